From an optimization exercise on the open Yosys and OpenROAD flow, aimed at small area and a short achievable clock period; shortcuts taken in it are not production practice.
At most, simulation tests tie the RTL to the original design; equivalence was not proved.
Runs are listed by start time; runs that overlapped did not see each other's results, and the first one shown may already differ from the original design.
Some runs may be left out. An edit can pass the tests and still lose a function that they never use.
The RTL of runs 2, 5, 6, 8 and 13 was laid out without a check of its function.
Power is estimated from default activity; no workload was simulated.

`flow/config.mk`:
```
export PLATFORM = sky130hd
export DESIGN_NAME = pcore_exe
export DESIGN_NICKNAME = pcore_exe
export VERILOG_FILES = /design/flow/design.v
export SDC_FILE = /design/flow/constraint.sdc
export NUM_CORES = 4
export LEC_CHECK = 0
export CAP_MARGIN = 20
export CORE_MARGIN = 2
export CORE_UTILIZATION = 40
export SETUP_SLACK_MARGIN = 0.3
export SLEW_MARGIN = 20
```
`flow/constraint.sdc`:
```
create_clock -name core_clock -period 12.0 [get_ports {clk}]
set_input_delay 2.4000 -clock core_clock [delete_from_list [all_inputs] [get_ports {clk}]]
set_output_delay 2.4000 -clock core_clock [all_outputs]
set_load 0.01 [all_outputs]
```
`flow/design.v`:
```
typedef enum logic [16-1:0] {
    MTIME_LOW_R     = 16'hbff8,
    MTIME_HIGH_R    = 16'hbffc,
    MTIMECMP_LOW_R  = 16'h4000,
    MTIMECMP_HIGH_R = 16'h4004
} type_mtime_regs_e;
localparam int unsigned CSR_MTVEC_BASE_ALIGN_VECTOR = 6;
localparam int unsigned CSR_MTVEC_BASE_ALIGN_DIRECT = 2;
localparam int unsigned MODE_BIT = 0;
localparam int unsigned CSR_STVEC_BASE_ALIGN_VECTOR = 6;
localparam int unsigned CSR_STVEC_BASE_ALIGN_DIRECT = 2;
typedef enum logic [11:0] {
    CSR_ADDR_MVENDORID  = 12'hF11,
    CSR_ADDR_MARCHID    = 12'hF12,
    CSR_ADDR_MIMPID     = 12'hF13,
    CSR_ADDR_MHARTID    = 12'hF14,
    CSR_ADDR_MSTATUS    = 12'h300,   
    CSR_ADDR_MISA       = 12'h301,   
    CSR_ADDR_MEDELEG    = 12'h302,   
    CSR_ADDR_MIDELEG    = 12'h303,   
    CSR_ADDR_MIE        = 12'h304,   
    CSR_ADDR_MTVEC      = 12'h305,   
    CSR_ADDR_MCOUNTEREN = 12'h306,   
    CSR_ADDR_MSTATUSH   = 12'h310,   
    CSR_ADDR_MSCRATCH   = 12'h340,   
    CSR_ADDR_MEPC       = 12'h341,   
    CSR_ADDR_MCAUSE     = 12'h342,   
    CSR_ADDR_MTVAL      = 12'h343,   
    CSR_ADDR_MIP        = 12'h344,   
    CSR_ADDR_SSTATUS    = 12'h100,
    CSR_ADDR_SIE        = 12'h104,
    CSR_ADDR_STVEC      = 12'h105,
    CSR_ADDR_SCOUNTEREN = 12'h106,
    CSR_ADDR_SSCRATCH   = 12'h140,
    CSR_ADDR_SEPC       = 12'h141,
    CSR_ADDR_SCAUSE     = 12'h142,
    CSR_ADDR_STVAL      = 12'h143,
    CSR_ADDR_SIP        = 12'h144,
    CSR_ADDR_SATP       = 12'h180,
    CSR_ADDR_PMPCFG0   = 12'h3A0,
    CSR_ADDR_PMPADDR0  = 12'h3B0,
    CSR_ADDR_PMPADDR1  = 12'h3B1,
    CSR_ADDR_PMPADDR2  = 12'h3B2,
    CSR_ADDR_PMPADDR3  = 12'h3B3,
    CSR_ADDR_MCYCLE        = 12'hB00,
    CSR_ADDR_MINSTRET      = 12'hB02,
    CSR_ADDR_MHPMCOUNTER3  = 12'hB03,
    CSR_ADDR_MINSTRETH     = 12'hB82,
    CSR_ADDR_MCYCLEH       = 12'hB80,
    CSR_ADDR_MHPMCOUNTER3H = 12'hB83,
    CSR_ADDR_MCOUNTINHIBIT = 12'h320,
    CSR_ADDR_CYCLE         = 12'hC00,
    CSR_ADDR_TIME          = 12'hC01,
    CSR_ADDR_INSTRET       = 12'hC02,
    CSR_ADDR_CYCLEH        = 12'hC80,
    CSR_ADDR_TIMEH         = 12'hC81,
    CSR_ADDR_INSTRETH      = 12'hC82
} type_csr_addr_e;
localparam int unsigned EXC_CODE_WIDTH = 4;
typedef enum logic [EXC_CODE_WIDTH-1:0] {
    EXC_CODE_INSTR_MISALIGN        = 4'd0,      
    EXC_CODE_INSTR_ACCESS_FAULT    = 4'd1,      
    EXC_CODE_ILLEGAL_INSTR         = 4'd2,      
    EXC_CODE_BREAKPOINT            = 4'd3,      
    EXC_CODE_LD_ADDR_MISALIGN      = 4'd4,      
    EXC_CODE_LD_ACCESS_FAULT       = 4'd5,      
    EXC_CODE_ST_ADDR_MISALIGN      = 4'd6,      
    EXC_CODE_ST_ACCESS_FAULT       = 4'd7,      
    EXC_CODE_ECALL_UMODE           = 4'd8,      
    EXC_CODE_ECALL_SMODE           = 4'd9,      
    EXC_CODE_ECALL_MMODE           = 4'd11,     
    EXC_CODE_INST_PAGE_FAULT       = 4'd12,     
    EXC_CODE_LD_PAGE_FAULT         = 4'd13,     
    EXC_CODE_ST_PAGE_FAULT         = 4'd15,     
    EXC_CODE_NO_EXCEPTION          = 4'd14      
} type_exc_code_e;
localparam int unsigned S_SOFT_INT_IDX  = 1;
localparam int unsigned M_SOFT_INT_IDX  = 3;
localparam int unsigned S_TIMER_INT_IDX = 5;
localparam int unsigned M_TIMER_INT_IDX = 7;
localparam int unsigned S_EXT_INT_IDX   = 9;
localparam int unsigned M_EXT_INT_IDX   = 11;
localparam logic [32-1:0] MIE_SSIP = 1 << S_SOFT_INT_IDX;
localparam logic [32-1:0] MIE_MSIP = 1 << M_SOFT_INT_IDX;
localparam logic [32-1:0] MIE_STIP = 1 << S_TIMER_INT_IDX;
localparam logic [32-1:0] MIE_MTIP = 1 << M_TIMER_INT_IDX;
localparam logic [32-1:0] MIE_SEIP = 1 << S_EXT_INT_IDX;
localparam logic [32-1:0] MIE_MEIP = 1 << M_EXT_INT_IDX;
localparam logic [32-1:0] MIE_MASK = MIE_SSIP | MIE_STIP | MIE_SEIP | MIE_MSIP | MIE_MTIP | MIE_MEIP;
localparam logic [32-1:0] MIP_MASK = MIE_MASK;
localparam logic [32-1:0] SIE_MASK = MIE_SSIP | MIE_STIP | MIE_SEIP;
localparam logic [32-1:0] SIP_MASK = SIE_MASK;
localparam logic [32-1:0] SIE_SSIP = MIE_SSIP;
localparam logic [32-1:0] SIP_SSIP = SIE_SSIP;
localparam int unsigned IRQ_CODE_WIDTH = 4;
typedef enum logic [IRQ_CODE_WIDTH-1:0] {
    IRQ_CODE_NONE       = 4'd0,
    IRQ_CODE_S_SOFTWARE = 4'd1,      
    IRQ_CODE_M_SOFTWARE = 4'd3,      
    IRQ_CODE_S_TIMER    = 4'd5,      
    IRQ_CODE_M_TIMER    = 4'd7,      
    IRQ_CODE_S_EXTERNAL = 4'd9,      
    IRQ_CODE_M_EXTERNAL = 4'd11      
} type_irq_code_e;
typedef enum logic[1:0] {
    PRIV_MODE_M = 2'b11,
    PRIV_MODE_S = 2'b01,
    PRIV_MODE_U = 2'b00
} type_priv_mode_e;
 typedef struct packed {
    logic              sd;      
    logic [7:0]        wpri3;   
    logic              tsr;     
    logic              tw;      
    logic              tvm;     
    logic              mxr;     
    logic              sum;     
    logic              mprv;    
    logic [1:0]        xs;      
    logic [1:0]        fs;      
    type_priv_mode_e   mpp;     
    logic [1:0]        vs;      
    logic              spp;     
    logic              mpie;    
    logic              ube;     
    logic              spie;    
    logic              wpri2;   
    logic              mie;     
    logic              wpri1;   
    logic              sie;     
    logic              wpri0;   
} type_status_reg_s;
localparam logic [32-1:0] STATUS_SIE  = 'h00000002;
localparam logic [32-1:0] STATUS_SPIE = 'h00000020;
localparam logic [32-1:0] STATUS_UBE  = 'h00000040;
localparam logic [32-1:0] STATUS_SPP  = 'h00000100;
localparam logic [32-1:0] STATUS_VS   = 'h00000600;
localparam logic [32-1:0] STATUS_FS   = 'h00006000;
localparam logic [32-1:0] STATUS_XS   = 'h00018000;
localparam logic [32-1:0] STATUS_SUM  = 'h00040000;
localparam logic [32-1:0] STATUS_MXR  = 'h00080000;
localparam logic [32-1:0] STATUS_SD   = 'h80000000;
localparam logic [32-1:0] SSTATUS_READ_MASK  = STATUS_SIE | STATUS_SPIE
                                                | STATUS_UBE | STATUS_SPP
                                                | STATUS_VS  | STATUS_FS
                                                | STATUS_XS  | STATUS_SUM
                                                | STATUS_MXR | STATUS_SD;
localparam logic [32-1:0] SSTATUS_WRITE_MASK = STATUS_SIE | STATUS_SPIE
                                                | STATUS_SPP | STATUS_FS
                                                | STATUS_SUM | STATUS_MXR;
localparam logic [32-1:0] SATP_ASID_MASK  = 'h803FFFFF;
localparam SATP_MODE_WIDTH = 1;
localparam SATP_ASID_WIDTH = 9;
localparam SATP_PPN_WIDTH  = 22;
localparam MODE_SV32       = 1;
typedef struct packed {
    logic [SATP_MODE_WIDTH-1:0] mode;
    logic [SATP_ASID_WIDTH-1:0] asid;
    logic [SATP_PPN_WIDTH-1:0]  ppn;
} type_satp_reg_s;
localparam TVEC_MODE_WIDTH = 2;
localparam TVEC_BASE_WIDTH = 30;
typedef struct packed {
    logic [TVEC_BASE_WIDTH-1:0] base;
    logic [TVEC_MODE_WIDTH-1:0] mode;
} type_tvec_reg_s;
typedef struct packed {
    logic [14:0]                warl7;    
    logic                       uart;
    logic [3:0]                 warl6;
    logic                       meie;     
    logic                       warl5;
    logic                       seie;     
    logic                       warl4;
    logic                       mtie;     
    logic                       warl3;
    logic                       stie;     
    logic                       warl2;
    logic                       msie;     
    logic                       warl1;
    logic                       ssie;     
    logic                       warl0;
} type_mie_reg_s;
typedef struct packed {
    logic [14:0]                warl7;    
    logic                       uart;
    logic [3:0]                 warl6;
    logic                       meip;     
    logic                       warl5;
    logic                       seip;     
    logic                       warl4;
    logic                       mtip;     
    logic                       warl3;
    logic                       stip;     
    logic                       warl2;
    logic                       msip;     
    logic                       warl1;
    logic                       ssip;     
    logic                       warl0;
} type_mip_reg_s;
typedef struct packed {
    logic [14:0]                warl10;    
    logic                       uart;
    logic [3:0]                 warl9;
    logic                       warl8;   
    logic                       warl7;
    logic                       seie;     
    logic                       warl6;
    logic                       warl5;    
    logic                       warl4;
    logic                       stie;     
    logic                       warl3;
    logic                       warl2;    
    logic                       warl1;
    logic                       ssie;     
    logic                       warl0;
} type_sie_reg_s;
typedef struct packed {
    logic [14:0]                warl10;    
    logic                       uart;
    logic [3:0]                 warl9;
    logic                       warl8;   
    logic                       warl7;
    logic                       seip;     
    logic                       warl6;
    logic                       warl5;    
    logic                       warl4;
    logic                       stip;     
    logic                       warl3;
    logic                       warl2;    
    logic                       warl1;
    logic                       ssip;     
    logic                       warl0;
} type_sip_reg_s;
typedef struct packed {
    logic [27:0]               warl1;
    logic                       hpm3;
    logic                       ir;
    logic                       warl0;
    logic                       cy;
} type_mcountinhibit_reg_s;
 typedef enum logic [3:0] {
    AMO_OPS_NONE = '0,
    AMO_OPS_LR,
    AMO_OPS_SC,
    AMO_OPS_SWAP,
    AMO_OPS_ADD,
    AMO_OPS_XOR,
    AMO_OPS_AND,
    AMO_OPS_OR,
    AMO_OPS_MIN,
    AMO_OPS_MAX,
    AMO_OPS_MINU,
    AMO_OPS_MAXU
} type_amo_ops_e;
typedef enum logic [2:0] {
    AMO_IDLE  = 3'h0,
    AMO_LOAD  = 3'h1,
    AMO_OP    = 3'h2,
    AMO_ST    = 3'h3,
    AMO_DONE  = 3'h4
} type_amo_states_e;
typedef struct packed {                            
    type_amo_ops_e                   amo_ops;              
    logic                            is_amo; 
    logic                            amo_flush; 
    logic                            ack;  
} type_lsu2amo_ctrl_s;
typedef struct packed {                            
    logic [32-1:0]                lsu_addr;
    logic [32-1:0]                rs2_operand;
    logic [32-1:0]                r_data; 
} type_lsu2amo_data_s;
typedef struct packed {                      
    logic                            amo_done;      
    logic                            ld_req;     
    logic                            st_req; 
    logic                            rd_wr_req;
} type_amo2lsu_ctrl_s;
typedef struct packed {                            
    logic [32-1:0]                w_data; 
    logic [32-1:0]                amo_wrb_data; 
} type_amo2lsu_data_s;
typedef enum logic [4:0] {
    OPCODE_LOAD_INST      = 5'b00000,
    OPCODE_STORE_INST     = 5'b01000,
    OPCODE_MEM_FENCE_INST = 5'b00011,
    OPCODE_IMM_INST       = 5'b00100,
    OPCODE_AUIPC_INST     = 5'b00101,
    OPCODE_ARITH_INST     = 5'b01100,
    OPCODE_LUI_INST       = 5'b01101,
    OPCODE_BRANCH_INST    = 5'b11000,
    OPCODE_JALR_INST      = 5'b11001,
    OPCODE_JAL_INST       = 5'b11011,
    OPCODE_AMO_INST       = 5'b01011,
    OPCODE_SYSTEM_INST    = 5'b11100
} type_rv_opcode_e;
typedef enum logic {
    ALU_OPR1_PC = '0,        
    ALU_OPR1_REG             
} type_alu_opr1_sel_e;
typedef enum logic {
    ALU_OPR2_IMM = '0,      
    ALU_OPR2_REG            
} type_alu_opr2_sel_e;
typedef enum logic {
    ALU_CMP_OPR2_IMM = '0,  
    ALU_CMP_OPR2_REG        
} type_alu_cmp_opr2_sel_e;
typedef enum logic [3:0] {
    ALU_I_OPS_NONE = '0,    
    ALU_I_OPS_ADD,           
    ALU_I_OPS_SUB,           
    ALU_I_OPS_AND,           
    ALU_I_OPS_OR,            
    ALU_I_OPS_XOR,           
    ALU_I_OPS_SLT,           
    ALU_I_OPS_SLTU,          
    ALU_I_OPS_SLL,           
    ALU_I_OPS_SRL,           
    ALU_I_OPS_SRA,           
    ALU_I_OPS_COPY_OPR1,     
    ALU_I_OPS_COPY_OPR2      
} type_alu_i_ops_e;
typedef enum logic [2:0] {
    ALU_M_OPS_NONE   = '0,    
    ALU_M_OPS_MUL    =  3'b100,         
    ALU_M_OPS_MULHU  =  3'b101,         
    ALU_M_OPS_MULHSU =  3'b110,         
    ALU_M_OPS_MULH   =  3'b111          
} type_alu_m_ops_e;
typedef enum logic [2:0] {
    ALU_D_OPS_NONE   = '0,    
    ALU_D_OPS_DIV    =  3'b100,          
    ALU_D_OPS_DIVU   =  3'b101,          
    ALU_D_OPS_REM    =  3'b110,          
    ALU_D_OPS_REMU   =  3'b111           
} type_alu_d_ops_e;
typedef enum logic [2:0] {
    BR_OPS_NONE = '0,   
    BR_OPS_EQ,           
    BR_OPS_NE,           
    BR_OPS_GE,           
    BR_OPS_GEU,          
    BR_OPS_LT,           
    BR_OPS_LTU           
} type_br_ops_e;
typedef enum logic [2:0] {
    LD_OPS_NONE = '0,
    LD_OPS_LB,
    LD_OPS_LBU,
    LD_OPS_LH,
    LD_OPS_LHU,
    LD_OPS_LW
} type_ld_ops_e;
typedef enum logic [1:0] {
    ST_OPS_NONE = '0,
    ST_OPS_SB,
    ST_OPS_SH,
    ST_OPS_SW
} type_st_ops_e;
typedef enum logic [2:0] {
    RD_WRB_NONE = '0,
    RD_WRB_ALU,                            
    RD_WRB_INC_PC,                         
    RD_WRB_DMEM,                           
    RD_WRB_CSR,                            
    RD_WRB_D_ALU                           
} type_rd_wrb_sel_e;
 typedef enum logic [2:0] {
    SYS_OPS_NONE = '0,
    SYS_OPS_SFENCE_VMA,
    SYS_OPS_SRET,
    SYS_OPS_MRET,
    SYS_OPS_WFI 
} type_sys_ops_e;
 typedef enum logic [1:0] {
    CSR_OPS_NONE = '0,
    CSR_OPS_WRITE,
    CSR_OPS_SET,
    CSR_OPS_CLEAR
} type_csr_ops_e;
typedef enum logic {
    CSR_OPR_REG = '0,        
    CSR_OPR_IMM              
} type_csr_opr_sel_e;
typedef struct packed {                            
    logic [32-1:0]                addr;
    logic                            req; 
} type_if2imem_s;
typedef struct packed {                            
    logic [32-1:0]                r_data;
    logic                            ack;  
} type_imem2if_s;
typedef struct packed {                            
    logic [32-1:0]                instr;
    logic [32-1:0]                pc;
    logic [32-1:0]                pc_next;
    type_exc_code_e                  exc_code;
    logic                            instr_flushed;
} type_if2id_data_s;
typedef struct packed {                            
    logic                            exc_req;
    logic                            irq_req;
} type_if2id_ctrl_s;
typedef struct packed {                            
    logic [32-1:0]                rs1_data;     
    logic [32-1:0]                rs2_data;
    logic [32-1:0]                instr;
    logic [32-1:0]                pc;
    logic [32-1:0]                pc_next;
    logic [32-1:0]                imm;  
    type_exc_code_e                  exc_code;
    logic                            instr_flushed;   
} type_id2exe_data_s;
typedef struct packed {                           
    type_alu_i_ops_e                 alu_i_ops;
    type_alu_m_ops_e                 alu_m_ops;
    type_alu_d_ops_e                 alu_d_ops;
    type_ld_ops_e                    ld_ops;
    type_st_ops_e                    st_ops;
    type_br_ops_e                    branch_ops;
    type_csr_ops_e                   csr_ops;
    type_amo_ops_e                   amo_ops;
    type_sys_ops_e                   sys_ops;
    type_alu_opr1_sel_e              alu_opr1_sel;
    type_alu_opr2_sel_e              alu_opr2_sel;
    type_alu_cmp_opr2_sel_e          alu_cmp_opr2_sel;
    type_csr_opr_sel_e               csr_opr_sel;
    type_rd_wrb_sel_e                rd_wrb_sel;
    logic                            exc_req;
    logic                            rd_wr_req;
    logic                            jump_req;
    logic                            branch_req;
    logic                            fence_i_req;
    logic                            fence_req;
    logic                            irq_req;
} type_id2exe_ctrl_s;
typedef struct packed {                            
    logic [32-1:0]                alu_result;
    logic [32-1:0]                pc_next;
    logic [32-1:0]                rs2_data;
} type_exe2lsu_data_s;
typedef struct packed {  
    logic [4:0]                      rd_addr;                         
    type_rd_wrb_sel_e                rd_wrb_sel;
    type_ld_ops_e                    ld_ops;
    type_st_ops_e                    st_ops;
    type_amo_ops_e                   amo_ops;
    logic                            rd_wr_req;
    logic                            jump_req;
    logic                            branch_req;
    logic                            fence_req;
} type_exe2lsu_ctrl_s;
typedef struct packed {                            
    logic [11:0]                     csr_addr;
    logic [32-1:0]                pc;
    logic [32-1:0]                instr;
    logic [32-1:0]                csr_wdata;  
    type_exc_code_e                  exc_code; 
    logic                            instr_flushed;     
} type_exe2csr_data_s;
typedef struct packed {                           
    type_csr_ops_e                   csr_ops;
    type_sys_ops_e                   sys_ops;
    logic                            exc_req;
    logic                            irq_req;
    logic                            csr_rd_req;
    logic                            csr_wr_req;
    logic                            fence_i_req;
} type_exe2csr_ctrl_s;
typedef struct packed {                           
    type_ld_ops_e                    ld_ops;
    type_st_ops_e                    st_ops;
    logic                            ld_page_fault;
    logic                            st_page_fault;
    logic                            dcache_flush_ack;  
} type_lsu2csr_ctrl_s;
typedef struct packed {                            
    logic [32-1:0]                dbus_addr;
    logic [32-1:0]                pc_next; 
} type_lsu2csr_data_s;
typedef struct packed {                            
    logic [32-1:0]                csr_rdata;     
} type_csr2wrb_data_s;
typedef struct packed { 
    logic [32-1:0]                csr_mhartid;                           
    logic [1:0]                      ext_irq;   
    logic                            timer_irq;   
    logic                            soft_irq; 
    logic                            uart_irq;    
} type_pipe2csr_s;
typedef struct packed {                            
    logic [32-1:0]                alu_result;
    logic [32-1:0]                pc_next;
    logic [32-1:0]                r_data;  
    logic [5-1:0]           rd_addr; 
} type_lsu2wrb_data_s;
typedef struct packed {                           
    type_rd_wrb_sel_e                rd_wrb_sel;
    logic                            rd_wr_req;
} type_lsu2wrb_ctrl_s;
typedef struct packed {                            
    logic [32-1:0]                addr;
    logic [32-1:0]                w_data;
    type_st_ops_e                    st_ops;
    logic                            ld_req;  
    logic                            st_req;  
} type_lsu2dbus_s;
typedef struct packed {                            
    logic [32-1:0]                r_data;
    logic                            ack;  
} type_dbus2lsu_s;
typedef struct packed {                            
    logic [32-1:0]                addr;
    logic [32-1:0]                w_data;
    logic [3:0]                      sel_byte;  
    logic                            w_en;  
    logic                            req;
} type_dbus2peri_s;
typedef struct packed {                            
    logic [32-1:0]                r_data;
    logic                            ack;  
} type_peri2dbus_s;
typedef struct packed {                            
    logic [32-1:0]                pc_new;
} type_exe2if_fb_s;
typedef struct packed {                            
    logic [32-1:0]                pc_new;
    logic                            icache_flush; 
    logic                            irq_req;
} type_csr2if_fb_s;
typedef struct packed {                            
    type_priv_mode_e                 priv_mode;
} type_csr2id_fb_s;
typedef struct packed {                            
    logic [32-1:0]                rd_data;
    logic [5-1:0]           rd_addr;
    logic                            rd_wr_req;  
} type_wrb2id_fb_s;
typedef struct packed {                        
    logic [5-1:0]           rd_addr;
    logic                            rd_wr_req;  
    logic                            lsu_req;
    logic                            lsu_ack;   
} type_lsu2fwd_s;
typedef struct packed {                            
    logic [5-1:0]           rd_addr;
    logic                            rd_wr_req;    
} type_wrb2fwd_s;
typedef struct packed {                            
    logic [5-1:0]           rs1_addr;
    logic [5-1:0]           rs2_addr;
    logic                            new_pc_req;  
    logic                            use_rs1;
    logic                            use_rs2; 
} type_exe2fwd_s;
typedef struct packed {                            
    logic                            new_pc_req; 
    logic                            irq_flush_lsu;
    logic                            wfi_req; 
    logic                            csr_read_req;
} type_csr2fwd_s;
typedef struct packed {  
    logic                            exe_new_pc_req;                            
    logic                            csr_new_pc_req;
    logic                            wfi_req; 
    logic                            if_stall;
} type_fwd2if_s;
typedef struct packed {                            
    logic                            fwd_wrb_rs1;
    logic                            fwd_wrb_rs2; 
    logic                            fwd_lsu_rs1;
    logic                            fwd_lsu_rs2; 
} type_fwd2exe_s;
typedef struct packed {  
    logic                            if2id_pipe_flush; 
    logic                            if2id_pipe_stall;
    logic                            id2exe_pipe_flush;  
    logic                            id2exe_pipe_stall; 
    logic                            exe2lsu_pipe_stall;
    logic                            exe2lsu_pipe_flush;
    logic                            lsu2wrb_pipe_flush; 
    logic                            pipe_fwd_wrb_rs1; 
    logic                            pipe_fwd_wrb_rs2;                          
} type_fwd2ptop_s;
typedef struct packed {  
    logic                            pipe_stall; 
} type_fwd2csr_s;
typedef struct packed {  
    logic                            lsu_flush;                           
} type_fwd2lsu_s;
typedef struct packed {                            
    logic [22-1:0]           satp_ppn;  
    logic                            en_vaddr;
    logic                            en_ld_st_vaddr;
    logic                            mxr; 
    logic                            lsu_flush;  
    logic                            tlb_flush;
    logic                            dcache_flush;
} type_csr2lsu_data_s;
typedef struct packed {                            
    logic [32-1:0]                timer_val_low;  
    logic [32-1:0]                timer_val_high;  
} type_clint2csr_s;
typedef struct packed {                            
    logic [32-1:0]                reg_data;
    logic [5-1:0]           reg_addr;
    logic                            reg_wr_req;  
} type_debug_port_s;
typedef struct packed {                            
    logic [32-1:0]                alu_operand_1;     
    logic [32-1:0]                alu_operand_2; 
    type_alu_d_ops_e                 alu_d_ops;
} type_exe2div_s;
typedef struct packed {                            
    logic                            div_req;
    logic                            div_ack;
} type_div2fwd_s;
typedef struct packed {                            
    logic  [32-1:0]                alu_d_result;   
} type_div2wrb_s;
typedef enum logic [1:0] {
    DIV_IDLE  = 2'h0,
    DIV_START = 2'h1,
    DIV_DONE  = 2'h2
} type_div_states_e;
module execute (
    input   logic                        rst_n,                     
    input   logic                        clk,                       
    input  wire type_id2exe_data_s       id2exe_data_i,
    input  wire type_id2exe_ctrl_s       id2exe_ctrl_i,             
    output type_exe2div_s                exe2div_o,
    output type_exe2lsu_data_s           exe2lsu_data_o,
    output type_exe2lsu_ctrl_s           exe2lsu_ctrl_o,
    output type_exe2csr_data_s           exe2csr_data_o,
    output type_exe2csr_ctrl_s           exe2csr_ctrl_o,
    input wire type_fwd2exe_s            fwd2exe_i,
    output type_exe2fwd_s                exe2fwd_o,    
    output type_exe2if_fb_s              exe2if_fb_o,
    input logic [32-1:0]              lsu2exe_fb_alu_result_i,
    input logic [32-1:0]              wrb2exe_fb_rd_data_i
);
type_id2exe_ctrl_s                   id2exe_ctrl;
type_id2exe_data_s                   id2exe_data;
type_exe2lsu_ctrl_s                  exe2lsu_ctrl;
type_exe2lsu_data_s                  exe2lsu_data;
type_exe2csr_ctrl_s                  exe2csr_ctrl;
type_exe2csr_data_s                  exe2csr_data;
type_exe2div_s                       exe2div;
type_exe2if_fb_s                     exe2if_fb;
type_alu_i_ops_e                     alu_i_operator;
type_br_ops_e                        branch_ops;
type_exe2fwd_s                       exe2fwd;
type_fwd2exe_s                       fwd2exe;
logic [32-1:0]                    lsu2exe_fb_alu_result;
logic [32-1:0]                    wrb2exe_fb_rd_data;
logic [32-1:0]                    operand_rs1_data;
logic [32-1:0]                    operand_rs2_data;
logic  [32-1:0]                   alu_adder_output;
logic  [32-1:0]                   alu_operand_1;
logic  [32-1:0]                   alu_operand_2;
logic  [32-1:0]                   alu_result;
logic  [32-1:0]                   cmp_operand_1;
logic  [32-1:0]                   cmp_operand_2;
logic  [32:0]                     cmp_output;
logic                                cmp_not_zero;
logic                                cmp_neg;
logic                                cmp_overflow;
logic                                branch_res;
logic                                fence_i_req;
logic  [4:0]                         shift_amt;
logic [5-1:0]               rs1_addr;            
logic [5-1:0]               rs2_addr;           
logic [5-1:0]               rd_addr;            
assign alu_i_operator = type_alu_i_ops_e'(id2exe_ctrl_i.alu_i_ops);
assign branch_ops     = type_br_ops_e'(id2exe_ctrl_i.branch_ops);
assign id2exe_ctrl    = id2exe_ctrl_i;
assign id2exe_data    = id2exe_data_i;
assign fence_i_req    = id2exe_ctrl.fence_i_req;
assign rd_addr  = id2exe_data.instr[11:7];
assign rs1_addr = id2exe_data.instr[19:15];
assign rs2_addr = id2exe_data.instr[24:20];
assign lsu2exe_fb_alu_result = lsu2exe_fb_alu_result_i;
assign wrb2exe_fb_rd_data    = wrb2exe_fb_rd_data_i;
assign fwd2exe = fwd2exe_i;
always_comb begin
    case (1'b1)
        fwd2exe.fwd_lsu_rs1 : begin
            operand_rs1_data = lsu2exe_fb_alu_result;
        end
        fwd2exe.fwd_wrb_rs1 : begin
            operand_rs1_data = wrb2exe_fb_rd_data;
        end
        default             : begin
            operand_rs1_data = id2exe_data.rs1_data;
        end
    endcase
end
always_comb begin
    case (1'b1)
        fwd2exe.fwd_lsu_rs2 : begin
            operand_rs2_data = lsu2exe_fb_alu_result;
        end
        fwd2exe.fwd_wrb_rs2 : begin
            operand_rs2_data = wrb2exe_fb_rd_data;
        end
        default             : begin
            operand_rs2_data = id2exe_data.rs2_data;
        end
    endcase
end
assign shift_amt = alu_operand_2[4:0];
always_comb begin
   alu_operand_1 = (id2exe_ctrl.alu_opr1_sel == ALU_OPR1_PC)
                 ? (id2exe_data.pc)                                
                 : (operand_rs1_data);                             
   alu_operand_2 = (id2exe_ctrl.alu_opr2_sel == ALU_OPR2_IMM)
                 ? (id2exe_data.imm)                               
                 : (operand_rs2_data);                             
end
always_comb begin
    alu_adder_output = (alu_i_operator == ALU_I_OPS_ADD)
                     ? (alu_operand_1 + alu_operand_2)    
                     : (alu_operand_1 - alu_operand_2);   
end
assign cmp_operand_1 = operand_rs1_data;
assign cmp_operand_2 = (id2exe_ctrl.alu_cmp_opr2_sel == ALU_CMP_OPR2_IMM)
                     ? id2exe_data.imm 
                     : operand_rs2_data;
assign cmp_output    = {1'b0, cmp_operand_1} - {1'b0, cmp_operand_2};
assign cmp_not_zero  = |cmp_output[32-1:0];
assign cmp_neg       = cmp_output[32-1];
assign cmp_overflow  = (cmp_neg & ~cmp_operand_1[32-1] & cmp_operand_2[32-1]) |
                       (~cmp_neg & cmp_operand_1[32-1] & ~cmp_operand_2[32-1]); 
always_comb begin 
   branch_res = 1'b0;
   case (id2exe_ctrl.branch_ops)
      BR_OPS_EQ:  branch_res = ~cmp_not_zero;
      BR_OPS_NE:  branch_res = cmp_not_zero;
      BR_OPS_LT:  branch_res = (cmp_neg ^ cmp_overflow);
      BR_OPS_LTU: branch_res = cmp_output[32];              
      BR_OPS_GE:  branch_res = ~(cmp_neg ^ cmp_overflow);
      BR_OPS_GEU: branch_res = ~cmp_output[32];             
      default: branch_res = 1'b0;
   endcase
end
always_comb begin
   alu_result = '0;
   case (alu_i_operator)
      ALU_I_OPS_AND : begin
         alu_result = alu_operand_1 & alu_operand_2;
      end
      ALU_I_OPS_OR : begin
         alu_result = alu_operand_1 | alu_operand_2;
      end
      ALU_I_OPS_XOR : begin
         alu_result = alu_operand_1 ^ alu_operand_2;
      end
      ALU_I_OPS_ADD : begin
         alu_result = alu_adder_output;
      end
      ALU_I_OPS_SUB : begin
         alu_result = alu_adder_output;
      end
      ALU_I_OPS_SLL : begin
         alu_result = alu_operand_1 << shift_amt;
      end
      ALU_I_OPS_SRL : begin
         alu_result = alu_operand_1 >> shift_amt;
      end
      ALU_I_OPS_SRA : begin
         alu_result = $signed(alu_operand_1) >>> shift_amt;
      end
      ALU_I_OPS_COPY_OPR1 : begin
         alu_result = alu_operand_1;
      end
      ALU_I_OPS_COPY_OPR2 : begin
         alu_result = alu_operand_2;
      end
      ALU_I_OPS_SLT : begin
         alu_result = 32'({cmp_neg ^ cmp_overflow});
      end
      ALU_I_OPS_SLTU : begin
         alu_result = 32'(cmp_output[32]);
      end
      default : begin 
         alu_result = '0; 
      end
   endcase
end
type_alu_m_ops_e                    alu_m_ops;
logic                               is_opr1_signed;
logic                               is_opr2_signed;
logic                               opr1_sgn;
logic                               opr2_sgn;
logic                               mul_cmd, mul_cmd_hi;
logic signed [32:0]              mul_opr1;
logic signed [32:0]              mul_opr2;
logic signed [2*32-1:0]          mul_output;
logic [32-1:0]                   alu_m_result;
assign alu_m_ops      = type_alu_m_ops_e'(id2exe_ctrl_i.alu_m_ops);
assign mul_cmd        = |alu_m_ops;
assign mul_cmd_hi     = alu_m_ops[1] | alu_m_ops[0];
assign is_opr1_signed = alu_m_ops[1];                
assign is_opr2_signed = alu_m_ops[1] & alu_m_ops[0];
assign opr1_sgn       = is_opr1_signed & alu_operand_1[32-1];
assign opr2_sgn       = is_opr2_signed & alu_operand_2[32-1];
assign mul_opr1 = $signed({opr1_sgn, alu_operand_1});
assign mul_opr2 = $signed({opr2_sgn, alu_operand_2});
assign mul_output = mul_opr1 * mul_opr2; 
assign alu_m_result = mul_cmd_hi ? mul_output[2*32-1:32]
                    : mul_output[32-1:0];
logic                               csr_rd_req;
logic                               csr_wr_req;
always_comb begin
    case (id2exe_ctrl.csr_ops)
        CSR_OPS_WRITE  : begin
            csr_rd_req = |rd_addr;
            csr_wr_req = 1'b1;
        end
        CSR_OPS_SET,
        CSR_OPS_CLEAR  : begin
            csr_rd_req = 1'b1;
            csr_wr_req = |rs1_addr;
        end
        default : begin
            csr_rd_req = 1'b0;
            csr_wr_req = 1'b0;
        end
    endcase
end
assign exe2csr_ctrl.csr_rd_req = csr_rd_req;
assign exe2csr_ctrl.csr_wr_req = csr_wr_req;
assign exe2div.alu_operand_1 = alu_operand_1;
assign exe2div.alu_operand_2 = alu_operand_2;
assign exe2div.alu_d_ops  = id2exe_ctrl.alu_d_ops;
assign exe2lsu_data.alu_result = mul_cmd ? alu_m_result : alu_result;
assign exe2lsu_data.pc_next    = id2exe_data.pc_next;
assign exe2lsu_data.rs2_data   = operand_rs2_data;  
assign exe2lsu_ctrl.rd_addr    = id2exe_data.instr[11:7];
assign exe2lsu_ctrl.rd_wrb_sel = id2exe_ctrl.rd_wrb_sel;
assign exe2lsu_ctrl.ld_ops     = id2exe_ctrl.ld_ops;
assign exe2lsu_ctrl.st_ops     = id2exe_ctrl.st_ops;
assign exe2lsu_ctrl.jump_req   = id2exe_ctrl.jump_req;                          
assign exe2lsu_ctrl.branch_req = id2exe_ctrl.branch_req; 
assign exe2lsu_ctrl.amo_ops    = id2exe_ctrl.amo_ops;
assign exe2lsu_ctrl.fence_req = id2exe_ctrl.fence_req;
assign exe2lsu_ctrl.rd_wr_req  = (|id2exe_ctrl.csr_ops) 
                               ? csr_rd_req 
                               : id2exe_ctrl.rd_wr_req;
assign exe2csr_ctrl.csr_ops    = id2exe_ctrl.csr_ops;
assign exe2csr_ctrl.exc_req    = id2exe_ctrl.exc_req;
assign exe2csr_ctrl.irq_req    = id2exe_ctrl.irq_req;                      
assign exe2csr_ctrl.sys_ops    = id2exe_ctrl.sys_ops;  
assign exe2csr_ctrl.fence_i_req = fence_i_req;                     
assign exe2csr_data.csr_addr   = id2exe_data.instr[31:20];
assign exe2csr_data.pc         = id2exe_data.pc;
assign exe2csr_data.instr      = id2exe_data.instr;
assign exe2csr_data.exc_code   = id2exe_data.exc_code;
assign exe2csr_data.instr_flushed = id2exe_data.instr_flushed;
assign exe2csr_data.csr_wdata = (id2exe_ctrl.csr_opr_sel == CSR_OPR_REG)
                              ? operand_rs1_data                                  
                              : {{32-5{1'b0}}, rs1_addr};             
assign exe2fwd.rs1_addr   = rs1_addr;
assign exe2fwd.rs2_addr   = rs2_addr;
assign exe2fwd.new_pc_req = id2exe_ctrl.jump_req || (id2exe_ctrl.branch_req & branch_res);  
assign exe2fwd.use_rs1 = (id2exe_ctrl.alu_opr1_sel == ALU_OPR1_REG) 
                       | id2exe_ctrl.branch_req;
assign exe2fwd.use_rs2 = (id2exe_ctrl.alu_opr2_sel == ALU_OPR2_REG) 
                       | (|id2exe_ctrl.st_ops)
                       | id2exe_ctrl.branch_req;
assign exe2lsu_ctrl_o  = exe2lsu_ctrl;
assign exe2lsu_data_o  = exe2lsu_data;
assign exe2csr_ctrl_o  = exe2csr_ctrl;
assign exe2csr_data_o  = exe2csr_data;
assign exe2fwd_o       = exe2fwd;
assign exe2div_o       = exe2div;
assign exe2if_fb.pc_new       = {alu_result[31:2], 2'b0};   
assign exe2if_fb_o            = exe2if_fb;                  
endmodule
module pcore_exe (
    input  logic          clk,
    input  logic          rst_n,                  
    input  logic [196:0]  id2exe_data_i,          
    input  logic [40:0]   id2exe_ctrl_i,          
    input  logic [3:0]    fwd2exe_i,              
    input  logic [31:0]   lsu2exe_fb_alu_result_i,
    input  logic [31:0]   wrb2exe_fb_rd_data_i,
    output logic [66:0]   exe2div_o,              
    output logic [95:0]   exe2lsu_data_o,         
    output logic [20:0]   exe2lsu_ctrl_o,         
    output logic [112:0]  exe2csr_data_o,         
    output logic [9:0]    exe2csr_ctrl_o,         
    output logic [12:0]   exe2fwd_o,              
    output logic [31:0]   exe2if_fb_o             
);
type_exe2div_s        exe2div;
type_exe2lsu_data_s   exe2lsu_data;
type_exe2lsu_ctrl_s   exe2lsu_ctrl;
type_exe2csr_data_s   exe2csr_data;
type_exe2csr_ctrl_s   exe2csr_ctrl;
type_exe2fwd_s        exe2fwd;
type_exe2if_fb_s      exe2if_fb;
execute execute_module (
    .rst_n                   (rst_n),
    .clk                     (clk),
    .id2exe_data_i           (type_id2exe_data_s'(id2exe_data_i)),
    .id2exe_ctrl_i           (type_id2exe_ctrl_s'(id2exe_ctrl_i)),
    .exe2div_o               (exe2div),
    .exe2lsu_data_o          (exe2lsu_data),
    .exe2lsu_ctrl_o          (exe2lsu_ctrl),
    .exe2csr_data_o          (exe2csr_data),
    .exe2csr_ctrl_o          (exe2csr_ctrl),
    .fwd2exe_i               (type_fwd2exe_s'(fwd2exe_i)),
    .exe2fwd_o               (exe2fwd),
    .exe2if_fb_o             (exe2if_fb),
    .lsu2exe_fb_alu_result_i (lsu2exe_fb_alu_result_i),
    .wrb2exe_fb_rd_data_i    (wrb2exe_fb_rd_data_i)
);
always_ff @(posedge clk) begin
    if (~rst_n) begin
        exe2div_o      <= '0;
        exe2lsu_data_o <= '0;
        exe2lsu_ctrl_o <= '0;
        exe2csr_data_o <= '0;
        exe2csr_ctrl_o <= '0;
        exe2fwd_o      <= '0;
        exe2if_fb_o    <= '0;
    end else begin
        exe2div_o      <= exe2div;
        exe2lsu_data_o <= exe2lsu_data;
        exe2lsu_ctrl_o <= exe2lsu_ctrl;
        exe2csr_data_o <= exe2csr_data;
        exe2csr_ctrl_o <= exe2csr_ctrl;
        exe2fwd_o      <= exe2fwd;
        exe2if_fb_o    <= exe2if_fb;
    end
end
endmodule
```
`flow/run.sh`:
```
#!/bin/bash
# synth_recipe.tcl (not shown) runs the flow's synth.tcl, then flattens the netlist and writes it again
# the make line also repeats each setting of config.mk as NAME=value (left out here)
make -C /OpenROAD-flow-scripts/flow DESIGN_CONFIG=/design/flow/config.mk WORK_HOME=/design/flow/orfs CLKGATE_MAP_FILE= SYNTH_SCRIPT=/design/flow/synth_recipe.tcl finish
```
==> results.py, run 1 <==
metrics = {
    "status": {
        "status": "finished clean",
    },
    "clock_tree": {
        "cts-resized-gates": 2,
        "hold_buffers": 0,
        "root_buffer": "clkbuf_16",
        "clock_path_buffers": 3,
        "clock_sinks": 323,
        "cts_setup_buffers": 0,
        "cts_tree": "done",
        "numCtsBuffers": 38,
        "clk_pin_slew_ns": 0.06,
        "h-tree-depth": 2,
    },
    "route": {
        "ant_nets": 0,
        "dr.pass1.iters": 6,
        "routedWlPerCell_um": 32.7,
        "routed_wirelength_um": 311000,
        "vias_per_cell": 5.67,
        "drc": 0,
        "drt-initial-drc-count": 5078,
        "vias": 53900,
    },
    "finish": {
        "nFillCells": 14200,
        "area_delta_synth_final_pct": 21.9,
        "final_cells": 9504,
        "layout-drive-gt1-share_pct": 9.62,
        "layout.nets": 9296,
    },
    "timing": {
        "rsz0062_at_grt": "false",
        "setup_ws_ns": 0.543,
        "setup_viol": 0,
        "max_slew_margin_pct": 14.5,
        "period_needed_ns": 11.46,
        "final-hold-violation-count": 0,
        "finalCritPeriodShare_pct": 95.5,
        "timing.fmax_mhz": 87.3,
        "maxSlewViolCount": 0,
        "tightest_slew_ns": 1.27,
    },
    "global_routing": {
        "grt-ovfl-total": 0,
        "grt_use_total_pct": 41.3,
        "grt_first_pass_wirelength_um": 436000,
        "grt_max_degree": 79,
        "grt_pass1_vias": 56300,
        "antenna_found_initial": 26,
    },
    "die": {
        "core-area_sq_um": 146000,
        "die_h_um": 387,
        "die_area_sq_um": 150000,
        "io_pins": 660,
        "dieWidth_um": 387,
        "rows": 140,
        "start_util_pct": 40.4,
    },
    "synth": {
        "netlist_top_cells_area": "fa_1, dfxtp_1, inv_1",
        "synth_edf_count": 0,
        "yosys.cell_count.top_type": "inv_1",
        "synth_xor_area_share_pct": 2.00,
        "ys_seq_area_share_pct": 11.0,
        "synth-warning-count": 2,
        "yosys-top-cells-count": "inv_1, fa_1, nand2_1",
        "syn_area_sq_um": 58800,
        "synth_mux_area_share_pct": 5.51,
        "synth_largest_area_cell": "fa_1",
        "synth_ff_type": "dfxtp_1",
        "synthArstFlopShare_pct": 0,
        "synth_adder_area_share_pct": 45.6,
        "synth.avg_cell_area_sq_um": 8.68,
        "netlist_instances": 6776,
        "synth_top_cell_area_share_pct": 38.4,
        "synth-simple-area-share_pct": 15.0,
        "synth_compound_area_share_pct": 10.0,
        "synth_top_family_by_area": "adder cells",
        "synth-seq-cells": 323,
        "ys_types": 93,
    },
    "placement": {
        "dp_hpwl_um": 262000,
        "place.gp.congestion": 1.07,
        "dp.cells": 9397,
        "place_ws_ns": -0.408,
        "io_buffers": 657,
    },
    "critical_path": {
        "cp-start-kind": "input pin",
        "end_kind": "flop",
        "crit_type": "input pin to flop",
        "arrival_ns": 11.96,
        "crit_path_max_incr_delay_ns": 0.63,
        "cp_slowest_cell": "clkdlybuf4s50_1",
        "worstPathRequired_ns": 12.50,
        "cpMostUsedCell": "fa_1",
        "worstPathMaxFanout": 4,
    },
    "flow_run": {
        "maxCapViolCount": 0,
    },
    "min_path": {
        "hold_class": "input pin to flop",
    },
}
flip-flops by register name, indices dropped and copies added (netlist names):
signal,count
exe2lsu_ctrl_o,20
exe2fwd_o,3
exe2csr_data_o,97
exe2lsu_data_o,96
exe2div_o,67
exe2csr_ctrl_o,10
exe2if_fb_o,30
per-stage QoR:
step	setup TNS [ns]	hold WS (ns)	cell area, sq um	utilization (%)
after floorplan	0	2.51	58800	-
after global placement	-2.56	2.86	70200	48.2
after detailed placement	-3.04	2.85	70200	48.2
after CTS	0	2.17	71600	49.1
after global routing	0	2.21	71700	49.2
final	0	2.21	71700	49.2
placed cells by master (no fill, tap or decap), types with 27 or more instances in the layout:
cell,count
clkdlybuf4s50_1,649
dfxtp_1,323
xnor2_1,94
nor2b_1,74
a221oi_1,41
inv_1,1177
a22oi_1,47
buf_4,455
clkbuf_16,38
a21o_1,63
diode_2,37
mux2i_1,232
nand3_1,63
fa_1,1128
o211ai_1,27
a21oi_1,158
nor3_1,35
buf_12,31
nor2_1,592
mux2_2,61
a31oi_1,33
ha_1,340
nand4_1,32
and2_1,153
a211oi_1,35
xor2_1,39
o21ai_0,168
nand2_1,978
layer usage:
metal / track usage (%) / vias up / part of all wire [%] / wire, um
li1: - / 22700 / - / -
met1: 48.8 / 27300 / 36 / 113000
met2: 64.8 / 3075 / 45 / 138000
met3: 8.31 / 851 / 8.4 / 26100
met4: 35.1 / 16 / 11 / 32800
met5: 0 / - / 0.036 / 113
kinds of logic (layout without fill, tap and decap cells):
| kind of cell | count (synthesis) | after routing |
|---|---|---|
| and+or+nand+nor | 2053 | 2053 |
| buffers and inverters | 1640 | 2413 |
| adders and majority gates | 1468 | 1468 |
| xor gates and xnor gates | 134 | 134 |
| DFF | 323 | 323 |
| AOI/OAI and AO/OA | 844 | 844 |
| other | 1 | 39 |
| muxes | 313 | 313 |
path summary, 6_finish.rpt:
path	startpoint	cells past startpoint	end
hold / removal	rst_n	2	exe2lsu_data_o[79]
setup / recovery	wrb2exe_fb_rd_data_i[31]	33	exe2lsu_data_o[81]
worst max-delay path: cells and delay by family:
family	cells	cell delay, ns
compound gates	7	2.07
mux	3	0.30
buf+inv	9	1.82
simple gates	5	1.19
fa+ha+maj	9	4.17
final cells by class:
cell class / count / area (sq um) / area share, %
tap: 1917 / 2400 / 3.35
inverter: 1201 / 4520 / 6.30
clock inverter: 16 / 278 / 0.387
antenna: 37 / 92.6 / 0.129
timing repair buffer: 1142 / 10600 / 14.7
sequential: 323 / 6470 / 9.02
multi-input combinational: 4814 / 46300 / 64.5
clock buffer: 54 / 1100 / 1.54
Power of run 1 is left out: the tool's default activity adds up to more than one toggle a clock period on the data nets, which glitch-free logic cannot reach.
## Run 2: large edit since run 1, in outline
flow/design.v: 940 -> 3702 lines; modules unchanged: 0
  pcore_mul_csa: new, 2863 lines, shown in part
  pcore_exe: edited, 59 -> 212 lines
  removed: execute
==> module pcore_mul_csa as of run 2, first 46 of 2863 lines <==
module pcore_mul_csa (
    input  wire [32:0] x,
    input  wire [32:0] y,
    output wire [63:0] s,
    output wire [63:0] c
);
wire one0 = y[0];
wire two0 = y[1] & ~y[0];
wire neg0 = y[1];
wire one1 = y[2] ^ y[1];
wire two1 = (y[3] & ~y[2] & ~y[1]) | (~y[3] & y[2] & y[1]);
wire neg1 = y[3] & ~(y[2] & y[1]);
wire one2 = y[4] ^ y[3];
wire two2 = (y[5] & ~y[4] & ~y[3]) | (~y[5] & y[4] & y[3]);
wire neg2 = y[5] & ~(y[4] & y[3]);
wire one3 = y[6] ^ y[5];
wire two3 = (y[7] & ~y[6] & ~y[5]) | (~y[7] & y[6] & y[5]);
wire neg3 = y[7] & ~(y[6] & y[5]);
wire one4 = y[8] ^ y[7];
wire two4 = (y[9] & ~y[8] & ~y[7]) | (~y[9] & y[8] & y[7]);
wire neg4 = y[9] & ~(y[8] & y[7]);
wire one5 = y[10] ^ y[9];
wire two5 = (y[11] & ~y[10] & ~y[9]) | (~y[11] & y[10] & y[9]);
wire neg5 = y[11] & ~(y[10] & y[9]);
wire one6 = y[12] ^ y[11];
wire two6 = (y[13] & ~y[12] & ~y[11]) | (~y[13] & y[12] & y[11]);
wire neg6 = y[13] & ~(y[12] & y[11]);
wire one7 = y[14] ^ y[13];
wire two7 = (y[15] & ~y[14] & ~y[13]) | (~y[15] & y[14] & y[13]);
wire neg7 = y[15] & ~(y[14] & y[13]);
wire one8 = y[16] ^ y[15];
wire two8 = (y[17] & ~y[16] & ~y[15]) | (~y[17] & y[16] & y[15]);
wire neg8 = y[17] & ~(y[16] & y[15]);
wire one9 = y[18] ^ y[17];
wire two9 = (y[19] & ~y[18] & ~y[17]) | (~y[19] & y[18] & y[17]);
wire neg9 = y[19] & ~(y[18] & y[17]);
wire one10 = y[20] ^ y[19];
wire two10 = (y[21] & ~y[20] & ~y[19]) | (~y[21] & y[20] & y[19]);
wire neg10 = y[21] & ~(y[20] & y[19]);
wire one11 = y[22] ^ y[21];
wire two11 = (y[23] & ~y[22] & ~y[21]) | (~y[23] & y[22] & y[21]);
wire neg11 = y[23] & ~(y[22] & y[21]);
wire one12 = y[24] ^ y[23];
wire two12 = (y[25] & ~y[24] & ~y[23]) | (~y[25] & y[24] & y[23]);
wire neg12 = y[25] & ~(y[24] & y[23]);
wire one13 = y[26] ^ y[25];
==> module pcore_exe as of run 2 <==
module pcore_exe (
    input  logic          clk,
    input  logic          rst_n,                  
    input  logic [196:0]  id2exe_data_i,          
    input  logic [40:0]   id2exe_ctrl_i,          
    input  logic [3:0]    fwd2exe_i,              
    input  logic [31:0]   lsu2exe_fb_alu_result_i,
    input  logic [31:0]   wrb2exe_fb_rd_data_i,
    output logic [66:0]   exe2div_o,              
    output logic [95:0]   exe2lsu_data_o,         
    output logic [20:0]   exe2lsu_ctrl_o,         
    output logic [112:0]  exe2csr_data_o,         
    output logic [9:0]    exe2csr_ctrl_o,         
    output logic [12:0]   exe2fwd_o,              
    output logic [31:0]   exe2if_fb_o             
);
wire [31:0] rs1_data      = id2exe_data_i[196:165];
wire [31:0] rs2_data      = id2exe_data_i[164:133];
wire [31:0] instr         = id2exe_data_i[132:101];
wire [31:0] pc            = id2exe_data_i[100:69];
wire [31:0] pc_next       = id2exe_data_i[68:37];
wire [31:0] imm           = id2exe_data_i[36:5];
wire [3:0]  exc_code      = id2exe_data_i[4:1];
wire        instr_flushed = id2exe_data_i[0];
wire [3:0]  alu_i_ops     = id2exe_ctrl_i[40:37];
wire [2:0]  alu_m_ops     = id2exe_ctrl_i[36:34];
wire [2:0]  alu_d_ops     = id2exe_ctrl_i[33:31];
wire [2:0]  ld_ops        = id2exe_ctrl_i[30:28];
wire [1:0]  st_ops        = id2exe_ctrl_i[27:26];
wire [2:0]  branch_ops    = id2exe_ctrl_i[25:23];
wire [1:0]  csr_ops       = id2exe_ctrl_i[22:21];
wire [3:0]  amo_ops       = id2exe_ctrl_i[20:17];
wire [2:0]  sys_ops       = id2exe_ctrl_i[16:14];
wire        opr1_sel      = id2exe_ctrl_i[13];    
wire        opr2_sel      = id2exe_ctrl_i[12];    
wire        cmp_opr2_sel  = id2exe_ctrl_i[11];    
wire        csr_opr_sel   = id2exe_ctrl_i[10];    
wire [2:0]  rd_wrb_sel    = id2exe_ctrl_i[9:7];
wire        exc_req       = id2exe_ctrl_i[6];
wire        rd_wr_req     = id2exe_ctrl_i[5];
wire        jump_req      = id2exe_ctrl_i[4];
wire        branch_req    = id2exe_ctrl_i[3];
wire        fence_i_req   = id2exe_ctrl_i[2];
wire        fence_req     = id2exe_ctrl_i[1];
wire        irq_req       = id2exe_ctrl_i[0];
wire        fwd_wrb_rs1   = fwd2exe_i[3];
wire        fwd_wrb_rs2   = fwd2exe_i[2];
wire        fwd_lsu_rs1   = fwd2exe_i[1];
wire        fwd_lsu_rs2   = fwd2exe_i[0];
wire [31:0] opr_a = fwd_lsu_rs1 ? lsu2exe_fb_alu_result_i
                  : fwd_wrb_rs1 ? wrb2exe_fb_rd_data_i : rs1_data;
wire [31:0] opr_b = fwd_lsu_rs2 ? lsu2exe_fb_alu_result_i
                  : fwd_wrb_rs2 ? wrb2exe_fb_rd_data_i : rs2_data;
wire [31:0] alu_opr1 = opr1_sel ? opr_a : pc;
wire [31:0] alu_opr2 = opr2_sel ? opr_b : imm;
wire [31:0] cmp_opr2 = cmp_opr2_sel ? opr_b : imm;
wire [32:0] cmp_diff = {1'b0, opr_a} - {1'b0, cmp_opr2};
wire        cmp_eq   = (opr_a == cmp_opr2);
wire        cmp_ltu  = cmp_diff[32];
wire        cmp_lt   = cmp_diff[32] ^ opr_a[31] ^ cmp_opr2[31];
logic branch_res;
always_comb begin
    case (branch_ops)
        3'd1:    branch_res = cmp_eq;
        3'd2:    branch_res = ~cmp_eq;
        3'd3:    branch_res = ~cmp_lt;
        3'd4:    branch_res = ~cmp_ltu;
        3'd5:    branch_res = cmp_lt;
        3'd6:    branch_res = cmp_ltu;
        default: branch_res = 1'b0;
    endcase
end
wire new_pc_req = jump_req | (branch_req & branch_res);
wire set_bit    = alu_i_ops[0] ? cmp_ltu : cmp_lt;    
logic csr_rd_req, csr_wr_req;
always_comb begin
    case (csr_ops)
        2'd1:    begin csr_rd_req = |instr[11:7]; csr_wr_req = 1'b1;          end
        2'd2,
        2'd3:    begin csr_rd_req = 1'b1;         csr_wr_req = |instr[19:15]; end
        default: begin csr_rd_req = 1'b0;         csr_wr_req = 1'b0;          end
    endcase
end
wire        lsu_rd_wr_req = (|csr_ops) ? csr_rd_req : rd_wr_req;
wire [31:0] csr_wdata     = csr_opr_sel ? {27'b0, instr[19:15]} : opr_a;
wire        use_rs1       = opr1_sel | branch_req;
wire        use_rs2       = opr2_sel | (|st_ops) | branch_req;
wire        mul_cmd    = |alu_m_ops;
wire        mul_cmd_hi = alu_m_ops[1] | alu_m_ops[0];
wire        opr1_sgn   = alu_m_ops[1] & alu_opr1[31];
wire        opr2_sgn   = alu_m_ops[1] & alu_m_ops[0] & alu_opr2[31];
wire [63:0] mul_s, mul_c;
pcore_mul_csa mul_csa (
    .x ({opr1_sgn, alu_opr1}),
    .y ({opr2_sgn, alu_opr2}),
    .s (mul_s),
    .c (mul_c)
);
logic [31:0] opr1_q, opr2_q, opr_b_q, csr_wdata_q, instr_q, pc_q, pc_next_q;
logic [2:0]  alu_d_ops_q, rd_wrb_sel_q, ld_ops_q, sys_ops_q;
logic [1:0]  st_ops_q, csr_ops_q;
logic [3:0]  amo_ops_q, exc_code_q, alu_op_q;
logic        rd_wr_req_q, jump_req_q, branch_req_q, fence_req_q, instr_flushed_q;
logic        exc_req_q, irq_req_q, csr_rd_req_q, csr_wr_req_q, fence_i_req_q;
logic        new_pc_req_q, use_rs1_q, use_rs2_q, mul_cmd_q, mul_hi_q;
always_ff @(posedge clk) begin
    if (~rst_n) begin
        opr1_q          <= '0;
        opr2_q          <= '0;
        opr_b_q         <= '0;
        csr_wdata_q     <= '0;
        instr_q         <= '0;
        pc_q            <= '0;
        pc_next_q       <= '0;
        alu_d_ops_q     <= '0;
        rd_wrb_sel_q    <= '0;
        ld_ops_q        <= '0;
        sys_ops_q       <= '0;
        st_ops_q        <= '0;
        csr_ops_q       <= '0;
        amo_ops_q       <= '0;
        exc_code_q      <= '0;
        alu_op_q        <= '0;
        rd_wr_req_q     <= '0;
        jump_req_q      <= '0;
        branch_req_q    <= '0;
        fence_req_q     <= '0;
        instr_flushed_q <= '0;
        exc_req_q       <= '0;
        irq_req_q       <= '0;
        csr_rd_req_q    <= '0;
        csr_wr_req_q    <= '0;
        fence_i_req_q   <= '0;
        new_pc_req_q    <= '0;
        use_rs1_q       <= '0;
        use_rs2_q       <= '0;
        mul_cmd_q       <= '0;
        mul_hi_q        <= '0;
    end else begin
        opr1_q          <= alu_opr1;
        opr2_q          <= alu_opr2;
        opr_b_q         <= opr_b;
        csr_wdata_q     <= csr_wdata;
        instr_q         <= instr;
        pc_q            <= pc;
        pc_next_q       <= pc_next;
        alu_d_ops_q     <= alu_d_ops;
        rd_wrb_sel_q    <= rd_wrb_sel;
        ld_ops_q        <= ld_ops;
        sys_ops_q       <= sys_ops;
        st_ops_q        <= st_ops;
        csr_ops_q       <= csr_ops;
        amo_ops_q       <= amo_ops;
        exc_code_q      <= exc_code;
        alu_op_q        <= alu_i_ops;
        rd_wr_req_q     <= lsu_rd_wr_req;
        jump_req_q      <= jump_req;
        branch_req_q    <= branch_req;
        fence_req_q     <= fence_req;
        instr_flushed_q <= instr_flushed;
        exc_req_q       <= exc_req;
        irq_req_q       <= irq_req;
        csr_rd_req_q    <= csr_rd_req;
        csr_wr_req_q    <= csr_wr_req;
        fence_i_req_q   <= fence_i_req;
        new_pc_req_q    <= new_pc_req;
        use_rs1_q       <= use_rs1;
        use_rs2_q       <= use_rs2;
        mul_cmd_q       <= mul_cmd;
        mul_hi_q        <= mul_cmd_hi;
    end
end
logic [63:0] mul_s_q, mul_c_q;
logic        set_bit_q;
always_ff @(posedge clk) begin
    mul_s_q   <= mul_s;
    mul_c_q   <= mul_c;
    set_bit_q <= set_bit;
end
wire        alu_sub   = (alu_op_q != 4'd1);
wire [31:0] alu_sum   = opr1_q + (alu_sub ? ~opr2_q : opr2_q) + {31'b0, alu_sub};
wire [4:0]  shamt     = opr2_q[4:0];
wire [31:0] shl       = opr1_q << shamt;
wire [31:0] shr       = $signed({alu_op_q == 4'd10 & opr1_q[31], opr1_q}) >>> shamt;
logic [31:0] alu_result;
always_comb begin
    case (alu_op_q)
        4'd1, 4'd2: alu_result = alu_sum;
        4'd3:       alu_result = opr1_q & opr2_q;
        4'd4:       alu_result = opr1_q | opr2_q;
        4'd5:       alu_result = opr1_q ^ opr2_q;
        4'd6, 4'd7: alu_result = {31'b0, set_bit_q};
        4'd8:       alu_result = shl;
        4'd9, 4'd10: alu_result = shr;
        4'd11:      alu_result = opr1_q;
        4'd12:      alu_result = opr2_q;
        default:    alu_result = '0;
    endcase
end
wire [63:0] mul_sum    = mul_s_q + mul_c_q;
wire [31:0] mul_result = mul_hi_q ? mul_sum[63:32] : mul_sum[31:0];
assign exe2div_o      = {opr1_q, opr2_q, alu_d_ops_q};
assign exe2lsu_data_o = {(mul_cmd_q ? mul_result : alu_result), pc_next_q, opr_b_q};
assign exe2lsu_ctrl_o = {instr_q[11:7], rd_wrb_sel_q, ld_ops_q, st_ops_q, amo_ops_q,
                         rd_wr_req_q, jump_req_q, branch_req_q, fence_req_q};
assign exe2csr_data_o = {instr_q[31:20], pc_q, instr_q, csr_wdata_q, exc_code_q,
                         instr_flushed_q};
assign exe2csr_ctrl_o = {csr_ops_q, sys_ops_q, exc_req_q, irq_req_q, csr_rd_req_q,
                         csr_wr_req_q, fence_i_req_q};
assign exe2fwd_o      = {instr_q[19:15], instr_q[24:20], new_pc_req_q, use_rs1_q, use_rs2_q};
assign exe2if_fb_o    = {alu_result[31:2], 2'b00};
endmodule
--- a/flow/config.mk
+++ b/flow/config.mk
@@ -10,3 +10,3 @@
 export CORE_UTILIZATION = 40
-export SETUP_SLACK_MARGIN = 0.3
+export SETUP_SLACK_MARGIN = 4.0
 export SLEW_MARGIN = 20
==> run 2 against run 1 <==
- still clean
- sequential share of layout area increased by 4.6 points
- synthesized cell count decreased by 21%
- via count decreased by 16%
- non-clock buffer count decreased by 329
- wire length decreased by 23%
- critical path type is now flop to output pin
- critical endpoint is now exe2lsu_data_o[81]
==> results.py, run 2 <==
metrics = {
    "status": {
        "status": "finished clean",
    },
    "synth": {
        "synth_ff_type": "dfxtp_1",
        "netlist_top_cells_area": "fa_1, dfxtp_1, xnor2_1",
        "synth-seq-cells": 395,
        "synth_largest_area_cell": "fa_1",
        "yosys.cell_count.top_type": "xnor2_1",
        "synthArstFlopShare_pct": 0,
        "synth_top_cell_area_share_pct": 19.7,
        "yosys-top-cells-count": "xnor2_1, inv_1, fa_1",
        "synth-warning-count": 1,
        "ys_types": 97,
        "netlist_instances": 5346,
        "synth.avg_cell_area_sq_um": 8.93,
        "ys_seq_area_share_pct": 16.6,
        "synth_edf_count": 0,
        "syn_area_sq_um": 47700,
    },
    "clock_tree": {
        "clock_sinks": 395,
        "clk_pin_slew_ns": 0.06,
        "h-tree-depth": 2,
        "root_buffer": "clkbuf_16",
        "hold_buffers": 0,
        "numCtsBuffers": 50,
        "clock_path_buffers": 3,
        "cts_tree": "done",
    },
    "die": {
        "start_util_pct": 40.4,
        "rows": 126,
        "die_h_um": 349,
        "die_area_sq_um": 122000,
        "io_pins": 660,
        "core-area_sq_um": 118000,
        "dieWidth_um": 349,
    },
    "placement": {
        "place.gp.congestion": 1.01,
        "place_ws_ns": 2.69,
        "dp.cells": 7221,
        "io_buffers": 657,
        "dp_hpwl_um": 181000,
    },
    "timing": {
        "timing.fmax_mhz": 127,
        "finalCritPeriodShare_pct": 65.8,
        "final-hold-violation-count": 0,
        "rsz0062_at_grt": "false",
        "max_slew_margin_pct": 14.1,
        "period_needed_ns": 7.90,
        "setup_ws_ns": 4.10,
        "tightest_slew_ns": 1.28,
        "timing.hold.ws_ns": 2.19,
        "maxSlewViolCount": 0,
        "setup_tns_ns": 0,
        "setup_viol": 0,
    },
    "finish": {
        "final_cells": 7352,
        "largest_reg_flops": 64,
        "layout.nets": 6792,
        "regMostFlops": "mul_s_q",
        "final_common_cell": "clkdlybuf4s50_1",
        "mostFrequentLayoutCells": "clkdlybuf4s50_1, xnor2_1, inv_1",
        "reg_top3": "mul_s_q (64), mul_c_q (63)",
        "layout-drive-gt1-share_pct": 8.14,
        "nFillCells": 11300,
        "multiInputGateArea_sq_um": 36600,
        "regArea_sq_um": 7920,
        "area_delta_synth_final_pct": 21.5,
    },
    "min_path": {
        "min-delay-start": "rst_n",
        "whs_endpoint": "instr_q[3]",
        "hold_class": "input pin to flop",
        "hold_path_depth": 2,
    },
    "route": {
        "routedWlPerCell_um": 32.4,
        "vias": 45500,
        "drc": 0,
        "routed_wirelength_um": 238000,
        "vias_per_cell": 6.19,
        "ant_nets": 0,
        "dr.pass1.iters": 6,
        "drt-initial-drc-count": 6299,
    },
    "power": {
        "p_comb_share_pct": 77.4,
        "switching_share_pct": 51.9,
        "p_int_uw": 8070,
        "p_clk_share_pct": 9.9,
        "p_leak_uw": 0.0234,
        "ir_drop_uv": 300,
        "p_per_area_nw_per_um2": 289,
        "seq_power_share_pct": 12.7,
        "power.switching_uw": 8690,
        "power_uw": 16800,
    },
    "global_routing": {
        "antenna_found_initial": 37,
        "grt_pass1_vias": 44600,
        "grt_use_total_pct": 37.9,
        "grt_first_pass_wirelength_um": 334000,
        "grt_max_degree": 105,
        "grt-ovfl-total": 0,
    },
    "critical_path": {
        "end_kind": "output pin",
        "crit_start": "alu_op_q[2]",
        "worstPathRequired_ns": 9.60,
        "cp-start-kind": "flop",
        "worstPathMaxFanout": 17,
        "crit_type": "flop to output pin",
        "arrival_ns": 5.50,
    },
    "flow_run": {
        "maxCapViolCount": 0,
    },
}
==> run 2: worst max-delay path by stage <==
stage                               to  slack, ns  depth (start not counted)
floorplan                  mul_c_q[29]       4.21                         20
global placement           mul_c_q[35]       2.78                         19
detailed placement         mul_c_q[35]       2.69                         19
CTS                        mul_c_q[31]       3.94                         19
global route               mul_c_q[34]       4.02                         18
finish              exe2lsu_data_o[81]       4.10                         14
==> run 2: layout make-up <==
class                   instances  area share (%)
clock buffers                  69            2.42
inverters                     521            3.39
repair buffers                813            13.4
diodes                         19          0.0820
flip-flops and latches        395            13.7
clock inverters                22           0.597
multi-input cells            3977            63.1
well taps                    1536            3.31
==> run 2: layer usage <==
layer | up-vias | track usage (%) | part of all wire, %
li1 | 19200 | - | -
met1 | 22400 | 51.2 | 41
met2 | 3200 | 55.5 | 41
met3 | 657 | 10.8 | 12
met4 | 18 | 18.5 | 6.1
met5 | - | 0 | 0.049
==> run 2: power by group through the flow <==
stage	clock [uW]	combinational, uW	sequential (uW)
2_1_floorplan	0	8360	2000
3_3_place_gp	0	12300	2140
3_5_place_dp	0	12600	2130
4_1_cts	1680	12800	2110
5_1_grt	1730	14600	2140
6_report	1660	13000	2130
==> run 2: critical path, cell delays in order, from the launching register on <==
cell,delay [ns]
dfxtp_1,0.46
nor4b_4,0.40
clkbuf_16,0.27
xnor2_1,0.14
ha_1,0.30
o21ai_0,0.32
a211oi_1,0.13
a22o_2,0.32
a22o_1,0.28
a31o_1,0.27
a21oi_1,0.20
a31oi_1,0.18
o211ai_1,0.67
o22a_1,0.34
clkdlybuf4s50_1,0.58
==> run 2: cell families (layout without fill, tap and decap cells) <==
family	count (synthesis)	after routing	share of synthesized area, %
AOI/OAI and AO/OA	1301	1301	19.1
muxes	296	296	7.85
other	1	22	0.00786
buffers and inverters	980	1425	8.40
DFF	395	395	16.6
adders and majority gates	726	726	26.4
and+or+nand+nor	1063	1067	10.9
xor gates and xnor gates	584	584	10.7
==> run 2: repair_timing <==
action,in CTS,in global routing
setup endpoints to repair,73,61
buffers inserted,5,10
gates cloned,2,3
pin swaps,6,6
resized for setup,24,26
==> run 2: per-stage QoR <==
step	utilization, %	cell area, sq um
after floorplan	-	47700
after global placement	47.2	55800
after detailed placement	47.2	55800
after CTS	48.8	57700
after global routing	49.0	58000
final	49.1	58000
==> inputs of run 3 (changes only) <==
--- a/flow/design.v
+++ b/flow/design.v
@@ -3490,2 +3490,651 @@
 endmodule
+module pcore_add64 (input wire [63:0] a, input wire [63:0] b, output wire [63:0] s);
+wire [63:0] p = a ^ b;
+wire [63:0] g = a & b;
+wire G0_1 = g[1] | (p[1] & g[0]);
+wire P0_1 = p[1] & p[0];
+wire G0_3 = g[3] | (p[3] & g[2]);
+wire P0_3 = p[3] & p[2];
+wire G0_5 = g[5] | (p[5] & g[4]);
+wire P0_5 = p[5] & p[4];
+wire G0_7 = g[7] | (p[7] & g[6]);
+wire P0_7 = p[7] & p[6];
+wire G0_9 = g[9] | (p[9] & g[8]);
+wire P0_9 = p[9] & p[8];
+wire G0_11 = g[11] | (p[11] & g[10]);
+wire P0_11 = p[11] & p[10];
+wire G0_13 = g[13] | (p[13] & g[12]);
+wire P0_13 = p[13] & p[12];
+wire G0_15 = g[15] | (p[15] & g[14]);
+wire P0_15 = p[15] & p[14];
+wire G0_17 = g[17] | (p[17] & g[16]);
+wire P0_17 = p[17] & p[16];
+wire G0_19 = g[19] | (p[19] & g[18]);
+wire P0_19 = p[19] & p[18];
+wire G0_21 = g[21] | (p[21] & g[20]);
+wire P0_21 = p[21] & p[20];
+wire G0_23 = g[23] | (p[23] & g[22]);
+wire P0_23 = p[23] & p[22];
+wire G0_25 = g[25] | (p[25] & g[24]);
+wire P0_25 = p[25] & p[24];
+wire G0_27 = g[27] | (p[27] & g[26]);
+wire P0_27 = p[27] & p[26];
+wire G0_29 = g[29] | (p[29] & g[28]);
+wire P0_29 = p[29] & p[28];
+wire G0_31 = g[31] | (p[31] & g[30]);
+wire P0_31 = p[31] & p[30];
+wire G0_33 = g[33] | (p[33] & g[32]);
+wire P0_33 = p[33] & p[32];
+wire G0_35 = g[35] | (p[35] & g[34]);
+wire P0_35 = p[35] & p[34];
+wire G0_37 = g[37] | (p[37] & g[36]);
+wire P0_37 = p[37] & p[36];
+wire G0_39 = g[39] | (p[39] & g[38]);
+wire P0_39 = p[39] & p[38];
+wire G0_41 = g[41] | (p[41] & g[40]);
+wire P0_41 = p[41] & p[40];
+wire G0_43 = g[43] | (p[43] & g[42]);
+wire P0_43 = p[43] & p[42];
+wire G0_45 = g[45] | (p[45] & g[44]);
+wire P0_45 = p[45] & p[44];
+wire G0_47 = g[47] | (p[47] & g[46]);
+wire P0_47 = p[47] & p[46];
+wire G0_49 = g[49] | (p[49] & g[48]);
+wire P0_49 = p[49] & p[48];
+wire G0_51 = g[51] | (p[51] & g[50]);
+wire P0_51 = p[51] & p[50];
+wire G0_53 = g[53] | (p[53] & g[52]);
+wire P0_53 = p[53] & p[52];
+wire G0_55 = g[55] | (p[55] & g[54]);
+wire P0_55 = p[55] & p[54];
+wire G0_57 = g[57] | (p[57] & g[56]);
+wire P0_57 = p[57] & p[56];
+wire G0_59 = g[59] | (p[59] & g[58]);
+wire P0_59 = p[59] & p[58];
+wire G0_61 = g[61] | (p[61] & g[60]);
+wire P0_61 = p[61] & p[60];
+wire G0_63 = g[63] | (p[63] & g[62]);
+wire P0_63 = p[63] & p[62];
+wire G1_2 = g[2] | (p[2] & G0_1);
+wire P1_2 = p[2] & P0_1;
+wire G1_3 = G0_3 | (P0_3 & G0_1);
+wire P1_3 = P0_3 & P0_1;
+wire G1_6 = g[6] | (p[6] & G0_5);
+wire P1_6 = p[6] & P0_5;
+wire G1_7 = G0_7 | (P0_7 & G0_5);
+wire P1_7 = P0_7 & P0_5;
+wire G1_10 = g[10] | (p[10] & G0_9);
+wire P1_10 = p[10] & P0_9;
+wire G1_11 = G0_11 | (P0_11 & G0_9);
+wire P1_11 = P0_11 & P0_9;
+wire G1_14 = g[14] | (p[14] & G0_13);
+wire P1_14 = p[14] & P0_13;
+wire G1_15 = G0_15 | (P0_15 & G0_13);
+wire P1_15 = P0_15 & P0_13;
+wire G1_18 = g[18] | (p[18] & G0_17);
+wire P1_18 = p[18] & P0_17;
+wire G1_19 = G0_19 | (P0_19 & G0_17);
+wire P1_19 = P0_19 & P0_17;
+wire G1_22 = g[22] | (p[22] & G0_21);
+wire P1_22 = p[22] & P0_21;
+wire G1_23 = G0_23 | (P0_23 & G0_21);
+wire P1_23 = P0_23 & P0_21;
+wire G1_26 = g[26] | (p[26] & G0_25);
+wire P1_26 = p[26] & P0_25;
+wire G1_27 = G0_27 | (P0_27 & G0_25);
+wire P1_27 = P0_27 & P0_25;
+wire G1_30 = g[30] | (p[30] & G0_29);
+wire P1_30 = p[30] & P0_29;
+wire G1_31 = G0_31 | (P0_31 & G0_29);
+wire P1_31 = P0_31 & P0_29;
+wire G1_34 = g[34] | (p[34] & G0_33);
+wire P1_34 = p[34] & P0_33;
+wire G1_35 = G0_35 | (P0_35 & G0_33);
+wire P1_35 = P0_35 & P0_33;
+wire G1_38 = g[38] | (p[38] & G0_37);
+wire P1_38 = p[38] & P0_37;
+wire G1_39 = G0_39 | (P0_39 & G0_37);
+wire P1_39 = P0_39 & P0_37;
+wire G1_42 = g[42] | (p[42] & G0_41);
+wire P1_42 = p[42] & P0_41;
+wire G1_43 = G0_43 | (P0_43 & G0_41);
+wire P1_43 = P0_43 & P0_41;
+wire G1_46 = g[46] | (p[46] & G0_45);
+wire P1_46 = p[46] & P0_45;
+wire G1_47 = G0_47 | (P0_47 & G0_45);
+wire P1_47 = P0_47 & P0_45;
+wire G1_50 = g[50] | (p[50] & G0_49);
+wire P1_50 = p[50] & P0_49;
+wire G1_51 = G0_51 | (P0_51 & G0_49);
+wire P1_51 = P0_51 & P0_49;
+wire G1_54 = g[54] | (p[54] & G0_53);
+wire P1_54 = p[54] & P0_53;
+wire G1_55 = G0_55 | (P0_55 & G0_53);
+wire P1_55 = P0_55 & P0_53;
+wire G1_58 = g[58] | (p[58] & G0_57);
+wire P1_58 = p[58] & P0_57;
+wire G1_59 = G0_59 | (P0_59 & G0_57);
+wire P1_59 = P0_59 & P0_57;
+wire G1_62 = g[62] | (p[62] & G0_61);
+wire P1_62 = p[62] & P0_61;
+wire G1_63 = G0_63 | (P0_63 & G0_61);
+wire P1_63 = P0_63 & P0_61;
+wire G2_4 = g[4] | (p[4] & G1_3);
+wire P2_4 = p[4] & P1_3;
+wire G2_5 = G0_5 | (P0_5 & G1_3);
+wire P2_5 = P0_5 & P1_3;
+wire G2_6 = G1_6 | (P1_6 & G1_3);
+wire P2_6 = P1_6 & P1_3;
+wire G2_7 = G1_7 | (P1_7 & G1_3);
+wire P2_7 = P1_7 & P1_3;
+wire G2_12 = g[12] | (p[12] & G1_11);
+wire P2_12 = p[12] & P1_11;
+wire G2_13 = G0_13 | (P0_13 & G1_11);
+wire P2_13 = P0_13 & P1_11;
+wire G2_14 = G1_14 | (P1_14 & G1_11);
+wire P2_14 = P1_14 & P1_11;
+wire G2_15 = G1_15 | (P1_15 & G1_11);
+wire P2_15 = P1_15 & P1_11;
+wire G2_20 = g[20] | (p[20] & G1_19);
+wire P2_20 = p[20] & P1_19;
+wire G2_21 = G0_21 | (P0_21 & G1_19);
+wire P2_21 = P0_21 & P1_19;
+wire G2_22 = G1_22 | (P1_22 & G1_19);
+wire P2_22 = P1_22 & P1_19;
+wire G2_23 = G1_23 | (P1_23 & G1_19);
+wire P2_23 = P1_23 & P1_19;
+wire G2_28 = g[28] | (p[28] & G1_27);
+wire P2_28 = p[28] & P1_27;
+wire G2_29 = G0_29 | (P0_29 & G1_27);
+wire P2_29 = P0_29 & P1_27;
+wire G2_30 = G1_30 | (P1_30 & G1_27);
+wire P2_30 = P1_30 & P1_27;
+wire G2_31 = G1_31 | (P1_31 & G1_27);
+wire P2_31 = P1_31 & P1_27;
+wire G2_36 = g[36] | (p[36] & G1_35);
+wire P2_36 = p[36] & P1_35;
+wire G2_37 = G0_37 | (P0_37 & G1_35);
+wire P2_37 = P0_37 & P1_35;
+wire G2_38 = G1_38 | (P1_38 & G1_35);
+wire P2_38 = P1_38 & P1_35;
+wire G2_39 = G1_39 | (P1_39 & G1_35);
+wire P2_39 = P1_39 & P1_35;
+wire G2_44 = g[44] | (p[44] & G1_43);
+wire P2_44 = p[44] & P1_43;
+wire G2_45 = G0_45 | (P0_45 & G1_43);
+wire P2_45 = P0_45 & P1_43;
+wire G2_46 = G1_46 | (P1_46 & G1_43);
+wire P2_46 = P1_46 & P1_43;
+wire G2_47 = G1_47 | (P1_47 & G1_43);
+wire P2_47 = P1_47 & P1_43;
+wire G2_52 = g[52] | (p[52] & G1_51);
+wire P2_52 = p[52] & P1_51;
+wire G2_53 = G0_53 | (P0_53 & G1_51);
+wire P2_53 = P0_53 & P1_51;
+wire G2_54 = G1_54 | (P1_54 & G1_51);
+wire P2_54 = P1_54 & P1_51;
+wire G2_55 = G1_55 | (P1_55 & G1_51);
+wire P2_55 = P1_55 & P1_51;
+wire G2_60 = g[60] | (p[60] & G1_59);
+wire P2_60 = p[60] & P1_59;
+wire G2_61 = G0_61 | (P0_61 & G1_59);
+wire P2_61 = P0_61 & P1_59;
+wire G2_62 = G1_62 | (P1_62 & G1_59);
+wire P2_62 = P1_62 & P1_59;
+wire G2_63 = G1_63 | (P1_63 & G1_59);
+wire P2_63 = P1_63 & P1_59;
+wire G3_8 = g[8] | (p[8] & G2_7);
+wire P3_8 = p[8] & P2_7;
+wire G3_9 = G0_9 | (P0_9 & G2_7);
+wire P3_9 = P0_9 & P2_7;
+wire G3_10 = G1_10 | (P1_10 & G2_7);
+wire P3_10 = P1_10 & P2_7;
+wire G3_11 = G1_11 | (P1_11 & G2_7);
+wire P3_11 = P1_11 & P2_7;
+wire G3_12 = G2_12 | (P2_12 & G2_7);
+wire P3_12 = P2_12 & P2_7;
+wire G3_13 = G2_13 | (P2_13 & G2_7);
+wire P3_13 = P2_13 & P2_7;
+wire G3_14 = G2_14 | (P2_14 & G2_7);
+wire P3_14 = P2_14 & P2_7;
+wire G3_15 = G2_15 | (P2_15 & G2_7);
+wire P3_15 = P2_15 & P2_7;
+wire G3_24 = g[24] | (p[24] & G2_23);
+wire P3_24 = p[24] & P2_23;
+wire G3_25 = G0_25 | (P0_25 & G2_23);
+wire P3_25 = P0_25 & P2_23;
+wire G3_26 = G1_26 | (P1_26 & G2_23);
+wire P3_26 = P1_26 & P2_23;
+wire G3_27 = G1_27 | (P1_27 & G2_23);
+wire P3_27 = P1_27 & P2_23;
+wire G3_28 = G2_28 | (P2_28 & G2_23);
+wire P3_28 = P2_28 & P2_23;
+wire G3_29 = G2_29 | (P2_29 & G2_23);
+wire P3_29 = P2_29 & P2_23;
+wire G3_30 = G2_30 | (P2_30 & G2_23);
+wire P3_30 = P2_30 & P2_23;
+wire G3_31 = G2_31 | (P2_31 & G2_23);
+wire P3_31 = P2_31 & P2_23;
+wire G3_40 = g[40] | (p[40] & G2_39);
+wire P3_40 = p[40] & P2_39;
+wire G3_41 = G0_41 | (P0_41 & G2_39);
+wire P3_41 = P0_41 & P2_39;
+wire G3_42 = G1_42 | (P1_42 & G2_39);
+wire P3_42 = P1_42 & P2_39;
+wire G3_43 = G1_43 | (P1_43 & G2_39);
+wire P3_43 = P1_43 & P2_39;
+wire G3_44 = G2_44 | (P2_44 & G2_39);
+wire P3_44 = P2_44 & P2_39;
+wire G3_45 = G2_45 | (P2_45 & G2_39);
+wire P3_45 = P2_45 & P2_39;
+wire G3_46 = G2_46 | (P2_46 & G2_39);
+wire P3_46 = P2_46 & P2_39;
+wire G3_47 = G2_47 | (P2_47 & G2_39);
+wire P3_47 = P2_47 & P2_39;
+wire G3_56 = g[56] | (p[56] & G2_55);
+wire P3_56 = p[56] & P2_55;
+wire G3_57 = G0_57 | (P0_57 & G2_55);
+wire P3_57 = P0_57 & P2_55;
+wire G3_58 = G1_58 | (P1_58 & G2_55);
+wire P3_58 = P1_58 & P2_55;
+wire G3_59 = G1_59 | (P1_59 & G2_55);
+wire P3_59 = P1_59 & P2_55;
+wire G3_60 = G2_60 | (P2_60 & G2_55);
+wire P3_60 = P2_60 & P2_55;
+wire G3_61 = G2_61 | (P2_61 & G2_55);
+wire P3_61 = P2_61 & P2_55;
+wire G3_62 = G2_62 | (P2_62 & G2_55);
+wire P3_62 = P2_62 & P2_55;
+wire G3_63 = G2_63 | (P2_63 & G2_55);
+wire P3_63 = P2_63 & P2_55;
+wire G4_16 = g[16] | (p[16] & G3_15);
+wire P4_16 = p[16] & P3_15;
+wire G4_17 = G0_17 | (P0_17 & G3_15);
+wire P4_17 = P0_17 & P3_15;
+wire G4_18 = G1_18 | (P1_18 & G3_15);
+wire P4_18 = P1_18 & P3_15;
+wire G4_19 = G1_19 | (P1_19 & G3_15);
+wire P4_19 = P1_19 & P3_15;
+wire G4_20 = G2_20 | (P2_20 & G3_15);
+wire P4_20 = P2_20 & P3_15;
+wire G4_21 = G2_21 | (P2_21 & G3_15);
+wire P4_21 = P2_21 & P3_15;
+wire G4_22 = G2_22 | (P2_22 & G3_15);
+wire P4_22 = P2_22 & P3_15;
+wire G4_23 = G2_23 | (P2_23 & G3_15);
+wire P4_23 = P2_23 & P3_15;
+wire G4_24 = G3_24 | (P3_24 & G3_15);
+wire P4_24 = P3_24 & P3_15;
+wire G4_25 = G3_25 | (P3_25 & G3_15);
+wire P4_25 = P3_25 & P3_15;
+wire G4_26 = G3_26 | (P3_26 & G3_15);
+wire P4_26 = P3_26 & P3_15;
+wire G4_27 = G3_27 | (P3_27 & G3_15);
+wire P4_27 = P3_27 & P3_15;
+wire G4_28 = G3_28 | (P3_28 & G3_15);
+wire P4_28 = P3_28 & P3_15;
+wire G4_29 = G3_29 | (P3_29 & G3_15);
+wire P4_29 = P3_29 & P3_15;
+wire G4_30 = G3_30 | (P3_30 & G3_15);
+wire P4_30 = P3_30 & P3_15;
+wire G4_31 = G3_31 | (P3_31 & G3_15);
+wire P4_31 = P3_31 & P3_15;
+wire G4_48 = g[48] | (p[48] & G3_47);
+wire P4_48 = p[48] & P3_47;
+wire G4_49 = G0_49 | (P0_49 & G3_47);
+wire P4_49 = P0_49 & P3_47;
+wire G4_50 = G1_50 | (P1_50 & G3_47);
+wire P4_50 = P1_50 & P3_47;
+wire G4_51 = G1_51 | (P1_51 & G3_47);
+wire P4_51 = P1_51 & P3_47;
+wire G4_52 = G2_52 | (P2_52 & G3_47);
+wire P4_52 = P2_52 & P3_47;
+wire G4_53 = G2_53 | (P2_53 & G3_47);
+wire P4_53 = P2_53 & P3_47;
+wire G4_54 = G2_54 | (P2_54 & G3_47);
+wire P4_54 = P2_54 & P3_47;
+wire G4_55 = G2_55 | (P2_55 & G3_47);
+wire P4_55 = P2_55 & P3_47;
+wire G4_56 = G3_56 | (P3_56 & G3_47);
+wire P4_56 = P3_56 & P3_47;
+wire G4_57 = G3_57 | (P3_57 & G3_47);
+wire P4_57 = P3_57 & P3_47;
+wire G4_58 = G3_58 | (P3_58 & G3_47);
+wire P4_58 = P3_58 & P3_47;
+wire G4_59 = G3_59 | (P3_59 & G3_47);
+wire P4_59 = P3_59 & P3_47;
+wire G4_60 = G3_60 | (P3_60 & G3_47);
+wire P4_60 = P3_60 & P3_47;
+wire G4_61 = G3_61 | (P3_61 & G3_47);
+wire P4_61 = P3_61 & P3_47;
+wire G4_62 = G3_62 | (P3_62 & G3_47);
+wire P4_62 = P3_62 & P3_47;
+wire G4_63 = G3_63 | (P3_63 & G3_47);
+wire P4_63 = P3_63 & P3_47;
+wire G5_32 = g[32] | (p[32] & G4_31);
+wire P5_32 = p[32] & P4_31;
+wire G5_33 = G0_33 | (P0_33 & G4_31);
+wire P5_33 = P0_33 & P4_31;
+wire G5_34 = G1_34 | (P1_34 & G4_31);
+wire P5_34 = P1_34 & P4_31;
+wire G5_35 = G1_35 | (P1_35 & G4_31);
+wire P5_35 = P1_35 & P4_31;
+wire G5_36 = G2_36 | (P2_36 & G4_31);
+wire P5_36 = P2_36 & P4_31;
+wire G5_37 = G2_37 | (P2_37 & G4_31);
+wire P5_37 = P2_37 & P4_31;
+wire G5_38 = G2_38 | (P2_38 & G4_31);
+wire P5_38 = P2_38 & P4_31;
+wire G5_39 = G2_39 | (P2_39 & G4_31);
+wire P5_39 = P2_39 & P4_31;
+wire G5_40 = G3_40 | (P3_40 & G4_31);
+wire P5_40 = P3_40 & P4_31;
+wire G5_41 = G3_41 | (P3_41 & G4_31);
+wire P5_41 = P3_41 & P4_31;
+wire G5_42 = G3_42 | (P3_42 & G4_31);
+wire P5_42 = P3_42 & P4_31;
+wire G5_43 = G3_43 | (P3_43 & G4_31);
+wire P5_43 = P3_43 & P4_31;
+wire G5_44 = G3_44 | (P3_44 & G4_31);
+wire P5_44 = P3_44 & P4_31;
+wire G5_45 = G3_45 | (P3_45 & G4_31);
+wire P5_45 = P3_45 & P4_31;
+wire G5_46 = G3_46 | (P3_46 & G4_31);
+wire P5_46 = P3_46 & P4_31;
+wire G5_47 = G3_47 | (P3_47 & G4_31);
+wire P5_47 = P3_47 & P4_31;
+wire G5_48 = G4_48 | (P4_48 & G4_31);
+wire P5_48 = P4_48 & P4_31;
+wire G5_49 = G4_49 | (P4_49 & G4_31);
+wire P5_49 = P4_49 & P4_31;
+wire G5_50 = G4_50 | (P4_50 & G4_31);
+wire P5_50 = P4_50 & P4_31;
+wire G5_51 = G4_51 | (P4_51 & G4_31);
+wire P5_51 = P4_51 & P4_31;
+wire G5_52 = G4_52 | (P4_52 & G4_31);
+wire P5_52 = P4_52 & P4_31;
+wire G5_53 = G4_53 | (P4_53 & G4_31);
+wire P5_53 = P4_53 & P4_31;
+wire G5_54 = G4_54 | (P4_54 & G4_31);
+wire P5_54 = P4_54 & P4_31;
+wire G5_55 = G4_55 | (P4_55 & G4_31);
+wire P5_55 = P4_55 & P4_31;
+wire G5_56 = G4_56 | (P4_56 & G4_31);
+wire P5_56 = P4_56 & P4_31;
+wire G5_57 = G4_57 | (P4_57 & G4_31);
+wire P5_57 = P4_57 & P4_31;
+wire G5_58 = G4_58 | (P4_58 & G4_31);
+wire P5_58 = P4_58 & P4_31;
+wire G5_59 = G4_59 | (P4_59 & G4_31);
+wire P5_59 = P4_59 & P4_31;
+wire G5_60 = G4_60 | (P4_60 & G4_31);
+wire P5_60 = P4_60 & P4_31;
+wire G5_61 = G4_61 | (P4_61 & G4_31);
+wire P5_61 = P4_61 & P4_31;
+wire G5_62 = G4_62 | (P4_62 & G4_31);
+wire P5_62 = P4_62 & P4_31;
+wire G5_63 = G4_63 | (P4_63 & G4_31);
+wire P5_63 = P4_63 & P4_31;
+assign s[0] = p[0] ^ 1'b0;
+assign s[1] = p[1] ^ g[0];
+assign s[2] = p[2] ^ G0_1;
+assign s[3] = p[3] ^ G1_2;
+assign s[4] = p[4] ^ G1_3;
+assign s[5] = p[5] ^ G2_4;
+assign s[6] = p[6] ^ G2_5;
+assign s[7] = p[7] ^ G2_6;
+assign s[8] = p[8] ^ G2_7;
+assign s[9] = p[9] ^ G3_8;
+assign s[10] = p[10] ^ G3_9;
+assign s[11] = p[11] ^ G3_10;
+assign s[12] = p[12] ^ G3_11;
+assign s[13] = p[13] ^ G3_12;
+assign s[14] = p[14] ^ G3_13;
+assign s[15] = p[15] ^ G3_14;
+assign s[16] = p[16] ^ G3_15;
+assign s[17] = p[17] ^ G4_16;
+assign s[18] = p[18] ^ G4_17;
+assign s[19] = p[19] ^ G4_18;
+assign s[20] = p[20] ^ G4_19;
+assign s[21] = p[21] ^ G4_20;
+assign s[22] = p[22] ^ G4_21;
+assign s[23] = p[23] ^ G4_22;
+assign s[24] = p[24] ^ G4_23;
+assign s[25] = p[25] ^ G4_24;
+assign s[26] = p[26] ^ G4_25;
+assign s[27] = p[27] ^ G4_26;
+assign s[28] = p[28] ^ G4_27;
+assign s[29] = p[29] ^ G4_28;
+assign s[30] = p[30] ^ G4_29;
+assign s[31] = p[31] ^ G4_30;
+assign s[32] = p[32] ^ G4_31;
+assign s[33] = p[33] ^ G5_32;
+assign s[34] = p[34] ^ G5_33;
+assign s[35] = p[35] ^ G5_34;
+assign s[36] = p[36] ^ G5_35;
+assign s[37] = p[37] ^ G5_36;
+assign s[38] = p[38] ^ G5_37;
+assign s[39] = p[39] ^ G5_38;
+assign s[40] = p[40] ^ G5_39;
+assign s[41] = p[41] ^ G5_40;
+assign s[42] = p[42] ^ G5_41;
+assign s[43] = p[43] ^ G5_42;
+assign s[44] = p[44] ^ G5_43;
+assign s[45] = p[45] ^ G5_44;
+assign s[46] = p[46] ^ G5_45;
+assign s[47] = p[47] ^ G5_46;
+assign s[48] = p[48] ^ G5_47;
+assign s[49] = p[49] ^ G5_48;
+assign s[50] = p[50] ^ G5_49;
+assign s[51] = p[51] ^ G5_50;
+assign s[52] = p[52] ^ G5_51;
+assign s[53] = p[53] ^ G5_52;
+assign s[54] = p[54] ^ G5_53;
+assign s[55] = p[55] ^ G5_54;
+assign s[56] = p[56] ^ G5_55;
+assign s[57] = p[57] ^ G5_56;
+assign s[58] = p[58] ^ G5_57;
+assign s[59] = p[59] ^ G5_58;
+assign s[60] = p[60] ^ G5_59;
+assign s[61] = p[61] ^ G5_60;
+assign s[62] = p[62] ^ G5_61;
+assign s[63] = p[63] ^ G5_62;
+endmodule
+module pcore_add32c (input wire [31:0] a, input wire [31:0] b, input wire ci, output wire [31:0] s);
+wire [31:0] p = a ^ b;
+wire [31:0] g = a & b;
+wire g0c = g[0] | (p[0] & ci);
+wire G0_1 = g[1] | (p[1] & g0c);
+wire P0_1 = p[1] & p[0];
+wire G0_3 = g[3] | (p[3] & g[2]);
+wire P0_3 = p[3] & p[2];
+wire G0_5 = g[5] | (p[5] & g[4]);
+wire P0_5 = p[5] & p[4];
+wire G0_7 = g[7] | (p[7] & g[6]);
+wire P0_7 = p[7] & p[6];
+wire G0_9 = g[9] | (p[9] & g[8]);
+wire P0_9 = p[9] & p[8];
+wire G0_11 = g[11] | (p[11] & g[10]);
+wire P0_11 = p[11] & p[10];
+wire G0_13 = g[13] | (p[13] & g[12]);
+wire P0_13 = p[13] & p[12];
+wire G0_15 = g[15] | (p[15] & g[14]);
+wire P0_15 = p[15] & p[14];
+wire G0_17 = g[17] | (p[17] & g[16]);
+wire P0_17 = p[17] & p[16];
+wire G0_19 = g[19] | (p[19] & g[18]);
+wire P0_19 = p[19] & p[18];
+wire G0_21 = g[21] | (p[21] & g[20]);
+wire P0_21 = p[21] & p[20];
+wire G0_23 = g[23] | (p[23] & g[22]);
+wire P0_23 = p[23] & p[22];
+wire G0_25 = g[25] | (p[25] & g[24]);
+wire P0_25 = p[25] & p[24];
+wire G0_27 = g[27] | (p[27] & g[26]);
+wire P0_27 = p[27] & p[26];
+wire G0_29 = g[29] | (p[29] & g[28]);
+wire P0_29 = p[29] & p[28];
+wire G0_31 = g[31] | (p[31] & g[30]);
+wire P0_31 = p[31] & p[30];
+wire G1_2 = g[2] | (p[2] & G0_1);
+wire P1_2 = p[2] & P0_1;
+wire G1_3 = G0_3 | (P0_3 & G0_1);
+wire P1_3 = P0_3 & P0_1;
+wire G1_6 = g[6] | (p[6] & G0_5);
+wire P1_6 = p[6] & P0_5;
+wire G1_7 = G0_7 | (P0_7 & G0_5);
+wire P1_7 = P0_7 & P0_5;
+wire G1_10 = g[10] | (p[10] & G0_9);
+wire P1_10 = p[10] & P0_9;
+wire G1_11 = G0_11 | (P0_11 & G0_9);
+wire P1_11 = P0_11 & P0_9;
+wire G1_14 = g[14] | (p[14] & G0_13);
+wire P1_14 = p[14] & P0_13;
+wire G1_15 = G0_15 | (P0_15 & G0_13);
+wire P1_15 = P0_15 & P0_13;
+wire G1_18 = g[18] | (p[18] & G0_17);
+wire P1_18 = p[18] & P0_17;
+wire G1_19 = G0_19 | (P0_19 & G0_17);
+wire P1_19 = P0_19 & P0_17;
+wire G1_22 = g[22] | (p[22] & G0_21);
+wire P1_22 = p[22] & P0_21;
+wire G1_23 = G0_23 | (P0_23 & G0_21);
+wire P1_23 = P0_23 & P0_21;
+wire G1_26 = g[26] | (p[26] & G0_25);
+wire P1_26 = p[26] & P0_25;
+wire G1_27 = G0_27 | (P0_27 & G0_25);
+wire P1_27 = P0_27 & P0_25;
+wire G1_30 = g[30] | (p[30] & G0_29);
+wire P1_30 = p[30] & P0_29;
+wire G1_31 = G0_31 | (P0_31 & G0_29);
+wire P1_31 = P0_31 & P0_29;
+wire G2_4 = g[4] | (p[4] & G1_3);
+wire P2_4 = p[4] & P1_3;
+wire G2_5 = G0_5 | (P0_5 & G1_3);
+wire P2_5 = P0_5 & P1_3;
+wire G2_6 = G1_6 | (P1_6 & G1_3);
+wire P2_6 = P1_6 & P1_3;
+wire G2_7 = G1_7 | (P1_7 & G1_3);
+wire P2_7 = P1_7 & P1_3;
+wire G2_12 = g[12] | (p[12] & G1_11);
+wire P2_12 = p[12] & P1_11;
+wire G2_13 = G0_13 | (P0_13 & G1_11);
+wire P2_13 = P0_13 & P1_11;
+wire G2_14 = G1_14 | (P1_14 & G1_11);
+wire P2_14 = P1_14 & P1_11;
+wire G2_15 = G1_15 | (P1_15 & G1_11);
+wire P2_15 = P1_15 & P1_11;
+wire G2_20 = g[20] | (p[20] & G1_19);
+wire P2_20 = p[20] & P1_19;
+wire G2_21 = G0_21 | (P0_21 & G1_19);
+wire P2_21 = P0_21 & P1_19;
+wire G2_22 = G1_22 | (P1_22 & G1_19);
+wire P2_22 = P1_22 & P1_19;
+wire G2_23 = G1_23 | (P1_23 & G1_19);
+wire P2_23 = P1_23 & P1_19;
+wire G2_28 = g[28] | (p[28] & G1_27);
+wire P2_28 = p[28] & P1_27;
+wire G2_29 = G0_29 | (P0_29 & G1_27);
+wire P2_29 = P0_29 & P1_27;
+wire G2_30 = G1_30 | (P1_30 & G1_27);
+wire P2_30 = P1_30 & P1_27;
+wire G2_31 = G1_31 | (P1_31 & G1_27);
+wire P2_31 = P1_31 & P1_27;
+wire G3_8 = g[8] | (p[8] & G2_7);
+wire P3_8 = p[8] & P2_7;
+wire G3_9 = G0_9 | (P0_9 & G2_7);
+wire P3_9 = P0_9 & P2_7;
+wire G3_10 = G1_10 | (P1_10 & G2_7);
+wire P3_10 = P1_10 & P2_7;
+wire G3_11 = G1_11 | (P1_11 & G2_7);
+wire P3_11 = P1_11 & P2_7;
+wire G3_12 = G2_12 | (P2_12 & G2_7);
+wire P3_12 = P2_12 & P2_7;
+wire G3_13 = G2_13 | (P2_13 & G2_7);
+wire P3_13 = P2_13 & P2_7;
+wire G3_14 = G2_14 | (P2_14 & G2_7);
+wire P3_14 = P2_14 & P2_7;
+wire G3_15 = G2_15 | (P2_15 & G2_7);
+wire P3_15 = P2_15 & P2_7;
+wire G3_24 = g[24] | (p[24] & G2_23);
+wire P3_24 = p[24] & P2_23;
+wire G3_25 = G0_25 | (P0_25 & G2_23);
+wire P3_25 = P0_25 & P2_23;
+wire G3_26 = G1_26 | (P1_26 & G2_23);
+wire P3_26 = P1_26 & P2_23;
+wire G3_27 = G1_27 | (P1_27 & G2_23);
+wire P3_27 = P1_27 & P2_23;
+wire G3_28 = G2_28 | (P2_28 & G2_23);
+wire P3_28 = P2_28 & P2_23;
+wire G3_29 = G2_29 | (P2_29 & G2_23);
+wire P3_29 = P2_29 & P2_23;
+wire G3_30 = G2_30 | (P2_30 & G2_23);
+wire P3_30 = P2_30 & P2_23;
+wire G3_31 = G2_31 | (P2_31 & G2_23);
+wire P3_31 = P2_31 & P2_23;
+wire G4_16 = g[16] | (p[16] & G3_15);
+wire P4_16 = p[16] & P3_15;
+wire G4_17 = G0_17 | (P0_17 & G3_15);
+wire P4_17 = P0_17 & P3_15;
+wire G4_18 = G1_18 | (P1_18 & G3_15);
+wire P4_18 = P1_18 & P3_15;
+wire G4_19 = G1_19 | (P1_19 & G3_15);
+wire P4_19 = P1_19 & P3_15;
+wire G4_20 = G2_20 | (P2_20 & G3_15);
+wire P4_20 = P2_20 & P3_15;
+wire G4_21 = G2_21 | (P2_21 & G3_15);
+wire P4_21 = P2_21 & P3_15;
+wire G4_22 = G2_22 | (P2_22 & G3_15);
+wire P4_22 = P2_22 & P3_15;
+wire G4_23 = G2_23 | (P2_23 & G3_15);
+wire P4_23 = P2_23 & P3_15;
+wire G4_24 = G3_24 | (P3_24 & G3_15);
+wire P4_24 = P3_24 & P3_15;
+wire G4_25 = G3_25 | (P3_25 & G3_15);
+wire P4_25 = P3_25 & P3_15;
+wire G4_26 = G3_26 | (P3_26 & G3_15);
+wire P4_26 = P3_26 & P3_15;
+wire G4_27 = G3_27 | (P3_27 & G3_15);
+wire P4_27 = P3_27 & P3_15;
+wire G4_28 = G3_28 | (P3_28 & G3_15);
+wire P4_28 = P3_28 & P3_15;
+wire G4_29 = G3_29 | (P3_29 & G3_15);
+wire P4_29 = P3_29 & P3_15;
+wire G4_30 = G3_30 | (P3_30 & G3_15);
+wire P4_30 = P3_30 & P3_15;
+wire G4_31 = G3_31 | (P3_31 & G3_15);
+wire P4_31 = P3_31 & P3_15;
+assign s[0] = p[0] ^ ci;
+assign s[1] = p[1] ^ g0c;
+assign s[2] = p[2] ^ G0_1;
+assign s[3] = p[3] ^ G1_2;
+assign s[4] = p[4] ^ G1_3;
+assign s[5] = p[5] ^ G2_4;
+assign s[6] = p[6] ^ G2_5;
+assign s[7] = p[7] ^ G2_6;
+assign s[8] = p[8] ^ G2_7;
+assign s[9] = p[9] ^ G3_8;
+assign s[10] = p[10] ^ G3_9;
+assign s[11] = p[11] ^ G3_10;
+assign s[12] = p[12] ^ G3_11;
+assign s[13] = p[13] ^ G3_12;
+assign s[14] = p[14] ^ G3_13;
+assign s[15] = p[15] ^ G3_14;
+assign s[16] = p[16] ^ G3_15;
+assign s[17] = p[17] ^ G4_16;
+assign s[18] = p[18] ^ G4_17;
+assign s[19] = p[19] ^ G4_18;
+assign s[20] = p[20] ^ G4_19;
+assign s[21] = p[21] ^ G4_20;
+assign s[22] = p[22] ^ G4_21;
+assign s[23] = p[23] ^ G4_22;
+assign s[24] = p[24] ^ G4_23;
+assign s[25] = p[25] ^ G4_24;
+assign s[26] = p[26] ^ G4_25;
+assign s[27] = p[27] ^ G4_26;
+assign s[28] = p[28] ^ G4_27;
+assign s[29] = p[29] ^ G4_28;
+assign s[30] = p[30] ^ G4_29;
+assign s[31] = p[31] ^ G4_30;
+endmodule
 module pcore_exe (
@@ -3563,3 +4212,13 @@
 wire new_pc_req = jump_req | (branch_req & branch_res);
-wire set_bit    = alu_i_ops[0] ? cmp_ltu : cmp_lt;    
+wire sel_sum = (alu_i_ops == 4'd1) | (alu_i_ops == 4'd2);
+wire sel_and = (alu_i_ops == 4'd3);
+wire sel_or  = (alu_i_ops == 4'd4);
+wire sel_xor = (alu_i_ops == 4'd5);
+wire sel_sll = (alu_i_ops == 4'd8);
+wire sel_shr = (alu_i_ops == 4'd9) | (alu_i_ops == 4'd10);
+wire sel_op1 = (alu_i_ops == 4'd11);
+wire sel_op2 = (alu_i_ops == 4'd12);
+wire alu_sub = (alu_i_ops == 4'd2);
+wire alu_sra = (alu_i_ops == 4'd10);
+wire set_val = ((alu_i_ops == 4'd6) & cmp_lt) | ((alu_i_ops == 4'd7) & cmp_ltu);
 logic csr_rd_req, csr_wr_req;
@@ -3579,2 +4238,4 @@
 wire        mul_cmd_hi = alu_m_ops[1] | alu_m_ops[0];
+wire        mul_lo     = alu_m_ops[2] & ~mul_cmd_hi;    
+wire        mul_hi     = mul_cmd_hi;                    
 wire        opr1_sgn   = alu_m_ops[1] & alu_opr1[31];
@@ -3591,6 +4252,8 @@
 logic [1:0]  st_ops_q, csr_ops_q;
-logic [3:0]  amo_ops_q, exc_code_q, alu_op_q;
+logic [3:0]  amo_ops_q, exc_code_q;
 logic        rd_wr_req_q, jump_req_q, branch_req_q, fence_req_q, instr_flushed_q;
 logic        exc_req_q, irq_req_q, csr_rd_req_q, csr_wr_req_q, fence_i_req_q;
-logic        new_pc_req_q, use_rs1_q, use_rs2_q, mul_cmd_q, mul_hi_q;
+logic        new_pc_req_q, use_rs1_q, use_rs2_q;
+logic        sel_sum_q, sel_and_q, sel_or_q, sel_xor_q, sel_sll_q, sel_shr_q;
+logic        sel_op1_q, sel_op2_q, set_val_q, mul_lo_q, mul_hi_q, alu_out_q;
 always_ff @(posedge clk) begin
@@ -3612,3 +4275,2 @@
         exc_code_q      <= '0;
-        alu_op_q        <= '0;
         rd_wr_req_q     <= '0;
@@ -3626,4 +4288,14 @@
         use_rs2_q       <= '0;
-        mul_cmd_q       <= '0;
+        sel_sum_q       <= '0;
+        sel_and_q       <= '0;
+        sel_or_q        <= '0;
+        sel_xor_q       <= '0;
+        sel_sll_q       <= '0;
+        sel_shr_q       <= '0;
+        sel_op1_q       <= '0;
+        sel_op2_q       <= '0;
+        set_val_q       <= '0;
+        mul_lo_q        <= '0;
         mul_hi_q        <= '0;
+        alu_out_q       <= '0;
     end else begin
@@ -3644,3 +4316,2 @@
         exc_code_q      <= exc_code;
-        alu_op_q        <= alu_i_ops;
         rd_wr_req_q     <= lsu_rd_wr_req;
@@ -3658,4 +4329,14 @@
         use_rs2_q       <= use_rs2;
-        mul_cmd_q       <= mul_cmd;
-        mul_hi_q        <= mul_cmd_hi;
+        sel_sum_q       <= sel_sum;
+        sel_and_q       <= sel_and;
+        sel_or_q        <= sel_or;
+        sel_xor_q       <= sel_xor;
+        sel_sll_q       <= sel_sll;
+        sel_shr_q       <= sel_shr;
+        sel_op1_q       <= sel_op1;
+        sel_op2_q       <= sel_op2;
+        set_val_q       <= set_val;
+        mul_lo_q        <= mul_lo;
+        mul_hi_q        <= mul_hi;
+        alu_out_q       <= ~mul_cmd;
     end
@@ -3663,3 +4344,3 @@
 logic [63:0] mul_s_q, mul_c_q;
-logic        set_bit_q;
+logic        alu_sub_q, alu_sra_q;
 always_ff @(posedge clk) begin
@@ -3667,28 +4348,39 @@
     mul_c_q   <= mul_c;
-    set_bit_q <= set_bit;
+    alu_sub_q <= alu_sub;
+    alu_sra_q <= alu_sra;
 end
-wire        alu_sub   = (alu_op_q != 4'd1);
-wire [31:0] alu_sum   = opr1_q + (alu_sub ? ~opr2_q : opr2_q) + {31'b0, alu_sub};
-wire [4:0]  shamt     = opr2_q[4:0];
-wire [31:0] shl       = opr1_q << shamt;
-wire [31:0] shr       = $signed({alu_op_q == 4'd10 & opr1_q[31], opr1_q}) >>> shamt;
-logic [31:0] alu_result;
-always_comb begin
-    case (alu_op_q)
-        4'd1, 4'd2: alu_result = alu_sum;
-        4'd3:       alu_result = opr1_q & opr2_q;
-        4'd4:       alu_result = opr1_q | opr2_q;
-        4'd5:       alu_result = opr1_q ^ opr2_q;
-        4'd6, 4'd7: alu_result = {31'b0, set_bit_q};
-        4'd8:       alu_result = shl;
-        4'd9, 4'd10: alu_result = shr;
-        4'd11:      alu_result = opr1_q;
-        4'd12:      alu_result = opr2_q;
-        default:    alu_result = '0;
-    endcase
-end
-wire [63:0] mul_sum    = mul_s_q + mul_c_q;
-wire [31:0] mul_result = mul_hi_q ? mul_sum[63:32] : mul_sum[31:0];
+wire [31:0] alu_sum;
+pcore_add32c alu_adder (
+    .a  (opr1_q),
+    .b  (alu_sub_q ? ~opr2_q : opr2_q),
+    .ci (alu_sub_q),
+    .s  (alu_sum)
+);
+function automatic [31:0] rev32(input [31:0] v);
+    for (int i = 0; i < 32; i++) rev32[i] = v[31 - i];
+endfunction
+wire [31:0] shift_in   = sel_sll_q ? rev32(opr1_q) : opr1_q;
+wire        shift_fill = alu_sra_q & opr1_q[31];
+wire [32:0] shift_ext  = {shift_fill, shift_in};
+wire [31:0] shift_out  = 32'($signed(shift_ext) >>> opr2_q[4:0]);
+wire [31:0] alu_result = ({32{sel_sum_q}} & alu_sum)
+                       | ({32{sel_and_q}} & (opr1_q & opr2_q))
+                       | ({32{sel_or_q}}  & (opr1_q | opr2_q))
+                       | ({32{sel_xor_q}} & (opr1_q ^ opr2_q))
+                       | ({32{sel_sll_q}} & rev32(shift_out))
+                       | ({32{sel_shr_q}} & shift_out)
+                       | ({32{sel_op1_q}} & opr1_q)
+                       | ({32{sel_op2_q}} & opr2_q)
+                       | {31'b0, set_val_q};
+wire [63:0] mul_sum;
+pcore_add64 mul_adder (
+    .a (mul_s_q),
+    .b (mul_c_q),
+    .s (mul_sum)
+);
+wire [31:0] lsu_result = ({32{mul_lo_q}}  & mul_sum[31:0])
+                       | ({32{mul_hi_q}}  & mul_sum[63:32])
+                       | ({32{alu_out_q}} & alu_result);
 assign exe2div_o      = {opr1_q, opr2_q, alu_d_ops_q};
-assign exe2lsu_data_o = {(mul_cmd_q ? mul_result : alu_result), pc_next_q, opr_b_q};
+assign exe2lsu_data_o = {lsu_result, pc_next_q, opr_b_q};
 assign exe2lsu_ctrl_o = {instr_q[11:7], rd_wrb_sel_q, ld_ops_q, st_ops_q, amo_ops_q,
==> flow/flow/run.sh (new file) <==
#!/bin/bash
# Layout flow: the standard synthesis and layout, with two changes that
# leave the design's function and registers as the standard synthesis makes
# them:
#  - after synthesis, flow/fa_polarity.py removes inverters around the full
#    adders by complementing the inputs and outputs of some of them (a full
#    adder is self-dual), and
#  - the port buffers are sky130_fd_sc_hd__buf_1 rather than the default
#    delay buffer, and
#  - repair_timing aims at a setup slack of 6.5 ns (SETUP_SLACK_MARGIN).
set -euo pipefail
RES=orfs/results/sky130hd/pcore_exe/base
bash standard.sh synth > synth.log 2>&1
cp $RES/1_2_yosys.v $RES/1_2_yosys_standard.v
python3 flow/fa_polarity.py $RES/1_2_yosys_standard.v $RES/1_2_yosys.v > polarity.log 2>&1
rm -f $RES/1_synth.odb $RES/1_synth.sdc
export BUFFER_PORTS_ARGS="-buffer_cell sky130_fd_sc_hd__buf_1"
bash standard.sh SETUP_SLACK_MARGIN=6.5 finish > layout.log 2>&1
==> flow/flow/fa_polarity.py (new file) <==
#!/usr/bin/env python3
"""Remove inverters around full adders in a mapped sky130hd netlist.

A full adder is self-dual: FA(~a, ~b, ~c) = (~sum, ~carry). Each fa cell may
therefore be "flipped" (fed complemented inputs, producing complemented
outputs) without changing the function. This script chooses flips greedily to
minimise the number of inverters needed, then rewires the netlist with one
inverter per net that needs both polarities.

usage: fa_polarity.py IN.v OUT.v
"""
import re
import sys
from collections import defaultdict

OUT_PINS = {"X", "Y", "SUM", "COUT", "Q", "Q_N", "HI", "LO"}
INV = "sky130_fd_sc_hd__inv_1"


def parse(path):
    lines = open(path).read().split("\n")
    head, insts, tail = [], [], []
    i = 0
    hdr = re.compile(r"^  (sky130_fd_sc_hd__\S+) (.+?) \($")
    pin = re.compile(r"^    \.(\w+)\((.*)\),?$")
    while i < len(lines) and not hdr.match(lines[i]):
        head.append(lines[i])
        i += 1
    while i < len(lines):
        m = hdr.match(lines[i])
        if not m:
            break
        typ, name = m.group(1), m.group(2)
        pins = []
        i += 1
        while lines[i] != "  );":
            pm = pin.match(lines[i])
            assert pm, lines[i]
            pins.append([pm.group(1), pm.group(2)])
            i += 1
        i += 1
        insts.append([typ, name, pins])
    tail = lines[i:]
    return head, insts, tail


def main(inp, outp):
    head, insts, tail = parse(inp)
    # port nets: anything declared input/output in the header
    ports = set()
    for l in head:
        m = re.match(r"^\s*(input|output)\s+(\[(\d+):(\d+)\]\s+)?(\S+);", l)
        if m:
            if m.group(2):
                hi, lo = int(m.group(3)), int(m.group(4))
                for b in range(min(hi, lo), max(hi, lo) + 1):
                    ports.add(f"{m.group(5)}[{b}]")
            else:
                ports.add(m.group(5))
    driver = {}
    for k, (typ, name, pins) in enumerate(insts):
        for p, n in pins:
            if p in OUT_PINS:
                driver[n] = (k, p)
    is_inv = lambda k: insts[k][0].startswith("sky130_fd_sc_hd__inv_") or insts[k][0].startswith("sky130_fd_sc_hd__clkinv_")
    is_fa = lambda k: insts[k][0].startswith("sky130_fd_sc_hd__fa_")

    # canonical (root, parity) of each net through inverter chains
    canon_cache = {}

    def canon(n):
        if n in canon_cache:
            return canon_cache[n]
        d = driver.get(n)
        if d is not None and is_inv(d[0]):
            a = dict(insts[d[0]][2])["A"]
            r, par = canon(a)
            res = (r, par ^ 1)
        else:
            res = (n, 0)
        canon_cache[n] = res
        return res

    # consumers of each root: (inst, pin index, parity) for non-inverter cells
    cons = defaultdict(list)
    inv_out_nets = defaultdict(set)   # root -> nets produced by inverters in its chain
    for k, (typ, name, pins) in enumerate(insts):
        if is_inv(k):
            y = dict(pins)["Y"]
            r, par = canon(y)
            inv_out_nets[r].add(y)
            continue
        for idx, (p, n) in enumerate(pins):
            if p in OUT_PINS:
                continue
            r, par = canon(n)
            cons[r].append((k, idx, par))
    # roots touching ports (other than as plain driver) are frozen
    frozen = set()
    for r, nets in inv_out_nets.items():
        if any(n in ports for n in nets):
            frozen.add(r)
    roots = set(cons) | set(inv_out_nets)
    x = defaultdict(int)   # flip state of fa instances

    def ph(r):
        d = driver.get(r)
        if d is not None and is_fa(d[0]):
            return x[d[0]]
        return 0

    def cost(r):
        if r in frozen:
            return len(inv_out_nets[r])
        p = ph(r)
        need = any((par ^ (x[k] if is_fa(k) else 0)) != p for k, idx, par in cons[r])
        return 1 if need else 0

    fa_roots = defaultdict(set)
    for r in roots:
        d = driver.get(r)
        if d is not None and is_fa(d[0]):
            fa_roots[d[0]].add(r)
        for k, idx, par in cons[r]:
            if is_fa(k):
                fa_roots[k].add(r)
    # frozen roots: their fa driver and fa consumers must not change polarity
    fixed = set()
    for r in frozen:
        d = driver.get(r)
        if d is not None and is_fa(d[0]):
            fixed.add(d[0])
        for k, idx, par in cons[r]:
            if is_fa(k):
                fixed.add(k)
    before = sum(cost(r) for r in roots)
    fas = [k for k in range(len(insts)) if is_fa(k) and k not in fixed]
    # greedy descent, then randomised plateau/uphill moves (annealing),
    # keeping the best assignment seen
    import math
    import random
    rng = random.Random(1)
    cur = before
    best, best_x = cur, dict(x)
    it = 0
    temps = [0.6] * 20 + [0.4] * 20 + [0.25] * 20 + [0.1] * 20 + [0.0] * 10
    for temp in temps:
        it += 1
        rng.shuffle(fas)
        for k in fas:
            rs = fa_roots[k]
            c0 = sum(cost(r) for r in rs)
            x[k] ^= 1
            c1 = sum(cost(r) for r in rs)
            d = c1 - c0
            if d < 0 or (d == 0 and rng.random() < 0.5) or (temp > 0 and rng.random() < math.exp(-d / temp)):
                cur += d
                if cur < best:
                    best, best_x = cur, dict(x)
            else:
                x[k] ^= 1
    x.clear()
    x.update(best_x)
    after = sum(cost(r) for r in roots)

    # rebuild
    new_insts = []
    ninv = [0]
    inv_net = {}

    def inv_of(r):
        if r not in inv_net:
            ninv[0] += 1
            y = f"_polinv_{ninv[0]}_"
            inv_net[r] = y
            new_insts.append([INV, f"_polinv_cell_{ninv[0]}_", [["A", r], ["Y", y]]])
        return inv_net[r]

    newwires = []
    for k, (typ, name, pins) in enumerate(insts):
        if is_inv(k):
            y = dict(pins)["Y"]
            r, par = canon(y)
            if r in frozen:
                new_insts.append([typ, name, pins])
            continue
        newpins = []
        for p, n in pins:
            if p in OUT_PINS:
                newpins.append([p, n])
                continue
            r, par = canon(n)
            if r in frozen:
                newpins.append([p, n])
                continue
            want = par ^ (x[k] if is_fa(k) else 0)
            newpins.append([p, r if want == ph(r) else inv_of(r)])
        new_insts.append([typ, name, newpins])

    # declare new wires after the existing declarations
    decl = [f"  wire {inv_net[r]};" for r in inv_net]
    out = []
    for l in head:
        out.append(l)
    # insert declarations before the first instance: head ends just before instances
    out.extend(decl)
    for typ, name, pins in new_insts:
        out.append(f"  {typ} {name} (")
        for j, (p, n) in enumerate(pins):
            out.append(f"    .{p}({n})" + ("," if j + 1 < len(pins) else ""))
        out.append("  );")
    out.extend(tail)
    open(outp, "w").write("\n".join(out))
    nflip = sum(1 for k in fas if x[k])
    old_inv = sum(1 for k in range(len(insts)) if is_inv(k))
    print(f"fa_polarity: fa={len(fas)} flipped={nflip} inverters {old_inv} -> "
          f"{old_inv - before + after} (root cost {before} -> {after}, {it} passes)")


if __name__ == "__main__":
    main(sys.argv[1], sys.argv[2])
==> flow/standard.sh (new file) <==
#!/bin/bash
# synth_recipe.tcl (not shown) runs the flow's synth.tcl, then flattens the netlist and writes it again
# the make line also repeats each setting of config.mk as NAME=value (left out here)
make -C /OpenROAD-flow-scripts/flow DESIGN_CONFIG=/design/flow/config.mk WORK_HOME=/design/flow/orfs CLKGATE_MAP_FILE= SYNTH_SCRIPT=/design/flow/synth_recipe.tcl "${@:-finish}"
--- a/flow/config.mk
+++ b/flow/config.mk
@@ -10,3 +10,3 @@
 export CORE_UTILIZATION = 40
-export SETUP_SLACK_MARGIN = 4.0
+export SETUP_SLACK_MARGIN = 5.0
 export SLEW_MARGIN = 20
removed: flow/run.sh
==> run 3 against run 2 <==
- still clean
- worst hold slack lost 0.25 ns
- total power grew 5.8%
- global-route usage grew 2.2 points
- via count shrank 3.9%
- core utilization grew 6.2 points
- design area grew 5.0%
- count of clock-buffer cells in the layout shrank 2
- critical path type unchanged
==> results.py, run 3 <==
metrics = {
    "timing": {
        "max_slew_margin_pct": 8.78,
        "rsz0062_at_grt": "true",
        "finalCritPeriodShare_pct": 59.4,
        "period_needed_ns": 7.13,
        "tightest_slew_ns": 1.35,
        "setup_tns_ns": 0,
        "final-hold-violation-count": 0,
        "timing.fmax_mhz": 140,
        "setup_viol": 0,
        "maxSlewViolCount": 0,
    },
    "min_path": {
        "hold_class": "input pin to flop",
        "min-delay-start": "id2exe_ctrl_i[32]",
        "hold_path_depth": 2,
    },
    "critical_path": {
        "cpMostUsedCell": "xor2_1",
        "cp-endpoint": "exe2lsu_data_o[73]",
        "worstPathMaxFanout": 6,
        "crit_type": "flop to output pin",
        "crit_start": "alu_sub_q",
        "crit_path_max_incr_delay_ns": 0.73,
        "cp_slowest_cell": "a222oi_1",
        "path_buf_inv": 4,
        "arrival_ns": 4.73,
        "end_kind": "output pin",
        "worstSetupPathDepth": 17,
        "cp-start-kind": "flop",
        "critPathTopFamily": "compound AO/OA/AOI/OAI gates",
        "crit_chain": "buf_12 > buf_4 > xor2_1 > ha_1 > a21oi_1 > o31ai_2 > and2_4 > o21a_1 > or2_4 > fa_2 > xor2_1 > nand2_1 > o2111ai_2 > a21o_2 > a222oi_1 > inv_1 > buf_2",
        "worstPathRequired_ns": 9.60,
    },
    "power": {
        "p_leak_uw": 0.0241,
        "ir_drop_uv": 264,
        "p_per_area_nw_per_um2": 291,
    },
    "synth": {
        "syn_area_sq_um": 44200,
        "synth.avg_cell_area_sq_um": 9.50,
        "netlist_instances": 4656,
        "synth-warning-count": 1,
    },
    "route": {
        "routed_wirelength_um": 235000,
        "met1_length_um": 89800,
        "wl_met2_um": 95200,
        "routedWlPerCell_um": 33.2,
        "dr.pass1.iters": 6,
        "dr_wl_met3_um": 33100,
        "vias": 43800,
        "drt-initial-drc-count": 5475,
        "drc": 0,
        "ant_nets": 0,
        "top_layer": "met5",
        "vias_per_cell": 6.20,
    },
    "die": {
        "start_util_pct": 40.1,
        "io_pins": 660,
        "die_h_um": 337,
        "core-area_sq_um": 110000,
        "die_area_sq_um": 113000,
        "dieWidth_um": 337,
        "rows": 122,
    },
    "finish": {
        "mostFrequentLayoutCells": "buf_1, dfxtp_1, xnor2_1",
        "stdcell_area_sq_um": 60900,
        "area_delta_synth_final_pct": 37.7,
        "largest_reg_flops": 64,
        "layout-drive-gt1-share_pct": 30.4,
        "reg_top3": "mul_s_q (64), mul_c_q (63)",
        "regMostFlops": "mul_s_q",
        "layout.nets": 6543,
        "final_common_cell": "buf_1",
    },
    "global_routing": {
        "grt_use_total_pct": 40.1,
        "antenna_found_initial": 58,
        "grt_first_pass_wirelength_um": 322000,
        "grt_max_degree": 89,
        "grt-ovfl-total": 0,
        "grt_pass1_vias": 43000,
    },
    "clock_tree": {
        "clk_pin_slew_ns": 0.07,
        "clock_path_buffers": 3,
        "root_buffer": "clkbuf_16",
        "cts_tree": "done",
        "h-tree-depth": 2,
        "hold_buffers": 0,
        "clock_sinks": 402,
        "numCtsBuffers": 48,
    },
    "placement": {
        "place.gp.congestion": 1.01,
        "place_area_sq_um": 49300,
        "io_buffers": 657,
        "dp_hpwl_um": 167000,
    },
    "status": {
        "status": "finished clean",
    },
    "flow_run": {
        "maxCapViolCount": 0,
    },
}
==> run 3: how the worst min path moves through the flow <==
| stage | endpoint | slack [ns] |
|---|---|---|
| after floorplan | alu_out_q | 2.47 |
| after global placement | instr_q[24] | 2.59 |
| after detailed placement | instr_q[24] | 2.60 |
| after CTS | instr_q[24] | 1.92 |
| after global routing | instr_q[20] | 1.94 |
| final | alu_d_ops_q[1] | 1.94 |
==> run 3: per-stage QoR <==
step / util, % / hold slack [ns] / std cells / total power [uW] / setup slack, ns
6_report: 55.3 / 1.94 / 7063 / 17700 / 4.87
5_1_grt: 55.2 / 1.94 / 7032 / 19200 / 4.83
4_1_cts: 53.0 / 1.92 / 6916 / 17100 / 5.02
3_5_place_dp: 44.8 / 2.60 / 6500 / 14200 / 3.11
3_3_place_gp: 44.8 / 2.59 / 6499 / 14100 / 3.15
2_1_floorplan: - / 2.47 / 4658 / 10300 / 4.84
==> run 3: per-layer routing <==
layer	track usage (%)	vias to the layer above
li1	-	17900
met1	51.8	21700
met2	57.1	3252
met3	15.1	834
met4	22.9	36
met5	0	-
==> run 3: final cells by class <==
type	count	area [sq um]
Antenna cell	34	85.1
Clock buffer	67	1370
Clock inverter	22	272
Fill cell	9731	49300
Inverter	329	1270
Multi-Input combinational cell	3523	38600
Sequential cell	402	8070
Tap cell	1488	1860
Timing Repair Buffer	1195	9320
Timing Repair inverter	3	33.8
==> run 3: where the power goes <==
| part | total (uW) | switching [uW] | internal [uW] |
|---|---|---|---|
| clock | 1580 | 682 | 897 |
| combinational | 14100 | 7820 | 6230 |
| sequential | 2090 | 201 | 1890 |
| total | 17700 | 8700 | 9020 |
==> run 3: what timing repair did <==
| item | CTS | global route |
|---|---|---|
| gates resized for setup | 927 | 326 |
| cloned | 37 | 6 |
| pin swaps | 280 | 205 |
| endpoints found under the setup margin | 185 | 173 |
| setup buffers | 290 | 107 |
==> inputs of run 4 (changes only) <==
--- a/flow/flow/run.sh
+++ b/flow/flow/run.sh
@@ -8,4 +8,3 @@
 #  - the port buffers are sky130_fd_sc_hd__buf_1 rather than the default
-#    delay buffer, and
-#  - repair_timing aims at a setup slack of 6.5 ns (SETUP_SLACK_MARGIN).
+#    delay buffer.
 set -euo pipefail
@@ -17,2 +16,2 @@
 export BUFFER_PORTS_ARGS="-buffer_cell sky130_fd_sc_hd__buf_1"
-bash standard.sh SETUP_SLACK_MARGIN=6.5 finish > layout.log 2>&1
+bash standard.sh > layout.log 2>&1
==> run 4 against run 3 <==
- count of clock-buffer cells in the layout fell by 4
- critical endpoint is now mul_c_q[33]
- sequential share of layout area increased by 2.2 points
- total power shrank 10%
- die area did not move
- largest cell class unchanged
- still clean on timing, DRC and antenna
==> results.py, run 4 <==
metrics = {
    "critical_path": {
        "cp-start-kind": "input pin",
        "cp_slowest_cell": "fa_1",
        "end_kind": "flop",
        "crit_path_max_incr_delay_ns": 0.55,
        "cpMostUsedCell": "fa_1",
        "worstPathRequired_ns": 12.52,
        "crit_chain": "clkbuf_2 > buf_12 > mux2i_1 > o21ai_1 > mux2i_4 > buf_4 > xnor2_1 > a22oi_1 > fa_1 > fa_1 > fa_2 > fa_2 > fa_1 > fa_1 > inv_1",
        "crit_type": "input pin to flop",
        "worstPathMaxFanout": 20,
        "arrival_ns": 7.53,
    },
    "clock_tree": {
        "hold_buffers": 0,
        "root_buffer": "clkbuf_16",
        "h-tree-depth": 2,
        "clk_pin_slew_ns": 0.06,
        "cts_tree": "done",
        "numCtsBuffers": 49,
        "clock_path_buffers": 3,
        "clock_sinks": 402,
    },
    "finish": {
        "reg_top3": "mul_s_q (64), mul_c_q (63)",
        "final_common_cell": "buf_1",
        "area_delta_synth_final_pct": 18.3,
        "largest_reg_flops": 64,
        "layout.nets": 6193,
        "mostFrequentLayoutCells": "buf_1, xnor2_1, fa_1",
        "regMostFlops": "mul_s_q",
        "layout-drive-gt1-share_pct": 11.7,
        "stdcell_area_sq_um": 52300,
    },
    "timing": {
        "setup_tns_ns": 0,
        "max_slew_margin_pct": 28.7,
        "maxSlewViolCount": 0,
        "rsz0062_at_grt": "true",
        "timing.fmax_mhz": 143,
        "setup_viol": 0,
        "tightest_slew_ns": 1.04,
        "finalCritPeriodShare_pct": 58.4,
        "period_needed_ns": 7.01,
        "final-hold-violation-count": 0,
    },
    "status": {
        "status": "finished clean",
    },
    "route": {
        "dr.pass1.iters": 7,
        "drc": 0,
        "vias_per_cell": 6.13,
        "vias": 41200,
        "routed_wirelength_um": 215000,
        "ant_nets": 0,
        "routedWlPerCell_um": 32.0,
        "drt-initial-drc-count": 5309,
    },
    "power": {
        "ir_drop_uv": 285,
        "switching_share_pct": 50.3,
        "p_int_uw": 7900,
        "p_leak_uw": 0.0207,
        "seq_power_share_pct": 13.0,
        "p_per_area_nw_per_um2": 303,
        "p_clk_share_pct": 10.4,
        "power.switching_uw": 7980,
        "p_comb_share_pct": 76.6,
    },
    "global_routing": {
        "grt_max_degree": 208,
        "grt-ovfl-total": 0,
        "antenna_found_initial": 64,
        "grt_use_total_pct": 37.0,
        "grt_first_pass_wirelength_um": 299000,
        "grt_pass1_vias": 40100,
    },
    "synth": {
        "synth-warning-count": 1,
        "netlist_instances": 4656,
        "synth.avg_cell_area_sq_um": 9.50,
        "syn_area_sq_um": 44200,
    },
    "die": {
        "io_pins": 660,
        "core-area_sq_um": 110000,
        "start_util_pct": 40.1,
        "die_area_sq_um": 113000,
        "die_h_um": 337,
        "rows": 122,
        "dieWidth_um": 337,
    },
    "placement": {
        "place.gp.congestion": 1.00,
        "dp_hpwl_um": 163000,
        "io_buffers": 657,
        "place_area_sq_um": 48600,
    },
    "flow_run": {
        "maxCapViolCount": 0,
    },
    "min_path": {
        "hold_path_depth": 2,
        "hold_class": "input pin to flop",
    },
}
## run 4: cell types whose count changed in the layout (fill, tap and decap cells not counted), moves of 58 or more
cell	previous run	this run
fa_1	241	442
fa_2	238	37
buf_4	269	136
xnor2_1	371	491
buf_6	131	19
a22oi_1	267	360
a22oi_2	107	14
xnor2_2	95	18
buf_12	84	19
o21ai_2	66	8
## run 4: area by class of cell
type / instances / area, sq um
Inverter: 329 / 1250
Sequential cell: 402 / 8070
Clock inverter: 24 / 379
Timing Repair inverter: 1 / 8.76
Multi-Input combinational cell: 3523 / 34800
Tap cell: 1488 / 1860
Clock buffer: 63 / 1360
Fill cell: 10800 / 57900
Antenna cell: 45 / 113
Timing Repair Buffer: 846 / 4520
## run 4: power groups by stage
stage / combinational (uW) / sequential (uW) / clock (uW)
global placement: 11600 / 2080 / 0
global route: 13600 / 2080 / 1710
CTS: 12000 / 2050 / 1660
detailed placement: 11800 / 2080 / 0
finish: 12200 / 2060 / 1650
floorplan: 7980 / 2030 / 0
## run 4: worst max-delay path: cells and delay by family
family | cells | cell delay (ns)
compound gates | 2 | 0.56
mux | 2 | 0.51
buf+inv | 4 | 0.96
fa+ha+maj | 6 | 2.81
xor+xnor | 1 | 0.19
## run 4: metal layers
| metal | wire [um] | vias to the layer above | global-route usage, % |
|---|---|---|---|
| met5 | 151 | - | 0.0851 |
| met4 | 13100 | 24 | 18.2 |
| met3 | 29200 | 634 | 12.7 |
| met2 | 88000 | 2895 | 53.3 |
| met1 | 84800 | 20400 | 49.3 |
| li1 | - | 17200 | - |
## run 4: path summary, 6_finish.rpt
| kind | from | to |
|---|---|---|
| max | fwd2exe_i[3] | mul_c_q[33] |
| min | id2exe_data_i[104] | instr_q[3] |
## run 4: through the flow
step	setup slack, ns	power (uW)	util (%)	hold WS, ns	std cells
5_1_grt	4.82	17400	47.4	1.93	6680
4_1_cts	4.83	15700	46.7	1.92	6636
2_1_floorplan	4.82	10000	-	2.47	4658
3_3_place_gp	3.29	13700	44.1	2.59	6505
6_report	4.99	15900	47.5	1.93	6721
3_5_place_dp	3.15	13900	44.1	2.60	6505
## run 4: repair_timing
item / in CTS / in global routing
endpoints found under the setup margin: 127 / 57
pin swaps: 24 / 30
setup buffers: 34 / 37
resized for setup: 141 / 111
gates cloned: 10 / 3
==> inputs of run 5 (changes only) <==
--- a/flow/design.v
+++ b/flow/design.v
@@ -3948,158 +3948,256 @@
 wire P0_1 = p[1] & p[0];
+wire G0_2 = g[2] | (p[2] & g[1]);
+wire P0_2 = p[2] & p[1];
 wire G0_3 = g[3] | (p[3] & g[2]);
 wire P0_3 = p[3] & p[2];
+wire G0_4 = g[4] | (p[4] & g[3]);
+wire P0_4 = p[4] & p[3];
 wire G0_5 = g[5] | (p[5] & g[4]);
 wire P0_5 = p[5] & p[4];
+wire G0_6 = g[6] | (p[6] & g[5]);
+wire P0_6 = p[6] & p[5];
 wire G0_7 = g[7] | (p[7] & g[6]);
 wire P0_7 = p[7] & p[6];
+wire G0_8 = g[8] | (p[8] & g[7]);
+wire P0_8 = p[8] & p[7];
 wire G0_9 = g[9] | (p[9] & g[8]);
 wire P0_9 = p[9] & p[8];
+wire G0_10 = g[10] | (p[10] & g[9]);
+wire P0_10 = p[10] & p[9];
 wire G0_11 = g[11] | (p[11] & g[10]);
 wire P0_11 = p[11] & p[10];
+wire G0_12 = g[12] | (p[12] & g[11]);
+wire P0_12 = p[12] & p[11];
 wire G0_13 = g[13] | (p[13] & g[12]);
 wire P0_13 = p[13] & p[12];
+wire G0_14 = g[14] | (p[14] & g[13]);
+wire P0_14 = p[14] & p[13];
 wire G0_15 = g[15] | (p[15] & g[14]);
 wire P0_15 = p[15] & p[14];
+wire G0_16 = g[16] | (p[16] & g[15]);
+wire P0_16 = p[16] & p[15];
 wire G0_17 = g[17] | (p[17] & g[16]);
 wire P0_17 = p[17] & p[16];
+wire G0_18 = g[18] | (p[18] & g[17]);
+wire P0_18 = p[18] & p[17];
 wire G0_19 = g[19] | (p[19] & g[18]);
 wire P0_19 = p[19] & p[18];
+wire G0_20 = g[20] | (p[20] & g[19]);
+wire P0_20 = p[20] & p[19];
 wire G0_21 = g[21] | (p[21] & g[20]);
 wire P0_21 = p[21] & p[20];
+wire G0_22 = g[22] | (p[22] & g[21]);
+wire P0_22 = p[22] & p[21];
 wire G0_23 = g[23] | (p[23] & g[22]);
 wire P0_23 = p[23] & p[22];
+wire G0_24 = g[24] | (p[24] & g[23]);
+wire P0_24 = p[24] & p[23];
 wire G0_25 = g[25] | (p[25] & g[24]);
 wire P0_25 = p[25] & p[24];
+wire G0_26 = g[26] | (p[26] & g[25]);
+wire P0_26 = p[26] & p[25];
 wire G0_27 = g[27] | (p[27] & g[26]);
 wire P0_27 = p[27] & p[26];
+wire G0_28 = g[28] | (p[28] & g[27]);
+wire P0_28 = p[28] & p[27];
 wire G0_29 = g[29] | (p[29] & g[28]);
 wire P0_29 = p[29] & p[28];
+wire G0_30 = g[30] | (p[30] & g[29]);
+wire P0_30 = p[30] & p[29];
 wire G0_31 = g[31] | (p[31] & g[30]);
 wire P0_31 = p[31] & p[30];
-wire G1_2 = g[2] | (p[2] & G0_1);
-wire P1_2 = p[2] & P0_1;
+wire G1_2 = G0_2 | (P0_2 & g0c);
+wire P1_2 = P0_2 & p[0];
 wire G1_3 = G0_3 | (P0_3 & G0_1);
 wire P1_3 = P0_3 & P0_1;
-wire G1_6 = g[6] | (p[6] & G0_5);
-wire P1_6 = p[6] & P0_5;
+wire G1_4 = G0_4 | (P0_4 & G0_2);
+wire P1_4 = P0_4 & P0_2;
+wire G1_5 = G0_5 | (P0_5 & G0_3);
+wire P1_5 = P0_5 & P0_3;
+wire G1_6 = G0_6 | (P0_6 & G0_4);
+wire P1_6 = P0_6 & P0_4;
 wire G1_7 = G0_7 | (P0_7 & G0_5);
 wire P1_7 = P0_7 & P0_5;
-wire G1_10 = g[10] | (p[10] & G0_9);
-wire P1_10 = p[10] & P0_9;
+wire G1_8 = G0_8 | (P0_8 & G0_6);
+wire P1_8 = P0_8 & P0_6;
+wire G1_9 = G0_9 | (P0_9 & G0_7);
+wire P1_9 = P0_9 & P0_7;
+wire G1_10 = G0_10 | (P0_10 & G0_8);
+wire P1_10 = P0_10 & P0_8;
 wire G1_11 = G0_11 | (P0_11 & G0_9);
 wire P1_11 = P0_11 & P0_9;
-wire G1_14 = g[14] | (p[14] & G0_13);
-wire P1_14 = p[14] & P0_13;
+wire G1_12 = G0_12 | (P0_12 & G0_10);
+wire P1_12 = P0_12 & P0_10;
+wire G1_13 = G0_13 | (P0_13 & G0_11);
+wire P1_13 = P0_13 & P0_11;
+wire G1_14 = G0_14 | (P0_14 & G0_12);
+wire P1_14 = P0_14 & P0_12;
 wire G1_15 = G0_15 | (P0_15 & G0_13);
 wire P1_15 = P0_15 & P0_13;
-wire G1_18 = g[18] | (p[18] & G0_17);
-wire P1_18 = p[18] & P0_17;
+wire G1_16 = G0_16 | (P0_16 & G0_14);
+wire P1_16 = P0_16 & P0_14;
+wire G1_17 = G0_17 | (P0_17 & G0_15);
+wire P1_17 = P0_17 & P0_15;
+wire G1_18 = G0_18 | (P0_18 & G0_16);
+wire P1_18 = P0_18 & P0_16;
 wire G1_19 = G0_19 | (P0_19 & G0_17);
 wire P1_19 = P0_19 & P0_17;
-wire G1_22 = g[22] | (p[22] & G0_21);
-wire P1_22 = p[22] & P0_21;
+wire G1_20 = G0_20 | (P0_20 & G0_18);
+wire P1_20 = P0_20 & P0_18;
+wire G1_21 = G0_21 | (P0_21 & G0_19);
+wire P1_21 = P0_21 & P0_19;
+wire G1_22 = G0_22 | (P0_22 & G0_20);
+wire P1_22 = P0_22 & P0_20;
 wire G1_23 = G0_23 | (P0_23 & G0_21);
 wire P1_23 = P0_23 & P0_21;
-wire G1_26 = g[26] | (p[26] & G0_25);
-wire P1_26 = p[26] & P0_25;
+wire G1_24 = G0_24 | (P0_24 & G0_22);
+wire P1_24 = P0_24 & P0_22;
+wire G1_25 = G0_25 | (P0_25 & G0_23);
+wire P1_25 = P0_25 & P0_23;
+wire G1_26 = G0_26 | (P0_26 & G0_24);
+wire P1_26 = P0_26 & P0_24;
 wire G1_27 = G0_27 | (P0_27 & G0_25);
 wire P1_27 = P0_27 & P0_25;
-wire G1_30 = g[30] | (p[30] & G0_29);
-wire P1_30 = p[30] & P0_29;
+wire G1_28 = G0_28 | (P0_28 & G0_26);
+wire P1_28 = P0_28 & P0_26;
+wire G1_29 = G0_29 | (P0_29 & G0_27);
+wire P1_29 = P0_29 & P0_27;
+wire G1_30 = G0_30 | (P0_30 & G0_28);
+wire P1_30 = P0_30 & P0_28;
 wire G1_31 = G0_31 | (P0_31 & G0_29);
 wire P1_31 = P0_31 & P0_29;
-wire G2_4 = g[4] | (p[4] & G1_3);
-wire P2_4 = p[4] & P1_3;
-wire G2_5 = G0_5 | (P0_5 & G1_3);
-wire P2_5 = P0_5 & P1_3;
-wire G2_6 = G1_6 | (P1_6 & G1_3);
-wire P2_6 = P1_6 & P1_3;
+wire G2_4 = G1_4 | (P1_4 & g0c);
+wire P2_4 = P1_4 & p[0];
+wire G2_5 = G1_5 | (P1_5 & G0_1);
+wire P2_5 = P1_5 & P0_1;
+wire G2_6 = G1_6 | (P1_6 & G1_2);
+wire P2_6 = P1_6 & P1_2;
 wire G2_7 = G1_7 | (P1_7 & G1_3);
 wire P2_7 = P1_7 & P1_3;
-wire G2_12 = g[12] | (p[12] & G1_11);
-wire P2_12 = p[12] & P1_11;
-wire G2_13 = G0_13 | (P0_13 & G1_11);
-wire P2_13 = P0_13 & P1_11;
-wire G2_14 = G1_14 | (P1_14 & G1_11);
-wire P2_14 = P1_14 & P1_11;
+wire G2_8 = G1_8 | (P1_8 & G1_4);
+wire P2_8 = P1_8 & P1_4;
+wire G2_9 = G1_9 | (P1_9 & G1_5);
+wire P2_9 = P1_9 & P1_5;
+wire G2_10 = G1_10 | (P1_10 & G1_6);
+wire P2_10 = P1_10 & P1_6;
+wire G2_11 = G1_11 | (P1_11 & G1_7);
+wire P2_11 = P1_11 & P1_7;
+wire G2_12 = G1_12 | (P1_12 & G1_8);
+wire P2_12 = P1_12 & P1_8;
+wire G2_13 = G1_13 | (P1_13 & G1_9);
+wire P2_13 = P1_13 & P1_9;
+wire G2_14 = G1_14 | (P1_14 & G1_10);
+wire P2_14 = P1_14 & P1_10;
 wire G2_15 = G1_15 | (P1_15 & G1_11);
 wire P2_15 = P1_15 & P1_11;
-wire G2_20 = g[20] | (p[20] & G1_19);
-wire P2_20 = p[20] & P1_19;
-wire G2_21 = G0_21 | (P0_21 & G1_19);
-wire P2_21 = P0_21 & P1_19;
-wire G2_22 = G1_22 | (P1_22 & G1_19);
-wire P2_22 = P1_22 & P1_19;
+wire G2_16 = G1_16 | (P1_16 & G1_12);
+wire P2_16 = P1_16 & P1_12;
+wire G2_17 = G1_17 | (P1_17 & G1_13);
+wire P2_17 = P1_17 & P1_13;
+wire G2_18 = G1_18 | (P1_18 & G1_14);
+wire P2_18 = P1_18 & P1_14;
+wire G2_19 = G1_19 | (P1_19 & G1_15);
+wire P2_19 = P1_19 & P1_15;
+wire G2_20 = G1_20 | (P1_20 & G1_16);
+wire P2_20 = P1_20 & P1_16;
+wire G2_21 = G1_21 | (P1_21 & G1_17);
+wire P2_21 = P1_21 & P1_17;
+wire G2_22 = G1_22 | (P1_22 & G1_18);
+wire P2_22 = P1_22 & P1_18;
 wire G2_23 = G1_23 | (P1_23 & G1_19);
 wire P2_23 = P1_23 & P1_19;
-wire G2_28 = g[28] | (p[28] & G1_27);
-wire P2_28 = p[28] & P1_27;
-wire G2_29 = G0_29 | (P0_29 & G1_27);
-wire P2_29 = P0_29 & P1_27;
-wire G2_30 = G1_30 | (P1_30 & G1_27);
-wire P2_30 = P1_30 & P1_27;
+wire G2_24 = G1_24 | (P1_24 & G1_20);
+wire P2_24 = P1_24 & P1_20;
+wire G2_25 = G1_25 | (P1_25 & G1_21);
+wire P2_25 = P1_25 & P1_21;
+wire G2_26 = G1_26 | (P1_26 & G1_22);
+wire P2_26 = P1_26 & P1_22;
+wire G2_27 = G1_27 | (P1_27 & G1_23);
+wire P2_27 = P1_27 & P1_23;
+wire G2_28 = G1_28 | (P1_28 & G1_24);
+wire P2_28 = P1_28 & P1_24;
+wire G2_29 = G1_29 | (P1_29 & G1_25);
+wire P2_29 = P1_29 & P1_25;
+wire G2_30 = G1_30 | (P1_30 & G1_26);
+wire P2_30 = P1_30 & P1_26;
 wire G2_31 = G1_31 | (P1_31 & G1_27);
 wire P2_31 = P1_31 & P1_27;
-wire G3_8 = g[8] | (p[8] & G2_7);
-wire P3_8 = p[8] & P2_7;
-wire G3_9 = G0_9 | (P0_9 & G2_7);
-wire P3_9 = P0_9 & P2_7;
-wire G3_10 = G1_10 | (P1_10 & G2_7);
-wire P3_10 = P1_10 & P2_7;
-wire G3_11 = G1_11 | (P1_11 & G2_7);
-wire P3_11 = P1_11 & P2_7;
-wire G3_12 = G2_12 | (P2_12 & G2_7);
-wire P3_12 = P2_12 & P2_7;
-wire G3_13 = G2_13 | (P2_13 & G2_7);
-wire P3_13 = P2_13 & P2_7;
-wire G3_14 = G2_14 | (P2_14 & G2_7);
-wire P3_14 = P2_14 & P2_7;
+wire G3_8 = G2_8 | (P2_8 & g0c);
+wire P3_8 = P2_8 & p[0];
+wire G3_9 = G2_9 | (P2_9 & G0_1);
+wire P3_9 = P2_9 & P0_1;
+wire G3_10 = G2_10 | (P2_10 & G1_2);
+wire P3_10 = P2_10 & P1_2;
+wire G3_11 = G2_11 | (P2_11 & G1_3);
+wire P3_11 = P2_11 & P1_3;
+wire G3_12 = G2_12 | (P2_12 & G2_4);
+wire P3_12 = P2_12 & P2_4;
+wire G3_13 = G2_13 | (P2_13 & G2_5);
+wire P3_13 = P2_13 & P2_5;
+wire G3_14 = G2_14 | (P2_14 & G2_6);
+wire P3_14 = P2_14 & P2_6;
 wire G3_15 = G2_15 | (P2_15 & G2_7);
 wire P3_15 = P2_15 & P2_7;
-wire G3_24 = g[24] | (p[24] & G2_23);
-wire P3_24 = p[24] & P2_23;
-wire G3_25 = G0_25 | (P0_25 & G2_23);
-wire P3_25 = P0_25 & P2_23;
-wire G3_26 = G1_26 | (P1_26 & G2_23);
-wire P3_26 = P1_26 & P2_23;
-wire G3_27 = G1_27 | (P1_27 & G2_23);
-wire P3_27 = P1_27 & P2_23;
-wire G3_28 = G2_28 | (P2_28 & G2_23);
-wire P3_28 = P2_28 & P2_23;
-wire G3_29 = G2_29 | (P2_29 & G2_23);
-wire P3_29 = P2_29 & P2_23;
-wire G3_30 = G2_30 | (P2_30 & G2_23);
-wire P3_30 = P2_30 & P2_23;
+wire G3_16 = G2_16 | (P2_16 & G2_8);
+wire P3_16 = P2_16 & P2_8;
+wire G3_17 = G2_17 | (P2_17 & G2_9);
+wire P3_17 = P2_17 & P2_9;
+wire G3_18 = G2_18 | (P2_18 & G2_10);
+wire P3_18 = P2_18 & P2_10;
+wire G3_19 = G2_19 | (P2_19 & G2_11);
+wire P3_19 = P2_19 & P2_11;
+wire G3_20 = G2_20 | (P2_20 & G2_12);
+wire P3_20 = P2_20 & P2_12;
+wire G3_21 = G2_21 | (P2_21 & G2_13);
+wire P3_21 = P2_21 & P2_13;
+wire G3_22 = G2_22 | (P2_22 & G2_14);
+wire P3_22 = P2_22 & P2_14;
+wire G3_23 = G2_23 | (P2_23 & G2_15);
+wire P3_23 = P2_23 & P2_15;
+wire G3_24 = G2_24 | (P2_24 & G2_16);
+wire P3_24 = P2_24 & P2_16;
+wire G3_25 = G2_25 | (P2_25 & G2_17);
+wire P3_25 = P2_25 & P2_17;
+wire G3_26 = G2_26 | (P2_26 & G2_18);
+wire P3_26 = P2_26 & P2_18;
+wire G3_27 = G2_27 | (P2_27 & G2_19);
+wire P3_27 = P2_27 & P2_19;
+wire G3_28 = G2_28 | (P2_28 & G2_20);
+wire P3_28 = P2_28 & P2_20;
+wire G3_29 = G2_29 | (P2_29 & G2_21);
+wire P3_29 = P2_29 & P2_21;
+wire G3_30 = G2_30 | (P2_30 & G2_22);
+wire P3_30 = P2_30 & P2_22;
 wire G3_31 = G2_31 | (P2_31 & G2_23);
 wire P3_31 = P2_31 & P2_23;
-wire G4_16 = g[16] | (p[16] & G3_15);
-wire P4_16 = p[16] & P3_15;
-wire G4_17 = G0_17 | (P0_17 & G3_15);
-wire P4_17 = P0_17 & P3_15;
-wire G4_18 = G1_18 | (P1_18 & G3_15);
-wire P4_18 = P1_18 & P3_15;
-wire G4_19 = G1_19 | (P1_19 & G3_15);
-wire P4_19 = P1_19 & P3_15;
-wire G4_20 = G2_20 | (P2_20 & G3_15);
-wire P4_20 = P2_20 & P3_15;
-wire G4_21 = G2_21 | (P2_21 & G3_15);
-wire P4_21 = P2_21 & P3_15;
-wire G4_22 = G2_22 | (P2_22 & G3_15);
-wire P4_22 = P2_22 & P3_15;
-wire G4_23 = G2_23 | (P2_23 & G3_15);
-wire P4_23 = P2_23 & P3_15;
-wire G4_24 = G3_24 | (P3_24 & G3_15);
-wire P4_24 = P3_24 & P3_15;
-wire G4_25 = G3_25 | (P3_25 & G3_15);
-wire P4_25 = P3_25 & P3_15;
-wire G4_26 = G3_26 | (P3_26 & G3_15);
-wire P4_26 = P3_26 & P3_15;
-wire G4_27 = G3_27 | (P3_27 & G3_15);
-wire P4_27 = P3_27 & P3_15;
-wire G4_28 = G3_28 | (P3_28 & G3_15);
-wire P4_28 = P3_28 & P3_15;
-wire G4_29 = G3_29 | (P3_29 & G3_15);
-wire P4_29 = P3_29 & P3_15;
-wire G4_30 = G3_30 | (P3_30 & G3_15);
-wire P4_30 = P3_30 & P3_15;
+wire G4_16 = G3_16 | (P3_16 & g0c);
+wire P4_16 = P3_16 & p[0];
+wire G4_17 = G3_17 | (P3_17 & G0_1);
+wire P4_17 = P3_17 & P0_1;
+wire G4_18 = G3_18 | (P3_18 & G1_2);
+wire P4_18 = P3_18 & P1_2;
+wire G4_19 = G3_19 | (P3_19 & G1_3);
+wire P4_19 = P3_19 & P1_3;
+wire G4_20 = G3_20 | (P3_20 & G2_4);
+wire P4_20 = P3_20 & P2_4;
+wire G4_21 = G3_21 | (P3_21 & G2_5);
+wire P4_21 = P3_21 & P2_5;
+wire G4_22 = G3_22 | (P3_22 & G2_6);
+wire P4_22 = P3_22 & P2_6;
+wire G4_23 = G3_23 | (P3_23 & G2_7);
+wire P4_23 = P3_23 & P2_7;
+wire G4_24 = G3_24 | (P3_24 & G3_8);
+wire P4_24 = P3_24 & P3_8;
+wire G4_25 = G3_25 | (P3_25 & G3_9);
+wire P4_25 = P3_25 & P3_9;
+wire G4_26 = G3_26 | (P3_26 & G3_10);
+wire P4_26 = P3_26 & P3_10;
+wire G4_27 = G3_27 | (P3_27 & G3_11);
+wire P4_27 = P3_27 & P3_11;
+wire G4_28 = G3_28 | (P3_28 & G3_12);
+wire P4_28 = P3_28 & P3_12;
+wire G4_29 = G3_29 | (P3_29 & G3_13);
+wire P4_29 = P3_29 & P3_13;
+wire G4_30 = G3_30 | (P3_30 & G3_14);
+wire P4_30 = P3_30 & P3_14;
 wire G4_31 = G3_31 | (P3_31 & G3_15);
@@ -4222,2 +4320,3 @@
 wire alu_sra = (alu_i_ops == 4'd10);
+wire [31:0] alu_addb = alu_sub ? ~alu_opr2 : alu_opr2;
 wire set_val = ((alu_i_ops == 4'd6) & cmp_lt) | ((alu_i_ops == 4'd7) & cmp_ltu);
@@ -4258,2 +4357,3 @@
 logic        sel_op1_q, sel_op2_q, set_val_q, mul_lo_q, mul_hi_q, alu_out_q;
+logic        sel_sum_l_q;
 always_ff @(posedge clk) begin
@@ -4300,2 +4400,3 @@
         alu_out_q       <= '0;
+        sel_sum_l_q     <= '0;
     end else begin
@@ -4341,2 +4442,3 @@
         alu_out_q       <= ~mul_cmd;
+        sel_sum_l_q     <= sel_sum & ~mul_cmd;
     end
@@ -4344,2 +4446,3 @@
 logic [63:0] mul_s_q, mul_c_q;
+logic [31:0] alu_addb_q;
 logic        alu_sub_q, alu_sra_q;
@@ -4348,2 +4451,3 @@
     mul_c_q   <= mul_c;
+    alu_addb_q <= alu_addb;
     alu_sub_q <= alu_sub;
@@ -4354,3 +4458,3 @@
     .a  (opr1_q),
-    .b  (alu_sub_q ? ~opr2_q : opr2_q),
+    .b  (alu_addb_q),
     .ci (alu_sub_q),
@@ -4365,4 +4469,3 @@
 wire [31:0] shift_out  = 32'($signed(shift_ext) >>> opr2_q[4:0]);
-wire [31:0] alu_result = ({32{sel_sum_q}} & alu_sum)
-                       | ({32{sel_and_q}} & (opr1_q & opr2_q))
+wire [31:0] alu_other  = ({32{sel_and_q}} & (opr1_q & opr2_q))
                        | ({32{sel_or_q}}  & (opr1_q | opr2_q))
@@ -4374,2 +4477,3 @@
                        | {31'b0, set_val_q};
+wire [31:0] alu_result = ({32{sel_sum_q}} & alu_sum) | alu_other;
 wire [63:0] mul_sum;
@@ -4380,5 +4484,6 @@
 );
-wire [31:0] lsu_result = ({32{mul_lo_q}}  & mul_sum[31:0])
-                       | ({32{mul_hi_q}}  & mul_sum[63:32])
-                       | ({32{alu_out_q}} & alu_result);
+wire [31:0] lsu_result = ({32{mul_lo_q}}    & mul_sum[31:0])
+                       | ({32{mul_hi_q}}    & mul_sum[63:32])
+                       | ({32{alu_out_q}}   & alu_other)
+                       | ({32{sel_sum_l_q}} & alu_sum);
 assign exe2div_o      = {opr1_q, opr2_q, alu_d_ops_q};
==> run 5 against run 4 <==
- via count grew 5.5%
- global-route usage rose by 2.0 points
- sequential cell count grew 33
- still clean on timing, DRC and antenna
- area after synthesis grew 3.5%
==> results.py, run 5 <==
metrics = {
    "die": {
        "rows": 124,
        "die_area_sq_um": 117000,
        "dieWidth_um": 342,
        "start_util_pct": 40.2,
        "die_h_um": 342,
        "io_pins": 660,
        "core-area_sq_um": 114000,
    },
    "route": {
        "vias": 43400,
        "ant_nets": 0,
        "routedWlPerCell_um": 34.1,
        "dr.pass1.iters": 12,
        "vias_per_cell": 6.18,
        "routed_wirelength_um": 240000,
        "drc": 0,
        "drt-initial-drc-count": 5638,
    },
    "placement": {
        "dp.cells": 6708,
        "io_buffers": 657,
        "place.gp.congestion": 1.03,
        "place_area_sq_um": 50200,
        "dp_hpwl_um": 183000,
    },
    "clock_tree": {
        "clock_sinks": 435,
        "h-tree-depth": 2,
        "root_buffer": "clkbuf_16",
        "cts_tree": "done",
        "clk_pin_slew_ns": 0.07,
        "clock_path_buffers": 3,
        "numCtsBuffers": 55,
    },
    "power": {
        "power.switching_uw": 8460,
        "p_comb_share_pct": 75.9,
        "p_int_uw": 8440,
        "switching_share_pct": 50.1,
        "power_uw": 16900,
        "ir_drop_uv": 402,
        "p_clk_share_pct": 10.8,
        "p_per_area_nw_per_um2": 305,
        "p_leak_uw": 0.0219,
        "seq_power_share_pct": 13.3,
    },
    "flow_run": {
        "maxCapViolCount": 0,
    },
    "finish": {
        "layout.nets": 6468,
        "final_common_cell": "buf_1",
        "layout-drive-gt1-share_pct": 13.8,
        "regMostFlops": "mul_s_q",
        "area_delta_synth_final_pct": 20.9,
        "final_cells": 7027,
        "reg_top3": "mul_s_q (64), mul_c_q (63)",
        "mostFrequentLayoutCells": "buf_1, xnor2_1, dfxtp_1",
        "stdcell_area_sq_um": 55400,
        "largest_reg_flops": 64,
    },
    "timing": {
        "rsz0062_at_grt": "true",
        "timing.fmax_mhz": 140,
        "tightest_slew_ns": 1.13,
        "setup_viol": 0,
        "maxSlewViolCount": 0,
        "period_needed_ns": 7.12,
        "final-hold-violation-count": 0,
        "max_slew_margin_pct": 24.0,
        "finalCritPeriodShare_pct": 59.4,
        "setup_tns_ns": 0,
    },
    "synth": {
        "synth-warning-count": 1,
        "syn_area_sq_um": 45800,
        "synth.avg_cell_area_sq_um": 9.49,
        "netlist_instances": 4826,
    },
    "critical_path": {
        "cp-start-kind": "flop",
        "worstPathRequired_ns": 9.60,
        "end_kind": "output pin",
        "worstPathMaxFanout": 13,
        "crit_start": "sel_sll_q",
        "crit_type": "flop to output pin",
        "arrival_ns": 4.72,
    },
    "min_path": {
        "hold_class": "input pin to flop",
        "min-delay-start": "id2exe_ctrl_i[14]",
    },
    "global_routing": {
        "grt_pass1_vias": 41000,
        "grt-ovfl-total": 0,
        "grt_max_degree": 106,
        "antenna_found_initial": 69,
        "grt_first_pass_wirelength_um": 323000,
        "grt_use_total_pct": 39.1,
    },
    "status": {
        "status": "finished clean",
    },
}
-- run 5: area by class of cell --
class	count	area (sq um)
antenna	41	103
clock buffer	74	1570
clock inverter	28	427
fill	10800	58500
inverter	338	1330
multi-input combinational	3639	35500
sequential	435	8720
tap	1512	1890
timing repair buffer	957	5760
timing repair inverter	3	25.0
-- run 5: timing repair --
action                                  4_1_cts  5_1_grt
hold endpoints to repair                      0        0
pin swaps                                    19       47
setup buffers                                55      100
resized for setup                           117      168
endpoints found under the setup margin      113       73
hold buffers                                  0        0
gates cloned                                  9       12
-- run 5: metrics by stage --
stage | setup WS [ns] | util (%) | hold slack (ns)
6_report | 4.88 | 48.6 | 1.89
5_1_grt | 4.92 | 48.6 | 1.90
4_1_cts | 4.97 | 47.0 | 1.86
3_5_place_dp | 3.05 | 44.1 | 2.60
3_3_place_gp | 3.17 | 44.1 | 2.59
2_1_floorplan | 4.75 | - | 2.47
-- run 5: worst max-delay path, stage by stage (launching register included) --
cell and delay (ns):
dfxtp_4 0.40, buf_12 0.18, mux4_2 0.57, mux2_2 0.36, mux2i_4 0.23, nor2_1 0.07, nor3_1 0.22, a21oi_2 0.12
a221o_1 0.44, a222oi_1 0.90, o21ai_1 0.30, clkbuf_2 0.22
-- run 5: power groups by stage --
stage	clock network (uW)	registers [uW]	logic (uW)
2_1_floorplan	0	2150	8290
3_3_place_gp	0	2250	12100
3_5_place_dp	0	2250	12200
4_1_cts	1840	2230	12300
5_1_grt	1890	2250	14200
6_report	1830	2240	12800
-- run 5: path summary, 6_finish.rpt --
path,endpoint,slack (ns),depth (start not counted)
worst max-delay path,exe2lsu_data_o[78],4.88,11
worst min-delay path,sys_ops_q[0],1.89,2
-- run 5: metal layers --
metal,track usage (%),part of all wire [%],up-vias
met2,55.6,40,3181
met1,51.4,39,21400
li1,-,-,18100
met4,19.9,6.9,40
met5,0,0.12,-
met3,14.7,14,713
==> inputs of run 6 (changes only) <==
--- a/flow/flow/run.sh
+++ b/flow/flow/run.sh
@@ -16,2 +16,2 @@
 export BUFFER_PORTS_ARGS="-buffer_cell sky130_fd_sc_hd__buf_1"
-bash standard.sh > layout.log 2>&1
+bash standard.sh SETUP_SLACK_MARGIN=5.75 finish > layout.log 2>&1
==> run 6 against run 5 <==
- synthesized cell count stayed put
- combinational power rose by 14%
- total power is 11% higher
- design area grew 12%
- sequential power about the same
- sequential cell count unchanged
- final cell count increased by 3.2%
- count of clock-buffer cells in the layout did not move
- wire length grew 6.8%
- global-route usage grew 3.4 points
- critical endpoint is now mul_c_q[33]
- setup slack better by 0.25 ns
- via count rose by 5.0%
==> results.py, run 6 <==
metrics = {
    "status": {
        "status": "finished clean",
    },
    "finish": {
        "regMostFlops": "mul_s_q",
        "stdcell_area_sq_um": 61800,
        "area_delta_synth_final_pct": 35.1,
        "layout.nets": 6705,
        "nFillCells": 10100,
        "largest_reg_flops": 64,
        "final_common_cell": "buf_1",
        "mostFrequentLayoutCells": "buf_1, xnor2_1, dfxtp_1",
        "reg_top3": "mul_s_q (64), mul_c_q (63)",
        "layout-drive-gt1-share_pct": 27.6,
    },
    "timing": {
        "final-hold-violation-count": 0,
        "maxSlewViolCount": 0,
        "setup_viol": 0,
        "period_needed_ns": 6.88,
        "setup_tns_ns": 0,
        "rsz0062_at_grt": "true",
        "timing.fmax_mhz": 145,
        "max_slew_margin_pct": 22.3,
        "setup_ws_ns": 5.12,
        "finalCritPeriodShare_pct": 57.3,
        "tightest_slew_ns": 1.16,
    },
    "critical_path": {
        "crit_type": "input pin to flop",
        "worstPathRequired_ns": 12.57,
        "end_kind": "flop",
        "arrival_ns": 7.45,
        "cp-start-kind": "input pin",
        "worstPathMaxFanout": 20,
    },
    "placement": {
        "place_ws_ns": 3.00,
        "io_buffers": 657,
        "place_area_sq_um": 50300,
        "place.gp.congestion": 1.00,
        "dp_hpwl_um": 184000,
    },
    "route": {
        "wl_met2_um": 103000,
        "met1_length_um": 95600,
        "drc": 0,
        "drt-initial-drc-count": 6270,
        "top_layer": "met5",
        "routedWlPerCell_um": 35.3,
        "dr.pass1.iters": 8,
        "vias": 45600,
        "routed_wirelength_um": 256000,
        "ant_nets": 0,
        "dr_wl_met3_um": 37200,
        "vias_per_cell": 6.29,
    },
    "power": {
        "ir_drop_uv": 323,
        "p_comb_share_pct": 78.3,
        "p_clk_share_pct": 9.6,
        "p_int_uw": 9460,
        "power_uw": 18700,
        "p_per_area_nw_per_um2": 302,
        "seq_power_share_pct": 12.1,
        "power.switching_uw": 9230,
        "p_leak_uw": 0.0244,
        "switching_share_pct": 49.4,
    },
    "clock_tree": {
        "numCtsBuffers": 55,
        "clock_path_buffers": 3,
        "cts_tree": "done",
        "clock_sinks": 435,
        "root_buffer": "clkbuf_16",
        "clk_pin_slew_ns": 0.06,
        "h-tree-depth": 2,
    },
    "die": {
        "die_h_um": 342,
        "rows": 124,
        "start_util_pct": 40.2,
        "die_area_sq_um": 117000,
        "core-area_sq_um": 114000,
        "io_pins": 660,
        "dieWidth_um": 342,
    },
    "min_path": {
        "hold_class": "input pin to flop",
    },
    "flow_run": {
        "maxCapViolCount": 0,
    },
    "synth": {
        "synth-warning-count": 1,
        "synth.avg_cell_area_sq_um": 9.49,
        "netlist_instances": 4826,
        "syn_area_sq_um": 45800,
    },
    "global_routing": {
        "grt_first_pass_wirelength_um": 349000,
        "grt_pass1_vias": 43800,
        "antenna_found_initial": 57,
        "grt_max_degree": 193,
        "grt_use_total_pct": 42.4,
        "grt-ovfl-total": 0,
    },
}
-- run 6: power by group through the flow --
stage	clock network [uW]	registers, uW	logic (uW)
after CTS	1800	2230	13700
after detailed placement	0	2260	12400
after global routing	1860	2260	15900
after global placement	0	2260	12100
final	1800	2260	14600
after floorplan	0	2150	8400
-- run 6: worst paths after layout --
kind,from,end,slack [ns],cells past startpoint
max,id2exe_data_i[194],mul_c_q[33],5.12,15
min,id2exe_ctrl_i[30],ld_ops_q[2],1.88,2
-- run 6: final cells by class --
| type | count | area [sq um] | share of cell area, % |
|---|---|---|---|
| antenna | 29 | 72.6 | 0.117 |
| clock inverter | 30 | 340 | 0.550 |
| clock buffer | 74 | 1600 | 2.58 |
| tap | 1512 | 1890 | 3.06 |
| timing repair inverter | 6 | 75.1 | 0.121 |
| timing repair buffer | 1189 | 8850 | 14.3 |
| sequential | 435 | 8780 | 14.2 |
| inverter | 338 | 1350 | 2.18 |
| multi-input combinational | 3641 | 38900 | 62.9 |
-- run 6: metrics by stage --
stage,std cells,utilization [%],hold WS [ns]
6_report,7254,54.3,1.88
5_1_grt,7236,54.3,1.88
4_1_cts,7139,52.4,1.85
3_5_place_dp,6696,44.2,2.60
3_3_place_gp,6696,44.2,2.60
2_1_floorplan,4828,-,2.47
-- run 6: critical path, cell delays in order --
cell,delay (ns)
buf_1,0.40
mux2i_1,0.16
o21ai_0,0.60
mux2i_4,0.13
buf_6,0.25
xnor2_1,0.25
a22o_1,0.29
fa_1,0.48
inv_1,0.05
fa_1,0.53
fa_2,0.47
fa_2,0.35
fa_2,0.43
fa_2,0.54
inv_1,0.04
-- run 6: metal layers --
layer / vias up / track usage, %
met5: - / 0.204
met4: 36 / 26.8
met3: 905 / 17.2
met2: 3576 / 59.2
met1: 22500 / 54.1
li1: 18600 / -
-- run 6: timing repair --
| item | in CTS | in global routing |
|---|---|---|
| pin swaps | 263 | 180 |
| endpoints found under the setup margin | 171 | 121 |
| gates cloned | 39 | 5 |
| endpoints found under the hold margin | 0 | 0 |
| gates resized for setup | 886 | 316 |
| hold buffers | 0 | 0 |
| setup buffers | 300 | 81 |
==> inputs of run 7 (changes only) <==
==> flow/design.v: back to that of run 3 <==
--- a/flow/config.mk
+++ b/flow/config.mk
@@ -12 +12,2 @@
 export SLEW_MARGIN = 20
+export TNS_END_PERCENT = 0
==> run 7 against run 6 <==
- combinational power down 15%
- worst hold slack better by 0.053 ns
- fmax down 3.0%
- clock power down 12%
- area after synthesis down 3.4%
- total power down 14%
- critical path type unchanged
- sequential share of layout area up 1.3 points
- wire length down 14%
- count of clock-buffer cells in the layout down 11
- die area down 3.4%
==> results.py, run 7 <==
metrics = {
    "status": {
        "status": "finished clean",
    },
    "synth": {
        "synth-warning-count": 1,
        "netlist_instances": 4656,
        "syn_area_sq_um": 44200,
        "synth.avg_cell_area_sq_um": 9.50,
    },
    "power": {
        "p_comb_share_pct": 77.4,
        "p_clk_share_pct": 9.8,
        "power_uw": 16000,
        "seq_power_share_pct": 12.8,
        "p_per_area_nw_per_um2": 309,
        "ir_drop_uv": 288,
        "power.switching_uw": 8210,
        "p_leak_uw": 0.0206,
        "switching_share_pct": 51.1,
        "p_int_uw": 7840,
    },
    "finish": {
        "layout-drive-gt1-share_pct": 10.6,
        "layout.nets": 6189,
        "largest_reg_flops": 64,
        "regMostFlops": "mul_s_q",
        "reg_top3": "mul_s_q (64), mul_c_q (63)",
        "final_common_cell": "buf_1",
        "area_delta_synth_final_pct": 17.3,
        "mostFrequentLayoutCells": "buf_1, xnor2_1, fa_1",
    },
    "die": {
        "core-area_sq_um": 110000,
        "die_area_sq_um": 113000,
        "die_h_um": 337,
        "dieWidth_um": 337,
        "rows": 122,
        "io_pins": 660,
        "start_util_pct": 40.1,
    },
    "critical_path": {
        "cp_slowest_cell": "fa_1",
        "worstPathMaxFanout": 15,
        "crit_type": "input pin to flop",
        "cpMostUsedCell": "fa_1",
        "crit_chain": "buf_1 > mux2i_1 > o21ai_0 > mux2i_1 > buf_6 > inv_1 > ha_1 > nor2_4 > buf_12 > xnor2_1 > a22oi_1 > fa_1 > fa_1 > fa_1 > fa_1 > fa_1 > inv_1",
        "critPathTopFamily": "adder cells",
        "cp-start-kind": "input pin",
        "arrival_ns": 7.63,
        "path_buf_inv": 5,
        "worstPathRequired_ns": 12.54,
        "crit_path_max_incr_delay_ns": 0.66,
        "end_kind": "flop",
    },
    "timing": {
        "timing.fmax_mhz": 141,
        "setup_tns_ns": 0,
        "rsz0062_at_grt": "true",
        "setup_ws_ns": 4.91,
        "finalCritPeriodShare_pct": 59.1,
        "period_needed_ns": 7.09,
        "maxSlewViolCount": 0,
        "timing.hold.ws_ns": 1.94,
        "setup_viol": 0,
        "final-hold-violation-count": 0,
        "max_slew_margin_pct": 23.1,
        "tightest_slew_ns": 1.15,
    },
    "global_routing": {
        "grt_first_pass_wirelength_um": 305000,
        "grt_max_degree": 95,
        "grt_use_total_pct": 37.9,
        "grt-ovfl-total": 0,
        "grt_pass1_vias": 40800,
        "antenna_found_initial": 68,
    },
    "route": {
        "drt-initial-drc-count": 5329,
        "routed_wirelength_um": 220000,
        "drc": 0,
        "vias_per_cell": 6.20,
        "vias": 41600,
        "dr.pass1.iters": 8,
        "routedWlPerCell_um": 32.8,
        "ant_nets": 0,
    },
    "clock_tree": {
        "clk_pin_slew_ns": 0.07,
        "clock_path_buffers": 3,
        "numCtsBuffers": 48,
        "root_buffer": "clkbuf_16",
        "h-tree-depth": 2,
        "clock_sinks": 402,
        "cts_tree": "done",
        "hold_buffers": 0,
    },
    "flow_run": {
        "maxCapViolCount": 0,
    },
    "placement": {
        "place_ws_ns": 3.02,
        "io_buffers": 657,
        "dp_hpwl_um": 167000,
        "place.gp.congestion": 1.02,
    },
    "min_path": {
        "hold_class": "input pin to flop",
    },
}
## run 7: area by class of cell
type | instances | area, sq um
inverter | 329 | 1250
antenna | 37 | 92.6
multi-input combinational | 3525 | 34500
clock buffer | 63 | 1330
fill | 10800 | 58300
clock inverter | 27 | 354
tap | 1488 | 1860
sequential | 402 | 8060
timing repair buffer | 842 | 4500
## run 7: worst paths after layout
path                                      from     endpoint  slack (ns)  cells past startpoint
worst min-delay path        id2exe_data_i[124]  instr_q[23]        1.94                      2
worst max-delay path  wrb2exe_fb_rd_data_i[29]  mul_c_q[40]        4.91                     17
## run 7: power groups by stage
| stage | Combinational, uW | Sequential (uW) | Clock (uW) |
|---|---|---|---|
| global placement | 11800 | 2070 | 0 |
| detailed placement | 12000 | 2070 | 0 |
| global route | 13800 | 2070 | 1640 |
| finish | 12400 | 2050 | 1580 |
| CTS | 12100 | 2050 | 1580 |
| floorplan | 7880 | 2030 | 0 |
## run 7: routing by layer
layer  vias up  part of all wire [%]  track usage (%)
met2      3106                    40             53.3
li1      17200                     -                -
met1     20600                    39             49.6
met5         -                 0.090                0
met4        32                   5.9             19.8
met3       691                    15             15.3
## run 7: through the flow
stage,cells,utilization [%],area (sq um)
after global placement,6506,43.9,48400
after global routing,6678,47.0,51800
after floorplan,4658,-,44700
after CTS,6652,46.5,51200
after detailed placement,6506,43.9,48400
final,6713,47.1,51900
## run 7: repair_timing
item / in CTS / in global routing
cloned: 8 / 4
buffers inserted: 48 / 20
pin swaps: 25 / 16
setup endpoints to repair: 178 / 152
gates resized for setup: 125 / 86
==> inputs of run 8 (changes only) <==
==> flow/design.v: back to that of run 5 <==
==> run 8 against run 7 <==
- clock power rose by 22%
- first-iteration DRC count rose by 21%
- wire length rose by 10%
- largest power group unchanged
- critical path depth rose by 1
==> results.py, run 8 <==
metrics = {
    "timing": {
        "rsz0062_at_grt": "true",
        "setup_tns_ns": 0,
        "setup_ws_ns": 5.10,
        "finalCritPeriodShare_pct": 57.5,
        "timing.fmax_mhz": 145,
        "maxSlewViolCount": 0,
        "period_needed_ns": 6.90,
        "setup_viol": 0,
        "max_slew_margin_pct": 30.5,
        "timing.hold.ws_ns": 1.88,
        "tightest_slew_ns": 1.04,
        "final-hold-violation-count": 0,
    },
    "critical_path": {
        "crit_chain": "buf_1 > nand2_1 > o21ai_0 > mux2i_1 > buf_4 > inv_1 > ha_4 > nor2_4 > buf_4 > buf_4 > xnor2_1 > a22oi_1 > fa_1 > fa_1 > fa_1 > fa_1 > inv_1 > fa_1",
        "cpMostUsedCell": "fa_1",
        "crit_path_max_incr_delay_ns": 0.56,
        "worstPathRequired_ns": 12.49,
        "crit_type": "input pin to flop",
        "worstPathMaxFanout": 12,
        "end_kind": "flop",
        "cp_slowest_cell": "fa_1",
        "cp-start-kind": "input pin",
        "arrival_ns": 7.39,
    },
    "die": {
        "core-area_sq_um": 114000,
        "io_pins": 660,
        "die_area_sq_um": 117000,
        "start_util_pct": 40.2,
        "rows": 124,
        "dieWidth_um": 342,
        "die_h_um": 342,
    },
    "finish": {
        "layout-drive-gt1-share_pct": 13.1,
        "reg_top3": "mul_s_q (64), mul_c_q (63)",
        "nFillCells": 10800,
        "regMostFlops": "mul_s_q",
        "final_cells": 7009,
        "final_common_cell": "buf_1",
        "mostFrequentLayoutCells": "buf_1, xnor2_1, fa_1",
        "largest_reg_flops": 64,
        "area_delta_synth_final_pct": 20.4,
        "layout.nets": 6448,
    },
    "route": {
        "routedWlPerCell_um": 34.7,
        "drt-initial-drc-count": 6425,
        "vias": 43800,
        "dr.pass1.iters": 12,
        "routed_wirelength_um": 243000,
        "vias_per_cell": 6.25,
        "drc": 0,
        "ant_nets": 0,
    },
    "placement": {
        "place_ws_ns": 2.77,
        "dp_hpwl_um": 186000,
        "place.gp.congestion": 1.03,
        "io_buffers": 657,
        "dp.cells": 6715,
    },
    "clock_tree": {
        "numCtsBuffers": 55,
        "h-tree-depth": 2,
        "clock_sinks": 435,
        "hold_buffers": 0,
        "cts_tree": "done",
        "clk_pin_slew_ns": 0.06,
        "clock_path_buffers": 3,
        "root_buffer": "clkbuf_16",
    },
    "global_routing": {
        "grt-ovfl-total": 0,
        "grt_pass1_vias": 41700,
        "grt_first_pass_wirelength_um": 333000,
        "grt_use_total_pct": 40.4,
        "grt_max_degree": 86,
        "antenna_found_initial": 67,
    },
    "power": {
        "ir_drop_uv": 409,
        "p_per_area_nw_per_um2": 314,
        "p_leak_uw": 0.0219,
    },
    "synth": {
        "netlist_instances": 4826,
        "synth.avg_cell_area_sq_um": 9.49,
        "synth-warning-count": 1,
        "syn_area_sq_um": 45800,
    },
    "min_path": {
        "hold_class": "input pin to flop",
    },
    "status": {
        "status": "finished clean",
    },
    "flow_run": {
        "maxCapViolCount": 0,
    },
}
-- run 8: metal layers --
layer	GRT usage (%)	part of all wire, %	vias to the layer above
met5	0	0.094	-
met4	21.8	6.3	32
met3	17.7	15	668
met2	56.7	41	3252
met1	51.6	38	21800
li1	-	-	18000
-- run 8: timing repair --
item	CTS	global route
setup endpoints to repair	174	135
pin swaps	66	21
resized for setup	316	45
gates cloned	16	2
setup buffers	122	8
-- run 8: final cells by class --
cell class / count / area (sq um) / area share, %
Timing Repair Buffer: 936 / 5510 / 9.99
Multi-Input combinational cell: 3640 / 35500 / 64.3
Tap cell: 1512 / 1890 / 3.43
Antenna cell: 42 / 105 / 0.191
Clock inverter: 35 / 562 / 1.02
Clock buffer: 68 / 1530 / 2.77
Sequential cell: 435 / 8730 / 15.8
Inverter: 338 / 1310 / 2.38
Timing Repair inverter: 3 / 26.3 / 0.0477
-- run 8: worst paths after layout --
kind	startpoint	endpoint	slack [ns]	cells past startpoint
worst max-delay path	lsu2exe_fb_alu_result_i[18]	mul_s_q[26]	5.10	18
worst min-delay path	id2exe_ctrl_i[14]	sys_ops_q[0]	1.88	2
-- run 8: worst max-delay path: cells and delay by family --
kind	cells	cell delay, ns
multiplexers	1	0.17
buffers and inverters	6	1.22
adder cells (fa/ha/maj)	6	2.62
XOR/XNOR	1	0.20
AND/OR/NAND/NOR	2	0.36
AO/OA/AOI/OAI	2	0.40
-- run 8: through the flow --
step | cell area [sq um] | total power, uW | utilization (%)
after global placement | 50100 | 14400 | 44.0
after global routing | 55000 | 18700 | 48.3
final | 55100 | 17300 | 48.4
after floorplan | 46300 | 10300 | -
after CTS | 54700 | 16800 | 48.0
after detailed placement | 50100 | 14600 | 44.0
-- run 8: where the power goes --
group          switching (uW)  internal, uW  total (uW)
combinational            7790          5350       13100
sequential                218          2010        2230
clock                     783          1150        1930
==> inputs of run 9 (changes only) <==
--- a/flow/design.v
+++ b/flow/design.v
@@ -3948,256 +3948,158 @@
 wire P0_1 = p[1] & p[0];
-wire G0_2 = g[2] | (p[2] & g[1]);
-wire P0_2 = p[2] & p[1];
 wire G0_3 = g[3] | (p[3] & g[2]);
 wire P0_3 = p[3] & p[2];
-wire G0_4 = g[4] | (p[4] & g[3]);
-wire P0_4 = p[4] & p[3];
 wire G0_5 = g[5] | (p[5] & g[4]);
 wire P0_5 = p[5] & p[4];
-wire G0_6 = g[6] | (p[6] & g[5]);
-wire P0_6 = p[6] & p[5];
 wire G0_7 = g[7] | (p[7] & g[6]);
 wire P0_7 = p[7] & p[6];
-wire G0_8 = g[8] | (p[8] & g[7]);
-wire P0_8 = p[8] & p[7];
 wire G0_9 = g[9] | (p[9] & g[8]);
 wire P0_9 = p[9] & p[8];
-wire G0_10 = g[10] | (p[10] & g[9]);
-wire P0_10 = p[10] & p[9];
 wire G0_11 = g[11] | (p[11] & g[10]);
 wire P0_11 = p[11] & p[10];
-wire G0_12 = g[12] | (p[12] & g[11]);
-wire P0_12 = p[12] & p[11];
 wire G0_13 = g[13] | (p[13] & g[12]);
 wire P0_13 = p[13] & p[12];
-wire G0_14 = g[14] | (p[14] & g[13]);
-wire P0_14 = p[14] & p[13];
 wire G0_15 = g[15] | (p[15] & g[14]);
 wire P0_15 = p[15] & p[14];
-wire G0_16 = g[16] | (p[16] & g[15]);
-wire P0_16 = p[16] & p[15];
 wire G0_17 = g[17] | (p[17] & g[16]);
 wire P0_17 = p[17] & p[16];
-wire G0_18 = g[18] | (p[18] & g[17]);
-wire P0_18 = p[18] & p[17];
 wire G0_19 = g[19] | (p[19] & g[18]);
 wire P0_19 = p[19] & p[18];
-wire G0_20 = g[20] | (p[20] & g[19]);
-wire P0_20 = p[20] & p[19];
 wire G0_21 = g[21] | (p[21] & g[20]);
 wire P0_21 = p[21] & p[20];
-wire G0_22 = g[22] | (p[22] & g[21]);
-wire P0_22 = p[22] & p[21];
 wire G0_23 = g[23] | (p[23] & g[22]);
 wire P0_23 = p[23] & p[22];
-wire G0_24 = g[24] | (p[24] & g[23]);
-wire P0_24 = p[24] & p[23];
 wire G0_25 = g[25] | (p[25] & g[24]);
 wire P0_25 = p[25] & p[24];
-wire G0_26 = g[26] | (p[26] & g[25]);
-wire P0_26 = p[26] & p[25];
 wire G0_27 = g[27] | (p[27] & g[26]);
 wire P0_27 = p[27] & p[26];
-wire G0_28 = g[28] | (p[28] & g[27]);
-wire P0_28 = p[28] & p[27];
 wire G0_29 = g[29] | (p[29] & g[28]);
 wire P0_29 = p[29] & p[28];
-wire G0_30 = g[30] | (p[30] & g[29]);
-wire P0_30 = p[30] & p[29];
 wire G0_31 = g[31] | (p[31] & g[30]);
 wire P0_31 = p[31] & p[30];
-wire G1_2 = G0_2 | (P0_2 & g0c);
-wire P1_2 = P0_2 & p[0];
+wire G1_2 = g[2] | (p[2] & G0_1);
+wire P1_2 = p[2] & P0_1;
 wire G1_3 = G0_3 | (P0_3 & G0_1);
 wire P1_3 = P0_3 & P0_1;
-wire G1_4 = G0_4 | (P0_4 & G0_2);
-wire P1_4 = P0_4 & P0_2;
-wire G1_5 = G0_5 | (P0_5 & G0_3);
-wire P1_5 = P0_5 & P0_3;
-wire G1_6 = G0_6 | (P0_6 & G0_4);
-wire P1_6 = P0_6 & P0_4;
+wire G1_6 = g[6] | (p[6] & G0_5);
+wire P1_6 = p[6] & P0_5;
 wire G1_7 = G0_7 | (P0_7 & G0_5);
 wire P1_7 = P0_7 & P0_5;
-wire G1_8 = G0_8 | (P0_8 & G0_6);
-wire P1_8 = P0_8 & P0_6;
-wire G1_9 = G0_9 | (P0_9 & G0_7);
-wire P1_9 = P0_9 & P0_7;
-wire G1_10 = G0_10 | (P0_10 & G0_8);
-wire P1_10 = P0_10 & P0_8;
+wire G1_10 = g[10] | (p[10] & G0_9);
+wire P1_10 = p[10] & P0_9;
 wire G1_11 = G0_11 | (P0_11 & G0_9);
 wire P1_11 = P0_11 & P0_9;
-wire G1_12 = G0_12 | (P0_12 & G0_10);
-wire P1_12 = P0_12 & P0_10;
-wire G1_13 = G0_13 | (P0_13 & G0_11);
-wire P1_13 = P0_13 & P0_11;
-wire G1_14 = G0_14 | (P0_14 & G0_12);
-wire P1_14 = P0_14 & P0_12;
+wire G1_14 = g[14] | (p[14] & G0_13);
+wire P1_14 = p[14] & P0_13;
 wire G1_15 = G0_15 | (P0_15 & G0_13);
 wire P1_15 = P0_15 & P0_13;
-wire G1_16 = G0_16 | (P0_16 & G0_14);
-wire P1_16 = P0_16 & P0_14;
-wire G1_17 = G0_17 | (P0_17 & G0_15);
-wire P1_17 = P0_17 & P0_15;
-wire G1_18 = G0_18 | (P0_18 & G0_16);
-wire P1_18 = P0_18 & P0_16;
+wire G1_18 = g[18] | (p[18] & G0_17);
+wire P1_18 = p[18] & P0_17;
 wire G1_19 = G0_19 | (P0_19 & G0_17);
 wire P1_19 = P0_19 & P0_17;
-wire G1_20 = G0_20 | (P0_20 & G0_18);
-wire P1_20 = P0_20 & P0_18;
-wire G1_21 = G0_21 | (P0_21 & G0_19);
-wire P1_21 = P0_21 & P0_19;
-wire G1_22 = G0_22 | (P0_22 & G0_20);
-wire P1_22 = P0_22 & P0_20;
+wire G1_22 = g[22] | (p[22] & G0_21);
+wire P1_22 = p[22] & P0_21;
 wire G1_23 = G0_23 | (P0_23 & G0_21);
 wire P1_23 = P0_23 & P0_21;
-wire G1_24 = G0_24 | (P0_24 & G0_22);
-wire P1_24 = P0_24 & P0_22;
-wire G1_25 = G0_25 | (P0_25 & G0_23);
-wire P1_25 = P0_25 & P0_23;
-wire G1_26 = G0_26 | (P0_26 & G0_24);
-wire P1_26 = P0_26 & P0_24;
+wire G1_26 = g[26] | (p[26] & G0_25);
+wire P1_26 = p[26] & P0_25;
 wire G1_27 = G0_27 | (P0_27 & G0_25);
 wire P1_27 = P0_27 & P0_25;
-wire G1_28 = G0_28 | (P0_28 & G0_26);
-wire P1_28 = P0_28 & P0_26;
-wire G1_29 = G0_29 | (P0_29 & G0_27);
-wire P1_29 = P0_29 & P0_27;
-wire G1_30 = G0_30 | (P0_30 & G0_28);
-wire P1_30 = P0_30 & P0_28;
+wire G1_30 = g[30] | (p[30] & G0_29);
+wire P1_30 = p[30] & P0_29;
 wire G1_31 = G0_31 | (P0_31 & G0_29);
 wire P1_31 = P0_31 & P0_29;
-wire G2_4 = G1_4 | (P1_4 & g0c);
-wire P2_4 = P1_4 & p[0];
-wire G2_5 = G1_5 | (P1_5 & G0_1);
-wire P2_5 = P1_5 & P0_1;
-wire G2_6 = G1_6 | (P1_6 & G1_2);
-wire P2_6 = P1_6 & P1_2;
+wire G2_4 = g[4] | (p[4] & G1_3);
+wire P2_4 = p[4] & P1_3;
+wire G2_5 = G0_5 | (P0_5 & G1_3);
+wire P2_5 = P0_5 & P1_3;
+wire G2_6 = G1_6 | (P1_6 & G1_3);
+wire P2_6 = P1_6 & P1_3;
 wire G2_7 = G1_7 | (P1_7 & G1_3);
 wire P2_7 = P1_7 & P1_3;
-wire G2_8 = G1_8 | (P1_8 & G1_4);
-wire P2_8 = P1_8 & P1_4;
-wire G2_9 = G1_9 | (P1_9 & G1_5);
-wire P2_9 = P1_9 & P1_5;
-wire G2_10 = G1_10 | (P1_10 & G1_6);
-wire P2_10 = P1_10 & P1_6;
-wire G2_11 = G1_11 | (P1_11 & G1_7);
-wire P2_11 = P1_11 & P1_7;
-wire G2_12 = G1_12 | (P1_12 & G1_8);
-wire P2_12 = P1_12 & P1_8;
-wire G2_13 = G1_13 | (P1_13 & G1_9);
-wire P2_13 = P1_13 & P1_9;
-wire G2_14 = G1_14 | (P1_14 & G1_10);
-wire P2_14 = P1_14 & P1_10;
+wire G2_12 = g[12] | (p[12] & G1_11);
+wire P2_12 = p[12] & P1_11;
+wire G2_13 = G0_13 | (P0_13 & G1_11);
+wire P2_13 = P0_13 & P1_11;
+wire G2_14 = G1_14 | (P1_14 & G1_11);
+wire P2_14 = P1_14 & P1_11;
 wire G2_15 = G1_15 | (P1_15 & G1_11);
 wire P2_15 = P1_15 & P1_11;
-wire G2_16 = G1_16 | (P1_16 & G1_12);
-wire P2_16 = P1_16 & P1_12;
-wire G2_17 = G1_17 | (P1_17 & G1_13);
-wire P2_17 = P1_17 & P1_13;
-wire G2_18 = G1_18 | (P1_18 & G1_14);
-wire P2_18 = P1_18 & P1_14;
-wire G2_19 = G1_19 | (P1_19 & G1_15);
-wire P2_19 = P1_19 & P1_15;
-wire G2_20 = G1_20 | (P1_20 & G1_16);
-wire P2_20 = P1_20 & P1_16;
-wire G2_21 = G1_21 | (P1_21 & G1_17);
-wire P2_21 = P1_21 & P1_17;
-wire G2_22 = G1_22 | (P1_22 & G1_18);
-wire P2_22 = P1_22 & P1_18;
+wire G2_20 = g[20] | (p[20] & G1_19);
+wire P2_20 = p[20] & P1_19;
+wire G2_21 = G0_21 | (P0_21 & G1_19);
+wire P2_21 = P0_21 & P1_19;
+wire G2_22 = G1_22 | (P1_22 & G1_19);
+wire P2_22 = P1_22 & P1_19;
 wire G2_23 = G1_23 | (P1_23 & G1_19);
 wire P2_23 = P1_23 & P1_19;
-wire G2_24 = G1_24 | (P1_24 & G1_20);
-wire P2_24 = P1_24 & P1_20;
-wire G2_25 = G1_25 | (P1_25 & G1_21);
-wire P2_25 = P1_25 & P1_21;
-wire G2_26 = G1_26 | (P1_26 & G1_22);
-wire P2_26 = P1_26 & P1_22;
-wire G2_27 = G1_27 | (P1_27 & G1_23);
-wire P2_27 = P1_27 & P1_23;
-wire G2_28 = G1_28 | (P1_28 & G1_24);
-wire P2_28 = P1_28 & P1_24;
-wire G2_29 = G1_29 | (P1_29 & G1_25);
-wire P2_29 = P1_29 & P1_25;
-wire G2_30 = G1_30 | (P1_30 & G1_26);
-wire P2_30 = P1_30 & P1_26;
+wire G2_28 = g[28] | (p[28] & G1_27);
+wire P2_28 = p[28] & P1_27;
+wire G2_29 = G0_29 | (P0_29 & G1_27);
+wire P2_29 = P0_29 & P1_27;
+wire G2_30 = G1_30 | (P1_30 & G1_27);
+wire P2_30 = P1_30 & P1_27;
 wire G2_31 = G1_31 | (P1_31 & G1_27);
 wire P2_31 = P1_31 & P1_27;
-wire G3_8 = G2_8 | (P2_8 & g0c);
-wire P3_8 = P2_8 & p[0];
-wire G3_9 = G2_9 | (P2_9 & G0_1);
-wire P3_9 = P2_9 & P0_1;
-wire G3_10 = G2_10 | (P2_10 & G1_2);
-wire P3_10 = P2_10 & P1_2;
-wire G3_11 = G2_11 | (P2_11 & G1_3);
-wire P3_11 = P2_11 & P1_3;
-wire G3_12 = G2_12 | (P2_12 & G2_4);
-wire P3_12 = P2_12 & P2_4;
-wire G3_13 = G2_13 | (P2_13 & G2_5);
-wire P3_13 = P2_13 & P2_5;
-wire G3_14 = G2_14 | (P2_14 & G2_6);
-wire P3_14 = P2_14 & P2_6;
+wire G3_8 = g[8] | (p[8] & G2_7);
+wire P3_8 = p[8] & P2_7;
+wire G3_9 = G0_9 | (P0_9 & G2_7);
+wire P3_9 = P0_9 & P2_7;
+wire G3_10 = G1_10 | (P1_10 & G2_7);
+wire P3_10 = P1_10 & P2_7;
+wire G3_11 = G1_11 | (P1_11 & G2_7);
+wire P3_11 = P1_11 & P2_7;
+wire G3_12 = G2_12 | (P2_12 & G2_7);
+wire P3_12 = P2_12 & P2_7;
+wire G3_13 = G2_13 | (P2_13 & G2_7);
+wire P3_13 = P2_13 & P2_7;
+wire G3_14 = G2_14 | (P2_14 & G2_7);
+wire P3_14 = P2_14 & P2_7;
 wire G3_15 = G2_15 | (P2_15 & G2_7);
 wire P3_15 = P2_15 & P2_7;
-wire G3_16 = G2_16 | (P2_16 & G2_8);
-wire P3_16 = P2_16 & P2_8;
-wire G3_17 = G2_17 | (P2_17 & G2_9);
-wire P3_17 = P2_17 & P2_9;
-wire G3_18 = G2_18 | (P2_18 & G2_10);
-wire P3_18 = P2_18 & P2_10;
-wire G3_19 = G2_19 | (P2_19 & G2_11);
-wire P3_19 = P2_19 & P2_11;
-wire G3_20 = G2_20 | (P2_20 & G2_12);
-wire P3_20 = P2_20 & P2_12;
-wire G3_21 = G2_21 | (P2_21 & G2_13);
-wire P3_21 = P2_21 & P2_13;
-wire G3_22 = G2_22 | (P2_22 & G2_14);
-wire P3_22 = P2_22 & P2_14;
-wire G3_23 = G2_23 | (P2_23 & G2_15);
-wire P3_23 = P2_23 & P2_15;
-wire G3_24 = G2_24 | (P2_24 & G2_16);
-wire P3_24 = P2_24 & P2_16;
-wire G3_25 = G2_25 | (P2_25 & G2_17);
-wire P3_25 = P2_25 & P2_17;
-wire G3_26 = G2_26 | (P2_26 & G2_18);
-wire P3_26 = P2_26 & P2_18;
-wire G3_27 = G2_27 | (P2_27 & G2_19);
-wire P3_27 = P2_27 & P2_19;
-wire G3_28 = G2_28 | (P2_28 & G2_20);
-wire P3_28 = P2_28 & P2_20;
-wire G3_29 = G2_29 | (P2_29 & G2_21);
-wire P3_29 = P2_29 & P2_21;
-wire G3_30 = G2_30 | (P2_30 & G2_22);
-wire P3_30 = P2_30 & P2_22;
+wire G3_24 = g[24] | (p[24] & G2_23);
+wire P3_24 = p[24] & P2_23;
+wire G3_25 = G0_25 | (P0_25 & G2_23);
+wire P3_25 = P0_25 & P2_23;
+wire G3_26 = G1_26 | (P1_26 & G2_23);
+wire P3_26 = P1_26 & P2_23;
+wire G3_27 = G1_27 | (P1_27 & G2_23);
+wire P3_27 = P1_27 & P2_23;
+wire G3_28 = G2_28 | (P2_28 & G2_23);
+wire P3_28 = P2_28 & P2_23;
+wire G3_29 = G2_29 | (P2_29 & G2_23);
+wire P3_29 = P2_29 & P2_23;
+wire G3_30 = G2_30 | (P2_30 & G2_23);
+wire P3_30 = P2_30 & P2_23;
 wire G3_31 = G2_31 | (P2_31 & G2_23);
 wire P3_31 = P2_31 & P2_23;
-wire G4_16 = G3_16 | (P3_16 & g0c);
-wire P4_16 = P3_16 & p[0];
-wire G4_17 = G3_17 | (P3_17 & G0_1);
-wire P4_17 = P3_17 & P0_1;
-wire G4_18 = G3_18 | (P3_18 & G1_2);
-wire P4_18 = P3_18 & P1_2;
-wire G4_19 = G3_19 | (P3_19 & G1_3);
-wire P4_19 = P3_19 & P1_3;
-wire G4_20 = G3_20 | (P3_20 & G2_4);
-wire P4_20 = P3_20 & P2_4;
-wire G4_21 = G3_21 | (P3_21 & G2_5);
-wire P4_21 = P3_21 & P2_5;
-wire G4_22 = G3_22 | (P3_22 & G2_6);
-wire P4_22 = P3_22 & P2_6;
-wire G4_23 = G3_23 | (P3_23 & G2_7);
-wire P4_23 = P3_23 & P2_7;
-wire G4_24 = G3_24 | (P3_24 & G3_8);
-wire P4_24 = P3_24 & P3_8;
-wire G4_25 = G3_25 | (P3_25 & G3_9);
-wire P4_25 = P3_25 & P3_9;
-wire G4_26 = G3_26 | (P3_26 & G3_10);
-wire P4_26 = P3_26 & P3_10;
-wire G4_27 = G3_27 | (P3_27 & G3_11);
-wire P4_27 = P3_27 & P3_11;
-wire G4_28 = G3_28 | (P3_28 & G3_12);
-wire P4_28 = P3_28 & P3_12;
-wire G4_29 = G3_29 | (P3_29 & G3_13);
-wire P4_29 = P3_29 & P3_13;
-wire G4_30 = G3_30 | (P3_30 & G3_14);
-wire P4_30 = P3_30 & P3_14;
+wire G4_16 = g[16] | (p[16] & G3_15);
+wire P4_16 = p[16] & P3_15;
+wire G4_17 = G0_17 | (P0_17 & G3_15);
+wire P4_17 = P0_17 & P3_15;
+wire G4_18 = G1_18 | (P1_18 & G3_15);
+wire P4_18 = P1_18 & P3_15;
+wire G4_19 = G1_19 | (P1_19 & G3_15);
+wire P4_19 = P1_19 & P3_15;
+wire G4_20 = G2_20 | (P2_20 & G3_15);
+wire P4_20 = P2_20 & P3_15;
+wire G4_21 = G2_21 | (P2_21 & G3_15);
+wire P4_21 = P2_21 & P3_15;
+wire G4_22 = G2_22 | (P2_22 & G3_15);
+wire P4_22 = P2_22 & P3_15;
+wire G4_23 = G2_23 | (P2_23 & G3_15);
+wire P4_23 = P2_23 & P3_15;
+wire G4_24 = G3_24 | (P3_24 & G3_15);
+wire P4_24 = P3_24 & P3_15;
+wire G4_25 = G3_25 | (P3_25 & G3_15);
+wire P4_25 = P3_25 & P3_15;
+wire G4_26 = G3_26 | (P3_26 & G3_15);
+wire P4_26 = P3_26 & P3_15;
+wire G4_27 = G3_27 | (P3_27 & G3_15);
+wire P4_27 = P3_27 & P3_15;
+wire G4_28 = G3_28 | (P3_28 & G3_15);
+wire P4_28 = P3_28 & P3_15;
+wire G4_29 = G3_29 | (P3_29 & G3_15);
+wire P4_29 = P3_29 & P3_15;
+wire G4_30 = G3_30 | (P3_30 & G3_15);
+wire P4_30 = P3_30 & P3_15;
 wire G4_31 = G3_31 | (P3_31 & G3_15);
@@ -4293,6 +4195,19 @@
 wire [31:0] cmp_opr2 = cmp_opr2_sel ? opr_b : imm;
-wire [32:0] cmp_diff = {1'b0, opr_a} - {1'b0, cmp_opr2};
-wire        cmp_eq   = (opr_a == cmp_opr2);
-wire        cmp_ltu  = cmp_diff[32];
-wire        cmp_lt   = cmp_diff[32] ^ opr_a[31] ^ cmp_opr2[31];
+logic [31:0] cmp_g [0:5];
+logic [31:0] cmp_p [0:5];
+always_comb begin
+    cmp_g[0] = opr_a & ~cmp_opr2;
+    cmp_p[0] = ~(opr_a ^ cmp_opr2);
+    for (int l = 1; l <= 5; l++) begin
+        cmp_g[l] = '0;
+        cmp_p[l] = '0;
+        for (int k = 0; k < (32 >> l); k++) begin
+            cmp_g[l][k] = cmp_g[l-1][2*k+1] | (cmp_p[l-1][2*k+1] & cmp_g[l-1][2*k]);
+            cmp_p[l][k] = cmp_p[l-1][2*k+1] & cmp_p[l-1][2*k];
+        end
+    end
+end
+wire        cmp_eq   = cmp_p[5][0];
+wire        cmp_ltu  = ~(cmp_g[5][0] | cmp_p[5][0]);
+wire        cmp_lt   = cmp_ltu ^ opr_a[31] ^ cmp_opr2[31];
 logic branch_res;
@@ -4320,3 +4235,2 @@
 wire alu_sra = (alu_i_ops == 4'd10);
-wire [31:0] alu_addb = alu_sub ? ~alu_opr2 : alu_opr2;
 wire set_val = ((alu_i_ops == 4'd6) & cmp_lt) | ((alu_i_ops == 4'd7) & cmp_ltu);
@@ -4357,3 +4271,2 @@
 logic        sel_op1_q, sel_op2_q, set_val_q, mul_lo_q, mul_hi_q, alu_out_q;
-logic        sel_sum_l_q;
 always_ff @(posedge clk) begin
@@ -4400,3 +4313,2 @@
         alu_out_q       <= '0;
-        sel_sum_l_q     <= '0;
     end else begin
@@ -4442,3 +4354,2 @@
         alu_out_q       <= ~mul_cmd;
-        sel_sum_l_q     <= sel_sum & ~mul_cmd;
     end
@@ -4446,3 +4357,2 @@
 logic [63:0] mul_s_q, mul_c_q;
-logic [31:0] alu_addb_q;
 logic        alu_sub_q, alu_sra_q;
@@ -4451,3 +4361,2 @@
     mul_c_q   <= mul_c;
-    alu_addb_q <= alu_addb;
     alu_sub_q <= alu_sub;
@@ -4458,3 +4367,3 @@
     .a  (opr1_q),
-    .b  (alu_addb_q),
+    .b  (alu_sub_q ? ~opr2_q : opr2_q),
     .ci (alu_sub_q),
@@ -4469,3 +4378,4 @@
 wire [31:0] shift_out  = 32'($signed(shift_ext) >>> opr2_q[4:0]);
-wire [31:0] alu_other  = ({32{sel_and_q}} & (opr1_q & opr2_q))
+wire [31:0] alu_result = ({32{sel_sum_q}} & alu_sum)
+                       | ({32{sel_and_q}} & (opr1_q & opr2_q))
                        | ({32{sel_or_q}}  & (opr1_q | opr2_q))
@@ -4477,3 +4387,2 @@
                        | {31'b0, set_val_q};
-wire [31:0] alu_result = ({32{sel_sum_q}} & alu_sum) | alu_other;
 wire [63:0] mul_sum;
@@ -4484,6 +4393,5 @@
 );
-wire [31:0] lsu_result = ({32{mul_lo_q}}    & mul_sum[31:0])
-                       | ({32{mul_hi_q}}    & mul_sum[63:32])
-                       | ({32{alu_out_q}}   & alu_other)
-                       | ({32{sel_sum_l_q}} & alu_sum);
+wire [31:0] lsu_result = ({32{mul_lo_q}}  & mul_sum[31:0])
+                       | ({32{mul_hi_q}}  & mul_sum[63:32])
+                       | ({32{alu_out_q}} & alu_result);
 assign exe2div_o      = {opr1_q, opr2_q, alu_d_ops_q};
--- a/flow/flow/run.sh
+++ b/flow/flow/run.sh
@@ -16,2 +16,2 @@
 export BUFFER_PORTS_ARGS="-buffer_cell sky130_fd_sc_hd__buf_1"
-bash standard.sh SETUP_SLACK_MARGIN=5.75 finish > layout.log 2>&1
+bash standard.sh > layout.log 2>&1
--- a/flow/config.mk
+++ b/flow/config.mk
@@ -7,7 +7,8 @@
 export LEC_CHECK = 0
-export CAP_MARGIN = 20
+export CAP_MARGIN = 10
 export CORE_MARGIN = 2
-export CORE_UTILIZATION = 40
+export CORE_UTILIZATION = 55
+export CTS_BUF_LIST = sky130_fd_sc_hd__clkbuf_4 sky130_fd_sc_hd__clkbuf_8
 export SETUP_SLACK_MARGIN = 5.0
-export SLEW_MARGIN = 20
+export SLEW_MARGIN = 10
 export TNS_END_PERCENT = 0
==> run 9 against run 8 <==
- still clean
- worst hold slack got worse by 0.060 ns
- non-clock buffer count fell by 98
- setup slack got worse by 0.32 ns
- total power fell by 12%
- die area fell by 29%
- sequential power fell by 8%
- combinational power fell by 11%
- area after synthesis fell by 3.2%
- sequential share of layout area fell by 0.081 points
- sequential cell count fell by 33
- via count fell by 6.0%
- critical path type is now flop to output pin
- critical endpoint is now exe2lsu_data_o[72]
==> results.py, run 9 <==
metrics = {
    "status": {
        "status": "finished clean",
    },
    "finish": {
        "mostFrequentLayoutCells": "buf_1, xnor2_1, fa_1",
        "final_cells": 6335,
        "layout.nets": 6232,
        "stdcell_area_sq_um": 51200,
        "regMostFlops": "mul_s_q",
        "area_delta_synth_final_pct": 15.5,
        "final_common_cell": "buf_1",
        "regArea_sq_um": 8060,
        "largest_reg_flops": 64,
        "reg_top3": "mul_s_q (64), mul_c_q (63)",
        "nFillCells": 7049,
        "layout-drive-gt1-share_pct": 10.8,
        "multiInputGateArea_sq_um": 34500,
    },
    "timing": {
        "timing.fmax_mhz": 138,
        "setup_tns_ns": 0,
        "finalCritPeriodShare_pct": 60.2,
        "period_needed_ns": 7.22,
        "maxSlewViolCount": 0,
        "tightest_slew_ns": 1.27,
        "timing.hold.ws_ns": 1.82,
        "rsz0062_at_grt": "true",
        "setup_viol": 0,
        "max_slew_margin_pct": 14.7,
        "final-hold-violation-count": 0,
    },
    "critical_path": {
        "crit_start": "alu_sub_q",
        "cpMostUsedCell": "o21ai_0",
        "cp-start-kind": "flop",
        "end_kind": "output pin",
        "path_buf_inv": 3,
        "worstPathMaxFanout": 15,
        "arrival_ns": 4.82,
        "cp_slowest_cell": "a222oi_1",
        "worstSetupPathDepth": 15,
        "crit_path_max_incr_delay_ns": 0.64,
        "crit_chain": "buf_12 > mux2_4 > fa_2 > a211oi_2 > o21ai_1 > a21oi_2 > o21ai_0 > fa_1 > nand2_1 > o21ai_0 > a221oi_2 > nand4_1 > a222oi_1 > inv_1 > buf_1",
        "crit_type": "flop to output pin",
        "worstPathRequired_ns": 9.60,
        "critPathTopFamily": "compound AO/OA/AOI/OAI gates",
        "cp-endpoint": "exe2lsu_data_o[72]",
    },
    "global_routing": {
        "grt_first_pass_wirelength_um": 282000,
        "grt_pass1_vias": 40100,
        "grt-ovfl-total": 0,
        "grt_max_degree": 93,
        "antenna_found_initial": 46,
        "grt_use_total_pct": 47.2,
    },
    "route": {
        "routedWlPerCell_um": 31.3,
        "vias_per_cell": 6.49,
        "drc": 0,
        "ant_nets": 0,
        "routed_wirelength_um": 198000,
        "dr.pass1.iters": 6,
        "vias": 41100,
        "drt-initial-drc-count": 5093,
    },
    "power": {
        "seq_power_share_pct": 13.5,
        "p_comb_share_pct": 76.0,
        "power_uw": 15300,
        "p_clk_share_pct": 10.6,
        "power.switching_uw": 7630,
        "switching_share_pct": 49.9,
        "p_leak_uw": 0.0206,
        "ir_drop_uv": 314,
        "p_per_area_nw_per_um2": 298,
        "p_int_uw": 7650,
    },
    "synth": {
        "netlist_instances": 4680,
        "synth.avg_cell_area_sq_um": 9.47,
        "synth-warning-count": 3,
        "syn_area_sq_um": 44300,
    },
    "clock_tree": {
        "clk_pin_slew_ns": 0.07,
        "clock_path_buffers": 3,
        "numCtsBuffers": 76,
        "cts_tree": "done",
        "root_buffer": "clkbuf_8",
        "h-tree-depth": 3,
        "clock_sinks": 402,
    },
    "placement": {
        "place.gp.congestion": 1.03,
        "place_area_sq_um": 48000,
        "dp_hpwl_um": 148000,
        "dp.cells": 6108,
        "io_buffers": 657,
    },
    "die": {
        "io_pins": 660,
        "start_util_pct": 55.3,
        "die_area_sq_um": 82900,
        "die_h_um": 288,
        "core-area_sq_um": 80200,
        "dieWidth_um": 288,
        "rows": 104,
    },
    "min_path": {
        "hold_path_depth": 2,
        "hold_class": "input pin to flop",
    },
    "flow_run": {
        "maxCapViolCount": 0,
    },
}
==> run 9: repair_timing <==
action	in CTS	in global routing
setup buffers	39	16
resized for setup	96	70
gates cloned	7	2
pin swaps	18	18
endpoints found under the hold margin	0	0
setup endpoints to repair	135	102
hold buffers	0	0
==> run 9: cell type report <==
class,instances,area share [%]
multi-input combinational,3550,67.3
sequential,402,15.8
timing repair buffer,838,8.27
clock buffer,111,2.78
tap,1060,2.59
inverter,323,2.45
clock inverter,25,0.711
antenna,26,0.127
==> run 9: metal layers <==
layer  vias to the layer above  track usage, %  wire, um
li1                      17300               -         -
met1                     20100            60.1     73900
met2                      2955            68.5     83100
met3                       730            16.3     26000
met4                        26            29.7     15100
met5                         -               0       156
==> run 9: metrics by stage <==
stage	utilization [%]	worst slack [ns]
floorplan	-	4.80
global placement	59.8	2.98
detailed placement	59.8	2.80
CTS	63.2	4.90
global route	63.8	4.78
finish	63.9	4.78
==> run 9: power groups by stage <==
| stage | Clock, uW | Combinational (uW) | Sequential [uW] |
|---|---|---|---|
| floorplan | 0 | 7900 | 2030 |
| global placement | 0 | 11000 | 2080 |
| detailed placement | 0 | 11300 | 2080 |
| CTS | 1620 | 11400 | 2050 |
| global route | 1680 | 13000 | 2070 |
| finish | 1610 | 11600 | 2060 |
==> run 9: worst min path at each step <==
stage / startpoint / to
after floorplan: id2exe_ctrl_i[36] / alu_out_q
after global placement: id2exe_ctrl_i[36] / alu_out_q
after detailed placement: id2exe_data_i[124] / instr_q[23]
final: id2exe_data_i[54] / pc_next_q[17]
after CTS: id2exe_data_i[68] / pc_next_q[31]
after global routing: id2exe_data_i[54] / pc_next_q[17]
==> inputs of run 10 (changes only) <==
--- a/flow/config.mk
+++ b/flow/config.mk
@@ -7,8 +7,8 @@
 export LEC_CHECK = 0
-export CAP_MARGIN = 10
+export CAP_MARGIN = 20
 export CORE_MARGIN = 2
-export CORE_UTILIZATION = 55
+export CORE_UTILIZATION = 50
 export CTS_BUF_LIST = sky130_fd_sc_hd__clkbuf_4 sky130_fd_sc_hd__clkbuf_8
 export SETUP_SLACK_MARGIN = 5.0
-export SLEW_MARGIN = 10
+export SLEW_MARGIN = 20
 export TNS_END_PERCENT = 0
==> run 10 against run 9 <==
- via count is 0.12% lower
- still clean on timing, DRC and antenna
- final cell count is 2.0% higher
- design area hardly changed
- sequential share of layout area hardly changed
- core utilization is 5.7 points lower
- critical path type is now input pin to flop
==> results.py, run 10 <==
metrics = {
    "timing": {
        "period_needed_ns": 7.21,
        "final-hold-violation-count": 0,
        "finalCritPeriodShare_pct": 60.1,
        "setup_tns_ns": 0,
        "rsz0062_at_grt": "true",
        "setup_viol": 0,
        "setup_ws_ns": 4.79,
        "tightest_slew_ns": 1.19,
        "maxSlewViolCount": 0,
        "timing.fmax_mhz": 139,
        "max_slew_margin_pct": 19.7,
    },
    "synth": {
        "netlist_instances": 4680,
        "synth-warning-count": 3,
        "synth.avg_cell_area_sq_um": 9.47,
        "syn_area_sq_um": 44300,
    },
    "finish": {
        "regArea_sq_um": 8060,
        "layout.nets": 6237,
        "regMostFlops": "mul_s_q",
        "final_common_cell": "buf_1",
        "largest_reg_flops": 64,
        "area_delta_synth_final_pct": 15.6,
        "reg_top3": "mul_s_q (64), mul_c_q (63)",
        "nFillCells": 8092,
        "layout-drive-gt1-share_pct": 10.8,
        "mostFrequentLayoutCells": "buf_1, xnor2_1, fa_1",
        "multiInputGateArea_sq_um": 34400,
    },
    "route": {
        "drt-initial-drc-count": 5030,
        "routedWlPerCell_um": 31.9,
        "vias_per_cell": 6.36,
        "vias": 41100,
        "routed_wirelength_um": 206000,
        "drc": 0,
        "dr.pass1.iters": 11,
        "ant_nets": 0,
    },
    "global_routing": {
        "grt_max_degree": 170,
        "grt-ovfl-total": 0,
        "grt_use_total_pct": 44.7,
        "grt_first_pass_wirelength_um": 289000,
        "grt_pass1_vias": 40500,
        "antenna_found_initial": 60,
    },
    "die": {
        "rows": 109,
        "die_h_um": 302,
        "core-area_sq_um": 88100,
        "die_area_sq_um": 91000,
        "io_pins": 660,
        "start_util_pct": 50.3,
        "dieWidth_um": 302,
    },
    "min_path": {
        "hold_path_depth": 2,
        "hold_class": "input pin to flop",
    },
    "status": {
        "status": "finished clean",
    },
    "clock_tree": {
        "h-tree-depth": 3,
        "cts_tree": "done",
        "clk_pin_slew_ns": 0.06,
        "clock_path_buffers": 3,
        "clock_sinks": 402,
        "root_buffer": "clkbuf_8",
        "numCtsBuffers": 76,
        "hold_buffers": 0,
    },
    "power": {
        "p_leak_uw": 0.0206,
        "ir_drop_uv": 464,
        "power_uw": 15100,
        "p_per_area_nw_per_um2": 296,
    },
    "placement": {
        "io_buffers": 657,
        "dp_hpwl_um": 156000,
        "place.gp.congestion": 1.03,
        "place_ws_ns": 2.86,
    },
    "critical_path": {
        "crit_type": "input pin to flop",
        "cpMostUsedCell": "fa_1",
        "cp_slowest_cell": "o21ai_0",
        "worstPathRequired_ns": 12.64,
        "worstPathMaxFanout": 32,
        "end_kind": "flop",
        "arrival_ns": 7.85,
        "cp-start-kind": "input pin",
        "crit_chain": "clkbuf_2 > buf_8 > mux2i_1 > o21ai_0 > mux2i_4 > buf_4 > xnor2_1 > a22oi_1 > fa_1 > fa_1 > fa_1 > fa_2 > fa_1 > fa_1 > inv_1",
        "crit_path_max_incr_delay_ns": 0.93,
    },
    "flow_run": {
        "maxCapViolCount": 0,
    },
}
-- run 10: layout make-up --
class | count | share of cell area (%)
multi-input cells | 3548 | 67.2
flip-flops and latches | 402 | 15.7
repair buffers | 845 | 8.26
well taps | 1165 | 2.85
clock buffers | 108 | 2.66
inverters | 323 | 2.44
clock inverters | 26 | 0.623
diodes | 47 | 0.230
-- run 10: path summary, 6_finish.rpt --
check                    startpoint            end
setup / recovery       fwd2exe_i[3]    mul_c_q[34]
hold / removal    id2exe_data_i[48]  pc_next_q[11]
-- run 10: where the power goes --
group          internal, uW  switching [uW]
sequential             1890             182
clock                   835             683
combinational          4830            6720
-- run 10: per-stage QoR --
stage | instance area, sq um | util, % | instances | hold WS (ns)
floorplan | 44900 | - | 4682 | 2.47
global placement | 48100 | 54.6 | 6209 | 2.58
detailed placement | 48100 | 54.6 | 6209 | 2.59
CTS | 50400 | 57.2 | 6374 | 1.81
global route | 51200 | 58.1 | 6438 | 1.82
finish | 51200 | 58.1 | 6464 | 1.85
-- run 10: what timing repair did --
action | CTS | global route
hold endpoints to repair | 0 | 0
gates resized for setup | 68 | 96
pin swaps | 13 | 18
setup endpoints to repair | 133 | 104
gates cloned | 4 | 1
buffers inserted | 27 | 42
-- run 10: layer usage --
metal  track usage, %  vias up  part of all wire, %
met5                0        -                0.037
met4             29.2       14                  7.6
met3             15.4      728                   13
met2             65.4     2895                   42
met1             56.1    20200                   37
li1                 -    17300                    -
-- run 10: worst max-delay path, delay by kind of cell --
kind / cells / cell delay [ns]
mux: 2 / 0.25
compound gates: 2 / 1.13
buf+inv: 4 / 0.81
xor+xnor: 1 / 0.40
fa+ha+maj: 6 / 2.78
==> inputs of run 11 (changes only) <==
--- a/flow/config.mk
+++ b/flow/config.mk
@@ -9,4 +9,5 @@
 export CORE_MARGIN = 2
-export CORE_UTILIZATION = 50
-export CTS_BUF_LIST = sky130_fd_sc_hd__clkbuf_4 sky130_fd_sc_hd__clkbuf_8
+export CORE_UTILIZATION = 45
+export CTS_CLUSTER_DIAMETER = 60
+export CTS_CLUSTER_SIZE = 40
 export SETUP_SLACK_MARGIN = 5.0
==> run 11 against run 10 <==
- highest routed layer unchanged
- fmax increased by 1.4%
- count of clock-buffer cells in the layout decreased by 52
- still clean on timing, DRC and antenna
- critical path depth decreased by 2
- via count about the same
- sequential power about the same
- global-route usage decreased by 3.5 points
- area after synthesis unchanged
- setup slack improved by 0.099 ns
- design area increased by 0.90%
- die area increased by 11%
- synthesized cell count unchanged
==> results.py, run 11 <==
metrics = {
    "flow_run": {
        "maxCapViolCount": 0,
    },
    "global_routing": {
        "grt_max_degree": 179,
        "grt_pass1_vias": 40200,
        "antenna_found_initial": 61,
        "grt_use_total_pct": 41.2,
        "grt-ovfl-total": 0,
        "grt_first_pass_wirelength_um": 299000,
    },
    "clock_tree": {
        "h-tree-depth": 2,
        "numCtsBuffers": 49,
        "root_buffer": "clkbuf_16",
        "cts_tree": "done",
        "clk_pin_slew_ns": 0.07,
        "clock_sinks": 402,
        "clock_path_buffers": 3,
    },
    "timing": {
        "setup_viol": 0,
        "finalCritPeriodShare_pct": 59.3,
        "timing.fmax_mhz": 141,
        "setup_ws_ns": 4.89,
        "timing.hold.ws_ns": 1.92,
        "final-hold-violation-count": 0,
        "setup_tns_ns": 0,
        "maxSlewViolCount": 0,
        "tightest_slew_ns": 1.16,
        "period_needed_ns": 7.11,
        "rsz0062_at_grt": "true",
        "max_slew_margin_pct": 22.1,
    },
    "critical_path": {
        "crit_path_max_incr_delay_ns": 0.54,
        "arrival_ns": 4.71,
        "cp_slowest_cell": "xor2_1",
        "critPathTopFamily": "compound AO/OA/AOI/OAI gates",
        "worstPathRequired_ns": 9.60,
        "cp-start-kind": "flop",
        "crit_type": "flop to output pin",
        "crit_chain": "ha_1 > a21oi_1 > o21ai_0 > a211oi_1 > or3_1 > a211oi_1 > buf_4 > o21a_1 > nand2b_1 > a31oi_1 > xor2_1 > o21ai_0 > buf_1",
        "path_buf_inv": 2,
        "worstSetupPathDepth": 13,
        "end_kind": "output pin",
        "worstPathMaxFanout": 5,
    },
    "route": {
        "routedWlPerCell_um": 32.8,
        "ant_nets": 0,
        "drc": 0,
        "vias": 41100,
        "routed_wirelength_um": 214000,
        "dr.pass1.iters": 7,
        "drt-initial-drc-count": 4972,
        "vias_per_cell": 6.29,
    },
    "die": {
        "io_pins": 660,
        "dieWidth_um": 318,
        "rows": 115,
        "core-area_sq_um": 98000,
        "die_area_sq_um": 101000,
        "start_util_pct": 45.2,
        "die_h_um": 318,
    },
    "synth": {
        "syn_area_sq_um": 44300,
        "synth.avg_cell_area_sq_um": 9.47,
        "netlist_instances": 4680,
        "synth-warning-count": 3,
    },
    "min_path": {
        "hold_path_depth": 2,
        "hold_class": "input pin to flop",
    },
    "status": {
        "status": "finished clean",
    },
    "placement": {
        "dp_hpwl_um": 165000,
        "place_ws_ns": 3.01,
        "io_buffers": 657,
        "place.gp.congestion": 1.01,
    },
    "finish": {
        "mostFrequentLayoutCells": "buf_1, xnor2_1, fa_1",
        "final_common_cell": "buf_1",
        "reg_top3": "mul_s_q (64), mul_c_q (63)",
        "layout-drive-gt1-share_pct": 10.1,
        "layout.nets": 6216,
        "largest_reg_flops": 64,
        "regMostFlops": "mul_s_q",
        "area_delta_synth_final_pct": 16.6,
        "nFillCells": 9241,
    },
    "power": {
        "p_per_area_nw_per_um2": 298,
        "p_leak_uw": 0.0206,
        "ir_drop_uv": 400,
    },
}
run 11: cell types whose count changed in the layout (fill, tap and decap cells not counted), moves of 5 or more:
cell | before | now
diode_2 | 47 | 33
clkbuf_4 | 22 | 1
clkbuf_16 | 1 | 55
buf_6 | 13 | 19
buf_8 | 9 | 2
inv_6 | 0 | 5
o21ai_0 | 170 | 164
clkinv_2 | 12 | 4
clkbuf_8 | 90 | 8
inv_8 | 1 | 8
buf_12 | 13 | 19
run 11: final timing paths:
path,from,endpoint,slack (ns)
worst max-delay path,mul_s_q[21],exe2lsu_data_o[74],4.89
worst min-delay path,id2exe_data_i[50],pc_next_q[13],1.92
run 11: what timing repair did:
action	4_1_cts	5_1_grt
resized for setup	121	67
pin swaps	15	15
buffers inserted	33	33
cloned	4	6
hold buffers	0	0
endpoints found under the setup margin	143	90
run 11: layout make-up:
class | count | area [sq um] | share of cell area, %
multi-input cells | 3548 | 34400 | 66.7
flip-flops and latches | 402 | 8060 | 15.6
repair buffers | 851 | 4430 | 8.57
well taps | 1287 | 1610 | 3.12
clock buffers | 56 | 1290 | 2.50
inverters | 323 | 1270 | 2.46
clock inverters | 36 | 485 | 0.939
diodes | 33 | 82.6 | 0.160
run 11: where the power goes:
group          total, uW  leakage, uW  internal [uW]  switching [uW]
combinational      11700       0.0164           4910            6810
clock               1650     0.000859            904             743
sequential          2050      0.00336           1890             168
total              15400       0.0206           7700            7720
run 11: routing by layer:
metal  track usage, %  part of all wire (%)
met1             53.7                    39
met2             61.0                    42
met3             13.0                    12
met4             21.9                   6.7
met5                0                 0.077
run 11: per-stage QoR:
stage                     utilization [%]  total power, uW  std cells  instance area (sq um)
after floorplan                         -             9920       4682                  44900
after global placement               49.3            13200       6335                  48300
after detailed placement             49.3            13500       6335                  48300
after CTS                            52.0            15300       6464                  51000
after global routing                 52.7            16900       6511                  51600
final                                52.7            15400       6536                  51700
==> inputs of run 12 (changes only) <==
--- a/flow/config.mk
+++ b/flow/config.mk
@@ -10,4 +10,5 @@
 export CORE_UTILIZATION = 45
-export CTS_CLUSTER_DIAMETER = 60
-export CTS_CLUSTER_SIZE = 40
+export CTS_CLUSTER_DIAMETER = 80
+export CTS_CLUSTER_SIZE = 30
+export GPL_TIMING_DRIVEN = 0
 export SETUP_SLACK_MARGIN = 5.0
==> run 12 against run 11 <==
- setup slack got worse by 0.42 ns
- highest routed layer unchanged
- fmax fell by 5.6%
- critical path type is now input pin to flop
- sequential power barely moved
- core utilization rose by 0.22 points
- critical path depth rose by 1
- critical endpoint is now mul_c_q[25]
- count of clock-buffer cells in the layout fell by 30
- largest cell class unchanged
- largest power group unchanged
- wire length rose by 17%
- still clean on timing, DRC and antenna
==> results.py, run 12 <==
metrics = {
    "global_routing": {
        "grt_pass1_vias": 41800,
        "grt_first_pass_wirelength_um": 338000,
        "antenna_found_initial": 57,
        "grt_use_total_pct": 48.2,
        "grt_max_degree": 31,
        "grt-ovfl-total": 0,
    },
    "placement": {
        "io_buffers": 649,
        "place.gp.congestion": 1.10,
        "dp_hpwl_um": 208000,
        "place_area_sq_um": 49000,
        "place_ws_ns": 2.68,
        "dp.cells": 6622,
    },
    "finish": {
        "regMostFlops": "mul_s_q",
        "area_delta_synth_final_pct": 17.1,
        "regArea_sq_um": 8060,
        "mostFrequentLayoutCells": "buf_1, xnor2_1, fa_1",
        "multiInputGateArea_sq_um": 34200,
        "reg_top3": "mul_s_q (64), mul_c_q (63)",
        "largest_reg_flops": 64,
        "layout.nets": 6476,
        "stdcell_area_sq_um": 51900,
        "nFillCells": 9521,
        "layout-drive-gt1-share_pct": 11.3,
        "final_cells": 6786,
        "final_common_cell": "buf_1",
    },
    "critical_path": {
        "cpMostUsedCell": "fa_1",
        "crit_type": "input pin to flop",
        "cp_slowest_cell": "clkbuf_1",
        "end_kind": "flop",
        "crit_path_max_incr_delay_ns": 0.97,
        "arrival_ns": 8.05,
        "crit_chain": "clkbuf_1 > clkbuf_4 > mux2i_1 > o21ai_0 > mux2i_1 > clkbuf_1 > xnor2_1 > a22oi_1 > fa_1 > fa_1 > fa_1 > fa_1 > inv_1 > fa_1",
        "worstPathRequired_ns": 12.51,
        "worstPathMaxFanout": 10,
        "cp-start-kind": "input pin",
    },
    "timing": {
        "period_needed_ns": 7.53,
        "setup_ws_ns": 4.47,
        "setup_tns_ns": 0,
        "rsz0062_at_grt": "true",
        "tightest_slew_ns": 1.29,
        "max_slew_margin_pct": 13.5,
        "setup_viol": 0,
        "maxSlewViolCount": 0,
        "finalCritPeriodShare_pct": 62.8,
        "timing.fmax_mhz": 133,
        "final-hold-violation-count": 0,
    },
    "route": {
        "drt-initial-drc-count": 6622,
        "routed_wirelength_um": 250000,
        "dr.pass1.iters": 10,
        "vias_per_cell": 6.44,
        "ant_nets": 0,
        "drc": 0,
        "vias": 43700,
        "routedWlPerCell_um": 36.8,
    },
    "synth": {
        "netlist_instances": 4680,
        "synth.avg_cell_area_sq_um": 9.47,
        "syn_area_sq_um": 44300,
        "synth-warning-count": 3,
    },
    "die": {
        "start_util_pct": 45.2,
        "io_pins": 660,
        "die_h_um": 318,
        "core-area_sq_um": 98000,
        "dieWidth_um": 318,
        "die_area_sq_um": 101000,
        "rows": 115,
    },
    "power": {
        "ir_drop_uv": 626,
        "p_leak_uw": 0.0210,
        "p_per_area_nw_per_um2": 332,
    },
    "clock_tree": {
        "clock_sinks": 402,
        "cts_tree": "done",
        "root_buffer": "clkbuf_16",
        "clk_pin_slew_ns": 0.12,
        "hold_buffers": 0,
        "numCtsBuffers": 25,
        "clock_path_buffers": 3,
        "h-tree-depth": 1,
    },
    "min_path": {
        "hold_path_depth": 2,
        "hold_class": "input pin to flop",
        "min-delay-start": "id2exe_data_i[101]",
        "whs_endpoint": "instr_q[0]",
    },
    "flow_run": {
        "maxCapViolCount": 0,
    },
    "status": {
        "status": "finished clean",
    },
}
-- run 12: how the worst max path moves through the flow --
stage                     cells past startpoint               from                  to
after floorplan                              18       fwd2exe_i[2]         mul_c_q[35]
after global placement                       13  id2exe_ctrl_i[13]         mul_c_q[37]
after detailed placement                     16       fwd2exe_i[0]         mul_c_q[39]
after CTS                                    18          opr2_q[0]  exe2lsu_data_o[80]
after global routing                         18       fwd2exe_i[2]         mul_c_q[39]
final                                        14       fwd2exe_i[3]         mul_c_q[25]
-- run 12: layer usage --
metal | GRT usage [%] | routed length (um)
met4 | 29.3 | 19300
met2 | 66.8 | 97900
met1 | 61.1 | 93500
met5 | 0.331 | 353
met3 | 21.4 | 38700
-- run 12: layout make-up --
| class | instances | area share, % |
|---|---|---|
| sequential | 402 | 15.5 |
| inverter | 323 | 2.36 |
| timing repair buffer | 726 | 6.06 |
| tap | 1287 | 3.10 |
| buffer | 412 | 4.95 |
| clock buffer | 26 | 1.21 |
| clock inverter | 17 | 0.653 |
| antenna | 48 | 0.231 |
| multi-input combinational | 3545 | 65.9 |
-- run 12: stage by stage --
step / hold slack (ns) / total power [uW] / utilization [%]
after global routing: 1.94 / 18400 / 52.9
final: 1.93 / 17200 / 53.0
after floorplan: 2.47 / 9920 / -
after detailed placement: 2.60 / 15300 / 50.0
after CTS: 1.92 / 16500 / 52.5
after global placement: 2.60 / 15300 / 49.9
-- run 12: worst max-delay path, delay by kind of cell --
family	cells	cell delay, ns
AOI/OAI and AO/OA	2	0.64
muxes	2	0.58
adders and majority gates	5	2.49
xor gates and xnor gates	1	0.26
buffers and inverters	4	1.69
-- run 12: report_power, final --
part / switching, uW / internal (uW) / total (uW)
combinational: 8530 / 5600 / 14100
sequential: 166 / 1880 / 2050
clock: 601 / 437 / 1040
-- run 12: timing repair --
action | in CTS | in global routing
resized for setup | 339 | 64
cloned | 0 | 1
pin swaps | 24 | 11
setup endpoints to repair | 151 | 106
setup buffers | 56 | 16
==> inputs of run 13 (changes only) <==
--- a/flow/design.v
+++ b/flow/design.v
@@ -3948,158 +3948,256 @@
 wire P0_1 = p[1] & p[0];
+wire G0_2 = g[2] | (p[2] & g[1]);
+wire P0_2 = p[2] & p[1];
 wire G0_3 = g[3] | (p[3] & g[2]);
 wire P0_3 = p[3] & p[2];
+wire G0_4 = g[4] | (p[4] & g[3]);
+wire P0_4 = p[4] & p[3];
 wire G0_5 = g[5] | (p[5] & g[4]);
 wire P0_5 = p[5] & p[4];
+wire G0_6 = g[6] | (p[6] & g[5]);
+wire P0_6 = p[6] & p[5];
 wire G0_7 = g[7] | (p[7] & g[6]);
 wire P0_7 = p[7] & p[6];
+wire G0_8 = g[8] | (p[8] & g[7]);
+wire P0_8 = p[8] & p[7];
 wire G0_9 = g[9] | (p[9] & g[8]);
 wire P0_9 = p[9] & p[8];
+wire G0_10 = g[10] | (p[10] & g[9]);
+wire P0_10 = p[10] & p[9];
 wire G0_11 = g[11] | (p[11] & g[10]);
 wire P0_11 = p[11] & p[10];
+wire G0_12 = g[12] | (p[12] & g[11]);
+wire P0_12 = p[12] & p[11];
 wire G0_13 = g[13] | (p[13] & g[12]);
 wire P0_13 = p[13] & p[12];
+wire G0_14 = g[14] | (p[14] & g[13]);
+wire P0_14 = p[14] & p[13];
 wire G0_15 = g[15] | (p[15] & g[14]);
 wire P0_15 = p[15] & p[14];
+wire G0_16 = g[16] | (p[16] & g[15]);
+wire P0_16 = p[16] & p[15];
 wire G0_17 = g[17] | (p[17] & g[16]);
 wire P0_17 = p[17] & p[16];
+wire G0_18 = g[18] | (p[18] & g[17]);
+wire P0_18 = p[18] & p[17];
 wire G0_19 = g[19] | (p[19] & g[18]);
 wire P0_19 = p[19] & p[18];
+wire G0_20 = g[20] | (p[20] & g[19]);
+wire P0_20 = p[20] & p[19];
 wire G0_21 = g[21] | (p[21] & g[20]);
 wire P0_21 = p[21] & p[20];
+wire G0_22 = g[22] | (p[22] & g[21]);
+wire P0_22 = p[22] & p[21];
 wire G0_23 = g[23] | (p[23] & g[22]);
 wire P0_23 = p[23] & p[22];
+wire G0_24 = g[24] | (p[24] & g[23]);
+wire P0_24 = p[24] & p[23];
 wire G0_25 = g[25] | (p[25] & g[24]);
 wire P0_25 = p[25] & p[24];
+wire G0_26 = g[26] | (p[26] & g[25]);
+wire P0_26 = p[26] & p[25];
 wire G0_27 = g[27] | (p[27] & g[26]);
 wire P0_27 = p[27] & p[26];
+wire G0_28 = g[28] | (p[28] & g[27]);
+wire P0_28 = p[28] & p[27];
 wire G0_29 = g[29] | (p[29] & g[28]);
 wire P0_29 = p[29] & p[28];
+wire G0_30 = g[30] | (p[30] & g[29]);
+wire P0_30 = p[30] & p[29];
 wire G0_31 = g[31] | (p[31] & g[30]);
 wire P0_31 = p[31] & p[30];
-wire G1_2 = g[2] | (p[2] & G0_1);
-wire P1_2 = p[2] & P0_1;
+wire G1_2 = G0_2 | (P0_2 & g0c);
+wire P1_2 = P0_2 & p[0];
 wire G1_3 = G0_3 | (P0_3 & G0_1);
 wire P1_3 = P0_3 & P0_1;
-wire G1_6 = g[6] | (p[6] & G0_5);
-wire P1_6 = p[6] & P0_5;
+wire G1_4 = G0_4 | (P0_4 & G0_2);
+wire P1_4 = P0_4 & P0_2;
+wire G1_5 = G0_5 | (P0_5 & G0_3);
+wire P1_5 = P0_5 & P0_3;
+wire G1_6 = G0_6 | (P0_6 & G0_4);
+wire P1_6 = P0_6 & P0_4;
 wire G1_7 = G0_7 | (P0_7 & G0_5);
 wire P1_7 = P0_7 & P0_5;
-wire G1_10 = g[10] | (p[10] & G0_9);
-wire P1_10 = p[10] & P0_9;
+wire G1_8 = G0_8 | (P0_8 & G0_6);
+wire P1_8 = P0_8 & P0_6;
+wire G1_9 = G0_9 | (P0_9 & G0_7);
+wire P1_9 = P0_9 & P0_7;
+wire G1_10 = G0_10 | (P0_10 & G0_8);
+wire P1_10 = P0_10 & P0_8;
 wire G1_11 = G0_11 | (P0_11 & G0_9);
 wire P1_11 = P0_11 & P0_9;
-wire G1_14 = g[14] | (p[14] & G0_13);
-wire P1_14 = p[14] & P0_13;
+wire G1_12 = G0_12 | (P0_12 & G0_10);
+wire P1_12 = P0_12 & P0_10;
+wire G1_13 = G0_13 | (P0_13 & G0_11);
+wire P1_13 = P0_13 & P0_11;
+wire G1_14 = G0_14 | (P0_14 & G0_12);
+wire P1_14 = P0_14 & P0_12;
 wire G1_15 = G0_15 | (P0_15 & G0_13);
 wire P1_15 = P0_15 & P0_13;
-wire G1_18 = g[18] | (p[18] & G0_17);
-wire P1_18 = p[18] & P0_17;
+wire G1_16 = G0_16 | (P0_16 & G0_14);
+wire P1_16 = P0_16 & P0_14;
+wire G1_17 = G0_17 | (P0_17 & G0_15);
+wire P1_17 = P0_17 & P0_15;
+wire G1_18 = G0_18 | (P0_18 & G0_16);
+wire P1_18 = P0_18 & P0_16;
 wire G1_19 = G0_19 | (P0_19 & G0_17);
 wire P1_19 = P0_19 & P0_17;
-wire G1_22 = g[22] | (p[22] & G0_21);
-wire P1_22 = p[22] & P0_21;
+wire G1_20 = G0_20 | (P0_20 & G0_18);
+wire P1_20 = P0_20 & P0_18;
+wire G1_21 = G0_21 | (P0_21 & G0_19);
+wire P1_21 = P0_21 & P0_19;
+wire G1_22 = G0_22 | (P0_22 & G0_20);
+wire P1_22 = P0_22 & P0_20;
 wire G1_23 = G0_23 | (P0_23 & G0_21);
 wire P1_23 = P0_23 & P0_21;
-wire G1_26 = g[26] | (p[26] & G0_25);
-wire P1_26 = p[26] & P0_25;
+wire G1_24 = G0_24 | (P0_24 & G0_22);
+wire P1_24 = P0_24 & P0_22;
+wire G1_25 = G0_25 | (P0_25 & G0_23);
+wire P1_25 = P0_25 & P0_23;
+wire G1_26 = G0_26 | (P0_26 & G0_24);
+wire P1_26 = P0_26 & P0_24;
 wire G1_27 = G0_27 | (P0_27 & G0_25);
 wire P1_27 = P0_27 & P0_25;
-wire G1_30 = g[30] | (p[30] & G0_29);
-wire P1_30 = p[30] & P0_29;
+wire G1_28 = G0_28 | (P0_28 & G0_26);
+wire P1_28 = P0_28 & P0_26;
+wire G1_29 = G0_29 | (P0_29 & G0_27);
+wire P1_29 = P0_29 & P0_27;
+wire G1_30 = G0_30 | (P0_30 & G0_28);
+wire P1_30 = P0_30 & P0_28;
 wire G1_31 = G0_31 | (P0_31 & G0_29);
 wire P1_31 = P0_31 & P0_29;
-wire G2_4 = g[4] | (p[4] & G1_3);
-wire P2_4 = p[4] & P1_3;
-wire G2_5 = G0_5 | (P0_5 & G1_3);
-wire P2_5 = P0_5 & P1_3;
-wire G2_6 = G1_6 | (P1_6 & G1_3);
-wire P2_6 = P1_6 & P1_3;
+wire G2_4 = G1_4 | (P1_4 & g0c);
+wire P2_4 = P1_4 & p[0];
+wire G2_5 = G1_5 | (P1_5 & G0_1);
+wire P2_5 = P1_5 & P0_1;
+wire G2_6 = G1_6 | (P1_6 & G1_2);
+wire P2_6 = P1_6 & P1_2;
 wire G2_7 = G1_7 | (P1_7 & G1_3);
 wire P2_7 = P1_7 & P1_3;
-wire G2_12 = g[12] | (p[12] & G1_11);
-wire P2_12 = p[12] & P1_11;
-wire G2_13 = G0_13 | (P0_13 & G1_11);
-wire P2_13 = P0_13 & P1_11;
-wire G2_14 = G1_14 | (P1_14 & G1_11);
-wire P2_14 = P1_14 & P1_11;
+wire G2_8 = G1_8 | (P1_8 & G1_4);
+wire P2_8 = P1_8 & P1_4;
+wire G2_9 = G1_9 | (P1_9 & G1_5);
+wire P2_9 = P1_9 & P1_5;
+wire G2_10 = G1_10 | (P1_10 & G1_6);
+wire P2_10 = P1_10 & P1_6;
+wire G2_11 = G1_11 | (P1_11 & G1_7);
+wire P2_11 = P1_11 & P1_7;
+wire G2_12 = G1_12 | (P1_12 & G1_8);
+wire P2_12 = P1_12 & P1_8;
+wire G2_13 = G1_13 | (P1_13 & G1_9);
+wire P2_13 = P1_13 & P1_9;
+wire G2_14 = G1_14 | (P1_14 & G1_10);
+wire P2_14 = P1_14 & P1_10;
 wire G2_15 = G1_15 | (P1_15 & G1_11);
 wire P2_15 = P1_15 & P1_11;
-wire G2_20 = g[20] | (p[20] & G1_19);
-wire P2_20 = p[20] & P1_19;
-wire G2_21 = G0_21 | (P0_21 & G1_19);
-wire P2_21 = P0_21 & P1_19;
-wire G2_22 = G1_22 | (P1_22 & G1_19);
-wire P2_22 = P1_22 & P1_19;
+wire G2_16 = G1_16 | (P1_16 & G1_12);
+wire P2_16 = P1_16 & P1_12;
+wire G2_17 = G1_17 | (P1_17 & G1_13);
+wire P2_17 = P1_17 & P1_13;
+wire G2_18 = G1_18 | (P1_18 & G1_14);
+wire P2_18 = P1_18 & P1_14;
+wire G2_19 = G1_19 | (P1_19 & G1_15);
+wire P2_19 = P1_19 & P1_15;
+wire G2_20 = G1_20 | (P1_20 & G1_16);
+wire P2_20 = P1_20 & P1_16;
+wire G2_21 = G1_21 | (P1_21 & G1_17);
+wire P2_21 = P1_21 & P1_17;
+wire G2_22 = G1_22 | (P1_22 & G1_18);
+wire P2_22 = P1_22 & P1_18;
 wire G2_23 = G1_23 | (P1_23 & G1_19);
 wire P2_23 = P1_23 & P1_19;
-wire G2_28 = g[28] | (p[28] & G1_27);
-wire P2_28 = p[28] & P1_27;
-wire G2_29 = G0_29 | (P0_29 & G1_27);
-wire P2_29 = P0_29 & P1_27;
-wire G2_30 = G1_30 | (P1_30 & G1_27);
-wire P2_30 = P1_30 & P1_27;
+wire G2_24 = G1_24 | (P1_24 & G1_20);
+wire P2_24 = P1_24 & P1_20;
+wire G2_25 = G1_25 | (P1_25 & G1_21);
+wire P2_25 = P1_25 & P1_21;
+wire G2_26 = G1_26 | (P1_26 & G1_22);
+wire P2_26 = P1_26 & P1_22;
+wire G2_27 = G1_27 | (P1_27 & G1_23);
+wire P2_27 = P1_27 & P1_23;
+wire G2_28 = G1_28 | (P1_28 & G1_24);
+wire P2_28 = P1_28 & P1_24;
+wire G2_29 = G1_29 | (P1_29 & G1_25);
+wire P2_29 = P1_29 & P1_25;
+wire G2_30 = G1_30 | (P1_30 & G1_26);
+wire P2_30 = P1_30 & P1_26;
 wire G2_31 = G1_31 | (P1_31 & G1_27);
 wire P2_31 = P1_31 & P1_27;
-wire G3_8 = g[8] | (p[8] & G2_7);
-wire P3_8 = p[8] & P2_7;
-wire G3_9 = G0_9 | (P0_9 & G2_7);
-wire P3_9 = P0_9 & P2_7;
-wire G3_10 = G1_10 | (P1_10 & G2_7);
-wire P3_10 = P1_10 & P2_7;
-wire G3_11 = G1_11 | (P1_11 & G2_7);
-wire P3_11 = P1_11 & P2_7;
-wire G3_12 = G2_12 | (P2_12 & G2_7);
-wire P3_12 = P2_12 & P2_7;
-wire G3_13 = G2_13 | (P2_13 & G2_7);
-wire P3_13 = P2_13 & P2_7;
-wire G3_14 = G2_14 | (P2_14 & G2_7);
-wire P3_14 = P2_14 & P2_7;
+wire G3_8 = G2_8 | (P2_8 & g0c);
+wire P3_8 = P2_8 & p[0];
+wire G3_9 = G2_9 | (P2_9 & G0_1);
+wire P3_9 = P2_9 & P0_1;
+wire G3_10 = G2_10 | (P2_10 & G1_2);
+wire P3_10 = P2_10 & P1_2;
+wire G3_11 = G2_11 | (P2_11 & G1_3);
+wire P3_11 = P2_11 & P1_3;
+wire G3_12 = G2_12 | (P2_12 & G2_4);
+wire P3_12 = P2_12 & P2_4;
+wire G3_13 = G2_13 | (P2_13 & G2_5);
+wire P3_13 = P2_13 & P2_5;
+wire G3_14 = G2_14 | (P2_14 & G2_6);
+wire P3_14 = P2_14 & P2_6;
 wire G3_15 = G2_15 | (P2_15 & G2_7);
 wire P3_15 = P2_15 & P2_7;
-wire G3_24 = g[24] | (p[24] & G2_23);
-wire P3_24 = p[24] & P2_23;
-wire G3_25 = G0_25 | (P0_25 & G2_23);
-wire P3_25 = P0_25 & P2_23;
-wire G3_26 = G1_26 | (P1_26 & G2_23);
-wire P3_26 = P1_26 & P2_23;
-wire G3_27 = G1_27 | (P1_27 & G2_23);
-wire P3_27 = P1_27 & P2_23;
-wire G3_28 = G2_28 | (P2_28 & G2_23);
-wire P3_28 = P2_28 & P2_23;
-wire G3_29 = G2_29 | (P2_29 & G2_23);
-wire P3_29 = P2_29 & P2_23;
-wire G3_30 = G2_30 | (P2_30 & G2_23);
-wire P3_30 = P2_30 & P2_23;
+wire G3_16 = G2_16 | (P2_16 & G2_8);
+wire P3_16 = P2_16 & P2_8;
+wire G3_17 = G2_17 | (P2_17 & G2_9);
+wire P3_17 = P2_17 & P2_9;
+wire G3_18 = G2_18 | (P2_18 & G2_10);
+wire P3_18 = P2_18 & P2_10;
+wire G3_19 = G2_19 | (P2_19 & G2_11);
+wire P3_19 = P2_19 & P2_11;
+wire G3_20 = G2_20 | (P2_20 & G2_12);
+wire P3_20 = P2_20 & P2_12;
+wire G3_21 = G2_21 | (P2_21 & G2_13);
+wire P3_21 = P2_21 & P2_13;
+wire G3_22 = G2_22 | (P2_22 & G2_14);
+wire P3_22 = P2_22 & P2_14;
+wire G3_23 = G2_23 | (P2_23 & G2_15);
+wire P3_23 = P2_23 & P2_15;
+wire G3_24 = G2_24 | (P2_24 & G2_16);
+wire P3_24 = P2_24 & P2_16;
+wire G3_25 = G2_25 | (P2_25 & G2_17);
+wire P3_25 = P2_25 & P2_17;
+wire G3_26 = G2_26 | (P2_26 & G2_18);
+wire P3_26 = P2_26 & P2_18;
+wire G3_27 = G2_27 | (P2_27 & G2_19);
+wire P3_27 = P2_27 & P2_19;
+wire G3_28 = G2_28 | (P2_28 & G2_20);
+wire P3_28 = P2_28 & P2_20;
+wire G3_29 = G2_29 | (P2_29 & G2_21);
+wire P3_29 = P2_29 & P2_21;
+wire G3_30 = G2_30 | (P2_30 & G2_22);
+wire P3_30 = P2_30 & P2_22;
 wire G3_31 = G2_31 | (P2_31 & G2_23);
 wire P3_31 = P2_31 & P2_23;
-wire G4_16 = g[16] | (p[16] & G3_15);
-wire P4_16 = p[16] & P3_15;
-wire G4_17 = G0_17 | (P0_17 & G3_15);
-wire P4_17 = P0_17 & P3_15;
-wire G4_18 = G1_18 | (P1_18 & G3_15);
-wire P4_18 = P1_18 & P3_15;
-wire G4_19 = G1_19 | (P1_19 & G3_15);
-wire P4_19 = P1_19 & P3_15;
-wire G4_20 = G2_20 | (P2_20 & G3_15);
-wire P4_20 = P2_20 & P3_15;
-wire G4_21 = G2_21 | (P2_21 & G3_15);
-wire P4_21 = P2_21 & P3_15;
-wire G4_22 = G2_22 | (P2_22 & G3_15);
-wire P4_22 = P2_22 & P3_15;
-wire G4_23 = G2_23 | (P2_23 & G3_15);
-wire P4_23 = P2_23 & P3_15;
-wire G4_24 = G3_24 | (P3_24 & G3_15);
-wire P4_24 = P3_24 & P3_15;
-wire G4_25 = G3_25 | (P3_25 & G3_15);
-wire P4_25 = P3_25 & P3_15;
-wire G4_26 = G3_26 | (P3_26 & G3_15);
-wire P4_26 = P3_26 & P3_15;
-wire G4_27 = G3_27 | (P3_27 & G3_15);
-wire P4_27 = P3_27 & P3_15;
-wire G4_28 = G3_28 | (P3_28 & G3_15);
-wire P4_28 = P3_28 & P3_15;
-wire G4_29 = G3_29 | (P3_29 & G3_15);
-wire P4_29 = P3_29 & P3_15;
-wire G4_30 = G3_30 | (P3_30 & G3_15);
-wire P4_30 = P3_30 & P3_15;
+wire G4_16 = G3_16 | (P3_16 & g0c);
+wire P4_16 = P3_16 & p[0];
+wire G4_17 = G3_17 | (P3_17 & G0_1);
+wire P4_17 = P3_17 & P0_1;
+wire G4_18 = G3_18 | (P3_18 & G1_2);
+wire P4_18 = P3_18 & P1_2;
+wire G4_19 = G3_19 | (P3_19 & G1_3);
+wire P4_19 = P3_19 & P1_3;
+wire G4_20 = G3_20 | (P3_20 & G2_4);
+wire P4_20 = P3_20 & P2_4;
+wire G4_21 = G3_21 | (P3_21 & G2_5);
+wire P4_21 = P3_21 & P2_5;
+wire G4_22 = G3_22 | (P3_22 & G2_6);
+wire P4_22 = P3_22 & P2_6;
+wire G4_23 = G3_23 | (P3_23 & G2_7);
+wire P4_23 = P3_23 & P2_7;
+wire G4_24 = G3_24 | (P3_24 & G3_8);
+wire P4_24 = P3_24 & P3_8;
+wire G4_25 = G3_25 | (P3_25 & G3_9);
+wire P4_25 = P3_25 & P3_9;
+wire G4_26 = G3_26 | (P3_26 & G3_10);
+wire P4_26 = P3_26 & P3_10;
+wire G4_27 = G3_27 | (P3_27 & G3_11);
+wire P4_27 = P3_27 & P3_11;
+wire G4_28 = G3_28 | (P3_28 & G3_12);
+wire P4_28 = P3_28 & P3_12;
+wire G4_29 = G3_29 | (P3_29 & G3_13);
+wire P4_29 = P3_29 & P3_13;
+wire G4_30 = G3_30 | (P3_30 & G3_14);
+wire P4_30 = P3_30 & P3_14;
 wire G4_31 = G3_31 | (P3_31 & G3_15);
@@ -4271,2 +4369,3 @@
 logic        sel_op1_q, sel_op2_q, set_val_q, mul_lo_q, mul_hi_q, alu_out_q;
+logic        sel_sum_l_q;
 always_ff @(posedge clk) begin
@@ -4313,2 +4412,3 @@
         alu_out_q       <= '0;
+        sel_sum_l_q     <= '0;
     end else begin
@@ -4354,2 +4454,3 @@
         alu_out_q       <= ~mul_cmd;
+        sel_sum_l_q     <= sel_sum & ~mul_cmd;
     end
@@ -4378,4 +4479,3 @@
 wire [31:0] shift_out  = 32'($signed(shift_ext) >>> opr2_q[4:0]);
-wire [31:0] alu_result = ({32{sel_sum_q}} & alu_sum)
-                       | ({32{sel_and_q}} & (opr1_q & opr2_q))
+wire [31:0] alu_other  = ({32{sel_and_q}} & (opr1_q & opr2_q))
                        | ({32{sel_or_q}}  & (opr1_q | opr2_q))
@@ -4387,2 +4487,3 @@
                        | {31'b0, set_val_q};
+wire [31:0] alu_result = ({32{sel_sum_q}} & alu_sum) | alu_other;
 wire [63:0] mul_sum;
@@ -4393,5 +4494,6 @@
 );
-wire [31:0] lsu_result = ({32{mul_lo_q}}  & mul_sum[31:0])
-                       | ({32{mul_hi_q}}  & mul_sum[63:32])
-                       | ({32{alu_out_q}} & alu_result);
+wire [31:0] lsu_result = ({32{mul_lo_q}}    & mul_sum[31:0])
+                       | ({32{mul_hi_q}}    & mul_sum[63:32])
+                       | ({32{alu_out_q}}   & alu_other)
+                       | ({32{sel_sum_l_q}} & alu_sum);
 assign exe2div_o      = {opr1_q, opr2_q, alu_d_ops_q};
--- a/flow/flow/run.sh
+++ b/flow/flow/run.sh
@@ -1,3 +1,3 @@
 #!/bin/bash
-# Layout flow: the standard synthesis and layout, with two changes that
+# Layout flow: the standard synthesis and layout, with three changes that
 # leave the design's function and registers as the standard synthesis makes
@@ -8,3 +8,4 @@
 #  - the port buffers are sky130_fd_sc_hd__buf_1 rather than the default
-#    delay buffer.
+#    delay buffer, and
+#  - repair_timing aims at a setup slack of 5.4 ns (SETUP_SLACK_MARGIN).
 set -euo pipefail
@@ -16,2 +17,2 @@
 export BUFFER_PORTS_ARGS="-buffer_cell sky130_fd_sc_hd__buf_1"
-bash standard.sh > layout.log 2>&1
+bash standard.sh SETUP_SLACK_MARGIN=5.4 finish > layout.log 2>&1
--- a/flow/config.mk
+++ b/flow/config.mk
@@ -12,3 +12,2 @@
 export CTS_CLUSTER_SIZE = 30
-export GPL_TIMING_DRIVEN = 0
 export SETUP_SLACK_MARGIN = 5.0
==> run 13 against run 12 <==
- setup slack improved by 0.65 ns
- combinational power decreased by 14%
- final cell count decreased by 2.3%
- via count decreased by 2.8%
- core utilization increased by 1.0 points
- wire length decreased by 12%
- design area increased by 2.5%
- critical endpoint is now mul_c_q[39]
- sequential power about the same
- count of clock-buffer cells in the layout increased by 6
==> results.py, run 13 <==
metrics = {
    "finish": {
        "post-route-util_pct": 54.0,
        "reg_top3": "mul_s_q (64), mul_c_q (63)",
        "mostFrequentLayoutCells": "buf_1, xnor2_1, fa_1",
        "area_delta_synth_final_pct": 18.7,
        "regMostFlops": "mul_s_q",
        "stdcell_area_sq_um": 53200,
        "final_common_cell": "buf_1",
        "largest_reg_flops": 64,
        "layout.nets": 6327,
        "layout-drive-gt1-share_pct": 12.0,
    },
    "die": {
        "die_h_um": 320,
        "start_util_pct": 45.5,
        "dieWidth_um": 320,
        "io_pins": 660,
        "rows": 115,
        "core-area_sq_um": 98600,
        "die_area_sq_um": 102000,
    },
    "global_routing": {
        "grt_pass1_vias": 41300,
        "gr-usage-met3_pct": 14.3,
        "top_usage_layer": "met2",
        "met2_usage_pct": 59.9,
        "antenna_found_initial": 48,
        "grt_max_degree": 93,
        "grt_use_total_pct": 41.5,
        "grt-ovfl-total": 0,
        "grt_first_pass_wirelength_um": 305000,
        "met1_usage_pct": 54.8,
    },
    "critical_path": {
        "cpMostUsedCell": "fa_1",
        "crit_chain": "buf_2 > buf_12 > mux2i_1 > o21ai_1 > mux2i_4 > buf_4 > xnor2_1 > a22oi_2 > fa_2 > fa_1 > fa_1 > fa_1 > fa_1 > fa_1 > inv_1",
        "worstPathRequired_ns": 12.55,
        "end_kind": "flop",
        "arrival_ns": 7.44,
        "crit_type": "input pin to flop",
        "cp_slowest_cell": "fa_2",
        "cp-start-kind": "input pin",
        "crit_path_max_incr_delay_ns": 0.60,
        "worstPathMaxFanout": 20,
    },
    "synth": {
        "syn_area_sq_um": 44800,
        "netlist_instances": 4758,
        "synth-warning-count": 3,
        "synth.avg_cell_area_sq_um": 9.42,
    },
    "route": {
        "routed_wirelength_um": 221000,
        "dr.pass1.iters": 10,
        "routedWlPerCell_um": 33.3,
        "drc": 0,
        "drt-initial-drc-count": 5840,
        "vias": 42500,
        "ant_nets": 0,
        "vias_per_cell": 6.41,
    },
    "placement": {
        "place_area_sq_um": 48700,
        "dp_hpwl_um": 165000,
        "place_ws_ns": 2.97,
        "place.gp.congestion": 1.04,
        "io_buffers": 657,
    },
    "timing": {
        "timing.hold.ws_ns": 1.91,
        "final-hold-violation-count": 0,
        "setup_viol": 0,
        "finalCritPeriodShare_pct": 57.4,
        "rsz0062_at_grt": "true",
        "period_needed_ns": 6.89,
        "max_slew_margin_pct": 22.4,
        "tightest_slew_ns": 1.15,
        "setup_ws_ns": 5.11,
        "setup_tns_ns": 0,
        "timing.fmax_mhz": 145,
        "maxSlewViolCount": 0,
    },
    "clock_tree": {
        "clock_sinks": 403,
        "root_buffer": "clkbuf_16",
        "cts_tree": "done",
        "hold_buffers": 0,
        "numCtsBuffers": 28,
        "clk_pin_slew_ns": 0.11,
        "clock_path_buffers": 3,
        "h-tree-depth": 1,
    },
    "power": {
        "ir_drop_uv": 256,
        "p_per_area_nw_per_um2": 290,
        "p_leak_uw": 0.0212,
    },
    "min_path": {
        "hold_path_depth": 2,
        "hold_class": "input pin to flop",
    },
    "status": {
        "status": "finished clean",
    },
    "flow_run": {
        "maxCapViolCount": 0,
    },
}
[run 13: cell type report]
class	instances	area, sq um
clock buffer	32	757
timing repair buffer	911	5530
timing repair inverter	2	17.5
antenna	31	77.6
fill	9178	45400
inverter	313	1210
clock inverter	20	417
tap	1287	1610
sequential	403	8090
multi-input combinational	3630	35500
[run 13: report_power, final]
group / internal, uW / switching, uW
Sequential: 1890 / 177
Clock: 539 / 656
Combinational: 5060 / 7090
[run 13: worst max-delay path: cells and delay by family]
kind	cells	cell delay, ns
XOR/XNOR	1	0.47
multiplexers	2	0.23
AO/OA/AOI/OAI	2	0.71
buffers and inverters	4	0.81
adder cells (fa/ha/maj)	6	2.80
[run 13: worst paths after layout]
check                 slack [ns]              start        endpoint
worst max-delay path        5.11       fwd2exe_i[3]     mul_c_q[39]
worst min-delay path        1.91  id2exe_ctrl_i[32]  alu_d_ops_q[1]
[run 13: metrics by stage]
| stage | power (uW) | cells |
|---|---|---|
| finish | 15400 | 6629 |
| global route | 16900 | 6604 |
| CTS | 15100 | 6540 |
| detailed placement | 13600 | 6396 |
| global placement | 13400 | 6396 |
| floorplan | 10100 | 4760 |
[run 13: repair_timing]
| item | CTS | global route |
|---|---|---|
| buffers inserted | 72 | 50 |
| gates cloned | 20 | 8 |
| hold endpoints to repair | 0 | 0 |
| setup endpoints to repair | 141 | 109 |
| pin swaps | 30 | 41 |
| resized for setup | 223 | 142 |
[run 13: per-layer routing]
layer	wire length [um]	vias to the layer above	share of wire, %
li1	-	17600	-
met1	86500	21000	39
met2	89900	3188	41
met3	29800	709	14
met4	14200	22	6.4
met5	310	-	0.14
==> inputs of run 14 (changes only) <==
==> flow/design.v: back to that of run 9 <==
==> flow/run.sh (new file) <==
#!/bin/bash
# synth_recipe.tcl (not shown) runs the flow's synth.tcl, then flattens the netlist and writes it again
# the make line also repeats each setting of config.mk as NAME=value (left out here)
make -C /OpenROAD-flow-scripts/flow DESIGN_CONFIG=/design/flow/config.mk WORK_HOME=/design/flow/orfs CLKGATE_MAP_FILE= SYNTH_SCRIPT=/design/flow/synth_recipe.tcl finish
removed: flow/flow/run.sh
removed: flow/flow/fa_polarity.py
removed: flow/standard.sh
==> run 14 against run 13 <==
- still clean on timing, DRC and antenna
- core utilization rose by 2.7 points
- worst hold slack improved by 0.31 ns
- synthesized cell count up 2.5%
- fmax shrank 6.3%
- critical path type unchanged
- critical endpoint is now mul_c_q[36]
- largest power group unchanged
- highest routed layer unchanged
==> results.py, run 14 <==
metrics = {
    "route": {
        "routed_wirelength_um": 222000,
        "drc": 0,
        "drt-initial-drc-count": 5585,
        "vias_per_cell": 6.25,
        "dr.pass1.iters": 9,
        "ant_nets": 0,
        "routedWlPerCell_um": 33.0,
        "vias": 42100,
    },
    "critical_path": {
        "arrival_ns": 7.82,
        "cp-start-kind": "input pin",
        "worstPathRequired_ns": 12.47,
        "end_kind": "flop",
        "worstPathMaxFanout": 20,
        "crit_type": "input pin to flop",
    },
    "die": {
        "rows": 116,
        "start_util_pct": 45.2,
        "core-area_sq_um": 99700,
        "die_area_sq_um": 103000,
        "io_pins": 660,
        "dieWidth_um": 320,
        "die_h_um": 320,
    },
    "synth": {
        "syn_area_sq_um": 45100,
        "synth_xor_area_share_pct": 11.3,
        "synth_adder_area_share_pct": 28.3,
        "synth-warning-count": 3,
        "ys_types": 79,
        "synth_largest_area_cell": "fa_1",
        "synth_ff_type": "dfxtp_1",
        "synth-seq-cells": 402,
        "synth_compound_area_share_pct": 17.7,
        "synthArstFlopShare_pct": 0,
        "yosys.cell_count.top_type": "xnor2_1",
        "netlist_instances": 4879,
        "synth_top_family_by_area": "adder cells",
        "synth.avg_cell_area_sq_um": 9.24,
        "synth-simple-area-share_pct": 9.27,
        "synth_top_cell_area_share_pct": 21.3,
        "ys_seq_area_share_pct": 17.9,
        "synth_mux_area_share_pct": 7.20,
        "yosys-top-cells-count": "xnor2_1, inv_1, fa_1",
        "synth_edf_count": 0,
        "netlist_top_cells_area": "fa_1, dfxtp_1, xnor2_1",
    },
    "power": {
        "ir_drop_uv": 438,
        "p_per_area_nw_per_um2": 268,
        "p_leak_uw": 0.0234,
    },
    "clock_tree": {
        "clock_sinks": 402,
        "numCtsBuffers": 34,
        "clock_path_buffers": 3,
        "h-tree-depth": 2,
        "clk_pin_slew_ns": 0.10,
        "root_buffer": "clkbuf_16",
        "hold_buffers": 0,
        "cts_tree": "done",
    },
    "timing": {
        "maxSlewViolCount": 0,
        "tightest_slew_ns": 1.12,
        "max_slew_margin_pct": 24.5,
        "timing.hold.ws_ns": 2.22,
        "timing.fmax_mhz": 136,
        "final-hold-violation-count": 0,
        "period_needed_ns": 7.35,
        "finalCritPeriodShare_pct": 61.3,
        "setup_viol": 0,
        "rsz0062_at_grt": "true",
        "setup_tns_ns": 0,
    },
    "min_path": {
        "hold_class": "input pin to flop",
    },
    "finish": {
        "layout-drive-gt1-share_pct": 10.2,
        "multiInputGateArea_sq_um": 34700,
        "regMostFlops": "mul_s_q",
        "final_common_cell": "clkdlybuf4s50_1",
        "regArea_sq_um": 8060,
        "area_delta_synth_final_pct": 25.3,
        "layout.nets": 6426,
        "nFillCells": 8987,
        "largest_reg_flops": 64,
        "mostFrequentLayoutCells": "clkdlybuf4s50_1, inv_1, xnor2_1",
        "reg_top3": "mul_s_q (64), mul_c_q (63)",
    },
    "placement": {
        "place.gp.congestion": 1.00,
        "io_buffers": 657,
        "dp_hpwl_um": 168000,
    },
    "flow_run": {
        "maxCapViolCount": 0,
    },
    "global_routing": {
        "grt_pass1_vias": 41900,
        "grt_first_pass_wirelength_um": 311000,
        "grt_use_total_pct": 42.5,
        "antenna_found_initial": 56,
        "grt_max_degree": 74,
        "grt-ovfl-total": 0,
    },
    "status": {
        "status": "finished clean",
    },
}
[run 14: logic make-up (layout without fill, tap and decap cells)]
kind of cell    count (synthesis)  count (layout)
other cells                     1              31
xor+xnor                      579             579
flops                         402             402
simple gates                  832             837
buf+inv                       934            1457
mux                           272             272
compound gates               1126            1128
fa+ha+maj                     733             733
[run 14: per-layer routing]
layer / global-route usage [%] / vias up / share of wire [%]
met5: 0.236 / - / 0.086
met4: 23.2 / 20 / 6.4
met3: 12.7 / 684 / 12
met2: 64.0 / 2818 / 43
met1: 54.6 / 20900 / 38
li1: - / 17700 / -
[run 14: final cells by class]
cell class              count  share of cell area [%]
inverters                 522                    3.56
clock inverters            26                   0.565
repair inverters            1                  0.0155
diodes                     28                   0.124
flip-flops and latches    402                    14.3
multi-input cells        3552                    61.5
repair buffers            872                    15.6
clock buffers              36                    1.52
well taps                1298                    2.88
[run 14: power by group]
part / switching [uW] / leakage (uW) / internal, uW
Clock: 677 / 0.000576 / 576
Sequential: 170 / 0.00336 / 1880
Combinational: 6970 / 0.0194 / 4860
[run 14: final timing paths]
path                startpoint           to  slack (ns)  depth (start not counted)
max   wrb2exe_fb_rd_data_i[11]  mul_c_q[36]        4.65                         16
min                      rst_n    use_rs1_q        2.22                          2
[run 14: worst max-delay path, cell delays in order]
cell             delay [ns]
clkdlybuf4s50_1        0.58
mux2i_1                0.10
o21ai_0                0.87
mux2i_4                0.11
buf_4                  0.35
xnor2_1                0.34
a22oi_1                0.15
fa_1                   0.43
fa_1                   0.49
fa_1                   0.57
inv_1                  0.06
fa_1                   0.37
inv_1                  0.08
fa_1                   0.41
inv_1                  0.08
fa_1                   0.41
[run 14: timing repair]
action / 4_1_cts / 5_1_grt
endpoints found under the setup margin: 147 / 106
gates resized for setup: 223 / 81
cloned: 14 / 2
setup buffers: 64 / 19
pin swaps: 30 / 23
[run 14: metrics by stage]
step	cells	setup slack [ns]	util [%]	total power, uW	cell area, sq um
after floorplan	4881	4.74	-	9650	45500
after global placement	6548	3.06	53.2	13100	53100
after detailed placement	6548	2.89	53.2	13500	53100
after CTS	6688	4.82	56.1	15000	55900
after global routing	6725	4.72	56.6	16700	56400
final	6737	4.65	56.6	15100	56400
==> inputs of run 15 (changes only) <==
==> flow/flow/run.sh (new file) <==
#!/bin/bash
# Layout flow: the standard synthesis and layout, with two changes that
# leave the design's function and registers as the standard synthesis makes
# them:
#  - after synthesis, flow/fa_polarity.py removes inverters around the full
#    adders by complementing the inputs and outputs of some of them (a full
#    adder is self-dual), and
#  - the port buffers are sky130_fd_sc_hd__buf_1 rather than the default
#    delay buffer.
set -euo pipefail
RES=orfs/results/sky130hd/pcore_exe/base
bash standard.sh synth > synth.log 2>&1
cp $RES/1_2_yosys.v $RES/1_2_yosys_standard.v
python3 flow/fa_polarity.py $RES/1_2_yosys_standard.v $RES/1_2_yosys.v > polarity.log 2>&1
rm -f $RES/1_synth.odb $RES/1_synth.sdc
export BUFFER_PORTS_ARGS="-buffer_cell sky130_fd_sc_hd__buf_1"
bash standard.sh > layout.log 2>&1
==> flow/flow/fa_polarity.py: back to that of run 3 <==
==> flow/standard.sh (new file) <==
#!/bin/bash
# synth_recipe.tcl (not shown) runs the flow's synth.tcl, then flattens the netlist and writes it again
# the make line also repeats each setting of config.mk as NAME=value (left out here)
make -C /OpenROAD-flow-scripts/flow DESIGN_CONFIG=/design/flow/config.mk WORK_HOME=/design/flow/orfs CLKGATE_MAP_FILE= SYNTH_SCRIPT=/design/flow/synth_recipe.tcl "${@:-finish}"
removed: flow/run.sh
==> run 15 against run 14 <==
- still clean on timing, DRC and antenna
- clock power increased by 8%
- die area decreased by 1.6%
- core utilization decreased by 4.5 points
- synthesized cell count decreased by 4.1%
- sequential cell count unchanged
- non-clock buffer count decreased by 31
- via count decreased by 2.8%
- worst hold slack got worse by 0.27 ns
- count of clock-buffer cells in the layout increased by 7
- wire length decreased by 3.7%
- global-route usage decreased by 1.3 points
- setup slack improved by 0.22 ns
- largest power group unchanged
==> results.py, run 15 <==
metrics = {
    "route": {
        "drt-initial-drc-count": 5153,
        "ant_nets": 0,
        "vias": 40900,
        "routedWlPerCell_um": 32.9,
        "routed_wirelength_um": 214000,
        "drc": 0,
        "vias_per_cell": 6.30,
        "dr.pass1.iters": 7,
    },
    "critical_path": {
        "crit_chain": "clkbuf_2 > buf_8 > mux2i_1 > o21ai_0 > mux2i_4 > buf_4 > xnor2_1 > a22o_1 > fa_1 > inv_1 > fa_1 > fa_2 > fa_2 > fa_1 > fa_1 > inv_1",
        "crit_type": "input pin to flop",
        "arrival_ns": 7.63,
        "critPathTopFamily": "adder cells",
        "worstPathMaxFanout": 32,
        "cp-start-kind": "input pin",
        "cp_slowest_cell": "o21ai_0",
        "crit_path_max_incr_delay_ns": 0.75,
        "cpMostUsedCell": "fa_1",
        "path_buf_inv": 5,
        "worstPathRequired_ns": 12.50,
        "end_kind": "flop",
    },
    "timing": {
        "timing.hold.ws_ns": 1.95,
        "finalCritPeriodShare_pct": 59.4,
        "setup_tns_ns": 0,
        "setup_viol": 0,
        "max_slew_margin_pct": 28.3,
        "period_needed_ns": 7.13,
        "final-hold-violation-count": 0,
        "tightest_slew_ns": 1.06,
        "rsz0062_at_grt": "true",
        "timing.fmax_mhz": 140,
        "maxSlewViolCount": 0,
    },
    "clock_tree": {
        "clock_sinks": 402,
        "clk_pin_slew_ns": 0.11,
        "root_buffer": "clkbuf_16",
        "clock_path_buffers": 3,
        "numCtsBuffers": 36,
        "h-tree-depth": 2,
        "hold_buffers": 0,
        "cts_tree": "done",
    },
    "placement": {
        "dp.cells": 6335,
        "io_buffers": 657,
        "place.gp.congestion": 1.01,
        "place_area_sq_um": 48300,
        "dp_hpwl_um": 165000,
    },
    "finish": {
        "final_common_cell": "buf_1",
        "regMostFlops": "mul_s_q",
        "largest_reg_flops": 64,
        "final_cells": 6494,
        "stdcell_area_sq_um": 51100,
        "layout-drive-gt1-share_pct": 9.29,
        "mostFrequentLayoutCells": "buf_1, xnor2_1, fa_1",
        "layout.nets": 6193,
        "area_delta_synth_final_pct": 15.3,
        "nFillCells": 9248,
        "reg_top3": "mul_s_q (64), mul_c_q (63)",
    },
    "flow_run": {
        "maxCapViolCount": 0,
    },
    "power": {
        "seq_power_share_pct": 13.6,
        "p_int_uw": 7450,
        "ir_drop_uv": 401,
        "p_per_area_nw_per_um2": 296,
        "switching_share_pct": 50.7,
        "power.switching_uw": 7660,
        "p_leak_uw": 0.0203,
        "p_clk_share_pct": 8.9,
        "p_comb_share_pct": 77.5,
    },
    "synth": {
        "netlist_instances": 4680,
        "syn_area_sq_um": 44300,
        "synth.avg_cell_area_sq_um": 9.47,
        "synth-warning-count": 3,
    },
    "die": {
        "core-area_sq_um": 98000,
        "die_area_sq_um": 101000,
        "io_pins": 660,
        "rows": 115,
        "dieWidth_um": 318,
        "die_h_um": 318,
        "start_util_pct": 45.2,
    },
    "global_routing": {
        "grt_first_pass_wirelength_um": 299000,
        "grt-ovfl-total": 0,
        "grt_pass1_vias": 39900,
        "grt_max_degree": 179,
        "antenna_found_initial": 62,
        "grt_use_total_pct": 41.2,
    },
    "status": {
        "status": "finished clean",
    },
    "min_path": {
        "hold_class": "input pin to flop",
    },
}
==> run 15: cell count changes in the layout (fill, tap and decap cells not counted), sizes merged <==
| cell | change |
|---|---|
| clkbuf | +16 |
| dlygate4sd2 | -9 |
| clkdlybuf4s50 | -626 |
| o21bai | -2 |
| bufbuf | -5 |
| nor2 | -2 |
| clkinv | +1 |
| inv | -206 |
| dlymetal6s2s | -13 |
| bufinv | +1 |
| buf | +613 |
==> run 15: what timing repair did <==
item | in CTS | in global routing
setup buffers | 37 | 20
gates resized for setup | 125 | 57
pin swaps | 15 | 12
gates cloned | 4 | 4
setup endpoints to repair | 143 | 83
endpoints found under the hold margin | 0 | 0
==> run 15: path summary, 6_finish.rpt <==
kind                from           to  slack, ns  cells past startpoint
min   id2exe_data_i[128]  instr_q[27]       1.95                      2
max         fwd2exe_i[3]  mul_c_q[33]       4.87                     16
==> run 15: final cells by class <==
| cell class | instances | area, sq um | share of cell area (%) |
|---|---|---|---|
| Antenna cell | 28 | 70.1 | 0.137 |
| Timing Repair Buffer | 841 | 4320 | 8.46 |
| Clock inverter | 22 | 369 | 0.722 |
| Tap cell | 1287 | 1610 | 3.15 |
| Clock buffer | 43 | 968 | 1.89 |
| Sequential cell | 402 | 8050 | 15.8 |
| Inverter | 323 | 1270 | 2.49 |
| Multi-Input combinational cell | 3548 | 34400 | 67.4 |
==> run 15: power groups by stage <==
stage          logic (uW)  registers, uW  clock network (uW)
3_3_place_gp        11100           2080                   0
6_report            11700           2050                1350
2_1_floorplan        7900           2030                   0
3_5_place_dp        11400           2080                   0
4_1_cts             11600           2050                1370
5_1_grt             13100           2070                1410
==> run 15: stage by stage <==
stage	total power, uW	setup slack (ns)	util [%]
6_report	15100	4.87	52.2
5_1_grt	16600	4.79	52.1
4_1_cts	15000	4.88	51.6
3_5_place_dp	13500	3.01	49.3
3_3_place_gp	13200	3.13	49.3
2_1_floorplan	9920	4.80	-
==> run 15: layer usage <==
layer  up-vias  global-route usage, %  wire (um)
met5         -                      0        165
met4        24                   21.3      13400
met3       651                   13.2      26600
met2      2805                   61.4      90800
met1     20200                   53.4      82900
li1      17200                      -          -

re-timing with driven ports:
The results above use ideal ports. As a check the final layouts listed here were re-extracted and re-timed, cells and wires unchanged.
Step 1: set_driving_cell puts a clkbuf_16 on clk and a buf_2 on each other input, an assumption about the parent block.
Step 2 also shifts input and output timing later by t, the mid clock arrival at the registers, as if the neighbouring blocks saw the same clock.
Three values: ideal, step 1, step 2; two values: the first two.
run | shift t [ns] | slack for setup (ns) | hold WS [ns]
run 1 | 0.714 | 0.543 / 0.602 / -0.113 | 2.213 / 2.145 / 2.860
run 2 | 0.714 | 4.102 / 4.035 / 3.357 | 2.187 / 2.153 / 2.867
run 3 | 0.718 | 4.867 / 4.793 / 4.426 | 1.940 / 1.891 / 2.609
run 4 | 0.720 | 4.992 / 4.936 / 4.313 | 1.935 / 1.883 / 2.603
run 5 | 0.743 | 4.876 / 4.795 / 4.310 | 1.892 / 1.837 / 2.580
run 6 | 0.774 | 5.122 / 5.140 / 4.367 | 1.882 / 1.827 / 2.600
run 7 | 0.713 | 4.910 / 4.877 / 4.243 | 1.935 / 1.892 / 2.605
run 8 | 0.759 | 5.097 / 5.025 / 4.280 | 1.876 / 1.822 / 2.581
run 9 | 0.823 | 4.777 / 4.707 / 4.091 | 1.817 / 1.782 / 2.605
run 10 | 0.812 | 4.788 / 4.812 / 4.021 | 1.853 / 1.802 / 2.614
run 11 | 0.722 | 4.887 / 4.822 / 4.218 | 1.918 / 1.882 / 2.605
run 12 | 0.692 | 4.465 / 4.439 / 3.787 | 1.927 / 1.885 / 2.577
run 13 | 0.723 | 5.113 / 5.100 / 4.428 | 1.912 / 1.860 / 2.583
run 14 | 0.690 | 4.649 / 4.608 / 3.918 | 2.223 / 2.194 / 2.884
run 15 | 0.689 | 4.867 / 4.833 / 4.209 | 1.950 / 1.912 / 2.601
With both steps, setup timing fails in run 1, where it was met with ideal ports. For run 8, which loses most, drivers alone change the setup slack by -0.072 ns; drivers and shift together by -0.817 ns.
